This is an optimization exercise on Yosys and OpenROAD, whose aim is small area, not a production implementation.
In this exercise RTL edits were held to simulation tests only and were not proved equivalent to the original.
The runs stand in the order in which they began. Some may have run side by side, so a run need not build on the results above it, and the first need not be the original design.
Some runs may be left out. An edit can pass the tests and still lose a function that they never use.
The flow treats the clock pin as an ideal source, which a real chip does not have.
No activity file was given, so power comes from the tool's default toggle rates.

**flow/config.mk**
```make
export PLATFORM = sky130hd
export DESIGN_NAME = display
export DESIGN_NICKNAME = display
export VERILOG_FILES = /design/flow/design.v
export SDC_FILE = /design/flow/constraint.sdc
export NUM_CORES = 4
export LEC_CHECK = 0
export CAP_MARGIN = 20
export CORE_MARGIN = 2
export CORE_UTILIZATION = 40
export SLEW_MARGIN = 20
```
**flow/design.v**
```verilog
module display(clk,rst_n,rst_n1,hex1,hex2,hex3,hex4,hex5,hex6,add_in,sub_in,model_in);
	input clk;
	input rst_n;
	input rst_n1;
	output reg [6:0] hex1,hex2,hex3,hex4,hex5,hex6;
	input  add_in,sub_in,model_in;
	reg [3:0] out1,out2,out3,out4,out5,out6;
	reg [12:0] cnt;
	reg [3:0]temp1,temp2,temp3,temp4,temp5,temp6;
	reg model;
	always@(posedge clk or negedge rst_n)
	if(rst_n==1'b0)
		cnt<=13'd0;
	else if(cnt==13'd4_999)
		cnt<=13'd0;
	else
		cnt<=cnt+1'b1;
	reg[6:0] cnt1;
   always @(posedge clk or negedge rst_n)
   if(!rst_n) 
		cnt1 <= 7'd0;
	else if(cnt1== 7'd99)
		cnt1<=7'd0;
   else 
		cnt1 <= cnt1 + 1'b1;
	reg[5:0] cnt3;
   always @(posedge clk or negedge rst_n)
   if(!rst_n) 
		cnt3 <= 6'd0;
	else if(cnt3== 6'd4)
		cnt3<=6'd0;
   else 
		cnt3 <= cnt1 + 1'b1;
   reg[2:0] pin_status;
   always @(posedge clk or negedge rst_n)
   if(!rst_n) 
		pin_status <= 3'b111;
   else if(cnt1 == 7'd99) 
		pin_status <= {add_in,sub_in,model_in};
   reg[2:0] pin_status_r;
   always @(posedge clk or negedge rst_n)
   if(!rst_n) 
		pin_status_r <= 3'b111;
   else 
		pin_status_r <= pin_status;
   wire[2:0]  pin_status_ctrl;
   assign pin_status_ctrl = pin_status_r & (~pin_status);
	reg[1:0] Time_model;
	always @(posedge clk or negedge rst_n)
   if(!rst_n) 
		Time_model <= 2'b00;
   else if(pin_status_ctrl[0]) 
   begin
      if(Time_model == 2'b11)
          Time_model <= 2'b00;
      else
			 Time_model <= Time_model + 1'b1;
   end
	always @(posedge clk or negedge rst_n)
	if(!rst_n)
	begin
		out1<=4'b0000;
		out2<=4'b0000;
		out3<=4'b0000;
		out4<=4'b0000;
		out5<=4'b0000;
		out6<=4'b0000;
		temp1<=4'b0000;
		temp2<=4'b0000;
		temp3<=4'b0000;
		temp4<=4'b0000;
		temp5<=4'b0000;
		temp6<=4'b0000;
	end
	else
	begin
		case(Time_model)
			2'b00:
			begin
				model<=1'b1;
				if(cnt==13'd4_999)
				begin
					out1<=out1+1'b1;
					if(out1==4'b1001)
					begin
						out1<=4'b0000;
						out2<=out2+1'b1;
						if(out2==4'b0101)
						begin
							out2<=4'b0000;
							out3<=out3+4'b1;
							if(out3==4'b1001)
							begin
								out3<=4'b0000;
								out4<=out4+1'b1;
								if(out4==4'b0101)
								begin
									out4<=4'b0000;
									if(out6==4'b0010)
									begin
										if(out5==4'b0011)
										begin
											out5<=4'b0000;
											out6<=4'b0000;
										end
										else
										begin
											out5<=out5+1'b1;
										end
									end
									else
									begin
										out5<=out5+1'b1;
										if(out5==4'b1000)
										begin
											out5<=4'b0000;
											out6<=out6+1'b1;
										end
									end
								end
							end
						end
					end
				end
			end
			2'b01:
			begin
				model<=1'b1;
				out3<=out3;
				out4<=out4;
				if(pin_status_ctrl[2])
				begin
					out3<=out3+1'b1;
					if(out3==4'b1001)
					begin
						out4<=out4+1'b1;
						out3<=4'b0000;
						if(out4==4'b0101)
							out4<=4'b0000;
					end	
				end
				else if(pin_status_ctrl[1])
				begin
					out3<=out3-1'b1;
					if(out3==4'b0000)
					begin
						out3<=4'b1001;
						out4<=out4-1'b1;
						if(out4==4'b0000)
							out4<=4'b0101;
					end	
				end
			end
			2'b10:
			begin
			model<=1'b1;
			out5<=out5;
			out6<=out6;
			if(pin_status_ctrl[2])
				begin
					if(out6==4'b0010)
					begin
						if(out5==4'b0011)
						begin
							out6<=4'b0000;
							out5<=4'b0000;
						end
						else
							out5<=out5+1'b1;
					end
					else
					begin
						out5<=out5+1'b1;
						if(out5==4'b1001)
						begin
							out5<=4'b0000;
							out6<=out6+1'b1;
						end						
					end	
				end
				else if(pin_status_ctrl[1])
				begin
					if(out6==4'b0000)
					begin
						out5<=out5-1'b1;
						if(out5==4'b0000)
						begin
							out6<=4'b0010;
							out5<=4'b0011;
						end
					end
					else
					begin
						out5<=out5-1'b1;
						if(out5==4'b0000)
						begin
							out5<=4'b1001;
							out6<=out6-1'b1;
						end
					end
				end
		   end
			2'b11:
			begin
				model<=1'b0;
				if(cnt==13'd4_999)
				begin
					out1<=out1+1'b1;
					if(out1==4'b1001)
					begin
						out1<=4'b0000;
						out2<=out2+1'b1;
						if(out2==4'b0101)
						begin
							out2<=4'b0000;
							out3<=out3+4'b1;
							if(out3==4'b1001)
							begin
								out3<=4'b0000;
								out4<=out4+1'b1;
								if(out4==4'b0101)
								begin
									out4<=4'b0000;
									if(out6==4'b0010)
									begin
										if(out5==4'b0011)
										begin
											out5<=4'b0000;
											out6<=4'b0000;
										end
										else
										begin
											out5<=out5+1'b1;
										end
									end
									else
									begin
										out5<=out5+1'b1;
										if(out5==4'b1000)
										begin
											out5<=4'b0000;
											out6<=out6+1'b1;
										end
									end
								end
							end
						end
					end
				end
				if(!rst_n1)
				begin
					temp1<=temp1;
					temp2<=temp2;
				   temp3<=temp3;
					temp4<=temp4;
					temp5<=temp5;
					temp6<=temp6;
					if(pin_status_ctrl[2])
					begin
						temp1<=4'b0000;
					   temp2<=4'b0000;
						temp3<=4'b0000;
						temp4<=4'b0000;
						temp5<=4'b0000;
						temp6<=4'b0000;
					end
				end
				else
				begin
				if(cnt3== 6'd4)
				begin
					temp1<=temp1+1'b1;
					if(temp1==4'b1001)
					begin
						temp1<=4'b0000;
						temp2<=temp2+1'b1;
						if(temp2==4'b1001)
						begin
							temp2<=4'b0000;
							temp3<=temp3+1'b1;
							if(temp3==4'b1001)
							begin
								temp3<=4'b0000;
								temp4<=temp4+1'b1;
								if(temp4==4'b0101)
								begin
									temp4<=4'b0000;
									temp5<=temp5+1'b1;
									if(temp5==4'b1001)
									begin
										temp5<=4'b0000;
										temp6<=temp5+1'b1;
										if(temp6==4'b0101)
										begin
											out6<=4'b0000;
										end
									end
								end
							end
						end
					end
				end
			end
		end
		endcase
	end
   reg[3:0]tmp1,tmp2,tmp3,tmp4,tmp5,tmp6;	
	always@*
	begin
		if(model==1'b1)
		begin
			tmp1<=out1;
			tmp2<=out2;
			tmp3<=out3;
			tmp4<=out4;
			tmp5<=out5;
			tmp6<=out6;
		end
		else
		begin
			tmp1<=temp1;
			tmp2<=temp2;
			tmp3<=temp3;
			tmp4<=temp4;
			tmp5<=temp5;
			tmp6<=temp6;
		end
	end
	always@*
	begin
		case(tmp1)
			4'b0000: hex1[6:0]=7'b0000001;
			4'b0001: hex1[6:0]=7'b1001111;
			4'b0010: hex1[6:0]=7'b0010010;
			4'b0011: hex1[6:0]=7'b0000110;
			4'b0100: hex1[6:0]=7'b1001100;
			4'b0101: hex1[6:0]=7'b0100100;
			4'b0110: hex1[6:0]=7'b0100000;
			4'b0111: hex1[6:0]=7'b0001111;
			4'b1000: hex1[6:0]=7'b0000000;
			4'b1001: hex1[6:0]=7'b0000100;
			default: hex1[6:0]=7'b1111111;
		endcase
	end
	always@*
	begin
		case(tmp2)
			4'b0000: hex2[6:0]=7'b0000001;
			4'b0001: hex2[6:0]=7'b1001111;
			4'b0010: hex2[6:0]=7'b0010010;
			4'b0011: hex2[6:0]=7'b0000110;
			4'b0100: hex2[6:0]=7'b1001100;
			4'b0101: hex2[6:0]=7'b0100100;
			4'b0110: hex2[6:0]=7'b0100000;
			4'b0111: hex2[6:0]=7'b0001111;
			4'b1000: hex2[6:0]=7'b0000000;
			4'b1001: hex2[6:0]=7'b0000100;
			default: hex2[6:0]=7'b1111111;
		endcase
	end
	always@*
	begin
		case(tmp3)
			4'b0000: hex3[6:0]=7'b0000001;
			4'b0001: hex3[6:0]=7'b1001111;
			4'b0010: hex3[6:0]=7'b0010010;
			4'b0011: hex3[6:0]=7'b0000110;
			4'b0100: hex3[6:0]=7'b1001100;
			4'b0101: hex3[6:0]=7'b0100100;
			4'b0110: hex3[6:0]=7'b0100000;
			4'b0111: hex3[6:0]=7'b0001111;
			4'b1000: hex3[6:0]=7'b0000000;
			4'b1001: hex3[6:0]=7'b0000100;
			default: hex3[6:0]=7'b1111111;
		endcase
	end
	always@*
	begin
		case(tmp4)
			4'b0000: hex4[6:0]=7'b0000001;
			4'b0001: hex4[6:0]=7'b1001111;
			4'b0010: hex4[6:0]=7'b0010010;
			4'b0011: hex4[6:0]=7'b0000110;
			4'b0100: hex4[6:0]=7'b1001100;
			4'b0101: hex4[6:0]=7'b0100100;
			4'b0110: hex4[6:0]=7'b0100000;
			4'b0111: hex4[6:0]=7'b0001111;
			4'b1000: hex4[6:0]=7'b0000000;
			4'b1001: hex4[6:0]=7'b0000100;
			default: hex4[6:0]=7'b1111111;
		endcase
	end
	always@*
	begin
		case(tmp5)
			4'b0000: hex5[6:0]=7'b0000001;
			4'b0001: hex5[6:0]=7'b1001111;
			4'b0010: hex5[6:0]=7'b0010010;
			4'b0011: hex5[6:0]=7'b0000110;
			4'b0100: hex5[6:0]=7'b1001100;
			4'b0101: hex5[6:0]=7'b0100100;
			4'b0110: hex5[6:0]=7'b0100000;
			4'b0111: hex5[6:0]=7'b0001111;
			4'b1000: hex5[6:0]=7'b0000000;
			4'b1001: hex5[6:0]=7'b0000100;
			default: hex5[6:0]=7'b1111111;
		endcase
	end
	always@*
	begin
		case(tmp6)
			4'b0000: hex6[6:0]=7'b0000001;
			4'b0001: hex6[6:0]=7'b1001111;
			4'b0010: hex6[6:0]=7'b0010010;
			4'b0011: hex6[6:0]=7'b0000110;
			4'b0100: hex6[6:0]=7'b1001100;
			4'b0101: hex6[6:0]=7'b0100100;
			4'b0110: hex6[6:0]=7'b0100000;
			4'b0111: hex6[6:0]=7'b0001111;
			4'b1000: hex6[6:0]=7'b0000000;
			4'b1001: hex6[6:0]=7'b0000100;
			default: hex6[6:0]=7'b1111111;
		endcase
	end
endmodule 
```
**flow/run.sh**
```bash
#!/bin/bash
# synth_recipe.tcl (not shown) runs the flow's synth.tcl, then flattens the netlist and writes it again
# the make line also repeats each setting of config.mk as NAME=value (left out here)
make -C /OpenROAD-flow-scripts/flow DESIGN_CONFIG=/design/flow/config.mk WORK_HOME=/design/flow/orfs CLKGATE_MAP_FILE= SYNTH_SCRIPT=/design/flow/synth_recipe.tcl finish
```
**flow/constraint.sdc**
```tcl
create_clock -name core_clock -period 20.0 [get_ports {clk}]
set_input_delay 4.0000 -clock core_clock [delete_from_list [all_inputs] [get_ports {clk}]]
set_output_delay 4.0000 -clock core_clock [all_outputs]
set_load 0.01 [all_outputs]
```
==> impl_metrics.ini, run 1 <==
[run_status]
status = complete, no violations

[yosys]
syn_avg_cell_area_um2 = 8.80
synth-compound-area-share = 0.170
syn_nets = 796
ys_seq_area_frac = 0.324
synthAdderAreaFrac = 0.113
syn_area_um2 = 6440
synth_cells = 732
synth-seq-cells = 83
synth.area.mux_share = 0.0900
ys.flop_type = dfrtp_1
synth_area_leaders = dfrtp_1, ha_1, mux2i_1
yosysTopAreaCell = dfrtp_1
synthXorXnorAreaFrac = 0.0326
synth_top_family_by_area = simple AND/OR/NAND/NOR gates
netlist.area_leader.share = 0.295
yosys.area_share.simple = 0.222
yosysWarnings = 1
async_flop_share = 0.988
synth_edf_count = 1
ys_types = 74

[worst_setup_path]
crit_path_start_kind = flop
reg2reg_slack_ns = 17.46
crit_fanout = 17
reg2regPathDepth = 7
required_ns = 16.00
r2r-start = out5[0]
r2r_end = out6[2]
crit_type = reg2out
endpoint_kind = primary output
arrival_ns = 3.26

[clock_network]
cts.repair.resized = 0
cts_buffer_depth = 2
clock_latency_ns = 0.35
cts.sinks = 83
cts_buffers = 9
htreeDepth = 3
postCtsHoldBufs = 0
cts_tree = yes
post_cts_buffers = 0
root_buffer = clkbuf_16
clkTransAtPathRegs_ns = 0.07

[pwr]
peakVddDrop_uv = 72.4
cellPowerDensity_nw_per_um2 = 48.3
leakage_nw = 3.35
p_total_w = 0.000356

[global_route]
busiest_layer = met2
grt-ovfl-total = 0
grt_util_met3 = 0.0399
grt_util_met2 = 0.303
grtUsageTotal = 0.184
antenna_found_initial = 0
grt_pass1_wl_mm = 25.2
grt_max_degree = 44
grt_pass1_vias = 5178
use_met1 = 0.251

[final_layout]
antenna_cells = 0
layout.cells.non_filler = 989
syn_to_final_growth_pct = 14.7
nNetsFinal = 832
final_common_cell = dfrtp_1
drive_gt1_frac = 0.0854
final_cell_mix = dfrtp_1, nand2_1, ha_1

[floorplan]
coreArea_um2 = 15800
die-width_um = 131
die_y_um = 131
initial_core_util = 0.407
dieArea_um2 = 17100
rows = 46
ios = 48

[timing]
tns_ns = 0
fin_hold_ws_ns = 0.365
min_period_ns = 7.26
max_slew.worst_pin.slew_ns = 0.880
drv_slew = 0
clock_skew_ns = 0.0135
setup_slack_ns = 12.74
slew-limit-headroom = 0.409
final_hold_viol_count = 0
rsz0062_at_grt = false
setup_viol = 0
fmax_mhz = 138
fin_crit_sh = 0.363

[place]
dp_slack_ns = 13.12
hpwl_mm = 11.1
dp.cells = 973
gp_congestion = 0.906
port_buffers = 47

[drt]
wl_per_cell_um = 15.2
drtIter0Drc = 332
antenna_left = 0
num_vias = 5375
drtPass1Iterations = 5
routed_wl_mm = 15.0
drc = 0
viasPerCell = 5.43

[min_path]
hold_start = pin_status[0]
hold-path-cell-count = 0
min_to = pin_status_r[0]
hp-class = reg2reg

[flow_run]
maxCapViolCount = 0
-- sequential cells by signal, summed over array words and instances (netlist names), 4 cells and up --
signal and count:
out6 4, temp5 4, out5 4, temp3 4, temp4 4, temp2 4
cnt 13, temp1 4, out3 4, out2 4, temp6 4, out4 4
out1 4, cnt1 7, cnt3 6
-- how the worst max path moves through the flow --
stage | start | end | slack [ns] | cells past startpoint
2_1_floorplan | model | hex3[2] | 13.90 | 7
3_3_place_gp | model | hex4[2] | 13.25 | 7
3_5_place_dp | model | hex1[2] | 13.12 | 7
4_1_cts | model | hex1[2] | 12.71 | 7
5_1_grt | model | hex3[2] | 12.59 | 7
6_report | model | hex4[2] | 12.74 | 7
-- final cells by class --
cell class                      count  area, um^2
Clock buffer                        9         225
Timing Repair Buffer               51         498
Fill cell                        1500        8440
Inverter                           48         180
Multi-Input combinational cell    575        4040
Sequential cell                    83        2090
Tap cell                          216         270
Clock inverter                      7        82.6
-- power breakdown --
group / leakage [nW] / switching [W] / internal [W] / total [W]
logic: 2.15 / 0.00000806 / 0.00000453 / 0.0000126
clock network: 0.150 / 0.0000765 / 0.0000990 / 0.000175
registers: 1.05 / 0.000000235 / 0.000168 / 0.000168
total: 3.35 / 0.0000848 / 0.000272 / 0.000356
-- worst max-delay path: stages, from the launching register on --
cell and delay, ns:
edfxtp_1 0.67, buf_4 0.39, mux2i_1 0.49, inv_1 0.17, ha_1 0.21, mux2_2 0.26, a21oi_1 0.15, clkdlybuf4s50_1 0.55
-- through the flow --
stage	util	area (um^2)
CTS	0.467	7390
finish	0.467	7390
global placement	0.447	7080
detailed placement	0.447	7080
floorplan	-	6440
global route	0.467	7390
-- cell families (layout without fill, tap and decap cells) --
| group | count (synthesis) | count (layout) |
|---|---|---|
| AND/OR/NAND/NOR | 263 | 263 |
| AO/OA/AOI/OAI | 174 | 174 |
| flip-flops | 83 | 83 |
| buffers and inverters | 74 | 115 |
| adder cells (fa/ha/maj) | 58 | 58 |
| multiplexers | 56 | 56 |
| XOR/XNOR | 24 | 24 |
-- routing by layer --
layer	share of wire	vias up
met1	0.48	2576
li1	-	2689
met2	0.48	102
met3	0.037	8
met4	0.0063	0
met5	0	-
-- Yosys cell counts (11+ instances only) --
| master | instances |
|---|---|
| a21oi_1 | 52 |
| xnor2_1 | 15 |
| ha_1 | 58 |
| o31ai_1 | 15 |
| nand2_1 | 64 |
| clkbuf_1 | 17 |
| mux2_2 | 15 |
| nand2b_1 | 13 |
| dfrtp_1 | 76 |
| mux2i_1 | 41 |
| nor2_1 | 56 |
| o21ai_0 | 52 |
| nor3_1 | 11 |
| inv_1 | 48 |
| nand3_1 | 31 |
| and2_1 | 13 |
==> inputs of run 2 (changes only) <==
==> flow/design.v (replaced) <==
module display(clk,rst_n,rst_n1,hex1,hex2,hex3,hex4,hex5,hex6,add_in,sub_in,model_in);
	input clk;
	input rst_n;
	input rst_n1;
	output reg [6:0] hex1,hex2,hex3,hex4,hex5,hex6;
	input  add_in,sub_in,model_in;
	reg [6:0] cnt1;
	reg [5:0] cnt2;
	wire t20 = cnt1[6] & cnt1[5] & cnt1[1] & cnt1[0];       
	wire t1s = t20 & cnt2[5] & cnt2[4] & cnt2[0];           
	wire tsw = ~cnt1[5] & ~cnt1[4] & ~cnt1[3] & cnt1[2] & ~cnt1[1] & ~cnt1[0];
	wire [6:0] a1;
	assign a1[0] = 1'b1;
	assign a1[1] = cnt1[0];
	assign a1[2] = cnt1[0] & cnt1[1];
	assign a1[3] = a1[2] & cnt1[2];
	assign a1[4] = a1[3] & cnt1[3];
	assign a1[5] = a1[4] & cnt1[4];
	assign a1[6] = a1[5] & cnt1[5];
	wire [6:0] tc1 = {a1[6] | t20, a1[5] | t20, a1[4], a1[3], a1[2] & ~(cnt1[6] & cnt1[5]), a1[1], a1[0]};
	always @(posedge clk or negedge rst_n)
	if (!rst_n)
		cnt1 <= 7'd0;
	else
		cnt1 <= cnt1 ^ tc1;
	wire [5:0] a2;
	assign a2[0] = t20;
	assign a2[1] = t20 & cnt2[0];
	assign a2[2] = a2[1] & cnt2[1];
	assign a2[3] = a2[2] & cnt2[2];
	assign a2[4] = a2[3] & cnt2[3];
	assign a2[5] = a2[4] & cnt2[4];
	wire [5:0] tc2 = {a2[5] | t1s, a2[4] | t1s, a2[3], a2[2], a2[1] & ~(cnt2[5] & cnt2[4]), a2[0]};
	always @(posedge clk or negedge rst_n)
	if (!rst_n)
		cnt2 <= 6'd0;
	else
		cnt2 <= cnt2 ^ tc2;
	reg [2:0] pin_status, pin_status_r;
	always @(posedge clk or negedge rst_n)
	if (!rst_n)
		pin_status <= 3'b111;
	else if (t20)
		pin_status <= {add_in,sub_in,model_in};
	always @(posedge clk)
		pin_status_r <= pin_status;
	wire [2:0] ev = pin_status_r & ~pin_status;
	wire ev_add = ev[2];
	wire ev_sub = ev[1] & ~ev[2];
	wire ev_mod = ev[0];
	reg [1:0] g;
	wire gx = g[1] ^ g[0];
	always @(posedge clk or negedge rst_n)
	if (!rst_n)
		g <= 2'd0;
	else
		g <= g ^ {ev_mod & gx, ev_mod & ~gx};
	wire md1 = g[0] & ~g[1];
	wire md2 = g[0] & g[1];
	wire md3 = ~g[0] & g[1];
	reg sw_sel;
	always @(posedge clk)
		sw_sel <= md3;
	reg [3:0] s1; reg [2:0] s2; reg [3:0] n1; reg [2:0] n2; reg [3:0] h1; reg [1:0] h2;
	wire es1 = t1s & ~g[0];                       
	wire as1 = es1 & s1[0];
	wire cs1 = as1 & s1[3];
	wire as2 = cs1 & s2[0];
	wire cs2 = as2 & s2[2];
	always @(posedge clk or negedge rst_n)
	if (!rst_n) begin
		s1 <= 4'd0; s2 <= 3'd0;
	end else begin
		s1 <= s1 ^ {as1 & (s1[3] | s1[1] & s1[2]), as1 & s1[1], as1 & ~s1[3], es1};
		s2 <= s2 ^ {as2 & (s2[1] | s2[2]), as2 & ~s2[2], cs1};
	end
	wire U = cs2 | (md1 & ev_add);
	wire D = md1 & ev_sub;
	wire [6:0] tn;
	assign tn[0] = U | D;
	assign tn[1] = (n1[0]&~n1[3]&U) | (~n1[0]&(n1[1]|n1[2]|n1[3])&D);
	assign tn[2] = (n1[0]&n1[1]&U) | (~n1[0]&~n1[1]&(n1[2]|n1[3])&D);
	assign tn[3] = (~n1[0]&~n1[1]&~n1[2]&D) | (n1[0]&(n1[3]|n1[1]&n1[2])&U);
	wire n1_9u = n1[0]&n1[3]&U;
	wire n1_0d = ~n1[0]&~n1[1]&~n1[2]&~n1[3]&D;
	assign tn[4] = n1_0d | n1_9u;
	assign tn[5] = (n1_0d & ~n2[0] & (n2[1] | n2[2])) | (n1_9u & n2[0] & ~n2[2]);
	assign tn[6] = (n1_0d & ~n2[0] & ~n2[1]) | (n1_9u & n2[0] & (n2[1] | n2[2]));
	always @(posedge clk or negedge rst_n)
	if (!rst_n) begin
		n1 <= 4'd0; n2 <= 3'd0;
	end else begin
		{n2, n1} <= {n2, n1} ^ tn;
	end
	wire A  = cs2 & n1[0] & n1[3] & n2[0] & n2[2];
	wire HU = md2 & ev_add;
	wire HD = md2 & ev_sub;
	wire [5:0] th;
	assign th[0] = ((~h1[3] | h1[0] | h1[1] | h1[2]) & A) | HU | HD;
	assign th[1] = (h1[0]&A) | (h1[0]&(~h1[3]|h1[1]|h1[2])&HU) | (~h1[0]&(h1[1]|h1[2]|h1[3]|(~h2[0]&~h2[1]))&HD);
	assign th[2] = (h1[0]&h1[1]&~h2[1]&(HU|A)) | (~h1[0]&~h1[1]&(h1[2]|h1[3])&HD);
	assign th[3] = (h1[0]&h1[1]&h1[2]&(HU|A)) | (~h1[0]&~h1[1]&h2[1]&HD) | (~h1[0]&~h1[1]&~h1[2]&h1[3]&(A|HD)) |
	               (~h1[0]&~h1[1]&~h1[2]&h2[0]&HD) | (h1[0]&~h1[1]&~h1[2]&h1[3]&HU);
	assign th[4] = (~h1[0]&~h1[1]&h2[1]&HD) | (~h1[0]&~h1[1]&~h1[2]&h1[3]&A) | (~h1[0]&~h1[1]&~h1[2]&~h1[3]&h2[0]&HD) | (h1[0]&~h1[1]&~h1[2]&h1[3]&HU);
	assign th[5] = (~h1[0]&~h1[1]&~h1[2]&~h1[3]&~h2[0]&HD) | (~h1[0]&~h1[1]&~h1[2]&h1[3]&h2[0]&A) | (h1[0]&~h1[1]&~h1[2]&h1[3]&h2[0]&HU) | (h1[0]&h1[1]&h2[1]&(A|HU));
	always @(posedge clk or negedge rst_n)
	if (!rst_n) begin
		h1 <= 4'd0; h2 <= 2'd0;
	end else begin
		{h2, h1} <= {h2, h1} ^ th;
	end
	reg [3:0] w1, w2, w3; reg [2:0] w4; reg [3:0] w5; reg w6;
	wire wclr = md3 & ~rst_n1 & ev_add;
	wire ew1 = md3 & rst_n1 & tsw;
	wire aw1 = ew1 & w1[0];
	wire ew2 = aw1 & w1[3];
	wire aw2 = ew2 & w2[0];
	wire ew3 = aw2 & w2[3];
	wire aw3 = ew3 & w3[0];
	wire ew4 = aw3 & w3[3];
	wire aw4 = ew4 & w4[0];
	wire ew5 = aw4 & w4[2];
	wire aw5 = ew5 & w5[0];
	wire ew6 = aw5 & w5[3];
	always @(posedge clk or negedge rst_n)
	if (!rst_n) begin
		w1 <= 4'd0; w2 <= 4'd0; w3 <= 4'd0; w4 <= 3'd0; w5 <= 4'd0; w6 <= 1'b0;
	end else if (wclr) begin
		w1 <= 4'd0; w2 <= 4'd0; w3 <= 4'd0; w4 <= 3'd0; w5 <= 4'd0; w6 <= 1'b0;
	end else begin
		w1 <= w1 ^ {aw1 & (w1[3] | w1[1] & w1[2]), aw1 & w1[1], aw1 & ~w1[3], ew1};
		w2 <= w2 ^ {aw2 & (w2[3] | w2[1] & w2[2]), aw2 & w2[1], aw2 & ~w2[3], ew2};
		w3 <= w3 ^ {aw3 & (w3[3] | w3[1] & w3[2]), aw3 & w3[1], aw3 & ~w3[3], ew3};
		w4 <= w4 ^ {aw4 & (w4[1] | w4[2]), aw4 & ~w4[2], ew4};
		w5 <= w5 ^ {aw5 & (w5[3] | w5[1] & w5[2]), aw5 & w5[1], aw5 & ~w5[3], ew5};
		w6 <= w6 | ew6;
	end
	wire [3:0] d1 = sw_sel ? w1 : s1;
	wire [3:0] d2 = sw_sel ? w2 : {1'b0, s2};
	wire [3:0] d3 = sw_sel ? w3 : n1;
	wire [2:0] d4 = sw_sel ? w4 : n2;
	wire [3:0] d5 = sw_sel ? w5 : h1;
	function [6:0] seg9;
		input [3:0] d;
		begin
			seg9[6] = ~d[3] & ~d[1] & (d[0] ^ d[2]);
			seg9[5] = d[2] & (d[0] ^ d[1]);
			seg9[4] = ~d[0] & d[1] & ~d[2];
			seg9[3] = (d[0]&~d[1]&~d[2]&~d[3]) | (d[2] & ~(d[0] ^ d[1]));
			seg9[2] = d[0] | (~d[1] & d[2]);
			seg9[1] = (d[0]&~d[2]&~d[3]) | (d[1]&~d[2]) | (d[0]&d[1]);
			seg9[0] = (~d[1]&~d[2]&~d[3]) | (d[0]&d[1]&d[2]);
		end
	endfunction
	function [6:0] seg5;
		input [2:0] d;
		begin
			seg5[6] = ~d[1] & (d[0] ^ d[2]);
			seg5[5] = d[0] & d[2];
			seg5[4] = ~d[0] & d[1];
			seg5[3] = ~d[1] & (d[0] ^ d[2]);
			seg5[2] = d[0] | d[2];
			seg5[1] = (d[0] & ~d[2]) | d[1];
			seg5[0] = ~d[1] & ~d[2];
		end
	endfunction
	function [6:0] seg15;
		input [3:0] d;
		case (d)
			4'd0: seg15 = 7'b0000001;
			4'd1: seg15 = 7'b1001111;
			4'd2: seg15 = 7'b0010010;
			4'd3: seg15 = 7'b0000110;
			4'd4: seg15 = 7'b1001100;
			4'd5: seg15 = 7'b0100100;
			4'd6: seg15 = 7'b0100000;
			4'd7: seg15 = 7'b0001111;
			4'd8: seg15 = 7'b0000000;
			4'd9: seg15 = 7'b0000100;
			default: seg15 = 7'b1111111;
		endcase
	endfunction
	always @* begin
		hex1 = seg9(d1);
		hex2 = seg9(d2);
		hex3 = seg9(d3);
		hex4 = seg5(d4);
		hex5 = seg15(d5);
		if (sw_sel)
			hex6 = w6 ? 7'b1111111 : 7'b0000001;
		else
			hex6 = {h2[0], 1'b0, h2[1], h2[0], h2[0], h2[0] | h2[1], ~h2[1]};
	end
endmodule
--- a/flow/config.mk
+++ b/flow/config.mk
@@ -9,3 +9,4 @@
 export CORE_MARGIN = 2
-export CORE_UTILIZATION = 40
+export CORE_UTILIZATION = 70
+export CTS_BUF_LIST = sky130_fd_sc_hd__clkbuf_4
 export SLEW_MARGIN = 20
==> run 2 against run 1 <==
Effect of this change:
- still clean
- via count fell by 43%
- die area down 64%
- clock-buffer cell count increased by 1
- core utilization is 36 points higher
- critical path depth is the same
- sequential cell count fell by 21
- hold slack better by 0.054 ns
- routed wire length shrank 48%
- first-iteration DRC count shrank 61%
==> impl_metrics.ini, run 2 <==
[drt]
drc = 0
drtIter0Drc = 130
routed_wl_mm = 7.75
antenna_left = 0
wl_per_cell_um = 14.7
viasPerCell = 5.81
num_vias = 3057
drtPass1Iterations = 6

[worst_setup_path]
crit_type = reg2out
crit_path_start_kind = flop
endpoint_kind = primary output
required_ns = 16.00
crit_fanout = 15
arrival_ns = 3.16

[timing]
fmax_mhz = 140
setup_viol = 0
rsz0062_at_grt = false
fin_crit_sh = 0.358
slew-limit-headroom = 0.520
setup_slack_ns = 12.84
tns_ns = 0
final_hold_viol_count = 0
clock_skew_ns = 0.0133
drv_slew = 0
max_slew.worst_pin.slew_ns = 0.719
min_period_ns = 7.16

[clock_network]
clock_latency_ns = 0.41
root_buffer = clkbuf_4
cts.repair.resized = 0
cts_tree = yes
cts_buffer_depth = 2
cts.sinks = 62
cts_buffers = 9
postCtsHoldBufs = 0
post_cts_buffers = 0
clkTransAtPathRegs_ns = 0.11
htreeDepth = 3

[floorplan]
rows = 27
coreArea_um2 = 5410
die_y_um = 78.3
dieArea_um2 = 6130
die-width_um = 78.3
initial_core_util = 0.715
ios = 48

[yosys]
yosysMostFrequentCell = dfrtp_1
synth_edf_count = 0
yosysWarnings = 1
synth_cells = 406
ys_types = 61
syn_area_um2 = 3860
ys_seq_area_frac = 0.397
synth_common_cells = dfrtp_1, ha_1, nand2_1
synth-seq-cells = 62
async_flop_share = 0.935
syn_avg_cell_area_um2 = 9.51
netlist.area_leader.share = 0.356
synth_area_leaders = dfrtp_1, ha_1, mux2i_1
ys.flop_type = dfrtp_1
syn_nets = 446
yosysTopAreaCell = dfrtp_1

[min_path]
hp-class = reg2reg

[final_layout]
regMostFlops = cnt1
largest_register_ffs = 7
nFillCells = 345
antenna_cells = 0
drive_gt1_frac = 0.0815
regArea_um2 = 1540
final_util = 0.828
layout.cells.non_filler = 526
final_common_cell = dfrtp_1
reg_top3 = cnt1: 7 flops, cnt2: 6 flops
syn_to_final_growth_pct = 15.9
final_cell_mix = dfrtp_1, clkdlybuf4s50_1, nand2_1, ha_1, nor2_1
nNetsFinal = 489
multiInputGateArea_um2 = 2100

[place]
port_buffers = 47
hpwl_mm = 5.58
dp_slack_ns = 13.30
dp.cells = 510
gp_congestion = 0.837

[global_route]
antenna_found_initial = 0
grtUsageTotal = 0.275
grt_pass1_wl_mm = 13.3
grt_max_degree = 59
grt_pass1_vias = 2985
grt-ovfl-total = 0

[flow_run]
maxCapViolCount = 0

[run_status]
status = complete, no violations
-- run 2: cell types whose count changed after synthesis, moves of 9 or more --
cell      previous run  this run
ha_1                58        34
nand4_1             10         1
dfrtp_1             76        55
nand2_1             64        34
nand3_1             31        17
nor2b_1              6        15
a21oi_1             52        18
nor2_1              56        31
mux2i_1             41        19
o21ai_0             52        24
o31ai_1             15         1
clkbuf_1            17         6
inv_1               48        28
-- run 2: layout make-up --
cell class,instances,area share
Inverter,28,0.0235
Sequential cell,62,0.343
Multi-Input combinational cell,298,0.468
Clock buffer,10,0.0168
Clock inverter,6,0.0193
Tap cell,72,0.0201
Timing Repair Buffer,50,0.109
-- run 2: worst paths after layout --
| check | startpoint | endpoint | slack [ns] | depth (start not counted) |
|---|---|---|---|---|
| setup / recovery | sw_sel | hex5[2] | 12.84 | 7 |
| hold / removal | pin_status[0] | pin_status_r[0] | 0.42 | 0 |
| setup reg to reg | cnt1[5] | n2[1] | 16.48 | 12 |
| hold reg to reg | pin_status[0] | pin_status_r[0] | 0.42 | 0 |
| max in group asynchronous | rst_n | w1[2] | 15.79 | 2 |
| min in group asynchronous | rst_n | n1[3] | 3.72 | 2 |
-- run 2: layer usage --
| layer | vias up | part of all wire | GRT usage |
|---|---|---|---|
| li1 | 1482 | - | - |
| met1 | 1486 | 0.44 | 0.339 |
| met2 | 72 | 0.51 | 0.481 |
| met3 | 17 | 0.039 | 0.0713 |
| met4 | 0 | 0.017 | 0.0754 |
| met5 | - | 0 | 0 |
-- run 2: per-stage QoR --
stage / hold WS, ns / cell area (um^2)
floorplan: 0.398 / 3860
global placement: 0.403 / 4320
detailed placement: 0.405 / 4320
CTS: 0.419 / 4480
global route: 0.431 / 4480
finish: 0.418 / 4480
-- run 2: logic make-up (layout without fill, tap and decap cells) --
family	after synthesis	after routing	share of synthesized area
buffers and inverters	46	94	0.0596
xor gates and xnor gates	18	18	0.0408
adders and majority gates	34	34	0.110
and+or+nand+nor	150	150	0.208
muxes	27	27	0.0732
DFF	62	62	0.397
AOI/OAI and AO/OA	69	69	0.111
-- run 2: critical path, stage by stage, from the launching register on --
cell	delay, ns
dfxtp_1	0.62
buf_4	0.34
mux2i_1	0.46
inv_1	0.16
ha_1	0.21
mux2_2	0.26
a21oi_1	0.15
clkdlybuf4s50_1	0.55
Power of run 2 is not shown: the default activity estimate is doubtful for this run.
==> inputs of run 3 (changes only) <==
==> flow/flow/run.sh (new file) <==
#!/bin/bash
set -euo pipefail
HERE=$(pwd)
export BUFFER_PORTS_ARGS="-buffer_cell sky130_fd_sc_hd__buf_1"
export CTS_ARGS="-sink_clustering_enable -repair_clock_nets -buf_list sky130_fd_sc_hd__clkbuf_4 -dont_use_dummy_load"
export PRE_RESIZE_TCL=$HERE/flow/downsize.tcl
bash standard.sh synth > $HERE/synth.log 2>&1
bash standard.sh > $HERE/layout.log 2>&1
==> flow/flow/downsize.tcl (new file) <==
# Swap every standard cell for the smallest cell of the same function
# (same name apart from the drive-strength suffix). repair_design, which
# runs right after this hook, upsizes again where slew or load need it.
set db [ord::get_db]
set block [ord::get_db_block]
set dont_use [split $::env(DONT_USE_CELLS)]
array set best {}
array set bestA {}
foreach lib [$db getLibs] {
  foreach m [$lib getMasters] {
    set n [$m getName]
    if {[lsearch -exact $dont_use $n] >= 0} continue
    if {![regexp {^(sky130_fd_sc_hd__[a-z0-9]+)_([0-9]+)$} $n -> base drv]} continue
    set a [expr {[$m getWidth] * [$m getHeight]}]
    if {![info exists bestA($base)] || $a < $bestA($base)} {
      set bestA($base) $a
      set best($base) $n
    }
  }
}
set count 0
foreach inst [$block getInsts] {
  set n [[$inst getMaster] getName]
  if {![regexp {^(sky130_fd_sc_hd__[a-z0-9]+)_([0-9]+)$} $n -> base drv]} continue
  if {[string match "*tapvpwrvgnd*" $base] || [string match "*fill*" $base] || [string match "*decap*" $base]} continue
  if {![info exists best($base)]} continue
  set a [expr {[[$inst getMaster] getWidth] * [[$inst getMaster] getHeight]}]
  if {$best($base) ne $n && $bestA($base) < $a} {
    replace_cell [$inst getName] $best($base)
    incr count
  }
}
puts "downsize.tcl: replaced $count cells"
==> flow/standard.sh (new file) <==
#!/bin/bash
# synth_recipe.tcl (not shown) runs the flow's synth.tcl, then flattens the netlist and writes it again
# the make line also repeats each setting of config.mk as NAME=value (left out here)
make -C /OpenROAD-flow-scripts/flow DESIGN_CONFIG=/design/flow/config.mk WORK_HOME=/design/flow/orfs CLKGATE_MAP_FILE= SYNTH_SCRIPT=/design/flow/synth_recipe.tcl "${@:-finish}"
removed: flow/run.sh
==> run 3 against run 2 <==
Effect of this change:
- sequential cell count unchanged
- non-clock buffer count up 2
- die area unchanged
- global-route usage down 2.7 points
- hold slack better by 0.0064 ns
- clock-buffer cell count down 1
- via count down 3.6%
- area after synthesis unchanged
- routed wire length down 9.9%
- core utilization down 6.8 points
- still clean
==> impl_metrics.ini, run 3 <==
[timing]
tns_ns = 0
drv_slew = 0
setup_viol = 0
max_slew.worst_pin.slew_ns = 0.955
fin_crit_sh = 0.362
final_hold_viol_count = 0
slew-limit-headroom = 0.364
clock_skew_ns = 0.0314
min_period_ns = 7.23
rsz0062_at_grt = false
fmax_mhz = 138

[place]
port_buffers = 47
hpwl_mm = 5.27
gp_congestion = 0.813

[yosys]
yosysTopAreaCell = dfrtp_1
syn_nets = 446
yosysMostFrequentCell = dfrtp_1
netlist.area_leader.share = 0.356
async_flop_share = 0.935
ys_types = 61
syn_avg_cell_area_um2 = 9.51
ys_seq_area_frac = 0.397
yosysWarnings = 1
syn_area_um2 = 3860
synth_area_leaders = dfrtp_1, ha_1, mux2i_1
synth_edf_count = 0
ys.flop_type = dfrtp_1
synth_cells = 406
synth_common_cells = dfrtp_1, ha_1, nand2_1
synth-seq-cells = 62

[global_route]
grt_max_degree = 23
grtUsageTotal = 0.248
grt_pass1_wl_mm = 12.0
antenna_found_initial = 0
grt_pass1_vias = 2741
grt-ovfl-total = 0

[worst_setup_path]
required_ns = 16.00
reg2reg_slack_ns = 16.34
endpoint_kind = primary output
crit_type = reg2out
path_common_cell = buf_1
slowest_delay_ns = 0.78
crit_fanout = 16
crit_path_start_kind = flop
cpMaxStageDelayCell = mux2i_1
arrival_ns = 3.23
cp_cell_sequence = buf_1 > mux2i_1 > mux2_2 > a21oi_1 > buf_1

[final_layout]
antenna_cells = 0
nNetsFinal = 491
final_common_cell = dfrtp_1
regMostFlops = cnt1
largest_register_ffs = 7
reg_top3 = cnt1: 7 flops, cnt2: 6 flops
nFillCells = 409
final_cell_mix = dfrtp_1, buf_1, nand2_1, ha_1, nor2_1
drive_gt1_frac = 0.0535
syn_to_final_growth_pct = 6.41

[clock_network]
cts_buffers = 9
root_buffer = clkbuf_4
post_cts_buffers = 0
clock_latency_ns = 0.41
htreeDepth = 3
clkTransAtPathRegs_ns = 0.10
cts_tree = yes
cts.repair.resized = 0
cts_buffer_depth = 2
cts.sinks = 62
postCtsHoldBufs = 0

[floorplan]
rows = 27
die-width_um = 78.3
die_y_um = 78.3
initial_core_util = 0.715
coreArea_um2 = 5410
dieArea_um2 = 6130
ios = 48

[drt]
antenna_left = 0
wl_per_cell_um = 13.4
drtIter0Drc = 141
viasPerCell = 5.66
drtPass1Iterations = 4
routed_wl_mm = 6.98
num_vias = 2947
drc = 0

[run_status]
status = complete, no violations

[flow_run]
maxCapViolCount = 0

[min_path]
hp-class = reg2reg
-- run 3: cell counts after synthesis --
Identical to the previous run, type by type.
-- run 3: metal layers --
layer  share of wire  global-route usage  up-vias
met5               0                   0        -
met4           0.018               0.104        0
met3           0.037              0.0483       14
met2            0.49               0.414       50
met1            0.46               0.317     1400
li1                -                   -     1483
-- run 3: layout make-up --
class | count | area [um^2] | area share
clock buffers | 9 | 67.6 | 0.0164
well taps | 72 | 90.1 | 0.0219
multi-input cells | 298 | 2070 | 0.503
flip-flops and latches | 62 | 1540 | 0.374
inverters | 28 | 105 | 0.0256
repair buffers | 52 | 244 | 0.0594
-- run 3: critical path: cells and delay by family (launching register included) --
kind	cells	cell delay (ns)
AOI/OAI and AO/OA	1	0.14
buffers and inverters	2	0.92
DFF	1	0.58
muxes	2	1.19
-- run 3: per-stage QoR --
stage / worst slack [ns] / cells / cell area (um^2) / hold slack (ns) / utilization
6_report: 12.77 / 521 / 4110 / 0.425 / 0.760
5_1_grt: 12.50 / 521 / 4110 / 0.436 / 0.760
4_1_cts: 12.76 / 521 / 4110 / 0.427 / 0.760
3_5_place_dp: 13.21 / 512 / 4040 / 0.408 / 0.748
3_3_place_gp: 13.76 / 510 / 4030 / 0.405 / 0.745
2_1_floorplan: 13.93 / 406 / 3860 / 0.398 / -
-- run 3: worst paths after layout --
kind,start,end,cells past startpoint
worst max-delay path,sw_sel,hex5[2],5
worst max register to register,cnt1[5],n2[1],12
worst min-delay path,pin_status[0],pin_status_r[0],0
min in group asynchronous,rst_n,h2[1],2
max in group asynchronous,rst_n,pin_status[2],3
worst min register to register,pin_status[0],pin_status_r[0],0
-- run 3: kinds of logic (layout without fill, tap and decap cells) --
| group | after synthesis | after routing | synth area share |
|---|---|---|---|
| AOI/OAI and AO/OA | 69 | 69 | 0.111 |
| and+or+nand+nor | 150 | 150 | 0.208 |
| DFF | 62 | 62 | 0.397 |
| xor gates and xnor gates | 18 | 18 | 0.0408 |
| buffers and inverters | 46 | 89 | 0.0596 |
| muxes | 27 | 27 | 0.0732 |
| adders and majority gates | 34 | 34 | 0.110 |
Power of run 3 is not shown: the default activity estimate is doubtful for this run.
==> inputs of run 4 (changes only) <==
--- a/flow/design.v
+++ b/flow/design.v
@@ -145,6 +145,6 @@
 		begin
-			seg9[6] = ~d[3] & ~d[1] & (d[0] ^ d[2]);
-			seg9[5] = d[2] & (d[0] ^ d[1]);
+			seg9[6] = (d[0]&~d[1]&~d[2]&~d[3]) | (~d[0]&~d[1]&d[2]);
+			seg9[5] = (d[0]&~d[1]&d[2]) | (~d[0]&d[1]&d[2]);
 			seg9[4] = ~d[0] & d[1] & ~d[2];
-			seg9[3] = (d[0]&~d[1]&~d[2]&~d[3]) | (d[2] & ~(d[0] ^ d[1]));
+			seg9[3] = (d[0]&~d[1]&~d[2]&~d[3]) | (~d[0]&~d[1]&d[2]) | (d[0]&d[1]&d[2]);
 			seg9[2] = d[0] | (~d[1] & d[2]);
@@ -157,6 +157,6 @@
 		begin
-			seg5[6] = ~d[1] & (d[0] ^ d[2]);
+			seg5[6] = (d[0]&~d[1]&~d[2]) | (~d[0]&d[2]);
 			seg5[5] = d[0] & d[2];
 			seg5[4] = ~d[0] & d[1];
-			seg5[3] = ~d[1] & (d[0] ^ d[2]);
+			seg5[3] = (d[0]&~d[1]&~d[2]) | (~d[0]&d[2]);
 			seg5[2] = d[0] | d[2];
@@ -168,15 +168,11 @@
 		input [3:0] d;
-		case (d)
-			4'd0: seg15 = 7'b0000001;
-			4'd1: seg15 = 7'b1001111;
-			4'd2: seg15 = 7'b0010010;
-			4'd3: seg15 = 7'b0000110;
-			4'd4: seg15 = 7'b1001100;
-			4'd5: seg15 = 7'b0100100;
-			4'd6: seg15 = 7'b0100000;
-			4'd7: seg15 = 7'b0001111;
-			4'd8: seg15 = 7'b0000000;
-			4'd9: seg15 = 7'b0000100;
-			default: seg15 = 7'b1111111;
-		endcase
+		begin
+			seg15[6] = (d[0]&~d[1]&~d[2]&~d[3]) | (~d[0]&~d[1]&d[2]) | (d[1]&d[3]) | (d[2]&d[3]);
+			seg15[5] = (d[0]&~d[1]&d[2]) | (~d[0]&d[1]&d[2]) | (d[1]&d[3]) | (d[2]&d[3]);
+			seg15[4] = (~d[0]&d[1]&~d[2]) | (d[1]&d[3]) | (d[2]&d[3]);
+			seg15[3] = (d[0]&~d[1]&~d[2]&~d[3]) | (~d[0]&~d[1]&d[2]) | (d[0]&d[1]&d[2]) | (d[1]&d[3]) | (d[2]&d[3]);
+			seg15[2] = d[0] | (d[1]&d[3]) | (~d[1]&d[2]);
+			seg15[1] = (d[0]&~d[2]&~d[3]) | (d[1]&~d[2]) | (d[0]&d[1]) | (d[2]&d[3]);
+			seg15[0] = (~d[1]&~d[2]&~d[3]) | (d[0]&d[1]&d[2]) | (d[1]&d[3]) | (d[2]&d[3]);
+		end
 	endfunction
==> run 4 against run 3 <==
Effect of this change:
- still clean
- routed wire length up 1.3%
- critical path depth up 1
- sequential share of layout area up 1.8 points
- final area down 4.6%
- non-clock buffer count down 1
- sequential cell count unchanged
- hold slack worse by 0.0045 ns
- global-route usage up 1.0 points
- register-to-register slack better by 0.36 ns
- final cell count down 3.5%
==> impl_metrics.ini, run 4 <==
[clock_network]
cts_tree = yes
clkTransAtPathRegs_ns = 0.11
postCtsHoldBufs = 0
clock_latency_ns = 0.40
cts.repair.resized = 0
cts_buffer_depth = 2
post_cts_buffers = 0
cts_buffers = 9
cts.sinks = 62
root_buffer = clkbuf_4
htreeDepth = 3

[flow_run]
maxCapViolCount = 0

[place]
hpwl_mm = 5.13
gp_congestion = 0.819
port_buffers = 47

[floorplan]
rows = 26
ios = 48
dieArea_um2 = 5910
initial_core_util = 0.728
coreArea_um2 = 5110
die-width_um = 76.9
die_y_um = 76.9

[drt]
drtIter0Drc = 242
routed-wl-met3_um = 230
met1_length_mm = 3.12
num_vias = 2965
drtPass1Iterations = 4
viasPerCell = 5.89
dr.max_layer_used = met4
routed_wl_mm = 7.07
antenna_left = 0
wl_per_cell_um = 14.1
drc = 0
wl_met2_mm = 3.62

[yosys]
yosysTopAreaCell = dfrtp_1
yosysWarnings = 1
syn_avg_cell_area_um2 = 9.49
synth-seq-cells = 62
yosys.area_share.simple = 0.206
ys.flop_type = dfrtp_1
synth_edf_count = 0
ys_types = 62
async_flop_share = 0.935
synth_common_cells = dfrtp_1, nor2_1, nand2_1
synth.area.mux_share = 0.105
syn_area_um2 = 3720
synth_area_leaders = dfrtp_1, ha_1, mux2i_1
ys_seq_area_frac = 0.413
synth_cells = 392
netlist.area_leader.share = 0.370
synth-compound-area-share = 0.139
synthAdderAreaFrac = 0.0437
syn_nets = 411
yosysMostFrequentCell = dfrtp_1
synthXorXnorAreaFrac = 0.0542
synth_top_family_by_area = simple AND/OR/NAND/NOR gates

[final_layout]
nNetsFinal = 454
final_common_cell = dfrtp_1
antenna_cells = 0
largest_register_ffs = 7
regMostFlops = cnt1
final_util = 0.768
final_cell_mix = dfrtp_1, buf_1, nor2_1
multiInputGateArea_um2 = 1980
regArea_um2 = 1540
reg_top3 = cnt1: 7 flops, cnt2: 6 flops
drive_gt1_frac = 0.0647
syn_to_final_growth_pct = 5.45
nFillCells = 399

[timing]
fmax_mhz = 147
max_slew.worst_pin.slew_ns = 0.934
min_period_ns = 6.80
slew-limit-headroom = 0.377
drv_slew = 0
final_hold_viol_count = 0
rsz0062_at_grt = false
clock_skew_ns = 0.0275
setup_viol = 0
fin_crit_sh = 0.340
tns_ns = 0

[global_route]
antenna_found_initial = 0
grt_pass1_vias = 2795
grt-ovfl-total = 0
grt_max_degree = 35
grtUsageTotal = 0.258
grt_pass1_wl_mm = 12.3

[worst_setup_path]
crit_path_start_kind = flop
endpoint_kind = primary output
reg2regPathDepth = 12
crit_fanout = 34
r2r_end = n2[1]
arrival_ns = 2.80
required_ns = 16.00
crit_type = reg2out
reg2reg_slack_ns = 16.70
r2r-start = cnt1[5]

[min_path]
hp-class = reg2reg
hold-path-cell-count = 0
hold_start = pin_status[0]
min_to = pin_status_r[0]

[run_status]
status = complete, no violations
[run 4: cell types whose count changed after synthesis, sizes merged, moves of 4 or more]
cell / previous run / this run
a21oi: 18 / 22
buf: 7 / 11
ha: 34 / 13
inv: 28 / 12
mux2: 7 / 14
nor2: 31 / 37
o21ai: 25 / 30
xor2: 4 / 10
[run 4: how the worst max path moves through the flow]
stage | start | end | slack, ns | cells after the start
global route | sw_sel | hex5[6] | 12.96 | 6
global placement | rst_n1 | w5[1] | 13.69 | 14
detailed placement | rst_n1 | w5[1] | 13.63 | 14
CTS | sw_sel | hex5[6] | 13.19 | 6
floorplan | rst_n1 | w5[1] | 13.91 | 13
finish | sw_sel | hex5[6] | 13.20 | 6
[run 4: logic make-up after synthesis]
kind of cell | Yosys count
buf+inv | 31
simple gates | 146
xor+xnor | 23
compound gates | 83
flops | 62
fa+ha+maj | 13
mux | 34
[run 4: critical path, stage by stage, from the launching register on]
cell      delay [ns]
dfxtp_1         0.32
buf_2           0.61
mux2i_1         0.70
nand2_1         0.17
or3_1           0.36
o221ai_1        0.08
buf_1           0.17
[run 4: layout make-up]
class / count / area share
Sequential cell: 62 / 0.391
Tap cell: 70 / 0.0223
Inverter: 12 / 0.0115
Multi-Input combinational cell: 299 / 0.504
Timing Repair Buffer: 51 / 0.0536
Clock buffer: 9 / 0.0172
[run 4: layer usage]
| metal | track usage | vias to the layer above |
|---|---|---|
| met5 | 0 | - |
| met4 | 0.113 | 0 |
| met3 | 0.0376 | 10 |
| met2 | 0.454 | 67 |
| met1 | 0.315 | 1425 |
| li1 | - | 1463 |
[run 4: stage by stage]
stage	setup slack, ns	hold WS, ns	instances	area (um^2)
after floorplan	13.91	0.398	392	3720
after global placement	13.69	0.402	493	3910
after detailed placement	13.63	0.405	494	3850
after CTS	13.19	0.423	503	3920
after global routing	12.96	0.429	503	3920
final	13.20	0.420	503	3920
Power of run 4 is not shown: the default activity estimate is doubtful for this run.
==> inputs of run 5 (changes only) <==
==> flow/flow/run.sh (replaced) <==
#!/bin/bash
# Layout flow:
#  2. the same synthesis again without adder extraction and with an
#     area-oriented ABC script; used only if its registers (names and cell
#     types) are exactly those of the standard synthesis
#  3. the standard layout steps, with port buffers of the smallest buffer
#     (buf_1), CTS with clkbuf_4 and no dummy loads, and every cell swapped to
#     its smallest drive strength just before placement repair.
set -euo pipefail
HERE=$(pwd)
FLOWDIR=$HERE/flow
RES=$HERE/orfs/results/$FLOW_PLATFORM/display/base

bash standard.sh synth > $HERE/synth_standard.log 2>&1
cp $RES/1_2_yosys.v $HERE/standard_netlist.v
python3 $FLOWDIR/regs.py $HERE/standard_netlist.v > $HERE/regs_standard.txt

python3 $FLOWDIR/own_synth.py $HERE $FLOWDIR $FLOW_HOME
MAKECMD=$(grep '^make -C' standard.sh | sed -e "s#SYNTH_SCRIPT=[^ ]*#SYNTH_SCRIPT=$HERE/own_synth.tcl#" -e 's#"${@:-finish}"#synth#')
rm -f $RES/1_2_yosys.v $RES/1_2_yosys.sdc $RES/1_synth.odb $RES/1_synth.sdc
if bash -c "set -euo pipefail; $MAKECMD" > $HERE/synth_own.log 2>&1 \
   && python3 $FLOWDIR/regs.py $RES/1_2_yosys.v > $HERE/regs_own.txt \
   && cmp -s $HERE/regs_standard.txt $HERE/regs_own.txt; then
  echo "own synthesis used" > $HERE/synth_choice.log
else
  echo "own synthesis refused, standard synthesis used" > $HERE/synth_choice.log
  rm -f $RES/1_2_yosys.v $RES/1_2_yosys.sdc $RES/1_synth.odb $RES/1_synth.sdc
  bash standard.sh synth > $HERE/synth_standard2.log 2>&1
fi

export BUFFER_PORTS_ARGS="-buffer_cell sky130_fd_sc_hd__buf_1"
export CTS_ARGS="-sink_clustering_enable -repair_clock_nets -buf_list sky130_fd_sc_hd__clkbuf_4 -dont_use_dummy_load"
export PRE_RESIZE_TCL=$FLOWDIR/downsize.tcl
bash standard.sh > $HERE/layout.log 2>&1
==> flow/flow/area.abc (new file) <==
strash
&get -n
&deepsyn -T 30
&put
dch -f
amap
==> flow/flow/own_synth.py (new file) <==
# Writes own_synth.tcl and synth_mod.tcl into the work folder: the standard flow's synthesis
# script with two changes in ORFS's synth.tcl: no half/full-adder extraction,
# and ABC run with an area-oriented script (flow/area.abc) instead of the
# delay-oriented one. Everything before ABC (and so every register) is unchanged.
import os, sys
here, flowdir, flow_home = sys.argv[1:4]
s = open(os.path.join(flow_home, 'scripts', 'synth.tcl')).read()
a = "  [env_var_exists_and_non_empty ADDER_MAP_FILE] &&"
assert s.count(a) == 1
s = s.replace(a, "  0 && [env_var_exists_and_non_empty ADDER_MAP_FILE] &&")
b = "  log_cmd abc {*}$abc_args"
assert s.count(b) == 1
s = s.replace(b, "  set abc_args [lreplace $abc_args 1 1 {%s}]\n%s" % (os.path.join(flowdir, 'area.abc'), b))
open(os.path.join(here, 'synth_mod.tcl'), 'w').write(s)
t = open(os.path.join(here, 'synth_recipe.tcl')).read()
c = "source $::env(SCRIPTS_DIR)/synth.tcl"
assert t.count(c) == 1
t = t.replace(c, "source {%s}" % os.path.join(here, 'synth_mod.tcl'))
open(os.path.join(here, 'own_synth.tcl'), 'w').write(t)
==> flow/flow/regs.py (new file) <==
# Prints the registers (cell type and instance name) of a Yosys netlist, sorted.
import re, sys
txt = open(sys.argv[1]).read()
regs = sorted(set(re.findall(r'^\s*(sky130_fd_sc_hd__(?:df|edf|sdf|dl)\w*)\s+(\S+)\s*\(', txt, re.M)))
for t, n in regs:
    print(t, n)
==> run 5 against run 4 <==
Effect of this change:
- final cell count did not move
- clock skew did not move
- critical endpoint unchanged
- critical path type unchanged
- first-iteration DRC count did not move
- via count did not move
- routed wire length did not move
- clock-buffer cell count did not move
- global-route usage did not move
- largest cell class unchanged
- register-to-register slack barely moved
==> impl_metrics.ini, run 5 <==
[timing]
final_hold_viol_count = 0
clock_skew_ns = 0.0275
slew-limit-headroom = 0.377
fin_hold_ws_ns = 0.420
setup_viol = 0
fmax_mhz = 147
tns_ns = 0
min_period_ns = 6.80
max_slew.worst_pin.slew_ns = 0.934
drv_slew = 0
rsz0062_at_grt = false
fin_crit_sh = 0.340

[global_route]
antenna_found_initial = 0
grt_pass1_vias = 2795
grt-ovfl-total = 0
grt_max_degree = 35
grt_pass1_wl_mm = 12.3
grtUsageTotal = 0.258

[yosys]
async_flop_share = 0.935
synth_common_cells = dfrtp_1, nor2_1, nand2_1
syn_nets = 411
ys.flop_type = dfrtp_1
synth_cells = 392
netlist.area_leader.share = 0.370
synth_edf_count = 0
syn_area_um2 = 3720
synth-seq-cells = 62
ys_seq_area_frac = 0.413
ys_types = 62
yosysWarnings = 1
yosysTopAreaCell = dfrtp_1
yosysMostFrequentCell = dfrtp_1
synth_area_leaders = dfrtp_1, ha_1, mux2i_1
syn_avg_cell_area_um2 = 9.49

[worst_setup_path]
required_ns = 16.00
crit_path_start_kind = flop
crit_fanout = 34
endpoint_kind = primary output
arrival_ns = 2.80
crit_type = reg2out

[final_layout]
regMostFlops = cnt1
drive_gt1_frac = 0.0647
antenna_cells = 0
syn_to_final_growth_pct = 5.45
largest_register_ffs = 7
final_common_cell = dfrtp_1
final_cell_mix = dfrtp_1, buf_1, nor2_1
final_util = 0.768
reg_top3 = cnt1: 7 flops, cnt2: 6 flops
nNetsFinal = 454
nFillCells = 399

[floorplan]
die-width_um = 76.9
initial_core_util = 0.728
die_y_um = 76.9
ios = 48
dieArea_um2 = 5910
rows = 26
coreArea_um2 = 5110

[drt]
wl_per_cell_um = 14.1
viasPerCell = 5.89
drtIter0Drc = 242
num_vias = 2965
drtPass1Iterations = 4
drc = 0
antenna_left = 0
routed_wl_mm = 7.07

[clock_network]
cts_buffer_depth = 2
cts.sinks = 62
htreeDepth = 3
post_cts_buffers = 0
postCtsHoldBufs = 0
clkTransAtPathRegs_ns = 0.11
cts.repair.resized = 0
cts_tree = yes
root_buffer = clkbuf_4
clock_latency_ns = 0.40
cts_buffers = 9

[place]
port_buffers = 47
hpwl_mm = 5.13
gp_congestion = 0.819

[run_status]
status = complete, no violations

[min_path]
hp-class = reg2reg

[flow_run]
maxCapViolCount = 0
## run 5: cell counts after synthesis
Identical to the previous run, type by type.
## run 5: kinds of logic (layout without fill, tap and decap cells)
group,count (synthesis),after routing,share of synthesized area
AO/OA/AOI/OAI,83,83,0.139
XOR/XNOR,23,23,0.0542
adder cells (fa/ha/maj),13,13,0.0437
buffers and inverters,31,72,0.0394
flip-flops,62,62,0.413
multiplexers,34,34,0.105
AND/OR/NAND/NOR,146,146,0.206
## run 5: path summary, 6_finish.rpt
check                      cells past startpoint         endpoint  slack (ns)           from
max                                            6          hex5[6]       13.20         sw_sel
min                                            0  pin_status_r[0]        0.42  pin_status[0]
max reg2reg                                   12            n2[1]       16.70        cnt1[5]
min reg2reg                                    0  pin_status_r[0]        0.42  pin_status[0]
max in group asynchronous                      3    pin_status[2]       15.67          rst_n
min in group asynchronous                      2            n2[2]        3.68          rst_n
## run 5: metrics by stage
stage	setup slack, ns	area [um^2]	instances
detailed placement	13.63	3850	494
floorplan	13.91	3720	392
CTS	13.19	3920	503
finish	13.20	3920	503
global placement	13.69	3910	493
global route	12.96	3920	503
## run 5: metal layers
metal,GRT usage,vias to the layer above,wire length (um)
met5,0,-,0
met3,0.0376,10,230
met1,0.315,1425,3120
li1,-,1463,-
met2,0.454,67,3620
met4,0.113,0,102
## run 5: layout make-up
| class | count | area [um^2] | share of cell area |
|---|---|---|---|
| Tap cell | 70 | 87.6 | 0.0223 |
| Sequential cell | 62 | 1540 | 0.391 |
| Timing Repair Buffer | 51 | 210 | 0.0536 |
| Multi-Input combinational cell | 299 | 1980 | 0.504 |
| Clock buffer | 9 | 67.6 | 0.0172 |
| Inverter | 12 | 45.0 | 0.0115 |
## run 5: worst max-delay path, stage by stage (launching register included)
cell      delay [ns]
dfxtp_1         0.32
buf_2           0.61
mux2i_1         0.70
nand2_1         0.17
or3_1           0.36
o221ai_1        0.08
buf_1           0.17
Power of run 5 is not shown: the default activity estimate is doubtful for this run.
==> inputs of run 6 (changes only) <==
--- a/flow/design.v
+++ b/flow/design.v
@@ -8,19 +8,10 @@
 	reg [5:0] cnt2;
-	wire t20 = cnt1[6] & cnt1[5] & cnt1[1] & cnt1[0];       
+	wire t20 = (cnt1[5:0] == 6'b110001);                    
 	wire t1s = t20 & cnt2[5] & cnt2[4] & cnt2[0];           
-	wire tsw = ~cnt1[5] & ~cnt1[4] & ~cnt1[3] & cnt1[2] & ~cnt1[1] & ~cnt1[0];
-	wire [6:0] a1;
-	assign a1[0] = 1'b1;
-	assign a1[1] = cnt1[0];
-	assign a1[2] = cnt1[0] & cnt1[1];
-	assign a1[3] = a1[2] & cnt1[2];
-	assign a1[4] = a1[3] & cnt1[3];
-	assign a1[5] = a1[4] & cnt1[4];
-	assign a1[6] = a1[5] & cnt1[5];
-	wire [6:0] tc1 = {a1[6] | t20, a1[5] | t20, a1[4], a1[3], a1[2] & ~(cnt1[6] & cnt1[5]), a1[1], a1[0]};
+	wire tsw = ((cnt1 & 7'b1101101) == 7'b0100100) | (cnt1[5:0] == 6'b100010);
 	always @(posedge clk or negedge rst_n)
 	if (!rst_n)
-		cnt1 <= 7'd0;
+		cnt1 <= 7'b1100011;
 	else
-		cnt1 <= cnt1 ^ tc1;
+		cnt1 <= {cnt1[5:0], cnt1[6] ^ (cnt1[5] & ~t20)};
 	wire [5:0] a2;
@@ -51,3 +42,2 @@
 	reg [1:0] g;
-	wire gx = g[1] ^ g[0];
 	always @(posedge clk or negedge rst_n)
@@ -55,4 +45,4 @@
 		g <= 2'd0;
-	else
-		g <= g ^ {ev_mod & gx, ev_mod & ~gx};
+	else if (ev_mod)
+		g <= {g[0], ~g[1]};
 	wire md1 = g[0] & ~g[1];
==> run 6 against run 5 <==
Effect of this change:
- synthesized cell count down 1.8%
- worst setup slack worse by 1.2 ns
- critical endpoint is now hex5[1]
- register-to-register slack worse by 0.58 ns
- global-route usage increased by 1.4 points
- final area decreased by 12%
- highest routed layer unchanged
- clock-buffer cell count stayed put
- die area decreased by 16%
- sequential share of layout area increased by 5.4 points
- fmax decreased by 15%
- clock skew is 0.0064 ns higher
- critical path depth is 8 higher
==> impl_metrics.ini, run 6 <==
[final_layout]
final_cell_mix = nor2_1, clkinv_1, dfrtp_1
drive_gt1_frac = 0.0451
final_util = 0.800
reg_top3 = cnt1: 7 flops, cnt2: 6 flops
nFillCells = 317
antenna_cells = 0
nNetsFinal = 451
finalInstanceArea_um2 = 3460
regMostFlops = cnt1
layout.cells.non_filler = 495
syn_to_final_growth_pct = 11.2
final_common_cell = nor2_1
largest_register_ffs = 7

[yosys]
yosysTopAreaCell = dfrtp_1
yosysMostFrequentCell = nor2_1
async_flop_share = 0.935
ys_seq_area_frac = 0.495
synth_edf_count = 0
ys_types = 36
synth-seq-cells = 62
syn_nets = 391
netlist.area_leader.share = 0.410
synth_area_leaders = dfrtp_1, nor2_1, clkinv_1
synth_cells = 385
syn_avg_cell_area_um2 = 8.08
synth_common_cells = nor2_1, clkinv_1, dfrtp_1
syn_area_um2 = 3110
ys.flop_type = dfrtp_1
yosysWarnings = 1

[clock_network]
cts_tree = yes
cts_buffer_depth = 2
root_buffer = clkbuf_4
cts.sinks = 62
cts.repair.resized = 0
postCtsHoldBufs = 0
cts_buffers = 9
post_cts_buffers = 0
htreeDepth = 3
clkTransAtPathRegs_ns = 0.11
clock_latency_ns = 0.40

[run_status]
status = complete, no violations

[floorplan]
ios = 48
coreArea_um2 = 4320
initial_core_util = 0.720
die-width_um = 70.7
dieArea_um2 = 4990
die_y_um = 70.7
rows = 24

[drt]
drtIter0Drc = 128
drc = 0
antenna_left = 0
viasPerCell = 5.65
drtPass1Iterations = 4
wl_per_cell_um = 12.6
routed_wl_mm = 6.25
num_vias = 2795

[timing]
setup_viol = 0
slew-limit-headroom = 0.465
max_slew.worst_pin.slew_ns = 0.802
clock_skew_ns = 0.0338
fin_crit_sh = 0.400
tns_ns = 0
rsz0062_at_grt = false
min_period_ns = 8.01
fmax_mhz = 125
drv_slew = 0
final_hold_viol_count = 0

[worst_setup_path]
crit_path_start_kind = flop
required_ns = 16.00
cp_cell_sequence = clkinv_1 > o22ai_1 > clkinv_1 > nor2_1 > clkinv_1 > nand2_1 > o21ai_0 > a31o_1 > o21ai_0 > clkinv_1 > nor2_1 > o21a_1 > nand2_1 > buf_1
path_common_cell = clkinv_1
endpoint_kind = primary output
crit_fanout = 23
cpMaxStageDelayCell = dfxtp_1
slowest_delay_ns = 0.85
arrival_ns = 4.01
crit_type = reg2out

[global_route]
grt_pass1_wl_mm = 10.8
antenna_found_initial = 0
grtUsageTotal = 0.272
grt_max_degree = 30
grt-ovfl-total = 0
grt_pass1_vias = 2647

[pwr]
peakVddDrop_uv = 45.9
p_total_w = 0.000188
leakage_nw = 1.44
cellPowerDensity_nw_per_um2 = 54.4

[place]
dp.cells = 485
placed_area_um2 = 3390
hpwl_mm = 4.79
gp_congestion = 0.787
port_buffers = 47

[flow_run]
maxCapViolCount = 0

[min_path]
hp-class = reg2reg
[run 6: worst paths after layout]
kind / from / slack [ns] / end / cells after the start
worst max-delay path: sw_sel / 11.99 / hex5[1] / 14
worst min-delay path: cnt1[5] / 0.35 / cnt1[6] / 0
worst max register to register: cnt1[5] / 16.12 / n1[3] / 16
worst min register to register: cnt1[5] / 0.35 / cnt1[6] / 0
max in group asynchronous: rst_n / 15.81 / cnt1[0] / 4
min in group asynchronous: rst_n / 3.49 / h2[0] / 2
[run 6: critical path: cells and delay by family, from the launching register on]
family / cells / cell delay, ns
buffers and inverters: 5 / 1.18
AOI/OAI and AO/OA: 5 / 1.16
DFF: 1 / 0.85
and+or+nand+nor: 4 / 0.42
[run 6: per-layer routing]
metal  vias to the layer above  wire [um]  track usage
li1                       1445          -            -
met1                      1282       2840        0.332
met2                        64       3070        0.471
met3                         4        287       0.0755
met4                         0         46       0.0922
met5                         -          0            0
[run 6: cells by family (layout without fill, tap and decap cells)]
logic type	count (synthesis)	in the layout	synth area share
and+or+nand+nor	147	147	0.206
DFF	62	62	0.495
AOI/OAI and AO/OA	110	110	0.216
buffers and inverters	66	124	0.0832
[run 6: power breakdown]
group          switching, W  leakage (nW)  internal [W]    total, W
Clock             0.0000370        0.0414     0.0000209   0.0000579
Sequential      0.000000227         0.809      0.000126    0.000126
Combinational    0.00000294         0.588    0.00000150  0.00000444
[run 6: final cells by class]
class,count,area [um^2],area share
Sequential cell,62,1540,0.445
Multi-Input combinational cell,257,1310,0.379
Timing Repair Buffer,52,238,0.0687
Inverter,63,236,0.0684
Clock buffer,9,67.6,0.0195
Tap cell,52,65.1,0.0188
[run 6: stage by stage]
stage | hold slack (ns) | setup slack, ns
4_1_cts | 0.350 | 12.00
2_1_floorplan | 0.354 | 13.15
5_1_grt | 0.354 | 11.51
6_report | 0.351 | 11.99
3_5_place_dp | 0.359 | 12.44
3_3_place_gp | 0.357 | 12.72
==> inputs of run 7 (changes only) <==
--- a/flow/config.mk
+++ b/flow/config.mk
@@ -7,3 +7,3 @@
 export LEC_CHECK = 0
-export CAP_MARGIN = 20
+export CAP_MARGIN = 0
 export CORE_MARGIN = 2
@@ -11,2 +11,2 @@
 export CTS_BUF_LIST = sky130_fd_sc_hd__clkbuf_4
-export SLEW_MARGIN = 20
+export SLEW_MARGIN = 0
==> run 7 against run 6 <==
Effect of this change:
- still clean
- clock skew grew 0.0013 ns
- final area down 0.72%
- die area stayed put
- combinational power shrank 9.9%
- first-iteration DRC count up 9.4%
- hold slack worse by 0.0029 ns
- core utilization fell by 0.58 points
- largest power group unchanged
==> impl_metrics.ini, run 7 <==
[yosys]
netlist.area_leader.share = 0.410
ys_types = 36
ys_seq_area_frac = 0.495
syn_avg_cell_area_um2 = 8.08
syn_area_um2 = 3110
syn_nets = 391
async_flop_share = 0.935
synth-seq-cells = 62
yosysWarnings = 1
synth_cells = 385
yosysMostFrequentCell = nor2_1
synth_edf_count = 0
ys.flop_type = dfrtp_1
synth_common_cells = nor2_1, clkinv_1, dfrtp_1
synth_area_leaders = dfrtp_1, nor2_1, clkinv_1
yosysTopAreaCell = dfrtp_1

[timing]
rsz0062_at_grt = false
drv_slew = 0
slew-limit-headroom = 0.335
setup_slack_ns = 11.95
min_period_ns = 8.05
clock_skew_ns = 0.0351
fmax_mhz = 124
fin_crit_sh = 0.402
tns_ns = 0
final_hold_viol_count = 0
setup_viol = 0
max_slew.worst_pin.slew_ns = 0.989
fin_hold_ws_ns = 0.348

[global_route]
grt_util_met2 = 0.471
grt_util_met3 = 0.0570
grt_pass1_vias = 2636
use_met1 = 0.343
antenna_found_initial = 0
grtUsageTotal = 0.278
grt_max_degree = 36
grt-ovfl-total = 0
busiest_layer = met2
grt_pass1_wl_mm = 11.0

[place]
hpwl_mm = 4.67
port_buffers = 47
gp_congestion = 0.787
dp_slack_ns = 12.44
placed_area_um2 = 3370

[worst_setup_path]
crit_path_start_kind = flop
path_common_cell = clkinv_1
crit_type = reg2out
path_buf_inv = 5
cp_cell_sequence = clkinv_1 > o22ai_1 > clkinv_1 > nor2_1 > clkinv_1 > nand2_1 > o21ai_0 > a31o_1 > o21ai_0 > clkinv_1 > nor2_1 > o21a_1 > nand2_1 > buf_1
slowest_delay_ns = 0.84
required_ns = 16.00
arrival_ns = 4.05
cpLargestDelayFamily = buffers and inverters
cpMaxStageDelayCell = dfxtp_1
endpoint_kind = primary output
crit_fanout = 23

[final_layout]
final_common_cell = nor2_1
nNetsFinal = 449
regMostFlops = cnt1
antenna_cells = 0
syn_to_final_growth_pct = 10.4
largest_register_ffs = 7
reg_top3 = cnt1: 7 flops, cnt2: 6 flops
finalInstanceArea_um2 = 3430
final_cell_mix = nor2_1, clkinv_1, dfrtp_1
drive_gt1_frac = 0.0408

[drt]
wl_per_cell_um = 12.6
antenna_left = 0
drc = 0
num_vias = 2790
routed_wl_mm = 6.22
drtPass1Iterations = 4
viasPerCell = 5.66
drtIter0Drc = 140

[clock_network]
cts.sinks = 62
postCtsHoldBufs = 0
clkTransAtPathRegs_ns = 0.11
cts_tree = yes
clock_latency_ns = 0.42
htreeDepth = 3
cts.repair.resized = 0
cts_buffer_depth = 2
post_cts_buffers = 0
root_buffer = clkbuf_4
cts_buffers = 9

[floorplan]
initial_core_util = 0.720
dieArea_um2 = 4990
ios = 48
die_y_um = 70.7
die-width_um = 70.7
rows = 24
coreArea_um2 = 4320

[run_status]
status = complete, no violations

[flow_run]
maxCapViolCount = 0

[pwr]
leakage_nw = 1.42
cellPowerDensity_nw_per_um2 = 54.8
peakVddDrop_uv = 46.5

[min_path]
hp-class = reg2reg
==> run 7: cell count changes in the layout (fill, tap and decap cells not counted) <==
cell,previous run,this run
buf_12,1,0
clkbuf_2,1,0
==> run 7: cell type report <==
cell class | count | area [um^2]
Multi-Input combinational cell | 257 | 1310
Fill cell | 307 | 890
Timing Repair Buffer | 50 | 213
Clock buffer | 9 | 67.6
Sequential cell | 62 | 1540
Tap cell | 52 | 65.1
Inverter | 63 | 236
==> run 7: final timing paths <==
kind / startpoint / end / slack (ns) / cells past startpoint
setup / recovery: sw_sel / hex5[1] / 11.95 / 14
hold reg to reg: cnt1[5] / cnt1[6] / 0.35 / 0
setup reg to reg: cnt1[5] / n1[3] / 15.67 / 16
min in group asynchronous: rst_n / h2[1] / 3.75 / 2
max in group asynchronous: rst_n / cnt1[0] / 15.55 / 3
hold / removal: cnt1[5] / cnt1[6] / 0.35 / 0
==> run 7: cells by family (layout without fill, tap and decap cells) <==
family | Yosys count | in the layout | share of synthesized area
flip-flops | 62 | 62 | 0.495
AO/OA/AOI/OAI | 110 | 110 | 0.216
buffers and inverters | 66 | 122 | 0.0832
AND/OR/NAND/NOR | 147 | 147 | 0.206
==> run 7: routing by layer <==
metal | share of wire | up-vias
met5 | 0 | -
met4 | 0.023 | 0
met3 | 0.044 | 11
met2 | 0.48 | 64
met1 | 0.45 | 1290
li1 | - | 1425
==> run 7: per-stage QoR <==
stage                     std cells  power, W  utilization
after floorplan                 385  0.000129            -
after global placement          483  0.000132        0.775
after detailed placement        484  0.000132        0.779
after CTS                       493  0.000189        0.794
after global routing            493  0.000194        0.794
final                           493  0.000188        0.794
==> run 7: power by group <==
| group | switching, W | internal (W) | total, W |
|---|---|---|---|
| Sequential | 0.000000216 | 0.000126 | 0.000126 |
| Combinational | 0.00000290 | 0.00000110 | 0.00000400 |
| Clock | 0.0000374 | 0.0000208 | 0.0000583 |
| Total | 0.0000405 | 0.000148 | 0.000188 |
==> run 7: worst reg2reg max path, delay by kind of cell (launching register included) <==
family | cells | cell delay (ns)
AOI/OAI and AO/OA | 4 | 1.15
DFF | 1 | 0.54
buffers and inverters | 2 | 0.20
and+or+nand+nor | 10 | 2.33
==> inputs of run 8 (changes only) <==
--- a/flow/flow/run.sh
+++ b/flow/flow/run.sh
@@ -31,3 +31,3 @@
 export BUFFER_PORTS_ARGS="-buffer_cell sky130_fd_sc_hd__buf_1"
-export CTS_ARGS="-sink_clustering_enable -repair_clock_nets -buf_list sky130_fd_sc_hd__clkbuf_4 -dont_use_dummy_load"
+export CTS_ARGS="-sink_clustering_enable -repair_clock_nets -buf_list sky130_fd_sc_hd__clkbuf_4 -dont_use_dummy_load -sink_clustering_size 30 -sink_clustering_max_diameter 80"
 export PRE_RESIZE_TCL=$FLOWDIR/downsize.tcl
--- a/flow/config.mk
+++ b/flow/config.mk
@@ -7,3 +7,3 @@
 export LEC_CHECK = 0
-export CAP_MARGIN = 0
+export CAP_MARGIN = 20
 export CORE_MARGIN = 2
@@ -11,2 +11,2 @@
 export CTS_BUF_LIST = sky130_fd_sc_hd__clkbuf_4
-export SLEW_MARGIN = 0
+export SLEW_MARGIN = 20
==> run 8 against run 7 <==
Effect of this change:
- non-clock buffer count rose by 2
- total power barely moved
- die area did not move
- sequential cell count did not move
- critical endpoint unchanged
- via count rose by 0.18%
- largest power group unchanged
- clock-buffer cell count did not move
- sequential power barely moved
- synthesized cell count did not move
- critical path depth did not move
- still clean on timing, DRC and antenna
- final area rose by 0.73%
==> impl_metrics.ini, run 8 <==
[global_route]
grt_pass1_wl_mm = 10.8
grt-ovfl-total = 0
grt_max_degree = 30
grt_pass1_vias = 2647
antenna_found_initial = 0
grtUsageTotal = 0.272

[worst_setup_path]
crit_type = reg2out
r2r-start = cnt1[5]
crit_start = sw_sel
timing.critical_path.to = hex5[1]
endpoint_kind = primary output
reg2reg_slack_ns = 16.12
arrival_ns = 4.01
crit_path_start_kind = flop
crit_fanout = 23
r2r_end = n1[3]
required_ns = 16.00
reg2regPathDepth = 16

[floorplan]
ios = 48
rows = 24
dieArea_um2 = 4990
die_y_um = 70.7
die-width_um = 70.7
initial_core_util = 0.720
coreArea_um2 = 4320

[yosys]
yosysTopAreaCell = dfrtp_1
ys_seq_area_frac = 0.495
yosysMostFrequentCell = nor2_1
synth-seq-cells = 62
async_flop_share = 0.935
netlist.area_leader.share = 0.410
synth_cells = 385
syn_area_um2 = 3110
ys.flop_type = dfrtp_1
yosysWarnings = 1
syn_avg_cell_area_um2 = 8.08
ys_types = 36
syn_nets = 391
synth_area_leaders = dfrtp_1, nor2_1, clkinv_1
synth_common_cells = nor2_1, clkinv_1, dfrtp_1
synth_edf_count = 0

[drt]
antenna_left = 0
drtPass1Iterations = 4
num_vias = 2795
drc = 0
viasPerCell = 5.65
wl_per_cell_um = 12.6
drtIter0Drc = 128
routed_wl_mm = 6.25

[timing]
min_period_ns = 8.01
fmax_mhz = 125
rsz0062_at_grt = false
final_hold_viol_count = 0
slew-limit-headroom = 0.465
clock_skew_ns = 0.0338
fin_crit_sh = 0.400
tns_ns = 0
setup_viol = 0
fin_hold_ws_ns = 0.351
drv_slew = 0
max_slew.worst_pin.slew_ns = 0.802

[final_layout]
final_cell_mix = nor2_1, clkinv_1, dfrtp_1
antenna_cells = 0
layout.cells.non_filler = 495
final_common_cell = nor2_1
final_util = 0.800
syn_to_final_growth_pct = 11.2
reg_top3 = cnt1: 7 flops, cnt2: 6 flops
drive_gt1_frac = 0.0451
nNetsFinal = 451
largest_register_ffs = 7
regMostFlops = cnt1

[pwr]
leakage_nw = 1.44
p_total_w = 0.000188
peakVddDrop_uv = 45.9
cellPowerDensity_nw_per_um2 = 54.4

[clock_network]
cts.sinks = 62
cts_buffers = 9
cts.repair.resized = 0
htreeDepth = 3
cts_tree = yes
post_cts_buffers = 0
clock_latency_ns = 0.40
cts_buffer_depth = 2
postCtsHoldBufs = 0
root_buffer = clkbuf_4
clkTransAtPathRegs_ns = 0.11

[place]
hpwl_mm = 4.79
port_buffers = 47
gp_congestion = 0.787
dp.cells = 485

[flow_run]
maxCapViolCount = 0

[run_status]
status = complete, no violations

[min_path]
hp-class = reg2reg
-- run 8: layer usage --
metal,vias up,part of all wire,track usage
li1,1445,-,-
met2,64,0.49,0.471
met1,1282,0.46,0.332
met5,-,0,0
met4,0,0.0074,0.0922
met3,4,0.046,0.0755
-- run 8: cell families after synthesis --
kind of cell / Yosys count / share of synthesized area
buffers and inverters: 66 / 0.0832
AND/OR/NAND/NOR: 147 / 0.206
flip-flops: 62 / 0.495
AO/OA/AOI/OAI: 110 / 0.216
-- run 8: report_power, final --
part           switching, W  leakage [nW]  internal (W)
clock             0.0000370        0.0414     0.0000209
combinational    0.00000294         0.588    0.00000150
sequential      0.000000227         0.809      0.000126
total             0.0000402          1.44      0.000148
-- run 8: area by class of cell --
cell class              instances  area, um^2
fillers                       317         865
well taps                      52        65.1
clock buffers                   9        67.6
inverters                      63         236
flip-flops and latches         62        1540
repair buffers                 52         238
multi-input cells             257        1310
-- run 8: how the worst min path moves through the flow --
| stage | start | depth (start not counted) | slack, ns | endpoint |
|---|---|---|---|---|
| after floorplan | cnt1[3] | 0 | 0.35 | cnt1[4] |
| after global placement | cnt1[5] | 0 | 0.36 | cnt1[6] |
| after detailed placement | cnt1[5] | 0 | 0.36 | cnt1[6] |
| after CTS | cnt1[5] | 0 | 0.35 | cnt1[6] |
| after global routing | cnt1[5] | 0 | 0.35 | cnt1[6] |
| final | cnt1[5] | 0 | 0.35 | cnt1[6] |
-- run 8: through the flow --
step                worst slack, ns  instance area [um^2]
finish                        11.99                  3460
detailed placement            12.44                  3390
global route                  11.51                  3460
global placement              12.72                  3350
floorplan                     13.15                  3110
CTS                           12.00                  3450
-- run 8: critical path, cell delays in order (launching register included) --
cell	delay, ns
dfxtp_1	0.85
clkinv_1	0.67
o22ai_1	0.49
clkinv_1	0.15
nor2_1	0.15
clkinv_1	0.10
nand2_1	0.11
o21ai_0	0.10
a31o_1	0.21
o21ai_0	0.23
clkinv_1	0.14
nor2_1	0.11
o21a_1	0.13
nand2_1	0.05
buf_1	0.12
==> inputs of run 9 (changes only) <==
==> flow/flow/run.sh (replaced) <==
#!/bin/bash
# Layout flow:
#  2. the same synthesis again, without adder extraction and with an
#     area-oriented ABC script, for several ABC random seeds; the smallest
#     netlist whose registers (names and cell types) are exactly those of the
#     standard synthesis replaces the standard one (if none, the standard
#     synthesis is kept)
#  3. the standard layout steps, with port buffers of the smallest buffer
#     (buf_1), CTS with clkbuf_4 and no dummy loads, and every cell swapped to
#     its smallest drive strength just before placement repair.
# Each tool's output goes to a log file in this folder (and ORFS's own logs).
set -euo pipefail
HERE=$(pwd)
FLOWDIR=$HERE/flow
RES=$HERE/orfs/results/$FLOW_PLATFORM/display/base

bash standard.sh synth > $HERE/synth_standard.log 2>&1
cp $RES/1_2_yosys.v $HERE/standard_netlist.v
python3 $FLOWDIR/regs.py $HERE/standard_netlist.v > $HERE/regs_standard.txt

SEEDS="0 1 2 3 4 5 6 7"
run_seed() {
  local S=$1
  python3 $FLOWDIR/own_synth.py $HERE $FLOWDIR $FLOW_HOME $S
  local CMD
  CMD=$(grep '^make -C' standard.sh | sed -e "s#SYNTH_SCRIPT=[^ ]*#SYNTH_SCRIPT=$HERE/own_synth_$S.tcl#" \
        -e "s#WORK_HOME=[^ ]*#WORK_HOME=$HERE/syn_$S#" -e 's#"${@:-finish}"#synth#')
  bash -c "set -euo pipefail; $CMD" > $HERE/synth_own_$S.log 2>&1 || true
}
for S in $SEEDS; do
  run_seed $S &
  while [ $(jobs -rp | wc -l) -ge 4 ]; do sleep 1; done
done
wait

BEST=""; BESTA=""
for S in $SEEDS; do
  R=$HERE/syn_$S/results/$FLOW_PLATFORM/display/base
  STAT=$HERE/syn_$S/reports/$FLOW_PLATFORM/display/base/synth_stat.txt
  [ -f $R/1_synth.odb ] && [ -f $STAT ] || continue
  python3 $FLOWDIR/regs.py $R/1_2_yosys.v > $HERE/regs_own_$S.txt
  cmp -s $HERE/regs_standard.txt $HERE/regs_own_$S.txt || continue
  A=$(grep "Chip area for module" $STAT | head -1 | awk '{print $NF}')
  echo "seed $S area $A" >> $HERE/synth_choice.log
  if [ -z "$BEST" ] || python3 -c "import sys; sys.exit(0 if float('$A') < float('$BESTA') else 1)"; then
    BEST=$S; BESTA=$A
  fi
done

if [ -n "$BEST" ]; then
  R=$HERE/syn_$BEST/results/$FLOW_PLATFORM/display/base
  for f in 1_2_yosys.v 1_2_yosys.sdc 1_synth.odb 1_synth.sdc; do
    cp $R/$f $RES/$f
    sleep 1
  done
  echo "own synthesis used: seed $BEST area $BESTA" >> $HERE/synth_choice.log
else
  echo "own synthesis refused, standard synthesis used" >> $HERE/synth_choice.log
fi
rm -rf $HERE/syn_*/objects

export BUFFER_PORTS_ARGS="-buffer_cell sky130_fd_sc_hd__buf_1"
export CTS_ARGS="-sink_clustering_enable -repair_clock_nets -buf_list sky130_fd_sc_hd__clkbuf_4 -dont_use_dummy_load"
export PRE_RESIZE_TCL=$FLOWDIR/downsize.tcl
bash standard.sh > $HERE/layout.log 2>&1
==> flow/flow/area.abc (replaced) <==
strash
&get -n
&deepsyn -J 200 -T 120 -S @SEED@
&put
dch -f
amap -m
==> flow/flow/own_synth.py (replaced) <==
# Writes own_synth_<seed>.tcl and synth_mod_<seed>.tcl (plus area_<seed>.abc)
# into the work folder: the standard flow's synthesis script with two changes in ORFS's
# synth.tcl: no half/full-adder extraction, and ABC run with an
# area-oriented script (flow/area.abc, random seed <seed>) instead of the
# delay-oriented one. Everything before ABC (so every register) is unchanged.
import os, sys
here, flowdir, flow_home, seed = sys.argv[1:5]
abc = open(os.path.join(flowdir, 'area.abc')).read().replace('@SEED@', seed)
abc_path = os.path.join(here, 'area_%s.abc' % seed)
open(abc_path, 'w').write(abc)
s = open(os.path.join(flow_home, 'scripts', 'synth.tcl')).read()
a = "  [env_var_exists_and_non_empty ADDER_MAP_FILE] &&"
assert s.count(a) == 1
s = s.replace(a, "  0 && [env_var_exists_and_non_empty ADDER_MAP_FILE] &&")
b = "  log_cmd abc {*}$abc_args"
assert s.count(b) == 1
s = s.replace(b, "  set abc_args [lreplace $abc_args 1 1 {%s}]\n%s" % (abc_path, b))
mod = os.path.join(here, 'synth_mod_%s.tcl' % seed)
open(mod, 'w').write(s)
t = open(os.path.join(here, 'synth_recipe.tcl')).read()
c = "source $::env(SCRIPTS_DIR)/synth.tcl"
assert t.count(c) == 1
t = t.replace(c, "source {%s}" % mod)
open(os.path.join(here, 'own_synth_%s.tcl' % seed), 'w').write(t)
--- a/flow/config.mk
+++ b/flow/config.mk
@@ -7,3 +7,3 @@
 export LEC_CHECK = 0
-export CAP_MARGIN = 20
+export CAP_MARGIN = 0
 export CORE_MARGIN = 2
@@ -11,2 +11,2 @@
 export CTS_BUF_LIST = sky130_fd_sc_hd__clkbuf_4
-export SLEW_MARGIN = 20
+export SLEW_MARGIN = 0
==> run 9 against run 8 <==
Effect of this change:
- synthesized cell count shrank 3.1%
- clock-buffer cell count stayed put
- first-iteration DRC count up 91%
- sequential share of layout area is 0.97 points higher
- register-to-register slack better by 0.05 ns
- critical path depth is 6 lower
- fmax grew 8.2%
- clock skew is 0.0020 ns lower
==> impl_metrics.ini, run 9 <==
[clock_network]
cts_buffers = 9
postCtsHoldBufs = 0
cts_tree = yes
clock_latency_ns = 0.40
clkTransAtPathRegs_ns = 0.10
cts_buffer_depth = 2
root_buffer = clkbuf_4
post_cts_buffers = 0
htreeDepth = 3
cts.sinks = 62
cts.repair.resized = 0

[global_route]
antenna_found_initial = 0
grt_pass1_vias = 2688
grt_max_degree = 43
grt-ovfl-total = 0
grt_pass1_wl_mm = 11.4
grtUsageTotal = 0.290

[worst_setup_path]
crit_path_start_kind = flop
crit_type = reg2out
slowest_delay_ns = 0.80
arrival_ns = 3.40
cpMaxStageDelayCell = dfxtp_1
cp_cell_sequence = clkinv_1 > o22ai_1 > nor2b_1 > a211oi_1 > a21oi_1 > o21ai_0 > clkinv_1 > buf_1
r2r-start = cnt1[5]
endpoint_kind = primary output
path_common_cell = clkinv_1
required_ns = 16.00
r2r_end = h1[3]
reg2regPathDepth = 18
reg2reg_slack_ns = 16.17
crit_fanout = 20

[drt]
routed-wl-met3_um = 320
routed_wl_mm = 6.55
num_vias = 2834
met1_length_mm = 2.95
drc = 0
wl_per_cell_um = 13.6
drtIter0Drc = 244
antenna_left = 0
dr.max_layer_used = met4
wl_met2_mm = 3.20
drtPass1Iterations = 4
viasPerCell = 5.89

[floorplan]
ios = 48
initial_core_util = 0.715
die-width_um = 70.2
dieArea_um2 = 4930
rows = 24
die_y_um = 70.2
coreArea_um2 = 4290

[yosys]
synth_cells = 373
yosysWarnings = 1
syn_area_um2 = 3070
syn_nets = 379
syn_avg_cell_area_um2 = 8.23

[min_path]
hold-path-cell-count = 0
hp-class = reg2reg
hold_start = cnt1[5]
min_to = cnt1[6]

[timing]
max_slew.worst_pin.slew_ns = 0.816
final_hold_viol_count = 0
min_period_ns = 7.40
slew-limit-headroom = 0.452
fmax_mhz = 135
clock_skew_ns = 0.0318
setup_viol = 0
drv_slew = 0
tns_ns = 0
fin_crit_sh = 0.370
rsz0062_at_grt = false

[place]
port_buffers = 47
gp_congestion = 0.846
hpwl_mm = 4.90

[final_layout]
final_cell_mix = nor2_1, clkinv_1, dfrtp_1
antenna_cells = 0
final_common_cell = nor2_1
syn_to_final_growth_pct = 10.3
regMostFlops = cnt1
largest_register_ffs = 7
drive_gt1_frac = 0.0420
reg_top3 = cnt1: 7 flops, cnt2: 6 flops
nNetsFinal = 437

[flow_run]
maxCapViolCount = 0

[run_status]
status = complete, no violations
-- run 9: area by class of cell --
type | count | area [um^2]
clock buffers | 9 | 67.6
fillers | 331 | 908
inverters | 52 | 195
multi-input cells | 256 | 1310
flip-flops and latches | 62 | 1540
well taps | 52 | 65.1
repair buffers | 50 | 205
-- run 9: layer usage --
layer	vias up	track usage
met4	0	0.0962
met3	10	0.0678
met5	-	0
met2	87	0.480
li1	1417	-
met1	1320	0.379
-- run 9: critical path: cells and delay by family (launching register included) --
kind,cells,cell delay [ns]
compound gates,4,1.14
simple gates,1,0.11
buf+inv,3,0.94
flops,1,0.80
-- run 9: stage by stage --
stage / setup slack, ns / cells / utilization / cell area (um^2) / hold slack [ns]
6_report: 12.60 / 481 / 0.788 / 3390 / 0.375
5_1_grt: 12.22 / 481 / 0.788 / 3390 / 0.379
4_1_cts: 12.63 / 481 / 0.788 / 3390 / 0.374
3_5_place_dp: 13.07 / 472 / 0.773 / 3320 / 0.359
3_3_place_gp: 13.23 / 471 / 0.771 / 3310 / 0.357
2_1_floorplan: 13.66 / 373 / - / 3070 / 0.354
-- run 9: worst max path at each step --
| stage | cells past startpoint | start | slack (ns) | to |
|---|---|---|---|---|
| global route | 8 | sw_sel | 12.22 | hex3[3] |
| floorplan | 7 | sw_sel | 13.66 | hex3[6] |
| CTS | 8 | sw_sel | 12.63 | hex3[3] |
| finish | 8 | sw_sel | 12.60 | hex3[3] |
| global placement | 8 | sw_sel | 13.23 | hex3[3] |
| detailed placement | 8 | sw_sel | 13.07 | hex3[3] |
Power of run 9 is not shown: the default activity estimate is doubtful for this run.
==> inputs of run 10 (changes only) <==
--- a/flow/config.mk
+++ b/flow/config.mk
@@ -9,4 +9,5 @@
 export CORE_MARGIN = 2
-export CORE_UTILIZATION = 70
+export CORE_UTILIZATION = 85
 export CTS_BUF_LIST = sky130_fd_sc_hd__clkbuf_4
+export PLACE_DENSITY = 0.9
 export SLEW_MARGIN = 0
==> run 10 against run 9 <==
Effect of this change:
- the flow now stops in global placement without I/O (3_1_place_gp_skip_io)
- synthesized cell count did not move
- area after synthesis did not move
==> impl_metrics.ini, run 10 <==
[floorplan]
rows = 21
die_y_um = 64.1
initial_core_util = 0.899
die-width_um = 64.1

[yosys]
synth_cells = 373
syn_avg_cell_area_um2 = 8.23
syn_nets = 379
syn_area_um2 = 3070
yosysWarnings = 1

[run_status]
status = aborted with a tool error
error = [ERROR GPL-0301] Utilization 102.569 % exceeds 100%.
failed_stage = global placement without I/O (3_1_place_gp_skip_io)
==> inputs of run 11 (changes only) <==
--- a/flow/flow/run.sh
+++ b/flow/flow/run.sh
@@ -8,4 +8,8 @@
 #  3. the standard layout steps, with port buffers of the smallest buffer
-#     (buf_1), CTS with clkbuf_4 and no dummy loads, and every cell swapped to
-#     its smallest drive strength just before placement repair.
+#     (buf_1); every cell swapped to its smallest drive strength and the
+#     reset pins driven by one buffer at their centre, just before placement
+#     repair; and, instead of TritonCTS's H-tree, a clock tree of four
+#     clkbuf_8, one per quarter of the flip-flops, each driven by the clock
+#     port (CTS is pointed at the port's own net, which then has no register
+#     sinks, so it adds nothing).
 # Each tool's output goes to a log file in this folder (and ORFS's own logs).
@@ -62,4 +66,5 @@
 export BUFFER_PORTS_ARGS="-buffer_cell sky130_fd_sc_hd__buf_1"
-export CTS_ARGS="-sink_clustering_enable -repair_clock_nets -buf_list sky130_fd_sc_hd__clkbuf_4 -dont_use_dummy_load"
-export PRE_RESIZE_TCL=$FLOWDIR/downsize.tcl
+export CTS_ARGS="-clk_nets clk -buf_list sky130_fd_sc_hd__clkbuf_4 -dont_use_dummy_load"
+export PRE_CTS_TCL=$FLOWDIR/clkbuf.tcl
+export PRE_RESIZE_TCL=$FLOWDIR/pre_resize.tcl
 bash standard.sh > $HERE/layout.log 2>&1
==> flow/flow/clkbuf.tcl (new file) <==
# Split the flip-flops into NX x NY groups by position; each group gets its
# own clock buffer at the centre of its flip-flops, driven by the clock port.
set block [ord::get_db_block]
set clknet [$block findNet clk]
set master [[ord::get_db] findMaster sky130_fd_sc_hd__clkbuf_8]
set nx 2; set ny 2
set pins {}
set xs {}; set ys {}
foreach it [$clknet getITerms] {
  if {[[$it getMTerm] getName] eq "CLK"} {
    set box [[$it getInst] getBBox]
    lappend pins [list $it [$box xMin] [$box yMin]]
  }
}
# split by x into nx columns (equal counts), then each column by y into ny rows
set pins [lsort -integer -index 1 $pins]
set n [llength $pins]
set k 0
for {set i 0} {$i < $nx} {incr i} {
  set col [lrange $pins [expr {$i * $n / $nx}] [expr {($i + 1) * $n / $nx - 1}]]
  set col [lsort -integer -index 2 $col]
  set m [llength $col]
  for {set j 0} {$j < $ny} {incr j} {
    set grp [lrange $col [expr {$j * $m / $ny}] [expr {($j + 1) * $m / $ny - 1}]]
    set net [odb::dbNet_create $block clk_leaf_$k]
    $net setSigType CLOCK
    set buf [odb::dbInst_create $block $master clk_leaf_buf_$k]
    set sx 0; set sy 0
    foreach p $grp {
      lassign $p it x y
      $it disconnect
      $it connect $net
      set sx [expr {$sx + $x}]; set sy [expr {$sy + $y}]
    }
    [$buf findITerm A] connect $clknet
    [$buf findITerm X] connect $net
    $buf setLocation [expr {$sx / [llength $grp]}] [expr {$sy / [llength $grp]}]
    $buf setPlacementStatus PLACED
    incr k
  }
}
puts "clkbuf.tcl: $n clock pins on $k buffers"
==> flow/flow/pre_resize.tcl (new file) <==
# Hook run before placement repair: smallest cell sizes, then one reset buffer.
source [file join [file dirname [info script]] downsize.tcl]
source [file join [file dirname [info script]] rstbuf.tcl]
==> flow/flow/rstbuf.tcl (new file) <==
# Reset net: one buffer (buf_4) at the centre of the flip-flops' reset pins drives
# them all; the reset port's input buffer then drives only that buffer.
proc my_split_net {netname cell bufname} {
  set block [ord::get_db_block]
  set net [$block findNet $netname]
  if {$net eq "NULL" || $net eq ""} { puts "rstbuf: no net $netname"; return }
  set drv ""
  set sinks {}
  foreach it [$net getITerms] {
    if {[$it getIoType] eq "OUTPUT"} { set drv $it } else { lappend sinks $it }
  }
  if {[llength $sinks] < 8} { return }
  set master [[ord::get_db] findMaster $cell]
  set newnet [odb::dbNet_create $block ${netname}_buf]
  set buf [odb::dbInst_create $block $master $bufname]
  set sx 0; set sy 0
  foreach it $sinks {
    set box [[$it getInst] getBBox]
    set sx [expr {$sx + [$box xMin]}]; set sy [expr {$sy + [$box yMin]}]
    $it disconnect
    $it connect $newnet
  }
  [$buf findITerm A] connect $net
  [$buf findITerm X] connect $newnet
  $buf setLocation [expr {$sx / [llength $sinks]}] [expr {$sy / [llength $sinks]}]
  $buf setPlacementStatus PLACED
  puts "rstbuf: [llength $sinks] sinks of $netname moved to $bufname ($cell)"
}
# the net that drives the flip-flops' asynchronous reset/set pins
set block [ord::get_db_block]
foreach net [$block getNets] {
  set k 0
  foreach it [$net getITerms] {
    set mt [[$it getMTerm] getName]
    if {$mt eq "RESET_B" || $mt eq "SET_B"} { incr k }
  }
  if {$k >= 8} { my_split_net [$net getName] sky130_fd_sc_hd__buf_4 rst_tree_buf; break }
}
--- a/flow/config.mk
+++ b/flow/config.mk
@@ -9,5 +9,4 @@
 export CORE_MARGIN = 2
-export CORE_UTILIZATION = 85
+export CORE_UTILIZATION = 70
 export CTS_BUF_LIST = sky130_fd_sc_hd__clkbuf_4
-export PLACE_DENSITY = 0.9
 export SLEW_MARGIN = 0
==> run 11 against run 10 <==
Effect of this change:
- the run now finishes clean
- area after synthesis did not move
- synthesized cell count did not move
==> impl_metrics.ini, run 11 <==
[worst_setup_path]
crit_type = reg2out
cpLargestDelayFamily = compound AO/OA/AOI/OAI gates
endpoint_kind = primary output
cpMaxStageDelayCell = dfxtp_1
required_ns = 16.00
path_buf_inv = 3
crit_fanout = 20
slowest_delay_ns = 0.79
crit_path_start_kind = flop
path_common_cell = clkinv_1
arrival_ns = 3.48
cp_cell_sequence = clkinv_1 > o22ai_1 > nor2b_1 > a211oi_1 > a21oi_1 > o21ai_0 > clkinv_1 > buf_1

[final_layout]
nNetsFinal = 435
final_util = 0.788
finalInstanceArea_um2 = 3380
largest_register_ffs = 7
final_cell_mix = nor2_1, clkinv_1, dfrtp_1
reg_top3 = cnt1: 7 flops, cnt2: 6 flops
nFillCells = 320
antenna_cells = 0
regMostFlops = cnt1
syn_to_final_growth_pct = 10.1
drive_gt1_frac = 0.0351
final_common_cell = nor2_1

[global_route]
grt_pass1_wl_mm = 11.4
grtUsageTotal = 0.282
grt_max_degree = 59
grt-ovfl-total = 0
grt_pass1_vias = 2649
antenna_found_initial = 0

[timing]
max_slew.worst_pin.slew_ns = 0.833
slew-limit-headroom = 0.441
min_period_ns = 7.48
clock_skew_ns = 0.0260
fin_crit_sh = 0.374
rsz0062_at_grt = false
setup_slack_ns = 12.52
setup_viol = 0
final_hold_viol_count = 0
drv_slew = 0
fmax_mhz = 134
tns_ns = 0

[drt]
drtPass1Iterations = 5
wl_per_cell_um = 13.9
routed_wl_mm = 6.67
drtIter0Drc = 237
antenna_left = 0
num_vias = 2866
viasPerCell = 5.98
drc = 0

[floorplan]
initial_core_util = 0.715
coreArea_um2 = 4290
rows = 24
die_y_um = 70.2
die-width_um = 70.2
ios = 48
dieArea_um2 = 4930

[run_status]
status = complete, no violations

[place]
gp_congestion = 0.846
dp_slack_ns = 13.06
placed_area_um2 = 3300
hpwl_mm = 4.81
port_buffers = 47

[flow_run]
maxCapViolCount = 0

[yosys]
syn_avg_cell_area_um2 = 8.23
syn_nets = 379
synth_cells = 373
yosysWarnings = 1
syn_area_um2 = 3070

[clock_network]
postCtsHoldBufs = 0
clock_latency_ns = 0.45
cts.repair.resized = 0
cts_tree = yes
cts_buffers = 3
clkTransAtPathRegs_ns = 0.10
post_cts_buffers = 0

[min_path]
hp-class = reg2reg
-- run 11: final cells by class, without the clock buffers --
class	instances	area, um^2	area share
repair buffers	49	184	0.0544
inverters	52	195	0.0577
flip-flops and latches	62	1540	0.455
multi-input cells	256	1310	0.388
well taps	52	65.1	0.0192
plain buffers	5	62.6	0.0185
-- run 11: per-layer routing --
layer,GRT usage,part of all wire
met4,0.0684,0.0057
met3,0.0289,0.054
met1,0.384,0.44
met2,0.488,0.50
met5,0,0
-- run 11: per-stage QoR --
step | hold WS [ns] | instances
after floorplan | 0.354 | 373
after global placement | 0.357 | 471
after detailed placement | 0.360 | 472
after CTS | 0.373 | 479
after global routing | 0.376 | 479
final | 0.372 | 479
-- run 11: path summary, 6_finish.rpt --
path / start / endpoint / slack [ns] / cells past startpoint
worst max register to register: cnt1[5] / h1[3] / 16.11 / 18
worst min-delay path: cnt1[5] / cnt1[6] / 0.37 / 0
worst max-delay path: sw_sel / hex3[3] / 12.52 / 8
max in group asynchronous: rst_n / s1[0] / 15.66 / 3
worst min register to register: cnt1[5] / cnt1[6] / 0.37 / 0
min in group asynchronous: rst_n / n2[1] / 3.86 / 3
Power of run 11 is not shown: the default activity estimate is doubtful for this run.
==> inputs of run 12 (changes only) <==
--- a/flow/flow/run.sh
+++ b/flow/flow/run.sh
@@ -12,4 +12,5 @@
 #     clkbuf_8, one per quarter of the flip-flops, each driven by the clock
-#     port (CTS is pointed at the port's own net, which then has no register
-#     sinks, so it adds nothing).
+#     port (TritonCTS is pointed at the reset port's net, which has a single
+#     sink, so it adds nothing; it would otherwise build an H-tree in front of
+#     the four buffers).
 # Each tool's output goes to a log file in this folder (and ORFS's own logs).
@@ -66,3 +67,3 @@
 export BUFFER_PORTS_ARGS="-buffer_cell sky130_fd_sc_hd__buf_1"
-export CTS_ARGS="-clk_nets clk -buf_list sky130_fd_sc_hd__clkbuf_4 -dont_use_dummy_load"
+export CTS_ARGS="-clk_nets rst_n -buf_list sky130_fd_sc_hd__clkbuf_4 -dont_use_dummy_load"
 export PRE_CTS_TCL=$FLOWDIR/clkbuf.tcl
==> run 12 against run 11 <==
Effect of this change:
- still clean on timing, DRC and antenna
- sequential share of layout area is 0.31 points higher
- core utilization is 0.52 points lower
- first-iteration DRC count is 15% lower
- area after synthesis stayed put
- hold slack hardly changed
- synthesized cell count stayed put
- fmax is 3.7% higher
- via count is 2.1% lower
==> impl_metrics.ini, run 12 <==
[worst_setup_path]
crit_type = reg2out
cpMaxStageDelayCell = dfxtp_1
endpoint_kind = primary output
crit_start = sw_sel
crit_fanout = 20
required_ns = 16.00
cp_cell_sequence = clkinv_1 > o22ai_1 > nor2b_1 > a211oi_1 > a21oi_1 > o21ai_0 > clkinv_1 > buf_1
slowest_delay_ns = 0.80
arrival_ns = 3.22
crit_path_start_kind = flop
path_common_cell = clkinv_1
r2r-start = cnt1[5]

[final_layout]
reg_top3 = cnt1: 7 flops, cnt2: 6 flops
regMostFlops = cnt1
syn_to_final_growth_pct = 9.41
final_common_cell = nor2_1
drive_gt1_frac = 0.0283
final_cell_mix = nor2_1, clkinv_1, dfrtp_1
nNetsFinal = 432
antenna_cells = 0
largest_register_ffs = 7

[drt]
met1_length_mm = 2.93
drtPass1Iterations = 5
antenna_left = 0
drtIter0Drc = 201
viasPerCell = 5.89
dr.max_layer_used = met4
routed_wl_mm = 6.41
drc = 0
routed-wl-met3_um = 317
wl_met2_mm = 3.13
wl_per_cell_um = 13.5
num_vias = 2806

[flow_run]
maxCapViolCount = 0

[timing]
rsz0062_at_grt = false
tns_ns = 0
min_period_ns = 7.22
clock_skew_ns = 0.0103
fin_crit_sh = 0.361
max_slew.worst_pin.slew_ns = 0.845
drv_slew = 0
final_hold_viol_count = 0
fmax_mhz = 138
slew-limit-headroom = 0.432
setup_viol = 0

[floorplan]
die_y_um = 70.2
die-width_um = 70.2
dieArea_um2 = 4930
ios = 48
rows = 24
coreArea_um2 = 4290
initial_core_util = 0.715

[yosys]
synth_cells = 373
yosysWarnings = 1
syn_nets = 379
syn_avg_cell_area_um2 = 8.23
syn_area_um2 = 3070

[min_path]
hold_start = cnt1[5]
hp-class = reg2reg

[global_route]
grt_pass1_vias = 2560
grt_max_degree = 59
grt_pass1_wl_mm = 10.9
antenna_found_initial = 0
grtUsageTotal = 0.263
grt-ovfl-total = 0

[place]
hpwl_mm = 4.81
port_buffers = 47
gp_congestion = 0.846

[clock_network]
post_cts_buffers = 0
cts.repair.resized = 0
postCtsHoldBufs = 0
clkTransAtPathRegs_ns = 0.10
clock_latency_ns = 0.16

[run_status]
status = complete, no violations
==> run 12: worst max-delay path, delay by kind of cell, from the launching register on <==
| kind | cells | cell delay, ns |
|---|---|---|
| AO/OA/AOI/OAI | 4 | 1.18 |
| AND/OR/NAND/NOR | 1 | 0.12 |
| flip-flops | 1 | 0.80 |
| buffers and inverters | 3 | 0.94 |
==> run 12: per-layer routing <==
metal  up-vias  GRT usage
met5         -          0
met3         5     0.0130
met1      1320      0.378
met4         0     0.0214
met2        90      0.464
li1       1391          -
==> run 12: worst paths after layout <==
path | to | slack (ns) | cells past startpoint
max in group asynchronous | cnt2[1] | 15.38 | 3
worst min-delay path | cnt1[6] | 0.37 | 0
worst min register to register | cnt1[6] | 0.37 | 0
worst max-delay path | hex3[3] | 12.78 | 8
worst max register to register | n2[2] | 16.17 | 18
min in group asynchronous | w4[2] | 4.17 | 3
==> run 12: final cells by class <==
cell class	count	area, um^2
buffer	5	62.6
multi-input combinational	256	1310
fill	330	935
tap	52	65.1
inverter	52	195
sequential	62	1540
timing repair buffer	49	184
==> run 12: stage by stage <==
step / hold WS (ns) / util / cell area [um^2] / setup WS, ns / cells
2_1_floorplan: 0.354 / - / 3070 / 13.66 / 373
3_3_place_gp: 0.357 / 0.771 / 3310 / 13.23 / 471
3_5_place_dp: 0.360 / 0.770 / 3300 / 13.06 / 472
4_1_cts: 0.360 / 0.782 / 3360 / 13.07 / 476
5_1_grt: 0.376 / 0.782 / 3360 / 12.41 / 476
6_report: 0.372 / 0.782 / 3360 / 12.78 / 476
Power of run 12 is not shown: the default activity estimate is doubtful for this run.
==> inputs of run 13 (changes only) <==
==> flow/flow/area.abc (replaced) <==
strash
&get -n
&deepsyn -J 200 -T 120 -S @SEED@
&put
dc2
dch -f
amap -m
==> run 13 against run 12 <==
Effect of this change:
- clock skew rose by 0.0026 ns
- via count barely moved
- worst setup slack got worse by 0.20 ns
- final area fell by 0.56%
- final cell count fell by 1.1%
- still clean
- first-iteration DRC count fell by 29%
==> impl_metrics.ini, run 13 <==
[run_status]
status = complete, no violations

[drt]
antenna_left = 0
routed_wl_mm = 6.58
drtIter0Drc = 142
viasPerCell = 5.95
drtPass1Iterations = 5
drc = 0
wl_per_cell_um = 14.0
num_vias = 2804

[final_layout]
final_cell_mix = nor2_1, dfrtp_1, buf_1
largest_register_ffs = 7
drive_gt1_frac = 0.0286
final_common_cell = nor2_1
reg_top3 = cnt1: 7 flops, cnt2: 6 flops
syn_to_final_growth_pct = 9.47
nNetsFinal = 427
regMostFlops = cnt1
nFillCells = 342
antenna_cells = 0

[floorplan]
die-width_um = 70.0
die_y_um = 70.0
initial_core_util = 0.716
ios = 48
dieArea_um2 = 4900
coreArea_um2 = 4260
rows = 24

[worst_setup_path]
crit_type = reg2out
crit_fanout = 23
required_ns = 16.00
reg2regPathDepth = 16
reg2reg_slack_ns = 15.70
r2r-start = cnt1[5]
r2r_end = h1[3]
cpMaxStageDelayCell = dfxtp_1
cp_cell_sequence = clkinv_1 > o22ai_1 > nand2_1 > nand2_1 > o21ai_0 > o21ai_0 > nand2_1 > or2_0 > o21ai_0 > buf_1
crit_path_start_kind = flop
slowest_delay_ns = 0.86
arrival_ns = 3.42
endpoint_kind = primary output

[timing]
rsz0062_at_grt = false
fin_crit_sh = 0.371
min_period_ns = 7.42
max_slew.worst_pin.slew_ns = 1.02
tns_ns = 0
clock_skew_ns = 0.0129
setup_viol = 0
slew-limit-headroom = 0.305
setup_slack_ns = 12.58
drv_slew = 0
fmax_mhz = 135
final_hold_viol_count = 0

[pwr]
cellPowerDensity_nw_per_um2 = 53.6
peakVddDrop_uv = 49.1
leakage_nw = 1.43

[place]
hpwl_mm = 4.88
port_buffers = 47
dp_slack_ns = 12.86
gp_congestion = 0.831

[clock_network]
cts.repair.resized = 0
clock_latency_ns = 0.16
clkTransAtPathRegs_ns = 0.09
post_cts_buffers = 0
postCtsHoldBufs = 0

[global_route]
grt_max_degree = 59
antenna_found_initial = 0
grt_pass1_wl_mm = 11.6
grt_pass1_vias = 2740
grt-ovfl-total = 0
grtUsageTotal = 0.280

[flow_run]
maxCapViolCount = 0

[min_path]
hold-path-cell-count = 0
hold_start = cnt1[0]
min_to = cnt1[1]
hp-class = reg2reg

[yosys]
syn_area_um2 = 3050
yosysWarnings = 1
synth_cells = 368
syn_avg_cell_area_um2 = 8.29
syn_nets = 374
-- run 13: cell types whose count changed in the layout (fill, tap and decap cells not counted), sizes merged, moves of 6 or more --
| cell | before | now |
|---|---|---|
| clkinv | 52 | 44 |
| o21ai | 27 | 33 |
| nand2 | 27 | 40 |
| nor3 | 21 | 11 |
| nor2 | 70 | 64 |
| a21oi | 22 | 28 |
-- run 13: per-layer routing --
metal / vias to the layer above / wire length, um / global-route usage
met5: - / 0 / 0
met4: 0 / 126 / 0.0769
met3: 15 / 357 / 0.0188
met2: 115 / 3250 / 0.487
met1: 1294 / 2840 / 0.386
li1: 1380 / - / -
-- run 13: critical path: cells and delay by family, from the launching register on --
kind / cells / cell delay, ns
compound gates: 4 / 0.90
buf+inv: 2 / 0.87
simple gates: 4 / 0.61
flops: 1 / 0.86
-- run 13: through the flow --
stage	hold slack (ns)	util	power (W)	instances	area (um^2)
after floorplan	0.354	-	0.000129	368	3050
after global placement	0.360	0.771	0.000132	466	3290
after detailed placement	0.365	0.771	0.000133	467	3290
after CTS	0.365	0.783	0.000170	471	3340
after global routing	0.386	0.783	0.000185	471	3340
final	0.379	0.783	0.000179	471	3340
-- run 13: final cells by class --
type	instances	area (um^2)	area share
multi-input combinational	259	1320	0.396
sequential	62	1540	0.461
inverter	44	165	0.0494
timing repair buffer	49	184	0.0551
buffer	5	62.6	0.0187
tap	52	65.1	0.0195
-- run 13: report_power, final --
part	leakage, nW	internal (W)	switching [W]	total (W)
Sequential	0.806	0.000126	0.000000391	0.000126
Clock	0.0288	0.0000185	0.0000306	0.0000491
Combinational	0.595	0.000000783	0.00000309	0.00000387
Total	1.43	0.000145	0.0000341	0.000179
-- run 13: worst max path at each step --
stage | slack (ns) | to | depth (start not counted) | startpoint
6_report | 12.58 | hex5[5] | 10 | sw_sel
3_3_place_gp | 13.10 | hex1[3] | 8 | sw_sel
2_1_floorplan | 13.49 | hex5[5] | 9 | sw_sel
3_5_place_dp | 12.86 | hex5[5] | 10 | sw_sel
5_1_grt | 12.25 | hex5[5] | 10 | sw_sel
4_1_cts | 12.86 | hex5[5] | 10 | sw_sel
==> inputs of run 14 (changes only) <==
--- a/flow/design.v
+++ b/flow/design.v
@@ -8,10 +8,10 @@
 	reg [5:0] cnt2;
-	wire t20 = (cnt1[5:0] == 6'b110001);                    
+	wire t20 = (cnt1[5:0] == 6'b001110);                    
 	wire t1s = t20 & cnt2[5] & cnt2[4] & cnt2[0];           
-	wire tsw = ((cnt1 & 7'b1101101) == 7'b0100100) | (cnt1[5:0] == 6'b100010);
+	wire tsw = ((cnt1 & 7'b1111100) == 7'b1001000) | ((cnt1 & 7'b1111011) == 7'b1011001);
 	always @(posedge clk or negedge rst_n)
 	if (!rst_n)
-		cnt1 <= 7'b1100011;
+		cnt1 <= 7'b0011100;
 	else
-		cnt1 <= {cnt1[5:0], cnt1[6] ^ (cnt1[5] & ~t20)};
+		cnt1 <= {cnt1[5:0], ~(cnt1[6] ^ cnt1[5]) ^ t20};
 	wire [5:0] a2;
@@ -88,9 +88,8 @@
 	wire [5:0] th;
-	assign th[0] = ((~h1[3] | h1[0] | h1[1] | h1[2]) & A) | HU | HD;
-	assign th[1] = (h1[0]&A) | (h1[0]&(~h1[3]|h1[1]|h1[2])&HU) | (~h1[0]&(h1[1]|h1[2]|h1[3]|(~h2[0]&~h2[1]))&HD);
-	assign th[2] = (h1[0]&h1[1]&~h2[1]&(HU|A)) | (~h1[0]&~h1[1]&(h1[2]|h1[3])&HD);
-	assign th[3] = (h1[0]&h1[1]&h1[2]&(HU|A)) | (~h1[0]&~h1[1]&h2[1]&HD) | (~h1[0]&~h1[1]&~h1[2]&h1[3]&(A|HD)) |
-	               (~h1[0]&~h1[1]&~h1[2]&h2[0]&HD) | (h1[0]&~h1[1]&~h1[2]&h1[3]&HU);
-	assign th[4] = (~h1[0]&~h1[1]&h2[1]&HD) | (~h1[0]&~h1[1]&~h1[2]&h1[3]&A) | (~h1[0]&~h1[1]&~h1[2]&~h1[3]&h2[0]&HD) | (h1[0]&~h1[1]&~h1[2]&h1[3]&HU);
-	assign th[5] = (~h1[0]&~h1[1]&~h1[2]&~h1[3]&~h2[0]&HD) | (~h1[0]&~h1[1]&~h1[2]&h1[3]&h2[0]&A) | (h1[0]&~h1[1]&~h1[2]&h1[3]&h2[0]&HU) | (h1[0]&h1[1]&h2[1]&(A|HU));
+	assign th[0] = (~h1[3]&A) | (h1[0]&A) | (h1[1]&A) | (HU) | (HD) | (h1[2]&A);
+	assign th[1] = (~h1[0]&~h2[0]&HD) | (h1[0]&~h1[3]&HU) | (h1[0]&h1[1]&HU) | (h1[0]&h1[2]&HU) | (~h1[0]&h1[1]&HD) | (~h1[0]&h1[2]&HD) | (~h1[0]&h1[3]&HD) | (h1[0]&A);
+	assign th[2] = (h1[0]&h1[1]&~h2[0]&HU) | (h1[0]&h1[1]&~h2[0]&A) | (~h1[0]&~h1[1]&h1[2]&HD) | (~h1[0]&~h1[1]&h1[3]&HD) | (h1[0]&h1[1]&h2[1]&A) | (h1[0]&h1[1]&h2[1]&HU);
+	assign th[3] = (h1[0]&h1[1]&h1[2]&HU) | (h1[0]&h1[1]&h1[2]&A) | (~h1[0]&~h1[1]&~h1[2]&h1[3]&A) | (~h1[0]&~h1[1]&~h1[2]&h1[3]&HD) | (h1[0]&~h1[1]&~h1[2]&h1[3]&HU) | (~h1[0]&~h1[1]&~h1[2]&h2[0]&HD);
+	assign th[4] = (~h1[0]&~h1[1]&~h1[2]&~h1[3]&~h2[0]&HD) | (~h1[0]&~h1[1]&~h1[2]&~h1[3]&h2[1]&HD) | (h1[0]&h1[1]&h2[0]&~h2[1]&A) | (h1[0]&h1[1]&h2[0]&~h2[1]&HU) | (h1[0]&~h1[1]&~h1[2]&h1[3]&~h2[1]&HU) | (~h1[0]&~h1[1]&~h1[2]&h1[3]&~h2[1]&A);
+	assign th[5] = (~h1[0]&~h1[1]&~h1[2]&h1[3]&A) | (h1[0]&~h1[1]&~h1[2]&h1[3]&HU) | (~h1[0]&~h1[1]&~h1[2]&~h1[3]&h2[0]&HD);
 	always @(posedge clk or negedge rst_n)
@@ -177,3 +176,3 @@
 		else
-			hex6 = {h2[0], 1'b0, h2[1], h2[0], h2[0], h2[0] | h2[1], ~h2[1]};
+			hex6 = {h2[1], 1'b0, h2[0] & ~h2[1], h2[1], h2[1], h2[0], ~h2[0] | h2[1]};
 	end
--- a/flow/flow/run.sh
+++ b/flow/flow/run.sh
@@ -25,3 +25,3 @@
 
-SEEDS="0 1 2 3 4 5 6 7"
+SEEDS="0 1 2 3 4 5 6 7 8 9 10 11"
 run_seed() {
==> run 14 against run 13 <==
Effect of this change:
- synthesized cell count down 1.4%
- critical path type unchanged
- hold slack worse by 0.0084 ns
- register-to-register slack better by 0.76 ns
- sequential share of layout area up 0.26 points
==> impl_metrics.ini, run 14 <==
[clock_network]
clkTransAtPathRegs_ns = 0.09
cts.repair.resized = 0
clock_latency_ns = 0.16
postCtsHoldBufs = 0
post_cts_buffers = 0

[min_path]
hold_start = cnt1[3]
hp-class = reg2reg

[worst_setup_path]
reg2reg_slack_ns = 16.46
cpMaxStageDelayCell = dfxtp_1
required_ns = 16.00
cp_cell_sequence = clkinv_1 > o22ai_1 > nand2_1 > nand2_1 > o21ai_0 > or3_1 > o21ai_0 > buf_1
crit_type = reg2out
endpoint_kind = primary output
crit_fanout = 21
arrival_ns = 3.30
crit_path_start_kind = flop
crit_start = sw_sel
slowest_delay_ns = 0.81
r2r-start = cnt1[2]

[timing]
rsz0062_at_grt = false
setup_slack_ns = 12.70
slew-limit-headroom = 0.503
drv_slew = 0
fin_hold_ws_ns = 0.370
min_period_ns = 7.30
setup_viol = 0
final_hold_viol_count = 0
fin_crit_sh = 0.365
tns_ns = 0
max_slew.worst_pin.slew_ns = 0.744
fmax_mhz = 137
clock_skew_ns = 0.0127

[pwr]
peakVddDrop_uv = 74.2
cellPowerDensity_nw_per_um2 = 53.8
p_total_w = 0.000178
leakage_nw = 1.40

[drt]
antenna_left = 0
num_vias = 2735
routed_wl_mm = 6.42
wl_per_cell_um = 13.8
viasPerCell = 5.88
drtIter0Drc = 278
drtPass1Iterations = 4
drc = 0

[place]
port_buffers = 47
hpwl_mm = 4.71
placed_area_um2 = 3260
gp_congestion = 0.901
dp_slack_ns = 12.97

[global_route]
grt_pass1_wl_mm = 10.8
grtUsageTotal = 0.263
grt-ovfl-total = 0
grt_pass1_vias = 2498
grt_max_degree = 59
antenna_found_initial = 0

[final_layout]
multiInputGateArea_um2 = 1290
antenna_cells = 0
final_common_cell = nor2_1
reg_top3 = cnt1: 7 flops, cnt2: 6 flops
drive_gt1_frac = 0.0265
final_cell_mix = nor2_1, dfrtp_1, buf_1
syn_to_final_growth_pct = 9.58
finalInstanceArea_um2 = 3320
largest_register_ffs = 7
nNetsFinal = 423
regMostFlops = cnt1
nFillCells = 282
regArea_um2 = 1540

[yosys]
yosysWarnings = 1
syn_avg_cell_area_um2 = 8.34
synth_cells = 363
syn_nets = 369
syn_area_um2 = 3030

[run_status]
status = complete, no violations

[floorplan]
ios = 48
dieArea_um2 = 4870
initial_core_util = 0.741
coreArea_um2 = 4090
die-width_um = 69.8
rows = 23
die_y_um = 69.8

[flow_run]
maxCapViolCount = 0
-- run 14: stage by stage --
step,utilization,cells
after floorplan,-,363
after global placement,0.802,460
after detailed placement,0.799,461
after CTS,0.812,465
after global routing,0.812,465
final,0.812,465
-- run 14: layout make-up --
class | instances | share of cell area
buffer | 5 | 0.0188
sequential | 62 | 0.464
tap | 50 | 0.0188
inverter | 47 | 0.0531
multi-input combinational | 251 | 0.389
timing repair buffer | 50 | 0.0565
-- run 14: worst max-delay path, delay by kind of cell (launching register included) --
family                 cells  cell delay [ns]
flip-flops                 1             0.81
AO/OA/AOI/OAI              3             0.77
AND/OR/NAND/NOR            3             0.65
buffers and inverters      2             0.93
-- run 14: power breakdown --
group | internal (W) | switching, W | total [W]
clock | 0.0000185 | 0.0000305 | 0.0000490
sequential | 0.000126 | 0.000000265 | 0.000126
combinational | 0.000000728 | 0.00000286 | 0.00000359
-- run 14: metal layers --
layer,vias up,global-route usage,routed length [um]
li1,1373,-,-
met4,0,0.0363,81
met1,1286,0.363,2800
met2,68,0.465,3230
met3,8,0.0247,298
met5,-,0,0
-- run 14: path summary, 6_finish.rpt --
path                           end  cells after the start
max in group asynchronous  cnt2[1]                      3
setup / recovery           hex5[5]                      8
setup reg to reg             h1[3]                     17
min in group asynchronous    s2[2]                      3
hold reg to reg            cnt1[4]                      0
hold / removal             cnt1[4]                      0
==> inputs of run 15 (changes only) <==
==> flow/design.v: back to that of run 6 <==
--- a/flow/flow/run.sh
+++ b/flow/flow/run.sh
@@ -25,3 +25,3 @@
 
-SEEDS="0 1 2 3 4 5 6 7 8 9 10 11"
+SEEDS="0 1 2 3 4 5 6 7"
 run_seed() {
--- a/flow/config.mk
+++ b/flow/config.mk
@@ -11,2 +11,3 @@
 export CTS_BUF_LIST = sky130_fd_sc_hd__clkbuf_4
+export GPL_TIMING_DRIVEN = 0
 export SLEW_MARGIN = 0
==> run 15 against run 14 <==
Effect of this change:
- final cell count grew 1.7%
- routed wire length fell by 2.6%
- final area is 0.98% higher
- global-route usage increased by 0.37 points
- sequential cell count did not move
- register-to-register slack lost 0.89 ns
- critical path type unchanged
- largest power group unchanged
- combinational power up 4%
- worst setup slack got worse by 0.0058 ns
==> impl_metrics.ini, run 15 <==
[clock_network]
clock_latency_ns = 0.15
cts.repair.resized = 0
postCtsHoldBufs = 0
post_cts_buffers = 0
clkTransAtPathRegs_ns = 0.09

[global_route]
grt_util_met3 = 0.0159
antenna_found_initial = 0
grt_max_degree = 59
use_met1 = 0.352
busiest_layer = met2
grt_pass1_vias = 2592
grtUsageTotal = 0.266
grt_util_met2 = 0.502
grt-ovfl-total = 0
grt_pass1_wl_mm = 11.0

[final_layout]
largest_register_ffs = 7
regArea_um2 = 1540
syn_to_final_growth_pct = 9.84
final_cell_mix = nor2_1, dfrtp_1, buf_1
multiInputGateArea_um2 = 1320
regMostFlops = cnt1
antenna_cells = 0
final_common_cell = nor2_1
nFillCells = 304
reg_top3 = cnt1: 7 flops, cnt2: 6 flops
drive_gt1_frac = 0.0309
nNetsFinal = 429

[worst_setup_path]
arrival_ns = 3.31
cp_cell_sequence = clkinv_1 > o22ai_1 > nor2_1 > nor3_1 > a21oi_1 > o21ai_0 > clkinv_1 > buf_1
cpLargestDelayFamily = compound AO/OA/AOI/OAI gates
reg2reg_slack_ns = 15.57
crit_fanout = 23
crit_type = reg2out
reg2regPathDepth = 16
slowest_delay_ns = 0.85
r2r_end = h1[3]
endpoint_kind = primary output
path_common_cell = clkinv_1
crit_path_start_kind = flop
crit_start = sw_sel
required_ns = 16.00
cpMaxStageDelayCell = dfxtp_1
path_buf_inv = 3
r2r-start = cnt1[5]

[pwr]
cellPowerDensity_nw_per_um2 = 52.9
share_comb_of_total_power = 0.021
p_int_w = 0.000145
peakVddDrop_uv = 61.5
switching_share = 0.183
seqPwrFrac = 0.711
leakage_nw = 1.44
pwr-share-clk = 0.268
power.switching_w = 0.0000325

[yosys]
yosysWarnings = 1
syn_nets = 374
syn_avg_cell_area_um2 = 8.29
syn_area_um2 = 3050
synth_cells = 368

[timing]
tns_ns = 0
min_period_ns = 7.31
setup_slack_ns = 12.69
drv_slew = 0
fmax_mhz = 137
setup_viol = 0
clock_skew_ns = 0.00573
slew-limit-headroom = 0.312
final_hold_viol_count = 0
max_slew.worst_pin.slew_ns = 1.01
rsz0062_at_grt = false
fin_crit_sh = 0.365

[place]
hpwl_mm = 4.74
dp_slack_ns = 12.93
gp_congestion = 0.834
port_buffers = 47

[floorplan]
die_y_um = 70.0
initial_core_util = 0.716
ios = 48
die-width_um = 70.0
rows = 24
dieArea_um2 = 4900
coreArea_um2 = 4260

[drt]
viasPerCell = 5.83
drc = 0
antenna_left = 0
drtPass1Iterations = 4
wl_per_cell_um = 13.2
routed_wl_mm = 6.25
num_vias = 2759
drtIter0Drc = 115

[flow_run]
maxCapViolCount = 0

[min_path]
min_to = cnt1[6]
hold-path-cell-count = 0
hp-class = reg2reg
hold_start = cnt1[5]

[run_status]
status = complete, no violations
## run 15: layer usage
| metal | share of wire | up-vias |
|---|---|---|
| met3 | 0.041 | 5 |
| li1 | - | 1389 |
| met1 | 0.45 | 1298 |
| met5 | 0 | - |
| met4 | 0.0082 | 0 |
| met2 | 0.50 | 67 |
## run 15: worst max-delay path by stage
| stage | endpoint | slack (ns) | depth (start not counted) |
|---|---|---|---|
| final | hex3[3] | 12.69 | 8 |
| after global routing | hex3[3] | 12.25 | 8 |
| after CTS | hex5[5] | 12.91 | 10 |
| after detailed placement | hex5[5] | 12.93 | 10 |
| after global placement | hex5[5] | 12.98 | 10 |
| after floorplan | hex5[5] | 13.49 | 9 |
## run 15: area by class of cell
class | instances | share of cell area
plain buffers | 8 | 0.0220
inverters | 44 | 0.0493
multi-input cells | 259 | 0.395
flip-flops and latches | 62 | 0.460
well taps | 52 | 0.0194
repair buffers | 48 | 0.0549
## run 15: worst reg2reg max path, delay by kind of cell, from the launching register on
| kind | cells | cell delay, ns |
|---|---|---|
| flops | 1 | 0.54 |
| buf+inv | 1 | 0.07 |
| simple gates | 12 | 2.52 |
| compound gates | 3 | 1.19 |
## run 15: power by group through the flow
| stage | Sequential, W | Combinational, W | Clock (W) |
|---|---|---|---|
| after floorplan | 0.000128 | 0.000000885 | 0 |
| after global placement | 0.000129 | 0.00000367 | 0 |
| after detailed placement | 0.000128 | 0.00000393 | 0 |
| after CTS | 0.000129 | 0.00000390 | 0.0000370 |
| after global routing | 0.000126 | 0.00000446 | 0.0000522 |
| final | 0.000126 | 0.00000375 | 0.0000476 |
## run 15: per-stage QoR
stage / hold WS (ns) / util / std cells / power (W) / cell area (um^2)
after floorplan: 0.354 / - / 368 / 0.000129 / 3050
after global placement: 0.358 / 0.772 / 467 / 0.000132 / 3290
after detailed placement: 0.361 / 0.773 / 469 / 0.000132 / 3300
after CTS: 0.358 / 0.786 / 473 / 0.000169 / 3350
after global routing: 0.375 / 0.786 / 473 / 0.000183 / 3350
final: 0.370 / 0.786 / 473 / 0.000177 / 3350
==> inputs of run 16 (changes only) <==
==> flow/design.v: back to that of run 14 <==
--- a/flow/flow/run.sh
+++ b/flow/flow/run.sh
@@ -25,3 +25,3 @@
 
-SEEDS="0 1 2 3 4 5 6 7"
+SEEDS="$(seq 0 23)"
 run_seed() {
--- a/flow/config.mk
+++ b/flow/config.mk
@@ -11,3 +11,2 @@
 export CTS_BUF_LIST = sky130_fd_sc_hd__clkbuf_4
-export GPL_TIMING_DRIVEN = 0
 export SLEW_MARGIN = 0
==> run 16 against run 15 <==
Effect of this change:
- highest routed layer unchanged
- via count down 0.87%
- clock skew is 0.0070 ns higher
- worst setup slack improved by 0.0058 ns
- global-route usage decreased by 0.37 points
- final area shrank 0.97%
- clock power up 3%
- sequential power barely moved
- still clean on timing, DRC and antenna
- register-to-register slack better by 0.89 ns
==> impl_metrics.ini, run 16 <==
[worst_setup_path]
cp_cell_sequence = clkinv_1 > o22ai_1 > nand2_1 > nand2_1 > o21ai_0 > or3_1 > o21ai_0 > buf_1
crit_path_start_kind = flop
crit_type = reg2out
path_buf_inv = 2
endpoint_kind = primary output
crit_fanout = 21
cpLargestDelayFamily = buffers and inverters
arrival_ns = 3.30
cpMaxStageDelayCell = dfxtp_1
required_ns = 16.00
slowest_delay_ns = 0.81

[drt]
drtIter0Drc = 278
routed-wl-met3_um = 298
num_vias = 2735
wl_met2_mm = 3.23
wl_per_cell_um = 13.8
drtPass1Iterations = 4
antenna_left = 0
met1_length_mm = 2.80
routed_wl_mm = 6.42
dr.max_layer_used = met4
viasPerCell = 5.88
drc = 0

[place]
hpwl_mm = 4.71
gp_congestion = 0.901
placed_area_um2 = 3260
port_buffers = 47

[timing]
clock_skew_ns = 0.0127
slew-limit-headroom = 0.503
drv_slew = 0
setup_viol = 0
rsz0062_at_grt = false
tns_ns = 0
fmax_mhz = 137
min_period_ns = 7.30
max_slew.worst_pin.slew_ns = 0.744
fin_crit_sh = 0.365
final_hold_viol_count = 0

[run_status]
status = complete, no violations

[clock_network]
post_cts_buffers = 0
postCtsHoldBufs = 0
cts.repair.resized = 0
clkTransAtPathRegs_ns = 0.09
clock_latency_ns = 0.16

[min_path]
hp-class = reg2reg

[pwr]
cellPowerDensity_nw_per_um2 = 53.8
peakVddDrop_uv = 74.2
p_total_w = 0.000178
leakage_nw = 1.40

[global_route]
grtUsageTotal = 0.263
grt_pass1_vias = 2498
grt_pass1_wl_mm = 10.8
grt-ovfl-total = 0
grt_max_degree = 59
antenna_found_initial = 0

[floorplan]
rows = 23
ios = 48
die_y_um = 69.8
initial_core_util = 0.741
dieArea_um2 = 4870
die-width_um = 69.8
coreArea_um2 = 4090

[yosys]
syn_avg_cell_area_um2 = 8.34
syn_nets = 369
synth_cells = 363
syn_area_um2 = 3030
yosysWarnings = 1

[final_layout]
nFillCells = 282
syn_to_final_growth_pct = 9.58
final_cell_mix = nor2_1, dfrtp_1, buf_1
largest_register_ffs = 7
final_common_cell = nor2_1
reg_top3 = cnt1: 7 flops, cnt2: 6 flops
drive_gt1_frac = 0.0265
regMostFlops = cnt1
nNetsFinal = 423
antenna_cells = 0
finalInstanceArea_um2 = 3320

[flow_run]
maxCapViolCount = 0
run 16: cell count changes in the layout (fill, tap and decap cells not counted), moves of 3 or more:
cell / before / now
nor4_1: 0 / 4
o22ai_1: 19 / 23
or2_0: 7 / 2
o21ai_0: 33 / 30
a211oi_1: 6 / 9
a21oi_1: 28 / 19
nand2_1: 40 / 36
clkinv_1: 44 / 47
o31ai_1: 0 / 3
nor2b_1: 7 / 12
run 16: power breakdown:
part | leakage, nW | internal (W) | total [W] | switching, W
registers | 0.799 | 0.000126 | 0.000126 | 0.000000265
logic | 0.574 | 0.000000728 | 0.00000359 | 0.00000286
clock network | 0.0288 | 0.0000185 | 0.0000490 | 0.0000305
run 16: per-stage QoR:
stage	hold WS, ns	std cells	worst slack, ns	util
floorplan	0.351	363	13.64	-
global placement	0.357	460	13.08	0.802
detailed placement	0.360	461	12.97	0.799
CTS	0.357	465	12.97	0.812
global route	0.377	465	12.42	0.812
finish	0.370	465	12.70	0.812
run 16: cell type report:
type	instances	area [um^2]	area share
sequential	62	1540	0.464
buffer	5	62.6	0.0188
multi-input combinational	251	1290	0.389
timing repair buffer	50	188	0.0565
inverter	47	176	0.0531
tap	50	62.6	0.0188
run 16: per-layer routing:
layer / track usage / vias up
met2: 0.465 / 68
met1: 0.363 / 1286
met4: 0.0363 / 0
met3: 0.0247 / 8
met5: 0 / -
li1: - / 1373
run 16: worst paths after layout:
kind,from,end,slack (ns),depth (start not counted)
hold reg to reg,cnt1[3],cnt1[4],0.37,0
setup / recovery,sw_sel,hex5[5],12.70,8
setup reg to reg,cnt1[2],h1[3],16.46,17
min in group asynchronous,rst_n,s2[2],4.14,3
max in group asynchronous,rst_n,cnt2[1],15.38,3
hold / removal,cnt1[3],cnt1[4],0.37,0
==> inputs of run 17 (changes only) <==
--- a/flow/flow/run.sh
+++ b/flow/flow/run.sh
@@ -3,3 +3,4 @@
 #  2. the same synthesis again, without adder extraction and with an
-#     area-oriented ABC script, for several ABC random seeds; the smallest
+#     area-oriented ABC script (three recipes, flow/area_*.abc), each for
+#     several ABC random seeds; the smallest
 #     netlist whose registers (names and cell types) are exactly those of the
@@ -25,6 +26,7 @@
 
-SEEDS="$(seq 0 23)"
+CANDS=""
+for R in r2 r1 r5; do for S in $(seq 0 11); do CANDS="$CANDS ${R}_$S"; done; done
 run_seed() {
   local S=$1
-  python3 $FLOWDIR/own_synth.py $HERE $FLOWDIR $FLOW_HOME $S
+  python3 $FLOWDIR/own_synth.py $HERE $FLOWDIR $FLOW_HOME ${S%%_*} ${S#*_}
   local CMD
@@ -34,3 +36,3 @@
 }
-for S in $SEEDS; do
+for S in $CANDS; do
   run_seed $S &
@@ -41,3 +43,3 @@
 BEST=""; BESTA=""
-for S in $SEEDS; do
+for S in $CANDS; do
   R=$HERE/syn_$S/results/$FLOW_PLATFORM/display/base
@@ -64,3 +66,3 @@
 fi
-rm -rf $HERE/syn_*/objects
+rm -rf $HERE/syn_*/objects $HERE/syn_*/results
 
==> flow/flow/area_r1.abc (new file) <==
strash
&get -n
&deepsyn -J 200 -T 120 -S @SEED@
&put
dch -f
amap -m
==> flow/flow/area_r2.abc (new file) <==
strash
&get -n
&deepsyn -J 200 -T 120 -S @SEED@
&put
dc2
dch -f
amap -m
==> flow/flow/area_r5.abc (new file) <==
strash
&get -n
&deepsyn -J 200 -T 120 -S @SEED@
&put
dc2
dch -f
amap -m
strash
dc2
dch -f
amap -m
==> flow/flow/own_synth.py (replaced) <==
# Writes own_synth_<tag>.tcl and synth_mod_<tag>.tcl (plus area_<tag>.abc)
# into the work folder: the standard flow's synthesis script with two changes in ORFS's
# synth.tcl: no half/full-adder extraction, and ABC run with an
# area-oriented script (flow/area_<recipe>.abc, ABC random seed <seed>) instead of the
# delay-oriented one. Everything before ABC (so every register) is unchanged.
import os, sys
here, flowdir, flow_home, recipe, seed = sys.argv[1:6]
tag = '%s_%s' % (recipe, seed)
abc = open(os.path.join(flowdir, 'area_%s.abc' % recipe)).read().replace('@SEED@', seed)
abc_path = os.path.join(here, 'area_%s.abc' % tag)
open(abc_path, 'w').write(abc)
s = open(os.path.join(flow_home, 'scripts', 'synth.tcl')).read()
a = "  [env_var_exists_and_non_empty ADDER_MAP_FILE] &&"
assert s.count(a) == 1
s = s.replace(a, "  0 && [env_var_exists_and_non_empty ADDER_MAP_FILE] &&")
b = "  log_cmd abc {*}$abc_args"
assert s.count(b) == 1
s = s.replace(b, "  set abc_args [lreplace $abc_args 1 1 {%s}]\n%s" % (abc_path, b))
mod = os.path.join(here, 'synth_mod_%s.tcl' % tag)
open(mod, 'w').write(s)
t = open(os.path.join(here, 'synth_recipe.tcl')).read()
c = "source $::env(SCRIPTS_DIR)/synth.tcl"
assert t.count(c) == 1
t = t.replace(c, "source {%s}" % mod)
open(os.path.join(here, 'own_synth_%s.tcl' % tag), 'w').write(t)
removed: flow/flow/area.abc
==> run 17 against run 16 <==
Effect of this change:
- first-iteration DRC count is the same
- area after synthesis is the same
- routed wire length is the same
- total power is the same
- hold slack is the same
- largest cell class unchanged
- critical path depth is the same
- synthesized cell count is the same
- sequential cell count is the same
- via count is the same
==> impl_metrics.ini, run 17 <==
[global_route]
grt_max_degree = 59
grt_pass1_vias = 2498
grt-ovfl-total = 0
grtUsageTotal = 0.263
grt_pass1_wl_mm = 10.8
antenna_found_initial = 0

[yosys]
syn_avg_cell_area_um2 = 8.34
syn_area_um2 = 3030
synth_cells = 363
syn_nets = 369
yosysWarnings = 1

[final_layout]
largest_register_ffs = 7
syn_to_final_growth_pct = 9.58
final_common_cell = nor2_1
final_cell_mix = nor2_1, dfrtp_1, buf_1
drive_gt1_frac = 0.0265
layout.cells.non_filler = 465
multiInputGateArea_um2 = 1290
regArea_um2 = 1540
antenna_cells = 0
nFillCells = 282
regMostFlops = cnt1
reg_top3 = cnt1: 7 flops, cnt2: 6 flops
nNetsFinal = 423

[floorplan]
initial_core_util = 0.741
rows = 23
ios = 48
die-width_um = 69.8
die_y_um = 69.8
dieArea_um2 = 4870
coreArea_um2 = 4090

[worst_setup_path]
reg2reg_slack_ns = 16.46
crit_fanout = 21
endpoint_kind = primary output
crit_type = reg2out
crit_path_start_kind = flop
required_ns = 16.00
reg2regPathDepth = 17
arrival_ns = 3.30

[timing]
fin_crit_sh = 0.365
rsz0062_at_grt = false
clock_skew_ns = 0.0127
fmax_mhz = 137
tns_ns = 0
min_period_ns = 7.30
final_hold_viol_count = 0
slew-limit-headroom = 0.503
setup_viol = 0
drv_slew = 0
max_slew.worst_pin.slew_ns = 0.744

[drt]
antenna_left = 0
dr.max_layer_used = met4
num_vias = 2735
wl_per_cell_um = 13.8
viasPerCell = 5.88
wl_met2_mm = 3.23
drtIter0Drc = 278
met1_length_mm = 2.80
drc = 0
routed_wl_mm = 6.42
routed-wl-met3_um = 298
drtPass1Iterations = 4

[clock_network]
cts.repair.resized = 0
post_cts_buffers = 0
postCtsHoldBufs = 0
clock_latency_ns = 0.16
clkTransAtPathRegs_ns = 0.09

[place]
hpwl_mm = 4.71
gp_congestion = 0.901
port_buffers = 47
dp.cells = 461

[flow_run]
maxCapViolCount = 0

[pwr]
cellPowerDensity_nw_per_um2 = 53.8
peakVddDrop_uv = 74.2
leakage_nw = 1.40

[min_path]
hp-class = reg2reg
hold-path-cell-count = 0

[run_status]
status = complete, no violations
==> run 17: cell counts in the layout (fill, tap and decap cells not counted) <==
Identical to the previous run, type by type.
==> run 17: critical path: stages, from the launching register on <==
cell and delay [ns]:
dfxtp_1 0.81, clkinv_1 0.76, o22ai_1 0.48, nand2_1 0.15, nand2_1 0.10, o21ai_0 0.12
or3_1 0.40, o21ai_0 0.17, buf_1 0.17
==> run 17: power breakdown <==
part / internal (W) / switching [W] / leakage, nW
sequential: 0.000126 / 0.000000265 / 0.799
combinational: 0.000000728 / 0.00000286 / 0.574
clock: 0.0000185 / 0.0000305 / 0.0288
total: 0.000145 / 0.0000336 / 1.40
==> run 17: per-stage QoR <==
step | power, W | setup WS (ns) | hold slack (ns) | util | instance area (um^2)
after floorplan | 0.000129 | 13.64 | 0.351 | - | 3030
after global placement | 0.000132 | 13.08 | 0.357 | 0.802 | 3280
after detailed placement | 0.000132 | 12.97 | 0.360 | 0.799 | 3260
after CTS | 0.000169 | 12.97 | 0.357 | 0.812 | 3320
after global routing | 0.000184 | 12.42 | 0.377 | 0.812 | 3320
final | 0.000178 | 12.70 | 0.370 | 0.812 | 3320
==> run 17: worst paths after layout <==
check | from | end
setup / recovery | sw_sel | hex5[5]
hold / removal | cnt1[3] | cnt1[4]
setup reg to reg | cnt1[2] | h1[3]
hold reg to reg | cnt1[3] | cnt1[4]
max in group asynchronous | rst_n | cnt2[1]
min in group asynchronous | rst_n | s2[2]
==> run 17: final cells by class <==
type	count	area share
multi-input cells	251	0.389
inverters	47	0.0531
well taps	50	0.0188
repair buffers	50	0.0565
flip-flops and latches	62	0.464
plain buffers	5	0.0188
==> run 17: metal layers <==
layer | vias up | global-route usage
li1 | 1373 | -
met1 | 1286 | 0.363
met2 | 68 | 0.465
met3 | 8 | 0.0247
met4 | 0 | 0.0363
met5 | - | 0
==> inputs of run 18 (changes only) <==
--- a/flow/flow/run.sh
+++ b/flow/flow/run.sh
@@ -10,3 +10,3 @@
 #     (buf_1); every cell swapped to its smallest drive strength and the
-#     reset pins driven by one buffer at their centre, just before placement
+#     reset pins driven by one buf_2 at their centre, just before placement
 #     repair; and, instead of TritonCTS's H-tree, a clock tree of four
==> flow/flow/pre_resize.tcl (replaced) <==
# Hook run before placement repair: smallest cell sizes, then one reset buffer
# (replacing any buffer global placement put on the reset net).
source [file join [file dirname [info script]] downsize.tcl]
source [file join [file dirname [info script]] unbuf_rst.tcl]
source [file join [file dirname [info script]] rstbuf.tcl]
--- a/flow/flow/rstbuf.tcl
+++ b/flow/flow/rstbuf.tcl
@@ -1,2 +1,2 @@
-# Reset net: one buffer (buf_4) at the centre of the flip-flops' reset pins drives
+# Reset net: one buffer (buf_2) at the centre of the flip-flops' reset pins drives
 # them all; the reset port's input buffer then drives only that buffer.
@@ -36,3 +36,3 @@
   }
-  if {$k >= 8} { my_split_net [$net getName] sky130_fd_sc_hd__buf_4 rst_tree_buf; break }
+  if {$k >= 8} { my_split_net [$net getName] sky130_fd_sc_hd__buf_2 rst_tree_buf; break }
 }
==> flow/flow/unbuf_rst.tcl (new file) <==
# If the net that drives the flip-flops' reset pins is driven by a buffer that
# global placement's repair inserted (place*), remove that buffer: rstbuf.tcl
# then drives the reset pins from one buffer at their centre.
set block [ord::get_db_block]
foreach net [$block getNets] {
  set k 0
  set drv ""
  foreach it [$net getITerms] {
    set mt [[$it getMTerm] getName]
    if {$mt eq "RESET_B" || $mt eq "SET_B"} { incr k }
    if {[$it getIoType] eq "OUTPUT"} { set drv [$it getInst] }
  }
  if {$k < 8 || $drv eq ""} continue
  if {![string match "place*" [$drv getName]]} break
  set in [[$drv findITerm A] getNet]
  foreach it [$net getITerms] {
    if {[$it getInst] eq $drv} continue
    $it disconnect
    $it connect $in
  }
  puts "unbuf_rst.tcl: removed [$drv getName]"
  odb::dbInst_destroy $drv
  odb::dbNet_destroy $net
  break
}
==> run 18 against run 17 <==
Effect of this change:
- clock power is 2% higher
- critical path type unchanged
- critical path depth is the same
- largest cell class unchanged
- worst setup slack improved by 0.039 ns
- area after synthesis is the same
- hold slack worse by 0.00081 ns
- clock skew rose by 0.0029 ns
- routed wire length fell by 0.59%
==> impl_metrics.ini, run 18 <==
[run_status]
status = complete, no violations

[worst_setup_path]
path_common_cell = clkinv_1
slowest_delay_ns = 0.81
cpLargestDelayFamily = buffers and inverters
cpMaxStageDelayCell = dfxtp_1
crit_fanout = 21
crit_path_start_kind = flop
crit_type = reg2out
arrival_ns = 3.26
required_ns = 16.00
cp_cell_sequence = clkinv_1 > o22ai_1 > nor2_1 > nor3_1 > a21oi_1 > o21ai_0 > clkinv_1 > buf_1
crit_cells = 8
reg2regPathDepth = 17
endpoint_kind = primary output
path_buf_inv = 3

[global_route]
antenna_found_initial = 0
grt_pass1_wl_mm = 10.7
grt-ovfl-total = 0
grt_max_degree = 59
grtUsageTotal = 0.259
grt_pass1_vias = 2523

[final_layout]
nNetsFinal = 422
final_common_cell = nor2_1
reg_top3 = cnt1: 7 flops, cnt2: 6 flops
final_cell_mix = nor2_1, dfrtp_1, buf_1
finalInstanceArea_um2 = 3320
antenna_cells = 0
syn_to_final_growth_pct = 9.46
multiInputGateArea_um2 = 1290
regArea_um2 = 1540
drive_gt1_frac = 0.0266
regMostFlops = cnt1
largest_register_ffs = 7
nFillCells = 279

[timing]
rsz0062_at_grt = false
tns_ns = 0
drv_slew = 0
final_hold_viol_count = 0
setup_viol = 0
fmax_mhz = 138
fin_crit_sh = 0.363
min_period_ns = 7.26
slew-limit-headroom = 0.506
clock_skew_ns = 0.0156
max_slew.worst_pin.slew_ns = 0.740

[pwr]
leakage_nw = 1.40
p_int_w = 0.000145
share_comb_of_total_power = 0.020
power.switching_w = 0.0000345
cellPowerDensity_nw_per_um2 = 54.1
switching_share = 0.192
pwr-share-clk = 0.278
seqPwrFrac = 0.702
peakVddDrop_uv = 57.3

[clock_network]
clock_latency_ns = 0.16
postCtsHoldBufs = 0
clkTransAtPathRegs_ns = 0.09
post_cts_buffers = 0
cts.repair.resized = 0

[yosys]
synth_cells = 363
syn_nets = 369
syn_area_um2 = 3030
syn_avg_cell_area_um2 = 8.34
yosysWarnings = 1

[floorplan]
initial_core_util = 0.741
ios = 48
rows = 23
die_y_um = 69.8
die-width_um = 69.8
coreArea_um2 = 4090
dieArea_um2 = 4870

[drt]
routed_wl_mm = 6.38
num_vias = 2720
drc = 0
antenna_left = 0
viasPerCell = 5.86
wl_per_cell_um = 13.7
drtPass1Iterations = 4
drtIter0Drc = 239

[min_path]
hp-class = reg2reg
hold-path-cell-count = 0

[place]
hpwl_mm = 4.71
placed_area_um2 = 3260
port_buffers = 47
gp_congestion = 0.901

[flow_run]
maxCapViolCount = 0
[run 18: layout make-up]
type                       count  area share
buffer                         5      0.0189
inverter                      47      0.0532
multi-input combinational    251       0.389
sequential                    62       0.464
tap                           50      0.0189
timing repair buffer          49      0.0555
[run 18: metal layers]
layer  vias up  GRT usage  part of all wire
met5         -          0                 0
met4         0     0.0726             0.014
met3        10     0.0174             0.046
met2        69      0.446              0.50
met1      1268      0.358              0.44
li1       1373          -                 -
[run 18: worst paths after layout]
| path | start | end | slack, ns |
|---|---|---|---|
| hold reg to reg | cnt1[3] | cnt1[4] | 0.37 |
| hold / removal | cnt1[3] | cnt1[4] | 0.37 |
| setup / recovery | sw_sel | hex1[3] | 12.74 |
| setup reg to reg | cnt1[2] | h1[3] | 16.46 |
| max in group asynchronous | rst_n | cnt1[1] | 15.48 |
| min in group asynchronous | rst_n | w3[0] | 4.05 |
[run 18: stage by stage]
| step | power (W) | util | hold WS (ns) | setup slack, ns | instances |
|---|---|---|---|---|---|
| 2_1_floorplan | 0.000129 | - | 0.351 | 13.64 | 363 |
| 3_3_place_gp | 0.000132 | 0.802 | 0.357 | 13.08 | 460 |
| 3_5_place_dp | 0.000132 | 0.797 | 0.360 | 12.93 | 460 |
| 4_1_cts | 0.000169 | 0.811 | 0.357 | 12.93 | 464 |
| 5_1_grt | 0.000185 | 0.811 | 0.377 | 12.34 | 464 |
| 6_report | 0.000179 | 0.811 | 0.369 | 12.74 | 464 |
[run 18: power groups by stage]
stage | combinational, W | clock [W] | sequential (W)
after floorplan | 0.000000702 | 0 | 0.000128
after global placement | 0.00000365 | 0 | 0.000128
after detailed placement | 0.00000363 | 0 | 0.000128
after CTS | 0.00000364 | 0.0000370 | 0.000128
after global routing | 0.00000426 | 0.0000544 | 0.000126
final | 0.00000351 | 0.0000499 | 0.000126
==> inputs of run 19 (changes only) <==
--- a/flow/design.v
+++ b/flow/design.v
@@ -29,11 +29,11 @@
 		cnt2 <= cnt2 ^ tc2;
-	reg [2:0] pin_status, pin_status_r;
+	reg [2:0] pin_status_n, pin_status_rn;
 	always @(posedge clk or negedge rst_n)
 	if (!rst_n)
-		pin_status <= 3'b111;
+		pin_status_n <= 3'b000;
 	else if (t20)
-		pin_status <= {add_in,sub_in,model_in};
+		pin_status_n <= ~{add_in,sub_in,model_in};
 	always @(posedge clk)
-		pin_status_r <= pin_status;
-	wire [2:0] ev = pin_status_r & ~pin_status;
+		pin_status_rn <= pin_status_n;
+	wire [2:0] ev = ~pin_status_rn & pin_status_n;
 	wire ev_add = ev[2];
==> run 19 against run 18 <==
Effect of this change:
- global-route usage is 0.82 points higher
- die area grew 0.59%
- clock skew shrank 0.011 ns
- routed wire length decreased by 1.0%
- sequential share of layout area shrank 0.32 points
- register-to-register slack better by 0.26 ns
- first-iteration DRC count is 7.5% lower
==> impl_metrics.ini, run 19 <==
[worst_setup_path]
path_buf_inv = 3
path_common_cell = clkinv_1
crit_start = sw_sel
endpoint_kind = primary output
arrival_ns = 3.43
slowest_delay_ns = 0.82
cpMaxStageDelayCell = dfxtp_1
required_ns = 16.00
crit_path_start_kind = flop
r2r-start = cnt1[2]
crit_fanout = 22
cp_cell_sequence = clkinv_1 > o22ai_1 > nor2_1 > a311oi_1 > a21oi_1 > o21ai_0 > clkinv_1 > buf_1
crit_type = reg2out
cpLargestDelayFamily = compound AO/OA/AOI/OAI gates

[final_layout]
syn_to_final_growth_pct = 9.28
final_cell_mix = nor2_1, dfrtp_1, clkinv_1
reg_top3 = cnt1: 7 flops, cnt2: 6 flops
regMostFlops = cnt1
nNetsFinal = 427
final_common_cell = nor2_1
final_util = 0.815
drive_gt1_frac = 0.0191
largest_register_ffs = 7
finalInstanceArea_um2 = 3330
antenna_cells = 0

[pwr]
pwr-share-clk = 0.269
peakVddDrop_uv = 57.4
share_comb_of_total_power = 0.021
seqPwrFrac = 0.710
p_int_w = 0.000145
switching_share = 0.184
power.switching_w = 0.0000326
leakage_nw = 1.37
cellPowerDensity_nw_per_um2 = 53.3

[min_path]
hold_start = cnt1[2]
hp-class = reg2reg

[timing]
clock_skew_ns = 0.00460
final_hold_viol_count = 0
setup_viol = 0
tns_ns = 0
fin_crit_sh = 0.371
max_slew.worst_pin.slew_ns = 0.754
slew-limit-headroom = 0.497
fmax_mhz = 135
min_period_ns = 7.43
rsz0062_at_grt = false
drv_slew = 0

[flow_run]
maxCapViolCount = 0

[place]
hpwl_mm = 4.82
port_buffers = 47
gp_congestion = 0.852
placed_area_um2 = 3270

[floorplan]
rows = 23
die_y_um = 70.0
coreArea_um2 = 4090
die-width_um = 70.0
initial_core_util = 0.746
ios = 48
dieArea_um2 = 4900

[drt]
wl_per_cell_um = 13.5
num_vias = 2753
drtIter0Drc = 221
drtPass1Iterations = 4
viasPerCell = 5.87
antenna_left = 0
drc = 0
routed_wl_mm = 6.31

[clock_network]
clkTransAtPathRegs_ns = 0.09
postCtsHoldBufs = 0
post_cts_buffers = 0
cts.repair.resized = 0
clock_latency_ns = 0.15

[yosys]
yosysWarnings = 1
syn_avg_cell_area_um2 = 8.26
syn_nets = 375
synth_cells = 369
syn_area_um2 = 3050

[global_route]
grtUsageTotal = 0.268
grt-ovfl-total = 0
antenna_found_initial = 0
grt_pass1_wl_mm = 11.2
grt_max_degree = 59
grt_pass1_vias = 2646

[run_status]
status = complete, no violations
[run 19: changes by cell type in the layout (fill, tap and decap cells not counted), moves of 4 or more]
| cell | delta |
|---|---|
| o22ai_1 | +5 |
| o21a_1 | +5 |
| nor2_1 | +4 |
| a21oi_1 | +5 |
| clkinv_1 | +5 |
| nand2_1 | -7 |
[run 19: worst paths after layout]
check	to	slack, ns	cells after the start
setup / recovery	hex3[3]	12.57	8
hold / removal	cnt1[3]	0.37	0
setup reg to reg	h1[2]	16.72	17
hold reg to reg	cnt1[3]	0.37	0
max in group asynchronous	s1[1]	15.46	2
min in group asynchronous	w5[3]	4.09	2
[run 19: layout make-up]
class	count	area (um^2)
flip-flops and latches	62	1540
repair buffers	48	180
inverters	52	195
plain buffers	5	62.6
fillers	280	756
well taps	50	62.6
multi-input cells	252	1290
[run 19: worst reg2reg max path, cell delays in order, from the launching register on]
cell	delay, ns
dfstp_2	0.54
nor2b_1	0.19
nand3_1	0.18
clkinv_1	0.18
nand4_1	0.16
nor2_1	0.17
nand2_1	0.13
nor2b_1	0.21
nand2_1	0.12
nor2_1	0.24
nand3_1	0.19
clkinv_1	0.09
a21oi_1	0.09
nor2_1	0.18
clkinv_1	0.14
o21ai_0	0.22
nor2_1	0.06
a21oi_1	0.12
[run 19: stage by stage]
| stage | hold WS [ns] | instances | power [W] | worst slack, ns |
|---|---|---|---|---|
| finish | 0.370 | 469 | 0.000178 | 12.57 |
| global route | 0.374 | 469 | 0.000184 | 12.23 |
| CTS | 0.358 | 469 | 0.000169 | 12.87 |
| detailed placement | 0.361 | 465 | 0.000132 | 12.85 |
| global placement | 0.355 | 465 | 0.000132 | 13.09 |
| floorplan | 0.351 | 369 | 0.000129 | 13.53 |
[run 19: per-layer routing]
| metal | up-vias | global-route usage | share of wire |
|---|---|---|---|
| met3 | 12 | 0.0130 | 0.040 |
| met4 | 0 | 0.0470 | 0.013 |
| li1 | 1374 | - | - |
| met5 | - | 0 | 0 |
| met1 | 1282 | 0.368 | 0.45 |
| met2 | 85 | 0.480 | 0.50 |
[run 19: power by group through the flow]
stage	logic (W)	clock network, W	registers [W]
2_1_floorplan	0.000000857	0	0.000128
3_3_place_gp	0.00000378	0	0.000128
3_5_place_dp	0.00000378	0	0.000128
4_1_cts	0.00000377	0.0000370	0.000129
5_1_grt	0.00000450	0.0000534	0.000126
6_report	0.00000372	0.0000478	0.000126

[re-timing with driven ports]
No port has a modelled driver above. Below, the same layouts with a new extraction and two added sets of constraints. Step 1 assumes that a clkbuf_16 drives the clock port and a buf_2 every other input. Step 2 adds t to the input delays and takes it off the output delays; t is the mean of the earliest and latest rising clock arrival at the registers after step 1. Input paths then give back, and output paths get back, about the clock's delay inside the block. Slacks: no drivers / after step 1 / after step 2; pairs: no drivers / after step 1.
run	shift t [ns]	slack for setup (ns)	slew at the worst register clock pin (ns)	worst slew at a driven data input, ns	cell pins on the clock port's net
run 1	0.387	12.743 / 12.704 / 13.091	0.07 / 0.07	0.03	1
run 2	0.424	12.840 / 12.815 / 13.240	0.11 / 0.11	0.03	1
run 3	0.415	12.768 / 12.744 / 13.159	0.10 / 0.10	0.03	1
run 4	0.418	13.199 / 13.172 / 13.590	0.11 / 0.11	0.03	1
run 5	0.418	13.199 / 13.172 / 13.590	0.11 / 0.11	0.03	1
run 6	0.411	11.992 / 11.967 / 12.379	0.11 / 0.11	0.03	1
run 7	0.425	11.951 / 11.925 / 12.350	0.11 / 0.11	0.03	1
run 8	0.411	11.992 / 11.967 / 12.379	0.11 / 0.11	0.03	1
run 9	0.411	12.596 / 12.572 / 12.983	0.11 / 0.11	0.03	1
run 11	0.459	12.516 / 12.492 / 12.951	0.10 / 0.10	0.03	1
run 12	0.204	12.779 / 12.727 / 12.931	0.10 / 0.10	0.03	4
run 13	0.206	12.581 / 12.527 / 12.732	0.10 / 0.10	0.03	4
run 14	0.210	12.696 / 12.637 / 12.847	0.10 / 0.10	0.03	4
run 15	0.204	12.690 / 12.634 / 12.838	0.09 / 0.09	0.03	4
run 16	0.210	12.696 / 12.637 / 12.847	0.10 / 0.10	0.03	4
run 17	0.210	12.696 / 12.637 / 12.847	0.10 / 0.10	0.03	4
run 18	0.208	12.735 / 12.679 / 12.887	0.10 / 0.10	0.03	4
run 19	0.205	12.573 / 12.518 / 12.722	0.09 / 0.09	0.03	4
After both steps every run listed still meets setup and hold.
